Source: an optimization exercise on an open RTL-to-GDS flow (aim: small area and a short achievable clock period). Production flows keep margins and buffers that such runs may drop. The RTL was checked by simulation tests, not by an equivalence proof against the original design. Order is by start time. A run may have started before the one above it ended, and the first run may already hold edits. Some runs may be left out. An edit can pass the tests and still lose a function that they never use. Power and IR drop assume default switching activity.

## design/flow/run.sh

```bash
#!/bin/bash
# synth_recipe.tcl (not shown) runs the flow's synth.tcl, then flattens the netlist and writes it again
# the make line also repeats each setting of config.mk as NAME=value (left out here)
make -C /OpenROAD-flow-scripts/flow DESIGN_CONFIG=/design/flow/config.mk WORK_HOME=/design/flow/orfs CLKGATE_MAP_FILE= SYNTH_SCRIPT=/design/flow/synth_recipe.tcl finish
```

## design/flow/config.mk

```make
export PLATFORM = sky130hd
export DESIGN_NAME = int_controller
export DESIGN_NICKNAME = int_controller
export VERILOG_FILES = /design/flow/design.v
export SDC_FILE = /design/flow/constraint.sdc
export NUM_CORES = 8
export LEC_CHECK = 0
export CAP_MARGIN = 20
export CORE_MARGIN = 2
export CORE_UTILIZATION = 40
export SLEW_MARGIN = 20
```

## design/flow/constraint.sdc

```tcl
create_clock -name core_clock -period 9.0 [get_ports {clock}]
set_input_delay 1.8000 -clock core_clock [delete_from_list [all_inputs] [get_ports {clock}]]
set_output_delay 1.8000 -clock core_clock [all_outputs]
set_load 0.01 [all_outputs]
```

## design/flow/design.v

```verilog
module Pixel_Counter(PxOut,clock, reset, ResetPx, IncPx);
input clock,reset,ResetPx,IncPx;
output reg[3:0] PxOut;
always @(posedge clock)
begin
	if(reset) PxOut <= 4'b0000;
	else if(ResetPx) PxOut <= 4'b0000;
	else if(IncPx) PxOut <= PxOut+4'b0001;
end
endmodule
module Line_Counter(LineOut, clock, reset, ResetLine, IncLine);
input clock,reset,ResetLine,IncLine;
output reg[3:0] LineOut;
always @(posedge clock)
begin
	if(reset) LineOut <= 4'b0;
	else if(ResetLine) LineOut <= 4'b0;
	else if(IncLine)LineOut <= LineOut+4'b0001; 
end
endmodule
module Addr0_Counter(Addr0,clock, reset, ResetAddr0, IncAddr0);
input clock,reset,ResetAddr0,IncAddr0;
output reg[6:0] Addr0;
always @(posedge clock)
begin
	if(reset) Addr0 <= 7'b0;
	else if(ResetAddr0) Addr0 <= 7'b0;
	else if(IncAddr0)  
        begin
       	Addr0 <= Addr0 + 7'b01;
	end
end
endmodule
module Addr1_Counter(Addr1,clock, reset, ResetAddr1, IncAddr1);
input clock,reset,ResetAddr1,IncAddr1;
output reg[6:0] Addr1;
always @(posedge clock)
begin
	if(reset) Addr1 <= 7'b0000000;
	else if(ResetAddr1) Addr1 <= 7'b0000000;
	else if(IncAddr1)  
        begin
       	Addr1 <= Addr1 + 7'b01;
	end
end
endmodule
module buf0(red_pix0, green_pix0, blue_pix0, row0, WData, RE0, WE0, Addr0, clock, reset);
output reg [7:0] red_pix0, green_pix0, blue_pix0;
output reg [6:0] row0;
input [23:0] WData;
input RE0, WE0, clock, reset;
input [6:0] Addr0;
reg [23:0] buff0 [99:0];
wire [23:0] out_data;
reg [6:0] i;
assign out_data = (Addr0 < 7'd100) ? buff0[Addr0] : 24'b0;
always@(posedge clock)
begin
	if(RE0)
	begin
		red_pix0 <=  out_data[23:16];
		green_pix0 <= out_data[15:8];
		blue_pix0 <= out_data[7:0];
	end
end
always@(posedge clock)
begin
	if(WE0)
	begin
		buff0[i] <= WData;
	end
end
always@(posedge clock)
begin
	if(reset)
	begin
		i <= 7'b0;
		row0 <= 7'b0;
	end
	else if(WE0)
	begin
		row0 <= i;
		if (i == 7'b1100011) i <= 7'b0;
		else i <= i + 7'b1;
	end
	else if(row0 == 7'b1100011) row0 <= i;
end
endmodule
module buf1(red_pix1, green_pix1, blue_pix1, row1, WData, RE1, WE1, Addr1, clock, reset);
output reg [7:0] red_pix1, green_pix1, blue_pix1;
output reg [6:0] row1;
input [23:0] WData;
input RE1, WE1, clock, reset;
input [6:0] Addr1;
reg [23:0] buff1 [99:0];
wire [23:0] out_data;
reg [6:0] i;
assign out_data = (Addr1 < 7'd100) ? buff1[Addr1] : 24'b0;
always@(posedge clock)
begin
	if(RE1)
	begin
		red_pix1 <=  out_data[23:16];
		green_pix1 <= out_data[15:8];
		blue_pix1 <= out_data[7:0];
	end
end
always@(posedge clock)
begin
	if(WE1)
	begin
		buff1[i] <= WData;
	end
end
always@(posedge clock)
begin
	if(reset)
	begin
		i <= 7'b0;
		row1 <= 7'b0;
	end
	else if(WE1)
	begin
		row1 <= i;
		if (i == 7'b1100011) i <= 7'b0;
		else i <= i + 7'b1;
	end
	else if(row1 == 7'b1100011) row1 <= i;
end
endmodule
module mux_buf0(B0, SelR0, SelG0, SelB0, red_pix0, green_pix0, blue_pix0);
output reg [7:0] B0;
input SelR0, SelG0, SelB0;
input [7:0] red_pix0, green_pix0, blue_pix0;
always@(*)
begin
	if(SelR0) B0 = red_pix0;
	else if(SelG0) B0 = green_pix0;
	else if(SelB0) B0 = blue_pix0;
	else B0 = 8'b0;
end
endmodule
module mux_buf1(B1, SelR1, SelG1, SelB1, red_pix1, green_pix1, blue_pix1);
output reg [7:0] B1;
input SelR1, SelG1, SelB1;
input [7:0] red_pix1, green_pix1, blue_pix1;
always@(*)
begin
	if(SelR1) B1 = red_pix1;
	else if(SelG1) B1 = green_pix1;
	else if(SelB1) B1 = blue_pix1;
	else B1 = 8'b0;
end
endmodule
module frame_mux(FrameIn,B0,B1,SelBuf0,SelBlank,SelBuf1);
output reg[7:0] FrameIn;
input[7:0] B0,B1;
input SelBuf0,SelBlank,SelBuf1;
always@(*)
begin
	FrameIn = 8'b0;
	if(SelBuf0) FrameIn = B0;
	if(SelBlank)FrameIn = 8'b0;
	if(SelBuf1) FrameIn = B1;
end
endmodule
module controller_buff0(RE0, WE0, RE1, WE1, SelR0, SelG0, SelB0, SelR1, SelG1, SelB1, SelBuf0, SelBlank, SelBuf1, IncPx, ResetPx, IncLine, ResetLine, SyncVB, Buf0Empty, Buf1Empty, IncAddr0, ResetAddr0, IncAddr1, ResetAddr1, row0, row1,
			PxOut, LineOut, VBOut, AIPOut, AILOut, CSDisplay, clock, reset);
output reg RE0, WE0, RE1, WE1, SelR0, SelG0, SelB0, SelR1, SelG1, SelB1, SelBuf0, SelBlank, SelBuf1, IncPx, ResetPx, IncLine, ResetLine, SyncVB, Buf0Empty, Buf1Empty, IncAddr0, ResetAddr0, IncAddr1, ResetAddr1;
input [3:0] VBOut, AILOut, AIPOut, PxOut, LineOut;
input [6:0] row0, row1;
input clock, reset, CSDisplay;
reg[8:0] counter;
parameter zero = 9'b0;
reg buf_select;
wire [8:0] cnt = counter + 9'b01;
wire [1:0] rgb_count = cnt % 3;
always@(posedge clock)
begin
	if(reset)
	begin
		counter <= 9'b111111111;
		buf_select <= 1'b0;
		{RE0, WE0, RE1, WE1, SelR0, SelG0, SelB0, SelR1, SelG1, SelB1} <= 10'b0;
		{SelBuf0, SelBlank, SelBuf1, IncPx, ResetPx, IncLine, ResetLine} <= 7'b0;
		{SyncVB, Buf0Empty, Buf1Empty, IncAddr0, ResetAddr0, IncAddr1, ResetAddr1} <= 7'b0;
	end
	else
	begin
	if(CSDisplay)
	begin
	   counter <= cnt;
	  if((cnt == zero) && (buf_select%2 == 0))                     
	  begin
		 SelBlank <= 1'b1;
  		 Buf1Empty <= 1'b1;
		 Buf0Empty <= 1'b0;
  		 SyncVB <= 1'b1;
		 RE0 <= 1'b0;
		 RE1 <= 1'b0;
		 SelB1 <= 1'b0;
		 WE0 <= 1'b1;
	  end
	  else if((cnt == zero) && (buf_select%2 == 1) )              
	  begin
		 SelBlank <= 1'b1;
  		 Buf0Empty <= 1'b1;
		 Buf1Empty <= 1'b0;
  		 SyncVB <= 1'b1;
		 RE0 <= 1'b0;
		 RE1 <= 1'b0;
		 SelB0 <= 1'b0; 
	  end
	  else if(cnt == 1)						
	  begin
	  	SyncVB <= 1'b0;
  	  end
	if(RE0)
	begin
		SelBlank <= 0;
		SelBuf0 <= 1;
		if(PxOut < AIPOut - 1)
	  	begin
			if(rgb_count == 0)			
			begin
				SelR0 <= 1;
				SelB0 <= 0;
				SelG0 <= 0;
				SelBuf0 <= 1;
				RE0 <= 1;
				IncPx <=0;
				IncAddr0 <= 0;
			end
			else if(rgb_count == 1)			
			begin
				SelG0 <= 1;
				SelB0 <= 0;
				SelR0 <= 0;
				SelBuf0 <= 1;
				RE0 <= 1;
				IncAddr0 <= 1;
				IncPx <=0;
			end
			else if(rgb_count == 2)			
			begin
				SelB0 <= 1;
				SelR0 <= 0;
				SelG0 <= 0;
				SelBuf0 <= 1;
				RE0 <= 1;
				IncPx <=1;
				IncAddr0 <= 0;
			end
	 	end
		else if(PxOut == AIPOut - 1)			
		begin
			if(rgb_count == 0)			
			begin
				SelR0 <= 1;
				SelB0 <= 0;
				SelG0 <= 0;
				SelBuf0 <= 1;
				RE0 <= 1;
				IncPx <= 0;
				ResetPx <= 0;
				IncLine <= 0;
				ResetLine <= 0;
				IncAddr0 <= 0;
			end
			else if(rgb_count == 1)			
			begin
				SelG0 <= 1;
				SelB0 <= 0;
				SelR0 <= 0;
				SelBuf0 <= 1;
				IncPx <= 0;
				ResetPx <= 0;
				IncLine <= 0;
				ResetLine <= 0;
				RE0 <= 1;
				IncAddr0 <= 1;
				if(LineOut == AILOut - 1)	
				begin
					ResetAddr0 <=1;
				end
			end
			else if(rgb_count == 2)			
			begin
				ResetPx <= 1;
				IncPx <= 0;
				SelB0 <= 1;
				SelR0 <= 0;
				SelG0 <= 0;
				SelBuf0 <= 1;
				IncAddr0 <= 0;
				if(LineOut < AILOut - 1)	
				begin
					IncLine <= 1;
					SelBlank <= 0;
					ResetLine <= 0;
				end
				else if(LineOut == AILOut - 1)				
				begin
					ResetLine <= 1;
					ResetAddr0 <= 0;
					counter <= 9'b111111111;			 
					buf_select <= buf_select + 1;                     
					RE0 <= 1'b0;
				end
			end
		end    
	end  
	else if(RE1)
	begin
		SelBlank <= 0;
		SelBuf1 <= 1;
		if(PxOut < AIPOut - 1)
	  	begin
	  		if(rgb_count == 0)			
			begin
				SelR1 <= 1;
				SelB1 <= 0;
				SelG1 <= 0;
				SelBuf1 <= 1;
				RE1 <= 1;
				IncPx <=0;
				IncAddr1 <= 0;
			end
			else if(rgb_count == 1)			
			begin
				SelG1 <= 1;
				SelB1 <= 0;
				SelR1 <= 0;
				SelBuf1 <= 1;
				RE1 <= 1;
				IncAddr1 <= 1;
				IncPx <=0;
			end
			else if(rgb_count == 2)			
			begin
				SelB1 <= 1;
				SelR1 <= 0;
				SelG1 <= 0;
				SelBuf1 <= 1;
				RE1 <= 1;
				IncPx <=1;
				IncAddr1 <= 0;
			end
	 	end
		else if(PxOut == AIPOut - 1)			
		begin
			if(rgb_count == 0)			
			begin
				SelR1 <= 1;
				SelB1 <= 0;
				SelG1 <= 0;
				SelBuf1 <= 1;
				RE1 <= 1;
				IncPx <= 0;
				ResetPx <= 0;
				IncLine <= 0;
				ResetLine <= 0;
				IncAddr1 <= 0;
			end
			else if(rgb_count == 1)			
			begin
				SelG1 <= 1;
				SelB1 <= 0;
				SelR1 <= 0;
				SelBuf1 <= 1;
				IncPx <= 0;
				ResetPx <= 0;
				IncLine <= 0;
				ResetLine <= 0;
				RE1 <= 1;
				IncAddr1 <= 1;
				if(LineOut == AILOut - 1)	
				begin
					ResetAddr1 <=1;
				end
			end
			else if(rgb_count == 2)			
			begin
				ResetPx <= 1;
				IncPx <= 0;
				SelB1 <= 1;
				SelR1 <= 0;
				SelG1 <= 0;
				SelBuf1 <= 1;
				IncAddr1 <= 0;
				if(LineOut < AILOut - 1)	
				begin
					IncLine <= 1;
					SelBlank <= 0;
					ResetLine <= 0;
				end
				else if(LineOut == AILOut - 1)				
				begin
					ResetLine <= 1;
					ResetAddr1 <= 0; 
					counter <= 9'b111111111;			 
					buf_select <= buf_select + 1;                      
					RE1 <= 1'b0;
				end
			end
		end   
	end 
	else 
	begin
	SelBuf1 <= 0;
	SelBuf0 <= 0;
	if(rgb_count == 2)
		begin
			if(PxOut < AIPOut - 1)       				
			begin
				IncPx <=1;
				SelBlank <= 1;
			end
			else if(PxOut == AIPOut -1)			    
			begin
				if(LineOut < VBOut - 1)			 
				begin
					ResetPx <= 1;
					IncPx <= 0;
					IncLine <= 1;
					SelBlank <=1;
				end
				else if(LineOut == VBOut -1)				 
				begin
					ResetPx <=1 ;
					ResetLine <= 1;
					IncLine <= 0;
					IncPx <= 0;
					if(buf_select%2 == 0) RE0 <= 1;			 
					else if(buf_select%2 == 1) RE1 <= 1;		 
				end
			end
		end
	else
	begin
		IncPx <= 0;
		ResetPx <= 0;
		ResetLine <= 0;
		IncLine <= 0;
	end
	end  
	end 
	if(CSDisplay)
	begin
		if(row0 == 7'b1100011) 
		begin	
			WE0 <= 1'b0;
			WE1 <= 1'b1;
		end
		if(row1 == 7'b1100011)
		begin
 			WE1 <= 1'b0;
		end
	end
	end 
end 
endmodule
module int_controller(FrameIn, SyncVB, SelBlank, WE0, WE1, Buf0Empty, Buf1Empty,
		WData, CSDisplay, VBOut, AILOut, AIPOut, clock, reset);
input clock, reset,CSDisplay;
input[3:0] VBOut,AILOut,AIPOut;
input [23:0] WData;
output [7:0] FrameIn;
output SyncVB, SelBlank, WE0, WE1, Buf0Empty, Buf1Empty;
wire clock,CSDisplay,reset;
wire [3:0] PxOut, LineOut, VBOut, AIPOut, AILOut ;
wire IncPx, ResetPx, IncLine, ResetLine,ResetAddr0,IncAddr0,ResetAddr1, IncAddr1,RE0, WE0, SelR0, SelG0, SelB0, RE1, WE1, SelR1, SelG1, SelB1, SelBuf0,SelBlank,SelBuf1;
wire[6:0] Addr0, Addr1, row0, row1;
wire[7:0] B0, B1, FrameIn, red_pix0, green_pix0, blue_pix0, red_pix1, green_pix1, blue_pix1;
Pixel_Counter pc (PxOut,clock, reset, ResetPx, IncPx);
Line_Counter  lc (LineOut, clock, reset, ResetLine, IncLine);
Addr0_Counter ac0(Addr0,clock, reset, ResetAddr0, IncAddr0);
buf0 b0 (red_pix0, green_pix0, blue_pix0, row0, WData, RE0, WE0, Addr0, clock, reset);
mux_buf0 mb0 (B0,SelR0, SelG0, SelB0, red_pix0, green_pix0, blue_pix0);
Addr1_Counter ac1(Addr1,clock, reset, ResetAddr1, IncAddr1);
buf1 b1 (red_pix1, green_pix1, blue_pix1, row1, WData, RE1, WE1, Addr1, clock, reset);
mux_buf1 mb1 (B1,SelR1, SelG1, SelB1, red_pix1, green_pix1, blue_pix1);
frame_mux fm (FrameIn,B0,B1,SelBuf0,SelBlank,SelBuf1);
 controller_buff0 cb(RE0, WE0, RE1, WE1, SelR0, SelG0, SelB0, SelR1, SelG1, SelB1, SelBuf0, SelBlank, SelBuf1, IncPx, ResetPx, IncLine, ResetLine, SyncVB, Buf0Empty, Buf1Empty, IncAddr0, ResetAddr0, IncAddr1, ResetAddr1, row0, row1,
			PxOut, LineOut, VBOut, AIPOut, AILOut, CSDisplay, clock, reset);
endmodule
```

==> flow_metrics.env, run 1 <==
export IMPL_worstSetupStartpointType="register"
export IMPL_grt_use_total_pct=19.5
export IMPL_top_usage_layer="met2"
export IMPL_ctsHoldBuffers=0
export IMPL_timing_hold_ws_ps=463
export IMPL_io_pins=53
export IMPL_die_w_um=694
export IMPL_grt_max_degree=134
export IMPL_hpwl_mm=259
export IMPL_hold_path_class="register to register"
export IMPL_port_buffers=52
export IMPL_yosysWarnings=10
export IMPL_p_per_area_nw_per_um2=212
export IMPL_power_mw=45.7
export IMPL_fmax_mhz=135
export IMPL_drt_initial_drc_count=11300
export IMPL_nets=8520
export IMPL_syn_to_final_growth_pct=13.1
export IMPL_grt_pass1_wl_mm=674
export IMPL_fin_crit_sh_pct=82.1
export IMPL_synth_seq_cells=4932
export IMPL_tns_ps=0
export IMPL_gr_total_overflow=0
export IMPL_clkSlewWorstSetupHoldPaths_ps=70
export IMPL_firstDrtPassIters=5
export IMPL_async_flop_share_pct=0
export IMPL_worstPathRequired_ps=9890
export IMPL_clock_sinks=4932
export IMPL_vdd_drop_max_mv=0.181
export IMPL_min_delay_start="cb.Buf0Empty"
export IMPL_drc=0
export IMPL_cap_violations=0
export IMPL_synth_area_top_cells="edfxtp_1 (77%), mux4_2 (18%), dfxtp_1 (0.88%)"
export IMPL_die_h_um=694
export IMPL_gp_congestion=0.811
export IMPL_crit_arrival_ps=8280
export IMPL_final_area_um2=215000
export IMPL_relSlewSlack_pct=20.7
export IMPL_crit_top_cell="ha_1"
export IMPL_drv_slew=0
export IMPL_die_area_um2=481000
export IMPL_setup_ws_ps=1610
export IMPL_initial_core_util_pct=40.1
export IMPL_synth_edf_count=4848
export IMPL_postRouteAntennaNets=0
export IMPL_clock_latency_ps=1020
export IMPL_synth_top_flop_cell="edfxtp_1"
export IMPL_yosys_area_top_type="edfxtp_1"
export IMPL_status="complete, no violations"
export IMPL_finalClockSkew_ps=41.9
export IMPL_viasPerCell=5.80
export IMPL_synth_nets=8134
export IMPL_antenna_found_initial=33
export IMPL_drive_gt1_share_pct=31.1
export IMPL_grtUsageMet3_pct=3.21
export IMPL_period_minus_slack_ps=7390
export IMPL_seq_area_frac_synth_pct=77.4
export IMPL_synth_cell_types=83
export IMPL_startpoint="cb.counter[0]"
export IMPL_cts_resized=0
export IMPL_wl_per_cell_um=31.6
export IMPL_dp_worst_setup_slack_ps=1700
export IMPL_cts_setup_buffers=0
export IMPL_crit_path_max_fanout=21
export IMPL_netlist_area_um2=190000
export IMPL_cp_slowest_stage_delay_ps=660
export IMPL_syn_instance_count=8068
export IMPL_vias=87600
export IMPL_p_leak_nw=63.3
export IMPL_clockBufferDepth=4
export IMPL_rsz0062_at_grt="no"
export IMPL_synth_top_area_share_pct=76.5
export IMPL_crit_path_end_kind="register"
export IMPL_grt_pass1_vias=89500
export IMPL_wl_mm=477
export IMPL_cts_max_level=5
export IMPL_cts_tree="done"
export IMPL_worstSetupPathType="register to register"
export IMPL_crit_slowest_cell="a22o_1"
export IMPL_worstMarginPinSlew_ps=1190
export IMPL_place_area_um2=200000
export IMPL_syn_area_per_cell_um2=23.6
export IMPL_setup_viol=0
export IMPL_cts_inserted_buffers=474
export IMPL_gr_usage_met1_pct=27.5
export IMPL_coreArea_um2=474000
export IMPL_hold_violations=0
export IMPL_rr_startpoint="cb.counter[0]"
export IMPL_cts_root_buf="clkbuf_16"
export IMPL_gr_usage_met2_pct=32.1
export IMPL_rows=253
-- worst max-delay path, delay by kind of cell, from the launching register on --
family	cells	cell delay (ps)
AO/OA/AOI/OAI	9	2840
XOR/XNOR	1	230
adder cells (fa/ha/maj)	4	1510
buffers and inverters	2	430
flip-flops	1	300
multiplexers	1	310
AND/OR/NAND/NOR	9	1670
-- cell families after synthesis --
| logic type | synth area share (%) |
|---|---|
| AO/OA/AOI/OAI | 0.971 |
| buffers and inverters | 0.959 |
| AND/OR/NAND/NOR | 1.56 |
| flip-flops | 77.4 |
| adder cells (fa/ha/maj) | 0.178 |
| multiplexers | 18.7 |
| XOR/XNOR | 0.189 |
-- Yosys cell counts, types with 4 or more instances --
| cell | n |
|---|---|
| edfxtp_1 | 4848 |
| mux4_2 | 1536 |
| nor2_1 | 341 |
| clkbuf_1 | 279 |
| buf_1 | 157 |
| nand2_1 | 144 |
| mux2i_1 | 107 |
| dfxtp_1 | 84 |
| o21ai_0 | 75 |
| a21oi_1 | 51 |
| nand3_1 | 43 |
| inv_1 | 31 |
| nor3_1 | 31 |
| ha_1 | 27 |
| nor2b_1 | 24 |
| xnor2_1 | 22 |
| a22oi_1 | 21 |
| xor2_1 | 19 |
| nand4_1 | 18 |
| o22ai_1 | 14 |
| a211oi_1 | 12 |
| nand2b_1 | 12 |
| a22o_1 | 10 |
| o21a_1 | 10 |
| or3_1 | 9 |
| a21o_1 | 8 |
| a31oi_1 | 8 |
| o21bai_1 | 8 |
| and3_1 | 7 |
| and2_1 | 6 |
| buf_2 | 6 |
| a2111oi_0 | 5 |
| nor4_1 | 5 |
| o2111ai_1 | 5 |
| o211ai_1 | 5 |
| or2_2 | 5 |
| and4_1 | 4 |
| o31a_1 | 4 |
-- final timing paths --
path                   endpoint  slack (ps)  cells past startpoint
setup / recovery  cb.buf_select        1610                     26
hold / removal     cb.Buf0Empty         460                      2
setup reg to reg  cb.buf_select        1610                     26
hold reg to reg    cb.Buf0Empty         460                      2
-- state kept, by name, indices dropped and copies added (netlist names), 8 cells and up --
signal         flops
b0.blue_pix0       8
b0.buff0        2400
b0.green_pix0      8
b0.red_pix0        8
b1.blue_pix1       8
b1.buff1        2400
b1.green_pix1      8
b1.red_pix1        8
cb.counter         9
-- through the flow --
step                      utilization [%]  instances
final                                45.4      15100
after global routing                 45.4      15100
after CTS                            45.3      15100
after detailed placement             42.2      14200
after global placement               42.2      14200
after floorplan                         -       8068
-- power by group --
| part | internal (mW) | switching (mW) |
|---|---|---|
| Clock | 10.6 | 8.49 |
| Sequential | 25.2 | 0.0398 |
| Combinational | 0.355 | 1.05 |
| Total | 36.1 | 9.59 |
-- layout by cell type (no fill, tap or decap), drive strengths merged, types with 14 or more instances in the layout --
master,instances
inv,50
bufinv,29
mux4,1536
xor2,19
clkdlybuf4s50,26
nand2,144
nor3,32
ha,27
nor2b,24
buf,327
dfxtp,84
xnor2,22
a22oi,22
nand3,44
clkbuf,582
nor2,344
o22ai,14
nand4,18
o21ai,78
a211oi,14
clkinv,224
diode,16
edfxtp,4848
a21oi,52
mux2i,107
-- metal layers --
layer	share of wire [%]	vias to the layer above	wire, um
met3	7.7	636	36500
met2	49	3277	234000
met1	41	48200	195000
li1	-	35400	-
met4	2.4	8	11500
met5	0.010	-	50
-- final cells by class --
type,count,area [um2]
Fill cell,38800,259000
Sequential cell,4932,147000
Multi-Input combinational cell,2657,41900
Clock buffer,579,12400
Tap cell,6247,7820
Timing Repair Buffer,356,3410
Clock inverter,282,2290
Inverter,33,124
Antenna cell,16,40.0
==> run 2, diff against run 1 <==
==> design/flow/design.v (replaced) <==
module Pixel_Counter(PxOut,clock, reset, ResetPx, IncPx);
input clock,reset,ResetPx,IncPx;
output reg[3:0] PxOut;
always @(posedge clock)
begin
	if(reset) PxOut <= 4'b0000;
	else if(ResetPx) PxOut <= 4'b0000;
	else if(IncPx) PxOut <= PxOut+4'b0001;
end
endmodule
module Line_Counter(LineOut, clock, reset, ResetLine, IncLine);
input clock,reset,ResetLine,IncLine;
output reg[3:0] LineOut;
always @(posedge clock)
begin
	if(reset) LineOut <= 4'b0;
	else if(ResetLine) LineOut <= 4'b0;
	else if(IncLine)LineOut <= LineOut+4'b0001; 
end
endmodule
module Addr0_Counter(lo_n, mid_n, hi_n, clock, reset, ResetAddr0, IncAddr0);
input clock,reset,ResetAddr0,IncAddr0;
output reg [3:0] lo_n, mid_n;
output reg [7:0] hi_n;
reg [3:0] lo, mid;
reg [7:0] hi;
always @(*)
begin
	lo_n = lo;
	mid_n = mid;
	hi_n = hi;
	if(ResetAddr0)
	begin
		lo_n = 4'b0001;
		mid_n = 4'b0001;
		hi_n = 8'b00000001;
	end
	else if(IncAddr0)
	begin
		lo_n = {lo[2:0], lo[3]};
		if(lo[3]) mid_n = {mid[2:0], mid[3]};
		if(lo[3] && mid[3]) hi_n = {hi[6:0], hi[7]};
	end
end
always @(posedge clock)
begin
	if(reset)
	begin
		lo <= 4'b0001;
		mid <= 4'b0001;
		hi <= 8'b00000001;
	end
	else
	begin
		lo <= lo_n;
		mid <= mid_n;
		hi <= hi_n;
	end
end
endmodule
module Addr1_Counter(lo_n, mid_n, hi_n, clock, reset, ResetAddr1, IncAddr1);
input clock,reset,ResetAddr1,IncAddr1;
output reg [3:0] lo_n, mid_n;
output reg [7:0] hi_n;
reg [3:0] lo, mid;
reg [7:0] hi;
always @(*)
begin
	lo_n = lo;
	mid_n = mid;
	hi_n = hi;
	if(ResetAddr1)
	begin
		lo_n = 4'b0001;
		mid_n = 4'b0001;
		hi_n = 8'b00000001;
	end
	else if(IncAddr1)
	begin
		lo_n = {lo[2:0], lo[3]};
		if(lo[3]) mid_n = {mid[2:0], mid[3]};
		if(lo[3] && mid[3]) hi_n = {hi[6:0], hi[7]};
	end
end
always @(posedge clock)
begin
	if(reset)
	begin
		lo <= 4'b0001;
		mid <= 4'b0001;
		hi <= 8'b00000001;
	end
	else
	begin
		lo <= lo_n;
		mid <= mid_n;
		hi <= hi_n;
	end
end
endmodule
module buf0(out_data, row0_99, WData, WE0, lo, mid, hi, clock, reset);
output reg row0_99;
input [23:0] WData;
input WE0, clock, reset;
input [3:0] lo, mid;
input [7:0] hi;
reg [2399:0] buff0;
reg [6:0] i;
output reg [23:0] out_data;
reg [23:0] rd;
integer k;
always @(*)
begin
	rd = 24'b0;
	for (k = 0; k < 100; k = k + 1)
		rd = rd | (buff0[k*24 +: 24] & {24{lo[k%4] & mid[(k/4)%4] & hi[k/16]}});
end
wire hit = WE0 & lo[i[1:0]] & mid[i[3:2]] & hi[i[6:4]];
always@(posedge clock)
	out_data <= hit ? WData : rd;
genvar r;
generate
	for (r = 0; r < 100; r = r + 1) begin : row
		always@(posedge clock)
			if (WE0 && i == r) buff0[r*24 +: 24] <= WData;
	end
endgenerate
always@(posedge clock)
begin
	if(reset)
	begin
		i <= 7'b0;
		row0_99 <= 1'b0;
	end
	else
	begin
		row0_99 <= (WE0 | row0_99) & (i == 7'd99);
		if(WE0)
		begin
			if (i == 7'd99) i <= 7'b0;
			else i <= i + 7'b1;
		end
	end
end
endmodule
module buf1(out_data, row1_99, WData, WE1, lo, mid, hi, clock, reset);
output reg row1_99;
input [23:0] WData;
input WE1, clock, reset;
input [3:0] lo, mid;
input [7:0] hi;
reg [2399:0] buff1;
reg [6:0] i;
output reg [23:0] out_data;
reg [23:0] rd;
integer k;
always @(*)
begin
	rd = 24'b0;
	for (k = 0; k < 100; k = k + 1)
		rd = rd | (buff1[k*24 +: 24] & {24{lo[k%4] & mid[(k/4)%4] & hi[k/16]}});
end
wire hit = WE1 & lo[i[1:0]] & mid[i[3:2]] & hi[i[6:4]];
always@(posedge clock)
	out_data <= hit ? WData : rd;
genvar r;
generate
	for (r = 0; r < 100; r = r + 1) begin : row
		always@(posedge clock)
			if (WE1 && i == r) buff1[r*24 +: 24] <= WData;
	end
endgenerate
always@(posedge clock)
begin
	if(reset)
	begin
		i <= 7'b0;
		row1_99 <= 1'b0;
	end
	else
	begin
		row1_99 <= (WE1 | row1_99) & (i == 7'd99);
		if(WE1)
		begin
			if (i == 7'd99) i <= 7'b0;
			else i <= i + 7'b1;
		end
	end
end
endmodule
module mux_buf0(B0, SelR0, SelG0, SelB0, red_pix0, green_pix0, blue_pix0);
output reg [7:0] B0;
input SelR0, SelG0, SelB0;
input [7:0] red_pix0, green_pix0, blue_pix0;
always@(*)
begin
	if(SelR0) B0 = red_pix0;
	else if(SelG0) B0 = green_pix0;
	else if(SelB0) B0 = blue_pix0;
	else B0 = 8'b0;
end
endmodule
module mux_buf1(B1, SelR1, SelG1, SelB1, red_pix1, green_pix1, blue_pix1);
output reg [7:0] B1;
input SelR1, SelG1, SelB1;
input [7:0] red_pix1, green_pix1, blue_pix1;
always@(*)
begin
	if(SelR1) B1 = red_pix1;
	else if(SelG1) B1 = green_pix1;
	else if(SelB1) B1 = blue_pix1;
	else B1 = 8'b0;
end
endmodule
module frame_mux(FrameIn,P0,P1,SelR0,SelG0,SelB0,SelR1,SelG1,SelB1,SelBuf0,SelBlank,SelBuf1,
		rgb,PxOut,AIPOut,RE0,RE1,CSDisplay,reset,clock);
output reg[7:0] FrameIn;
input [23:0] P0,P1;
input SelR0,SelG0,SelB0,SelR1,SelG1,SelB1,SelBuf0,SelBlank,SelBuf1;
input [1:0] rgb;
input [3:0] PxOut, AIPOut;
input RE0,RE1,CSDisplay,reset,clock;
wire le = (AIPOut == 4'd0) | (PxOut < AIPOut);
wire [7:0] H0, H1;
mux_buf0 mb0 (H0, SelR0, SelG0, SelB0, P0[23:16], P0[15:8], P0[7:0]);
mux_buf1 mb1 (H1, SelR1, SelG1, SelB1, P1[23:16], P1[15:8], P1[7:0]);
wire [7:0] C0, C1;
mux_buf0 mc0 (C0, rgb == 2'd0, rgb == 2'd1, rgb == 2'd2, P0[23:16], P0[15:8], P0[7:0]);
mux_buf1 mc1 (C1, rgb == 2'd0, rgb == 2'd1, rgb == 2'd2, P1[23:16], P1[15:8], P1[7:0]);
always@(posedge clock)
begin
	if(reset) FrameIn <= 8'b0;
	else if(RE0)
	begin
		if(CSDisplay) FrameIn <= le ? C0 : H0;
		else FrameIn <= (SelBuf0 & ~SelBlank) ? H0 : 8'b0;
	end
	else if(RE1)
	begin
		if(CSDisplay) FrameIn <= le ? C1 : H1;
		else FrameIn <= SelBuf1 ? H1 : 8'b0;
	end
	else if(CSDisplay) FrameIn <= 8'b0;
end
endmodule
module controller_buff0(RE0, WE0, RE1, WE1, SelR0, SelG0, SelB0, SelR1, SelG1, SelB1, SelBuf0, SelBlank, SelBuf1, IncPx, ResetPx, IncLine, ResetLine, SyncVB, Buf0Empty, Buf1Empty, IncAddr0, ResetAddr0, IncAddr1, ResetAddr1, row0_99, row1_99, ph,
			PxOut, LineOut, VBOut, AIPOut, AILOut, CSDisplay, clock, reset);
output reg RE0, WE0, RE1, WE1, SelR0, SelG0, SelB0, SelR1, SelG1, SelB1, SelBuf0, SelBlank, SelBuf1, IncPx, ResetPx, IncLine, ResetLine, SyncVB, Buf0Empty, Buf1Empty, IncAddr0, ResetAddr0, IncAddr1, ResetAddr1;
input [3:0] VBOut, AILOut, AIPOut, PxOut, LineOut;
input row0_99, row1_99;
input clock, reset, CSDisplay;
reg[8:0] counter;
parameter zero = 9'b0;
reg buf_select;
output reg [1:0] ph;
wire [8:0] cnt = counter + 9'b01;
wire [1:0] rgb_count = ph;
wire cnt_is0 = (counter == 9'd511);
wire cnt_is1 = (counter == 9'd0);
wire cnt_is511 = (counter == 9'd510);
wire [1:0] ph_inc = cnt_is511 ? 2'd0 : (ph == 2'd2) ? 2'd0 : ph + 2'd1;
reg [8:0] counter_n;
reg [1:0] ph_n;
reg SelR0_n, SelG0_n, SelB0_n, SelR1_n, SelG1_n, SelB1_n, SelBuf0_n, SelBlank_n, SelBuf1_n;
reg buf_select_n, RE0_n, WE0_n, RE1_n, WE1_n, IncPx_n, ResetPx_n, IncLine_n, ResetLine_n, SyncVB_n, Buf0Empty_n, Buf1Empty_n, IncAddr0_n, ResetAddr0_n, IncAddr1_n, ResetAddr1_n;
always @(*)
begin
	counter_n = counter;
	ph_n = ph;
	buf_select_n = buf_select;
	RE0_n = RE0;
	WE0_n = WE0;
	RE1_n = RE1;
	WE1_n = WE1;
	SelR0_n = SelR0;
	SelG0_n = SelG0;
	SelB0_n = SelB0;
	SelR1_n = SelR1;
	SelG1_n = SelG1;
	SelB1_n = SelB1;
	SelBuf0_n = SelBuf0;
	SelBlank_n = SelBlank;
	SelBuf1_n = SelBuf1;
	IncPx_n = IncPx;
	ResetPx_n = ResetPx;
	IncLine_n = IncLine;
	ResetLine_n = ResetLine;
	SyncVB_n = SyncVB;
	Buf0Empty_n = Buf0Empty;
	Buf1Empty_n = Buf1Empty;
	IncAddr0_n = IncAddr0;
	ResetAddr0_n = ResetAddr0;
	IncAddr1_n = IncAddr1;
	ResetAddr1_n = ResetAddr1;
	if(reset)
	begin
		counter_n = 9'b111111111;
		ph_n = 2'd0;
		buf_select_n = 1'b0;
		{RE0_n, WE0_n, RE1_n, WE1_n, SelR0_n, SelG0_n, SelB0_n, SelR1_n, SelG1_n, SelB1_n} = 10'b0;
		{SelBuf0_n, SelBlank_n, SelBuf1_n, IncPx_n, ResetPx_n, IncLine_n, ResetLine_n} = 7'b0;
		{SyncVB_n, Buf0Empty_n, Buf1Empty_n, IncAddr0_n, ResetAddr0_n, IncAddr1_n, ResetAddr1_n} = 7'b0;
	end
	else
	begin
	if(CSDisplay)
	begin
	   counter_n = cnt;
	   ph_n = ph_inc;
	  if(cnt_is0 && (buf_select%2 == 0))                     
	  begin
		 SelBlank_n = 1'b1;
  		 Buf1Empty_n = 1'b1;
		 Buf0Empty_n = 1'b0;
  		 SyncVB_n = 1'b1;
		 RE0_n = 1'b0;
		 RE1_n = 1'b0;
		 SelB1_n = 1'b0;
		 WE0_n = 1'b1;
	  end
	  else if(cnt_is0 && (buf_select%2 == 1) )              
	  begin
		 SelBlank_n = 1'b1;
  		 Buf0Empty_n = 1'b1;
		 Buf1Empty_n = 1'b0;
  		 SyncVB_n = 1'b1;
		 RE0_n = 1'b0;
		 RE1_n = 1'b0;
		 SelB0_n = 1'b0; 
	  end
	  else if(cnt_is1)						
	  begin
	  	SyncVB_n = 1'b0;
  	  end
	if(RE0)
	begin
		SelBlank_n = 0;
		SelBuf0_n = 1;
		if(PxOut < AIPOut - 1)
	  	begin
			if(rgb_count == 0)			
			begin
				SelR0_n = 1;
				SelB0_n = 0;
				SelG0_n = 0;
				SelBuf0_n = 1;
				RE0_n = 1;
				IncPx_n =0;
				IncAddr0_n = 0;
			end
			else if(rgb_count == 1)			
			begin
				SelG0_n = 1;
				SelB0_n = 0;
				SelR0_n = 0;
				SelBuf0_n = 1;
				RE0_n = 1;
				IncAddr0_n = 1;
				IncPx_n =0;
			end
			else if(rgb_count == 2)			
			begin
				SelB0_n = 1;
				SelR0_n = 0;
				SelG0_n = 0;
				SelBuf0_n = 1;
				RE0_n = 1;
				IncPx_n =1;
				IncAddr0_n = 0;
			end
	 	end
		else if(PxOut == AIPOut - 1)			
		begin
			if(rgb_count == 0)			
			begin
				SelR0_n = 1;
				SelB0_n = 0;
				SelG0_n = 0;
				SelBuf0_n = 1;
				RE0_n = 1;
				IncPx_n = 0;
				ResetPx_n = 0;
				IncLine_n = 0;
				ResetLine_n = 0;
				IncAddr0_n = 0;
			end
			else if(rgb_count == 1)			
			begin
				SelG0_n = 1;
				SelB0_n = 0;
				SelR0_n = 0;
				SelBuf0_n = 1;
				IncPx_n = 0;
				ResetPx_n = 0;
				IncLine_n = 0;
				ResetLine_n = 0;
				RE0_n = 1;
				IncAddr0_n = 1;
				if(LineOut == AILOut - 1)	
				begin
					ResetAddr0_n =1;
				end
			end
			else if(rgb_count == 2)			
			begin
				ResetPx_n = 1;
				IncPx_n = 0;
				SelB0_n = 1;
				SelR0_n = 0;
				SelG0_n = 0;
				SelBuf0_n = 1;
				IncAddr0_n = 0;
				if(LineOut < AILOut - 1)	
				begin
					IncLine_n = 1;
					SelBlank_n = 0;
					ResetLine_n = 0;
				end
				else if(LineOut == AILOut - 1)				
				begin
					ResetLine_n = 1;
					ResetAddr0_n = 0;
					ph_n = 2'd0;
					counter_n = 9'b111111111;			 
					buf_select_n = buf_select + 1;                     
					RE0_n = 1'b0;
				end
			end
		end    
	end  
	else if(RE1)
	begin
		SelBlank_n = 0;
		SelBuf1_n = 1;
		if(PxOut < AIPOut - 1)
	  	begin
	  		if(rgb_count == 0)			
			begin
				SelR1_n = 1;
				SelB1_n = 0;
				SelG1_n = 0;
				SelBuf1_n = 1;
				RE1_n = 1;
				IncPx_n =0;
				IncAddr1_n = 0;
			end
			else if(rgb_count == 1)			
			begin
				SelG1_n = 1;
				SelB1_n = 0;
				SelR1_n = 0;
				SelBuf1_n = 1;
				RE1_n = 1;
				IncAddr1_n = 1;
				IncPx_n =0;
			end
			else if(rgb_count == 2)			
			begin
				SelB1_n = 1;
				SelR1_n = 0;
				SelG1_n = 0;
				SelBuf1_n = 1;
				RE1_n = 1;
				IncPx_n =1;
				IncAddr1_n = 0;
			end
	 	end
		else if(PxOut == AIPOut - 1)			
		begin
			if(rgb_count == 0)			
			begin
				SelR1_n = 1;
				SelB1_n = 0;
				SelG1_n = 0;
				SelBuf1_n = 1;
				RE1_n = 1;
				IncPx_n = 0;
				ResetPx_n = 0;
				IncLine_n = 0;
				ResetLine_n = 0;
				IncAddr1_n = 0;
			end
			else if(rgb_count == 1)			
			begin
				SelG1_n = 1;
				SelB1_n = 0;
				SelR1_n = 0;
				SelBuf1_n = 1;
				IncPx_n = 0;
				ResetPx_n = 0;
				IncLine_n = 0;
				ResetLine_n = 0;
				RE1_n = 1;
				IncAddr1_n = 1;
				if(LineOut == AILOut - 1)	
				begin
					ResetAddr1_n =1;
				end
			end
			else if(rgb_count == 2)			
			begin
				ResetPx_n = 1;
				IncPx_n = 0;
				SelB1_n = 1;
				SelR1_n = 0;
				SelG1_n = 0;
				SelBuf1_n = 1;
				IncAddr1_n = 0;
				if(LineOut < AILOut - 1)	
				begin
					IncLine_n = 1;
					SelBlank_n = 0;
					ResetLine_n = 0;
				end
				else if(LineOut == AILOut - 1)				
				begin
					ResetLine_n = 1;
					ResetAddr1_n = 0; 
					ph_n = 2'd0;
					counter_n = 9'b111111111;			 
					buf_select_n = buf_select + 1;                      
					RE1_n = 1'b0;
				end
			end
		end   
	end 
	else 
	begin
	SelBuf1_n = 0;
	SelBuf0_n = 0;
	if(rgb_count == 2)
		begin
			if(PxOut < AIPOut - 1)       				
			begin
				IncPx_n =1;
				SelBlank_n = 1;
			end
			else if(PxOut == AIPOut -1)			    
			begin
				if(LineOut < VBOut - 1)			 
				begin
					ResetPx_n = 1;
					IncPx_n = 0;
					IncLine_n = 1;
					SelBlank_n =1;
				end
				else if(LineOut == VBOut -1)				 
				begin
					ResetPx_n =1 ;
					ResetLine_n = 1;
					IncLine_n = 0;
					IncPx_n = 0;
					if(buf_select%2 == 0) RE0_n = 1;			 
					else if(buf_select%2 == 1) RE1_n = 1;		 
				end
			end
		end
	else
	begin
		IncPx_n = 0;
		ResetPx_n = 0;
		ResetLine_n = 0;
		IncLine_n = 0;
	end
	end  
	end 
	if(CSDisplay)
	begin
		if(row0_99) 
		begin	
			WE0_n = 1'b0;
			WE1_n = 1'b1;
		end
		if(row1_99)
		begin
 			WE1_n = 1'b0;
		end
	end
	end 
end 
always @(posedge clock)
begin
	counter <= counter_n;
	ph <= ph_n;
	buf_select <= buf_select_n;
	RE0 <= RE0_n;
	WE0 <= WE0_n;
	RE1 <= RE1_n;
	WE1 <= WE1_n;
	SelR0 <= SelR0_n;
	SelG0 <= SelG0_n;
	SelB0 <= SelB0_n;
	SelR1 <= SelR1_n;
	SelG1 <= SelG1_n;
	SelB1 <= SelB1_n;
	SelBuf0 <= SelBuf0_n;
	SelBlank <= SelBlank_n;
	SelBuf1 <= SelBuf1_n;
	IncPx <= IncPx_n;
	ResetPx <= ResetPx_n;
	IncLine <= IncLine_n;
	ResetLine <= ResetLine_n;
	SyncVB <= SyncVB_n;
	Buf0Empty <= Buf0Empty_n;
	Buf1Empty <= Buf1Empty_n;
	IncAddr0 <= IncAddr0_n;
	ResetAddr0 <= ResetAddr0_n;
	IncAddr1 <= IncAddr1_n;
	ResetAddr1 <= ResetAddr1_n;
end
endmodule
module int_controller(FrameIn, SyncVB, SelBlank, WE0, WE1, Buf0Empty, Buf1Empty,
		WData, CSDisplay, VBOut, AILOut, AIPOut, clock, reset);
input clock, reset,CSDisplay;
input[3:0] VBOut,AILOut,AIPOut;
input [23:0] WData;
output [7:0] FrameIn;
output SyncVB, SelBlank, WE0, WE1, Buf0Empty, Buf1Empty;
wire clock,CSDisplay,reset;
wire [3:0] PxOut, LineOut, VBOut, AIPOut, AILOut ;
wire IncPx, ResetPx, IncLine, ResetLine,ResetAddr0,IncAddr0,ResetAddr1, IncAddr1,RE0, WE0, SelR0, SelG0, SelB0, RE1, WE1, SelR1, SelG1, SelB1, SelBuf0,SelBlank,SelBuf1;
wire [1:0] ph;
wire [3:0] lo0, mid0, lo1, mid1;
wire [7:0] hi0, hi1;
wire row0_99, row1_99;
wire [23:0] rd0, rd1;
wire[7:0] FrameIn;
Pixel_Counter pc (PxOut,clock, reset, ResetPx, IncPx);
Line_Counter  lc (LineOut, clock, reset, ResetLine, IncLine);
Addr0_Counter ac0(lo0, mid0, hi0, clock, reset, ResetAddr0, IncAddr0);
buf0 b0 (rd0, row0_99, WData, WE0, lo0, mid0, hi0, clock, reset);
Addr1_Counter ac1(lo1, mid1, hi1, clock, reset, ResetAddr1, IncAddr1);
buf1 b1 (rd1, row1_99, WData, WE1, lo1, mid1, hi1, clock, reset);
frame_mux fm (FrameIn,rd0,rd1,SelR0,SelG0,SelB0,SelR1,SelG1,SelB1,SelBuf0,SelBlank,SelBuf1,
		ph,PxOut,AIPOut,RE0,RE1,CSDisplay,reset,clock);
 controller_buff0 cb(RE0, WE0, RE1, WE1, SelR0, SelG0, SelB0, SelR1, SelG1, SelB1, SelBuf0, SelBlank, SelBuf1, IncPx, ResetPx, IncLine, ResetLine, SyncVB, Buf0Empty, Buf1Empty, IncAddr0, ResetAddr0, IncAddr1, ResetAddr1, row0_99, row1_99, ph,
			PxOut, LineOut, VBOut, AIPOut, AILOut, CSDisplay, clock, reset);
endmodule
==> run 2 against run 1 <==
Against the previous run:
- critical endpoint is now b1.out_data[6]
- die area shrank 3.5%
- sequential share of layout area up 0.33 points
- sequential power about the same
- largest cell class unchanged
- the layout now fails its checks (capacitance limit, slew limit)
- via count rose by 53%
- register-to-register slack improved by 850 ps
- total power increased by 2.4%
==> flow_metrics.env, run 2 <==
export IMPL_status="failed layout checks"
export IMPL_so_faults="capacitance limit, slew limit"
export IMPL_synth_compound_area_share_pct=12.3
export IMPL_clkSlewWorstSetupHoldPaths_ps=60
export IMPL_setup_viol=0
export IMPL_worstMarginPinSlew_ps=1500
export IMPL_cp_slowest_stage_delay_ps=1450
export IMPL_viasPerCell=7.46
export IMPL_port_buffers=52
export IMPL_cts_tree="done"
export IMPL_synth_top_family_by_area="compound AO/OA/AOI/OAI gates"
export IMPL_synth_edf_count=4800
export IMPL_gp_congestion=1.09
export IMPL_relSlewSlack_pct=-0.130
export IMPL_io_pins=53
export IMPL_synth_area_top_cells="edfxtp_1 (79%), a22oi_1 (5.5%), a22o_1 (1.8%)"
export IMPL_grt_max_degree=155
export IMPL_period_minus_slack_ps=6530
export IMPL_tns_ps=0
export IMPL_final_area_um2=214000
export IMPL_rr_startpoint="ac1.lo[3]"
export IMPL_drc=0
export IMPL_grt_pass1_wl_mm=1220
export IMPL_synth_xor_area_share_pct=0.143
export IMPL_die_w_um=681
export IMPL_layout_common_cells="edfxtp_1 (4,800), a22oi_1 (1,336), buf_4 (685)"
export IMPL_synthAdderAreaFrac_pct=0.259
export IMPL_synth_seq_cells=4948
export IMPL_seq_area_frac_synth_pct=80.2
export IMPL_yosysWarnings=10
export IMPL_cts_root_buf="clkbuf_16"
export IMPL_startpoint="ac1.lo[3]"
export IMPL_p_seq_share_pct=54.3
export IMPL_clockBufferDepth=4
export IMPL_wl_per_cell_um=54.0
export IMPL_worstSetupStartpointType="register"
export IMPL_synthMostInstantiatedCell="edfxtp_1"
export IMPL_netlist_area_um2=184000
export IMPL_drv_slew=1
export IMPL_synth_cell_types=104
export IMPL_yosys_area_top_type="edfxtp_1"
export IMPL_cap_violations=1
export IMPL_hold_path_class="register to register"
export IMPL_die_h_um=681
export IMPL_synth_top_area_share_pct=78.5
export IMPL_syn_to_final_growth_pct=16.6
export IMPL_synth_top_flop_cell="edfxtp_1"
export IMPL_crit_chain="nand3_4 -> a21oi_4 -> buf_4 -> nor2_4 -> buf_4 -> a221o_1 -> nor4_1 -> nand4_1 -> nor4_1 -> a31oi_1"
export IMPL_postRouteAntennaNets=0
export IMPL_rsz0062_at_grt="no"
export IMPL_cts_inserted_buffers=468
export IMPL_rows=248
export IMPL_yosys_area_share_simple_pct=5.36
export IMPL_final_common_cell="edfxtp_1"
export IMPL_wl_mm=966
export IMPL_syn_instance_count=10500
export IMPL_intPower_mw=36.8
export IMPL_fillers=38300
export IMPL_worstSetupPathType="register to register"
export IMPL_p_per_area_nw_per_um2=219
export IMPL_cts_setup_buffers=0
export IMPL_fin_crit_sh_pct=72.6
export IMPL_vdd_drop_max_mv=0.175
export IMPL_grtUsageMet3_pct=19.1
export IMPL_grt_use_total_pct=40.7
export IMPL_p_sw_share_pct=21.5
export IMPL_hpwl_mm=585
export IMPL_crit_arrival_ps=7470
export IMPL_coreArea_um2=456000
export IMPL_cts_max_level=5
export IMPL_async_flop_share_pct=0
export IMPL_crit_path_end_kind="register"
export IMPL_min_delay_start="cb.Buf0Empty"
export IMPL_largestRegisters="b0.buff0 (2400), b1.buff1 (2400)"
export IMPL_ys_top_cells_by_count="edfxtp_1 (4,800), a22oi_1 (1,341), nor2_1 (508), nand2_1 (459), clkbuf_1 (402)"
export IMPL_fmax_mhz=153
export IMPL_clkPwrFrac_pct=43.7
export IMPL_die_area_um2=464000
export IMPL_top_usage_layer="met2"
export IMPL_worstPathRequired_ps=9940
export IMPL_ctsHoldBuffers=0
export IMPL_clock_latency_ps=1120
export IMPL_grt_pass1_vias=117000
export IMPL_antenna_found_initial=174
export IMPL_firstDrtPassIters=10
export IMPL_nets=11300
export IMPL_vias=134000
export IMPL_clock_sinks=4948
export IMPL_gr_usage_met2_pct=56.3
export IMPL_drt_initial_drc_count=34900
export IMPL_syn_area_per_cell_um2=17.4
export IMPL_drive_gt1_share_pct=17.4
export IMPL_hold_violations=0
export IMPL_gr_total_overflow=0
export IMPL_synth_area_mux_share_pct=0.343
export IMPL_finalClockSkew_ps=66.4
export IMPL_crit_path_max_fanout=27
export IMPL_cts_resized=0
export IMPL_p_comb_share_pct=2.0
export IMPL_gr_usage_met1_pct=46.8
export IMPL_place_area_um2=198000
export IMPL_synth_nets=10600
export IMPL_initial_core_util_pct=40.2
export IMPL_switchingPower_mw=10.1
export IMPL_crit_slowest_cell="nor4_1"
export IMPL_p_leak_nw=65.9
==> run 2: stage by stage <==
stage / hold WS (ps) / worst slack (ps) / power [mW] / util, % / instances
2_1_floorplan: 418 / 4960 / 26.0 / - / 10500
3_3_place_gp: 456 / 2250 / 26.7 / 43.2 / 16800
3_5_place_dp: 456 / 3090 / 26.7 / 43.3 / 16800
4_1_cts: 465 / 3010 / 46.5 / 46.7 / 17700
5_1_grt: 503 / 2590 / 47.4 / 46.8 / 17800
6_report: 468 / 2470 / 46.8 / 46.9 / 17900
==> run 2: area by class of cell <==
| type | instances | area [um2] | share of cell area (%) |
|---|---|---|---|
| clock buffers | 592 | 12500 | 5.85 |
| flip-flops and latches | 4948 | 147000 | 68.8 |
| inverters | 30 | 113 | 0.0526 |
| multi-input cells | 4972 | 36700 | 17.1 |
| repair buffers | 785 | 6510 | 3.04 |
| well taps | 6125 | 7660 | 3.58 |
| diodes | 168 | 420 | 0.197 |
| clock inverters | 275 | 2930 | 1.37 |
==> run 2: worst paths after layout <==
| check | to | slack (ps) | cells past startpoint |
|---|---|---|---|
| min reg2reg | cb.Buf0Empty | 470 | 2 |
| max | b1.out_data[6] | 2470 | 10 |
| max reg2reg | b1.out_data[6] | 2470 | 10 |
| min | cb.Buf0Empty | 470 | 2 |
==> run 2: logic make-up after synthesis <==
logic type | Yosys count
flip-flops | 4948
AO/OA/AOI/OAI | 2885
AND/OR/NAND/NOR | 1963
buffers and inverters | 617
multiplexers | 56
adder cells (fa/ha/maj) | 38
XOR/XNOR | 30
==> run 2: metal layers <==
layer | vias to the layer above | routed length, um
li1 | 45800 | -
met1 | 66800 | 295000
met2 | 16400 | 393000
met3 | 4395 | 167000
met4 | 76 | 111000
met5 | - | 975
==> run 2: worst max-delay path: cells and delay by family (launching register included) <==
family | cells | cell delay, ps
simple gates | 5 | 3410
buf+inv | 2 | 850
compound gates | 3 | 920
flops | 1 | 990
==> run 2: power groups by stage <==
| stage | combinational, mW | clock (mW) | sequential [mW] |
|---|---|---|---|
| finish | 0.937 | 20.5 | 25.4 |
| global route | 0.907 | 21.1 | 25.4 |
| CTS | 0.862 | 20.3 | 25.4 |
| detailed placement | 0.862 | 0 | 25.9 |
| global placement | 0.835 | 0 | 25.9 |
| floorplan | 0.167 | 0 | 25.8 |
==> run 3, diff against run 2 <==
--- a/design/flow/config.mk
+++ b/design/flow/config.mk
@@ -8,4 +8,5 @@
 export CAP_MARGIN = 20
 export CORE_MARGIN = 2
 export CORE_UTILIZATION = 40
+export SETUP_SLACK_MARGIN = 4.5
 export SLEW_MARGIN = 20
==> run 3 against run 2 <==
Against the previous run:
- still fails the layout checks on capacitance limit, slew limit
- critical endpoint is now b1.out_data[23]
- fmax is 29% higher
- sequential power hardly changed
- core utilization up 0.53 points
- sequential share of layout area decreased by 0.76 points
- hold slack worse by 1.7 ps
- via count grew 0.95%
- total power hardly changed
- wire length grew 1.0%
- cell area increased by 1.1%
- first-iteration DRC count down 0.89%
- non-clock buffer count is 116 higher
==> flow_metrics.env, run 3 <==
export IMPL_status="failed layout checks"
export IMPL_so_faults="capacitance limit, slew limit"
export IMPL_timing_hold_ws_ps=466
export IMPL_coreArea_um2=456000
export IMPL_ys_top_cells_by_count="edfxtp_1 (4,800), a22oi_1 (1,341), nor2_1 (508), nand2_1 (459), clkbuf_1 (402)"
export IMPL_synth_area_top_cells="edfxtp_1 (79%), a22oi_1 (5.5%), a22o_1 (1.8%)"
export IMPL_finalClockSkew_ps=73.3
export IMPL_crit_chain="buf_12 -> buf_16 -> a21oi_2 -> buf_4 -> a22o_1 -> a22oi_2 -> nand4_1 -> or4_4 -> nor4_4 -> a41oi_1"
export IMPL_p_leak_nw=66.9
export IMPL_tns_ps=0
export IMPL_crit_path_end_kind="register"
export IMPL_drv_slew=3
export IMPL_worstSetupPathType="register to register"
export IMPL_synth_top_area_share_pct=78.5
export IMPL_largestRegisters="b0.buff0 (2400), b1.buff1 (2400)"
export IMPL_regArea_um2=147000
export IMPL_cts_inserted_buffers=468
export IMPL_rsz0062_at_grt="yes"
export IMPL_clock_sinks=4948
export IMPL_clkSlewWorstSetupHoldPaths_ps=60
export IMPL_die_area_um2=464000
export IMPL_grt_pass1_vias=118000
export IMPL_synth_top_flop_cell="edfxtp_1"
export IMPL_synth_xor_area_share_pct=0.143
export IMPL_gp_congestion=1.09
export IMPL_relSlewSlack_pct=-14.2
export IMPL_crit_arrival_ps=6000
export IMPL_fmax_mhz=198
export IMPL_worstMarginPinSlew_ps=1710
export IMPL_wl_per_cell_um=54.3
export IMPL_synthMostInstantiatedCell="edfxtp_1"
export IMPL_hpwl_mm=585
export IMPL_final_common_cell="edfxtp_1"
export IMPL_rows=248
export IMPL_vdd_drop_max_mv=0.175
export IMPL_postRouteAntennaNets=0
export IMPL_critPathBufInv=3
export IMPL_die_w_um=681
export IMPL_synth_cell_types=104
export IMPL_syn_to_final_growth_pct=17.9
export IMPL_yosys_area_share_simple_pct=5.36
export IMPL_crit_path_max_fanout=26
export IMPL_async_flop_share_pct=0
export IMPL_drc=0
export IMPL_p_per_area_nw_per_um2=217
export IMPL_clockBufferDepth=4
export IMPL_drive_gt1_share_pct=19.1
export IMPL_synth_area_mux_share_pct=0.343
export IMPL_crit_cells=10
export IMPL_wl_mm=976
export IMPL_die_h_um=681
export IMPL_cp_slowest_stage_delay_ps=990
export IMPL_yosysWarnings=10
export IMPL_port_buffers=52
export IMPL_cts_tree="done"
export IMPL_grt_use_total_pct=40.9
export IMPL_cts_max_level=5
export IMPL_nets=11400
export IMPL_io_pins=53
export IMPL_setup_viol=0
export IMPL_cts_root_buf="clkbuf_16"
export IMPL_cp_top_family="simple AND/OR/NAND/NOR gates"
export IMPL_synth_top_family_by_area="compound AO/OA/AOI/OAI gates"
export IMPL_initial_core_util_pct=40.2
export IMPL_grt_pass1_wl_mm=1230
export IMPL_period_minus_slack_ps=5060
export IMPL_multiInputGateArea_um2=37600
export IMPL_crit_slowest_cell="nand4_1"
export IMPL_hold_violations=0
export IMPL_antenna_found_initial=146
export IMPL_gr_total_overflow=0
export IMPL_syn_area_per_cell_um2=17.4
export IMPL_vias=135000
export IMPL_hold_path_class="register to register"
export IMPL_holdPathStages=2
export IMPL_grt_max_degree=155
export IMPL_firstDrtPassIters=10
export IMPL_worstPathRequired_ps=9950
export IMPL_seq_area_frac_synth_pct=80.2
export IMPL_clock_latency_ps=1150
export IMPL_synth_edf_count=4800
export IMPL_fillers=38100
export IMPL_worstRegToRegCells=10
export IMPL_yosys_area_top_type="edfxtp_1"
export IMPL_synth_seq_cells=4948
export IMPL_drt_initial_drc_count=34600
export IMPL_syn_instance_count=10500
export IMPL_synth_nets=10600
export IMPL_cap_violations=1
export IMPL_synth_compound_area_share_pct=12.3
export IMPL_synthAdderAreaFrac_pct=0.259
export IMPL_fin_crit_sh_pct=56.2
export IMPL_layout_common_cells="edfxtp_1 (4,800), a22oi_1 (1,327), buf_4 (726)"
export IMPL_worstSetupStartpointType="register"
export IMPL_netlist_area_um2=184000
export IMPL_viasPerCell=7.49
[run 3: cell types whose count changed in the layout (fill, tap and decap cells not counted), sizes merged]
cell,previous run,this run
diode,168,142
nand2,464,465
nand3,188,190
clkbuf,620,634
buf,730,832
and3,84,87
[run 3: power by group]
| part | switching (mW) | internal [mW] |
|---|---|---|
| logic | 0.802 | 0.140 |
| registers | 0.120 | 25.3 |
| clock network | 9.18 | 11.3 |
[run 3: layer usage]
layer	up-vias	part of all wire, %	track usage [%]
met5	-	0.090	1.02
met3	4606	18	19.7
met2	16800	40	56.1
li1	46100	-	-
met4	57	12	37.1
met1	67300	30	46.8
[run 3: timing repair]
action                     in CTS  in global routing
hold buffers                    0                  0
setup endpoints to repair      48                 39
setup buffers                  18                 89
gates resized for setup       113                185
pin swaps                      21                 48
gates cloned                    4                 12
[run 3: layout make-up]
| class | count | share of cell area, % |
|---|---|---|
| repair buffers | 901 | 3.74 |
| diodes | 142 | 0.164 |
| well taps | 6125 | 3.54 |
| clock inverters | 275 | 1.35 |
| multi-input cells | 4978 | 17.4 |
| clock buffers | 592 | 5.78 |
| inverters | 30 | 0.0520 |
| flip-flops and latches | 4948 | 68.0 |
[run 3: cell families after synthesis]
logic type               Yosys count
AND/OR/NAND/NOR                 1963
AO/OA/AOI/OAI                   2885
XOR/XNOR                          30
adder cells (fa/ha/maj)           38
multiplexers                      56
buffers and inverters            617
flip-flops                      4948
[run 3: worst reg2reg max path: cells and delay by family, from the launching register on]
kind                   cells  cell delay, ps
AO/OA/AOI/OAI              4             900
buffers and inverters      3             680
flip-flops                 1             490
AND/OR/NAND/NOR            3            2830
[run 3: final timing paths]
kind                                     from              end  slack (ps)
worst max-delay path            cb.ResetAddr1  b1.out_data[23]        3940
worst min-delay path             cb.Buf0Empty     cb.Buf0Empty         470
worst max register to register  cb.ResetAddr1  b1.out_data[23]        3940
worst min register to register   cb.Buf0Empty     cb.Buf0Empty         470
[run 3: metrics by stage]
| step | cells | power, mW | setup WS, ps | instance area [um2] | util [%] |
|---|---|---|---|---|---|
| floorplan | 10500 | 26.0 | 4960 | 184000 | - |
| global placement | 16800 | 26.7 | 2250 | 197000 | 43.2 |
| detailed placement | 16800 | 26.7 | 3090 | 198000 | 43.3 |
| CTS | 17700 | 46.5 | 4410 | 214000 | 46.9 |
| global route | 17900 | 47.4 | 4250 | 216000 | 47.3 |
| finish | 18000 | 46.9 | 3940 | 216000 | 47.4 |
==> run 4, diff against run 3 <==
--- a/design/flow/design.v
+++ b/design/flow/design.v
@@ -1,21 +1,21 @@
-module Pixel_Counter(PxOut,clock, reset, ResetPx, IncPx);
+module Pixel_Counter(Px1, clock, reset, ResetPx, IncPx);
 input clock,reset,ResetPx,IncPx;
-output reg[3:0] PxOut;
+output reg[4:0] Px1;
 always @(posedge clock)
 begin
-	if(reset) PxOut <= 4'b0000;
-	else if(ResetPx) PxOut <= 4'b0000;
-	else if(IncPx) PxOut <= PxOut+4'b0001;
+	if(reset) Px1 <= 5'd1;
+	else if(ResetPx) Px1 <= 5'd1;
+	else if(IncPx) Px1 <= (Px1 == 5'd16) ? 5'd1 : Px1 + 5'd1;
 end
 endmodule
-module Line_Counter(LineOut, clock, reset, ResetLine, IncLine);
+module Line_Counter(Ln1, clock, reset, ResetLine, IncLine);
 input clock,reset,ResetLine,IncLine;
-output reg[3:0] LineOut;
+output reg[4:0] Ln1;
 always @(posedge clock)
 begin
-	if(reset) LineOut <= 4'b0;
-	else if(ResetLine) LineOut <= 4'b0;
-	else if(IncLine)LineOut <= LineOut+4'b0001; 
+	if(reset) Ln1 <= 5'd1;
+	else if(ResetLine) Ln1 <= 5'd1;
+	else if(IncLine) Ln1 <= (Ln1 == 5'd16) ? 5'd1 : Ln1 + 5'd1;
 end
 endmodule
 module Addr0_Counter(lo_n, mid_n, hi_n, clock, reset, ResetAddr0, IncAddr0);
@@ -106,18 +106,20 @@
 input [7:0] hi;
 reg [2399:0] buff0;
 reg [6:0] i;
-output reg [23:0] out_data;
-reg [23:0] rd;
+output reg [95:0] out_data;
+reg [95:0] rd;
 integer k;
 always @(*)
 begin
-	rd = 24'b0;
+	rd = 96'b0;
 	for (k = 0; k < 100; k = k + 1)
-		rd = rd | (buff0[k*24 +: 24] & {24{lo[k%4] & mid[(k/4)%4] & hi[k/16]}});
+		rd[(k/32)*24 +: 24] = rd[(k/32)*24 +: 24] | (buff0[k*24 +: 24] & {24{lo[k%4] & mid[(k/4)%4] & hi[k/16]}});
 end
 wire hit = WE0 & lo[i[1:0]] & mid[i[3:2]] & hi[i[6:4]];
+integer g;
 always@(posedge clock)
-	out_data <= hit ? WData : rd;
+	for (g = 0; g < 4; g = g + 1)
+		out_data[g*24 +: 24] <= (hit && i[6:5] == g) ? WData : rd[g*24 +: 24];
 genvar r;
 generate
 	for (r = 0; r < 100; r = r + 1) begin : row
@@ -151,18 +153,20 @@
 input [7:0] hi;
 reg [2399:0] buff1;
 reg [6:0] i;
-output reg [23:0] out_data;
-reg [23:0] rd;
+output reg [95:0] out_data;
+reg [95:0] rd;
 integer k;
 always @(*)
 begin
-	rd = 24'b0;
+	rd = 96'b0;
 	for (k = 0; k < 100; k = k + 1)
-		rd = rd | (buff1[k*24 +: 24] & {24{lo[k%4] & mid[(k/4)%4] & hi[k/16]}});
+		rd[(k/32)*24 +: 24] = rd[(k/32)*24 +: 24] | (buff1[k*24 +: 24] & {24{lo[k%4] & mid[(k/4)%4] & hi[k/16]}});
 end
 wire hit = WE1 & lo[i[1:0]] & mid[i[3:2]] & hi[i[6:4]];
+integer g;
 always@(posedge clock)
-	out_data <= hit ? WData : rd;
+	for (g = 0; g < 4; g = g + 1)
+		out_data[g*24 +: 24] <= (hit && i[6:5] == g) ? WData : rd[g*24 +: 24];
 genvar r;
 generate
 	for (r = 0; r < 100; r = r + 1) begin : row
@@ -212,15 +216,18 @@
 	else B1 = 8'b0;
 end
 endmodule
-module frame_mux(FrameIn,P0,P1,SelR0,SelG0,SelB0,SelR1,SelG1,SelB1,SelBuf0,SelBlank,SelBuf1,
-		rgb,PxOut,AIPOut,RE0,RE1,CSDisplay,reset,clock);
+module frame_mux(FrameIn,Q0,Q1,SelR0,SelG0,SelB0,SelR1,SelG1,SelB1,SelBuf0,SelBlank,SelBuf1,
+		rgb,Px1,AIPOut,RE0,RE1,CSDisplay,reset,clock);
 output reg[7:0] FrameIn;
-input [23:0] P0,P1;
+input [95:0] Q0,Q1;
+wire [23:0] P0 = Q0[23:0] | Q0[47:24] | Q0[71:48] | Q0[95:72];
+wire [23:0] P1 = Q1[23:0] | Q1[47:24] | Q1[71:48] | Q1[95:72];
 input SelR0,SelG0,SelB0,SelR1,SelG1,SelB1,SelBuf0,SelBlank,SelBuf1;
 input [1:0] rgb;
-input [3:0] PxOut, AIPOut;
+input [4:0] Px1;
+input [3:0] AIPOut;
 input RE0,RE1,CSDisplay,reset,clock;
-wire le = (AIPOut == 4'd0) | (PxOut < AIPOut);
+wire le = (AIPOut == 4'd0) | (Px1 <= {1'b0, AIPOut});
 wire [7:0] H0, H1;
 mux_buf0 mb0 (H0, SelR0, SelG0, SelB0, P0[23:16], P0[15:8], P0[7:0]);
 mux_buf1 mb1 (H1, SelR1, SelG1, SelB1, P1[23:16], P1[15:8], P1[7:0]);
@@ -244,9 +251,16 @@
 end
 endmodule
 module controller_buff0(RE0, WE0, RE1, WE1, SelR0, SelG0, SelB0, SelR1, SelG1, SelB1, SelBuf0, SelBlank, SelBuf1, IncPx, ResetPx, IncLine, ResetLine, SyncVB, Buf0Empty, Buf1Empty, IncAddr0, ResetAddr0, IncAddr1, ResetAddr1, row0_99, row1_99, ph,
-			PxOut, LineOut, VBOut, AIPOut, AILOut, CSDisplay, clock, reset);
+			Px1, Ln1, VBOut, AIPOut, AILOut, CSDisplay, clock, reset);
 output reg RE0, WE0, RE1, WE1, SelR0, SelG0, SelB0, SelR1, SelG1, SelB1, SelBuf0, SelBlank, SelBuf1, IncPx, ResetPx, IncLine, ResetLine, SyncVB, Buf0Empty, Buf1Empty, IncAddr0, ResetAddr0, IncAddr1, ResetAddr1;
-input [3:0] VBOut, AILOut, AIPOut, PxOut, LineOut;
+input [3:0] VBOut, AILOut, AIPOut;
+input [4:0] Px1, Ln1;
+wire px_lt = (AIPOut == 4'd0) | (Px1 < {1'b0, AIPOut});
+wire px_eq = (Px1 == {1'b0, AIPOut});
+wire al_lt = (AILOut == 4'd0) | (Ln1 < {1'b0, AILOut});
+wire al_eq = (Ln1 == {1'b0, AILOut});
+wire vb_lt = (VBOut == 4'd0) | (Ln1 < {1'b0, VBOut});
+wire vb_eq = (Ln1 == {1'b0, VBOut});
 input row0_99, row1_99;
 input clock, reset, CSDisplay;
 reg[8:0] counter;
@@ -336,7 +350,7 @@
 	begin
 		SelBlank_n = 0;
 		SelBuf0_n = 1;
-		if(PxOut < AIPOut - 1)
+		if(px_lt)
 	  	begin
 			if(rgb_count == 0)			
 			begin
@@ -369,7 +383,7 @@
 				IncAddr0_n = 0;
 			end
 	 	end
-		else if(PxOut == AIPOut - 1)			
+		else if(px_eq)			
 		begin
 			if(rgb_count == 0)			
 			begin
@@ -396,7 +410,7 @@
 				ResetLine_n = 0;
 				RE0_n = 1;
 				IncAddr0_n = 1;
-				if(LineOut == AILOut - 1)	
+				if(al_eq)	
 				begin
 					ResetAddr0_n =1;
 				end
@@ -410,13 +424,13 @@
 				SelG0_n = 0;
 				SelBuf0_n = 1;
 				IncAddr0_n = 0;
-				if(LineOut < AILOut - 1)	
+				if(al_lt)	
 				begin
 					IncLine_n = 1;
 					SelBlank_n = 0;
 					ResetLine_n = 0;
 				end
-				else if(LineOut == AILOut - 1)				
+				else if(al_eq)				
 				begin
 					ResetLine_n = 1;
 					ResetAddr0_n = 0;
@@ -432,7 +446,7 @@
 	begin
 		SelBlank_n = 0;
 		SelBuf1_n = 1;
-		if(PxOut < AIPOut - 1)
+		if(px_lt)
 	  	begin
 	  		if(rgb_count == 0)			
 			begin
@@ -465,7 +479,7 @@
 				IncAddr1_n = 0;
 			end
 	 	end
-		else if(PxOut == AIPOut - 1)			
+		else if(px_eq)			
 		begin
 			if(rgb_count == 0)			
 			begin
@@ -492,7 +506,7 @@
 				ResetLine_n = 0;
 				RE1_n = 1;
 				IncAddr1_n = 1;
-				if(LineOut == AILOut - 1)	
+				if(al_eq)	
 				begin
 					ResetAddr1_n =1;
 				end
@@ -506,13 +520,13 @@
 				SelG1_n = 0;
 				SelBuf1_n = 1;
 				IncAddr1_n = 0;
-				if(LineOut < AILOut - 1)	
+				if(al_lt)	
 				begin
 					IncLine_n = 1;
 					SelBlank_n = 0;
 					ResetLine_n = 0;
 				end
-				else if(LineOut == AILOut - 1)				
+				else if(al_eq)				
 				begin
 					ResetLine_n = 1;
 					ResetAddr1_n = 0; 
@@ -530,21 +544,21 @@
 	SelBuf0_n = 0;
 	if(rgb_count == 2)
 		begin
-			if(PxOut < AIPOut - 1)       				
+			if(px_lt)       				
 			begin
 				IncPx_n =1;
 				SelBlank_n = 1;
 			end
-			else if(PxOut == AIPOut -1)			    
+			else if(px_eq)			    
 			begin
-				if(LineOut < VBOut - 1)			 
+				if(vb_lt)			 
 				begin
 					ResetPx_n = 1;
 					IncPx_n = 0;
 					IncLine_n = 1;
 					SelBlank_n =1;
 				end
-				else if(LineOut == VBOut -1)				 
+				else if(vb_eq)				 
 				begin
 					ResetPx_n =1 ;
 					ResetLine_n = 1;
@@ -617,22 +631,23 @@
 output [7:0] FrameIn;
 output SyncVB, SelBlank, WE0, WE1, Buf0Empty, Buf1Empty;
 wire clock,CSDisplay,reset;
-wire [3:0] PxOut, LineOut, VBOut, AIPOut, AILOut ;
+wire [3:0] VBOut, AIPOut, AILOut ;
+wire [4:0] Px1, Ln1;
 wire IncPx, ResetPx, IncLine, ResetLine,ResetAddr0,IncAddr0,ResetAddr1, IncAddr1,RE0, WE0, SelR0, SelG0, SelB0, RE1, WE1, SelR1, SelG1, SelB1, SelBuf0,SelBlank,SelBuf1;
 wire [1:0] ph;
 wire [3:0] lo0, mid0, lo1, mid1;
 wire [7:0] hi0, hi1;
 wire row0_99, row1_99;
-wire [23:0] rd0, rd1;
+wire [95:0] rd0, rd1;
 wire[7:0] FrameIn;
-Pixel_Counter pc (PxOut,clock, reset, ResetPx, IncPx);
-Line_Counter  lc (LineOut, clock, reset, ResetLine, IncLine);
+Pixel_Counter pc (Px1,clock, reset, ResetPx, IncPx);
+Line_Counter  lc (Ln1, clock, reset, ResetLine, IncLine);
 Addr0_Counter ac0(lo0, mid0, hi0, clock, reset, ResetAddr0, IncAddr0);
 buf0 b0 (rd0, row0_99, WData, WE0, lo0, mid0, hi0, clock, reset);
 Addr1_Counter ac1(lo1, mid1, hi1, clock, reset, ResetAddr1, IncAddr1);
 buf1 b1 (rd1, row1_99, WData, WE1, lo1, mid1, hi1, clock, reset);
 frame_mux fm (FrameIn,rd0,rd1,SelR0,SelG0,SelB0,SelR1,SelG1,SelB1,SelBuf0,SelBlank,SelBuf1,
-		ph,PxOut,AIPOut,RE0,RE1,CSDisplay,reset,clock);
+		ph,Px1,AIPOut,RE0,RE1,CSDisplay,reset,clock);
  controller_buff0 cb(RE0, WE0, RE1, WE1, SelR0, SelG0, SelB0, SelR1, SelG1, SelB1, SelBuf0, SelBlank, SelBuf1, IncPx, ResetPx, IncLine, ResetLine, SyncVB, Buf0Empty, Buf1Empty, IncAddr0, ResetAddr0, IncAddr1, ResetAddr1, row0_99, row1_99, ph,
-			PxOut, LineOut, VBOut, AIPOut, AILOut, CSDisplay, clock, reset);
+			Px1, Ln1, VBOut, AIPOut, AILOut, CSDisplay, clock, reset);
 endmodule
==> design/flow/flow/run.sh (new file) <==
#!/bin/bash
set -euo pipefail
bash standard.sh SETUP_SLACK_MARGIN=5.6 finish > layout.log 2>&1
==> design/flow/standard.sh (new file) <==
#!/bin/bash
# synth_recipe.tcl (not shown) runs the flow's synth.tcl, then flattens the netlist and writes it again
# the make line also repeats each setting of config.mk as NAME=value (left out here)
make -C /OpenROAD-flow-scripts/flow DESIGN_CONFIG=/design/flow/config.mk WORK_HOME=/design/flow/orfs CLKGATE_MAP_FILE= SYNTH_SCRIPT=/design/flow/synth_recipe.tcl "${@:-finish}"
==> design/flow/config.mk (replaced) <==
export PLATFORM = sky130hd
export DESIGN_NAME = int_controller
export DESIGN_NICKNAME = int_controller
export VERILOG_FILES = /design/flow/design.v
export SDC_FILE = /design/flow/constraint.sdc
export NUM_CORES = 8
export LEC_CHECK = 0
export CAP_MARGIN = 35
export CORE_MARGIN = 2
export CORE_UTILIZATION = 40
export SLEW_MARGIN = 35
removed: design/flow/run.sh
==> run 4 against run 3 <==
Against the previous run:
- the run now finishes clean
- die area up 0.68%
- fmax increased by 45%
- synthesized cell count is 2.3% higher
- critical path type unchanged
- critical endpoint is now b0.out_data[10]
==> flow_metrics.env, run 4 <==
export IMPL_p_leak_nw=68.0
export IMPL_drive_gt1_share_pct=16.4
export IMPL_setup_ws_ps=5520
export IMPL_startpoint="cb.ResetAddr0"
export IMPL_period_minus_slack_ps=3480
export IMPL_die_h_um=684
export IMPL_worstPathRequired_ps=9910
export IMPL_wl_mm=665
export IMPL_ys_top_cells_by_count="edfxtp_1 (4,800), a22oi_1 (2,214), nand2_1 (696), nor2_1 (660), clkbuf_1 (469)"
export IMPL_ctsHoldBuffers=0
export IMPL_antenna_found_initial=48
export IMPL_cts_max_level=6
export IMPL_synth_top_flop_cell="edfxtp_1"
export IMPL_cts_tree="done"
export IMPL_synthMostInstantiatedCell="edfxtp_1"
export IMPL_synth_seq_cells=5094
export IMPL_wl_per_cell_um=37.1
export IMPL_die_area_um2=467000
export IMPL_p_per_area_nw_per_um2=224
export IMPL_largestRegisters="b0.buff0 (2400), b1.buff1 (2400)"
export IMPL_hold_violations=0
export IMPL_final_common_cell="edfxtp_1"
export IMPL_crit_arrival_ps=4400
export IMPL_drc=0
export IMPL_clockBufferDepth=4
export IMPL_postRouteAntennaNets=0
export IMPL_vias=116000
export IMPL_cts_root_buf="clkbuf_16"
export IMPL_hold_path_class="register to register"
export IMPL_initial_core_util_pct=40.2
export IMPL_dp_worst_setup_slack_ps=3990
export IMPL_synth_area_top_cells="edfxtp_1 (78%), a22oi_1 (9.0%), dfxtp_1 (3.2%)"
export IMPL_hpwl_mm=344
export IMPL_synth_top_area_share_pct=78.0
export IMPL_fin_crit_sh_pct=38.7
export IMPL_drv_slew=0
export IMPL_worstSetupStartpointType="register"
export IMPL_setup_viol=0
export IMPL_crit_path_max_fanout=37
export IMPL_clkSlewWorstSetupHoldPaths_ps=60
export IMPL_tns_ps=0
export IMPL_grt_pass1_wl_mm=901
export IMPL_clock_latency_ps=1080
export IMPL_min_delay_start="cb.SelBuf1"
export IMPL_finalClockSkew_ps=80.0
export IMPL_synth_cell_types=82
export IMPL_viasPerCell=6.47
export IMPL_worstMarginPinSlew_ps=1130
export IMPL_status="complete, no violations"
export IMPL_cts_inserted_buffers=523
export IMPL_yosys_area_top_type="edfxtp_1"
export IMPL_port_buffers=52
export IMPL_grt_use_total_pct=27.5
export IMPL_syn_area_per_cell_um2=17.1
export IMPL_place_area_um2=197000
export IMPL_final_area_um2=215000
export IMPL_gp_congestion=0.908
export IMPL_rows=249
export IMPL_relSlewSlack_pct=24.8
export IMPL_syn_instance_count=10800
export IMPL_fmax_mhz=287
export IMPL_clock_sinks=5094
export IMPL_gr_total_overflow=0
export IMPL_layout_common_cells="edfxtp_1 (4,800), a22oi_1 (2,212), nand2_1 (694)"
export IMPL_io_pins=53
export IMPL_grt_pass1_vias=110000
export IMPL_syn_to_final_growth_pct=16.4
export IMPL_synth_nets=10800
export IMPL_netlist_area_um2=185000
export IMPL_firstDrtPassIters=7
export IMPL_crit_path_end_kind="register"
export IMPL_synth_edf_count=4800
export IMPL_vdd_drop_max_mv=0.205
export IMPL_nets=11400
export IMPL_drt_initial_drc_count=20000
export IMPL_seq_area_frac_synth_pct=81.2
export IMPL_rsz0062_at_grt="yes"
export IMPL_rr_startpoint="cb.ResetAddr0"
export IMPL_die_w_um=684
export IMPL_worstSetupPathType="register to register"
export IMPL_yosysWarnings=10
export IMPL_grt_max_degree=150
export IMPL_cap_violations=0
export IMPL_async_flop_share_pct=0
export IMPL_coreArea_um2=460000
## run 4: cell types whose count changed after synthesis, sizes merged, moves of 121 or more
cell	delta
a22o	-344
a221oi	-241
dfxtp	+146
a31oi	+121
a22oi	+871
nand2	+232
nor2	+150
## run 4: logic make-up (layout without fill, tap and decap cells)
kind of cell / count (synthesis) / count (layout) / synth area share, %
other cells: 0 / 22 / 0
flops: 5094 / 5094 / 81.2
compound gates: 2823 / 2823 / 11.4
fa+ha+maj: 32 / 32 / 0.217
simple gates: 2103 / 2106 / 5.22
xor+xnor: 23 / 23 / 0.109
mux: 79 / 81 / 0.507
buf+inv: 624 / 1587 / 1.33
## run 4: critical path: stages, from the launching register on
cell and delay [ps]:
dfxtp_2 390, buf_12 200, nor2_2 520, a32oi_4 260
buf_12 190, nor2_4 310, buf_4 490, a22oi_1 170
nand4_1 320, nor4_1 130, a21oi_1 350
## run 4: path summary, 6_finish.rpt
path	endpoint	slack (ps)	cells after the start
min	cb.SelBuf1	480	2
max	b0.out_data[10]	5520	10
max reg2reg	b0.out_data[10]	5520	10
min reg2reg	cb.SelBuf1	480	2
## run 4: layout make-up
type | instances | area [um2]
clock buffers | 692 | 14200
repair buffers | 594 | 5270
inverters | 46 | 191
flip-flops and latches | 5094 | 150000
diodes | 22 | 55.1
fillers | 38500 | 245000
multi-input cells | 5065 | 35100
well taps | 6149 | 7690
clock inverters | 254 | 2430
repair inverters | 1 | 5.00
## run 4: where the power goes
group          total, mW  switching (mW)  internal [mW]
combinational      0.767           0.629          0.138
clock               21.3            9.24           12.0
sequential          26.0          0.0846           25.9
## run 4: stage by stage
step / total power, mW / hold WS (ps) / util, % / instances
floorplan: 26.7 / 419 / - / 10800
global placement: 27.2 / 468 / 42.8 / 16900
detailed placement: 27.3 / 469 / 42.9 / 16900
CTS: 48.1 / 477 / 46.6 / 17900
global route: 49.1 / 499 / 46.8 / 17900
finish: 48.1 / 479 / 46.8 / 17900
## run 4: layer usage
metal | up-vias | global-route usage [%] | wire length (um)
met5 | - | 0 | 214
met4 | 32 | 12.6 | 36800
met3 | 1741 | 7.52 | 94600
met2 | 9431 | 42.3 | 297000
met1 | 59400 | 36.6 | 237000
li1 | 45300 | - | -
## run 4: repair_timing
item,in CTS,in global routing
endpoints found under the hold margin,0,0
resized for setup,202,44
setup buffers,10,13
pin swaps,5,6
gates cloned,6,1
setup endpoints to repair,302,115
==> run 5, diff against run 4 <==
--- a/design/flow/config.mk
+++ b/design/flow/config.mk
@@ -8,4 +8,6 @@
 export CAP_MARGIN = 35
 export CORE_MARGIN = 2
 export CORE_UTILIZATION = 40
+export CTS_CLUSTER_DIAMETER = 60
+export CTS_CLUSTER_SIZE = 25
 export SLEW_MARGIN = 35
==> run 5 against run 4 <==
Against the previous run:
- still clean on timing, DRC and antenna
- area after synthesis is the same
- critical path depth down 9
- combinational power is essentially flat
- fmax decreased by 1.1%
- clock power down 16%
- total power is 7.1% lower
- synthesized cell count is the same
- die area unchanged
- first-iteration DRC count shrank 0.58%
- critical endpoint is now WE0
==> flow_metrics.env, run 5 <==
export IMPL_p_sw_share_pct=22.4
export IMPL_yosysWarnings=10
export IMPL_hold_path_class="register to register"
export IMPL_clkSlewWorstSetupHoldPaths_ps=80
export IMPL_intPower_mw=34.7
export IMPL_clock_latency_ps=1020
export IMPL_p_per_area_nw_per_um2=211
export IMPL_synthMostInstantiatedCell="edfxtp_1"
export IMPL_crit_arrival_ps=1720
export IMPL_clkPwrFrac_pct=40.1
export IMPL_viasPerCell=6.51
export IMPL_grt_pass1_wl_mm=894
export IMPL_syn_to_final_growth_pct=14.4
export IMPL_layout_common_cells="edfxtp_1 (4,800), a22oi_1 (2,212), nand2_1 (694)"
export IMPL_nets=11200
export IMPL_cts_tree="done"
export IMPL_grt_use_total_pct=27.4
export IMPL_status="complete, no violations"
export IMPL_gp_congestion=0.908
export IMPL_tns_ps=0
export IMPL_largestRegisters="b0.buff0 (2400), b1.buff1 (2400)"
export IMPL_io_pins=53
export IMPL_die_w_um=684
export IMPL_syn_area_per_cell_um2=17.1
export IMPL_fin_crit_sh_pct=39.1
export IMPL_p_seq_share_pct=58.2
export IMPL_final_common_cell="edfxtp_1"
export IMPL_fillers=38800
export IMPL_die_area_um2=467000
export IMPL_synth_nets=10800
export IMPL_synth_top_area_share_pct=78.0
export IMPL_antenna_found_initial=36
export IMPL_synth_cell_types=82
export IMPL_cp_top_family="flip-flops"
export IMPL_cts_inserted_buffers=360
export IMPL_vdd_drop_max_mv=0.162
export IMPL_cts_root_buf="clkbuf_16"
export IMPL_crit_path_end_kind="output pin"
export IMPL_drc=0
export IMPL_firstDrtPassIters=9
export IMPL_gr_total_overflow=0
export IMPL_worstSetupPathType="register to output pin"
export IMPL_crit_chain="clkbuf_4"
export IMPL_period_minus_slack_ps=3520
export IMPL_rsz0062_at_grt="yes"
export IMPL_fmax_mhz=284
export IMPL_initial_core_util_pct=40.2
export IMPL_syn_instance_count=10800
export IMPL_relSlewSlack_pct=23.0
export IMPL_synth_seq_cells=5094
export IMPL_wl_mm=661
export IMPL_cp_slowest_stage_delay_ps=470
export IMPL_worstRegToRegCells=8
export IMPL_cts_max_level=5
export IMPL_yosys_area_top_type="edfxtp_1"
export IMPL_cap_violations=0
export IMPL_grt_max_degree=150
export IMPL_wl_per_cell_um=37.5
export IMPL_vias=115000
export IMPL_seq_area_frac_synth_pct=81.2
export IMPL_p_leak_nw=66.1
export IMPL_hpwl_mm=344
export IMPL_final_core_util_pct=46.0
export IMPL_die_h_um=684
export IMPL_rows=249
export IMPL_p_comb_share_pct=1.7
export IMPL_finalClockSkew_ps=85.2
export IMPL_netlist_area_um2=185000
export IMPL_postRouteAntennaNets=0
export IMPL_drv_slew=0
export IMPL_port_buffers=52
export IMPL_worstSetupStartpointType="register"
export IMPL_coreArea_um2=460000
export IMPL_drt_initial_drc_count=19900
export IMPL_crit_cells=1
export IMPL_switchingPower_mw=10.0
export IMPL_crit_slowest_cell="dfxtp_4"
export IMPL_critPathBufInv=1
export IMPL_synth_edf_count=4800
export IMPL_ys_top_cells_by_count="edfxtp_1 (4,800), a22oi_1 (2,214), nand2_1 (696), nor2_1 (660), clkbuf_1 (469)"
export IMPL_synth_top_flop_cell="edfxtp_1"
export IMPL_power_mw=44.7
export IMPL_holdPathStages=2
export IMPL_synth_area_top_cells="edfxtp_1 (78%), a22oi_1 (9.0%), dfxtp_1 (3.2%)"
export IMPL_crit_path_max_fanout=14
export IMPL_grt_pass1_vias=108000
export IMPL_worstMarginPinSlew_ps=1160
export IMPL_clockBufferDepth=4
export IMPL_drive_gt1_share_pct=16.1
export IMPL_worstPathRequired_ps=7200
export IMPL_setup_viol=0
export IMPL_async_flop_share_pct=0
export IMPL_clock_sinks=5094
export IMPL_hold_violations=0
run 5: changes by cell type in the layout (fill, tap and decap cells not counted), sizes merged:
cell and change:
buf +1, inv +122, clkinv -84, clkbuf -304, bufinv -10, diode +8, clkinvlp +5, dlygate4sd2 -3
run 5: routing by layer:
layer	share of wire, %	global-route usage, %
met5	0.018	0
met4	5.7	12.8
met3	14	6.98
met2	45	42.1
met1	36	36.5
run 5: worst min-delay path: cells and delay by family (launching register included):
| kind | cells | cell delay (ps) |
|---|---|---|
| AO/OA/AOI/OAI | 2 | 130 |
| flip-flops | 1 | 310 |
run 5: power by group through the flow:
| stage | logic (mW) | registers, mW | clock network, mW |
|---|---|---|---|
| 2_1_floorplan | 0.186 | 26.5 | 0 |
| 3_3_place_gp | 0.695 | 26.5 | 0 |
| 3_5_place_dp | 0.727 | 26.5 | 0 |
| 4_1_cts | 0.734 | 26.0 | 18.0 |
| 5_1_grt | 0.803 | 26.0 | 18.8 |
| 6_report | 0.764 | 26.0 | 17.9 |
run 5: kinds of logic after synthesis:
logic type / share of synthesized area [%]
xor+xnor: 0.109
compound gates: 11.4
simple gates: 5.22
flops: 81.2
buf+inv: 1.33
mux: 0.507
fa+ha+maj: 0.217
run 5: final cells by class:
type	instances	area (um2)	share of cell area, %
Inverter	46	191	0.0906
Clock inverter	288	3740	1.77
Tap cell	6149	7690	3.64
Sequential cell	5094	150000	71.0
Antenna cell	30	75.1	0.0355
Timing Repair Buffer	595	5200	2.46
Multi-Input combinational cell	5065	35100	16.6
Clock buffer	385	9260	4.38
run 5: repair_timing:
action / in CTS / in global routing
gates resized for setup: 204 / 45
hold buffers: 0 / 0
cloned: 6 / 0
pin swaps: 8 / 10
endpoints found under the setup margin: 302 / 104
buffers inserted: 12 / 14
run 5: path summary, 6_finish.rpt:
check	from	end	slack, ps
worst max-delay path	cb.WE0	WE0	5480
worst max register to register	cb.IncAddr0	b0.out_data[71]	5560
worst min-delay path	cb.SelBuf1	cb.SelBuf1	480
worst min register to register	cb.SelBuf1	cb.SelBuf1	480
run 5: through the flow:
step | setup WS, ps | cell area (um2) | hold slack, ps | cells
after floorplan | 5480 | 185000 | 419 | 10800
after global placement | 3720 | 197000 | 468 | 16900
after detailed placement | 3990 | 197000 | 469 | 16900
after CTS | 5350 | 211000 | 480 | 17600
after global routing | 5460 | 211000 | 501 | 17600
final | 5480 | 211000 | 480 | 17700
==> run 6, diff against run 5 <==
==> design/flow/flow/run.sh (replaced) <==
#!/bin/bash
set -euo pipefail
bash standard.sh SETUP_SLACK_MARGIN=6.0 finish > layout.log 2>&1
==> run 6 against run 5 <==
Against the previous run:
- fmax grew 4.7%
- non-clock buffer count grew 121
- sequential share of layout area shrank 0.92 points
- clock skew grew 12 ps
- wire length grew 1.4%
- critical endpoint is now FrameIn[0]
- largest cell class unchanged
==> flow_metrics.env, run 6 <==
export IMPL_nets=11400
export IMPL_gp_congestion=0.890
export IMPL_postRouteAntennaNets=0
export IMPL_synth_seq_cells=5094
export IMPL_initial_core_util_pct=40.2
export IMPL_viasPerCell=6.53
export IMPL_vias=116000
export IMPL_cp_slowest_stage_delay_ps=470
export IMPL_drive_gt1_share_pct=18.0
export IMPL_fmax_mhz=297
export IMPL_yosysWarnings=10
export IMPL_final_common_cell="edfxtp_1"
export IMPL_firstDrtPassIters=9
export IMPL_relSlewSlack_pct=18.9
export IMPL_die_w_um=684
export IMPL_vdd_drop_max_mv=0.177
export IMPL_critPathBufInv=1
export IMPL_clock_sinks=5094
export IMPL_cts_root_buf="clkbuf_16"
export IMPL_syn_instance_count=10800
export IMPL_tns_ps=0
export IMPL_yosys_area_top_type="edfxtp_1"
export IMPL_clock_latency_ps=1040
export IMPL_crit_arrival_ps=1560
export IMPL_dp_cells=16900
export IMPL_synth_area_top_cells="edfxtp_1 (78%), a22oi_1 (9.0%), dfxtp_1 (3.2%)"
export IMPL_grt_max_degree=131
export IMPL_synth_edf_count=4800
export IMPL_syn_to_final_growth_pct=15.9
export IMPL_largestRegisters="b0.buff0 (2400), b1.buff1 (2400)"
export IMPL_worstPathRequired_ps=7200
export IMPL_netlist_area_um2=185000
export IMPL_synthMostInstantiatedCell="edfxtp_1"
export IMPL_layout_cells_non_filler=17800
export IMPL_worstMarginPinSlew_ps=1210
export IMPL_coreArea_um2=460000
export IMPL_port_buffers=52
export IMPL_cts_inserted_buffers=369
export IMPL_gr_total_overflow=0
export IMPL_clkSlewWorstSetupHoldPaths_ps=60
export IMPL_ys_top_cells_by_count="edfxtp_1 (4,800), a22oi_1 (2,214), nand2_1 (696), nor2_1 (660), clkbuf_1 (469)"
export IMPL_drv_slew=0
export IMPL_crit_path_end_kind="output pin"
export IMPL_grt_pass1_vias=109000
export IMPL_final_core_util_pct=46.6
export IMPL_async_flop_share_pct=0
export IMPL_io_pins=53
export IMPL_rows=249
export IMPL_clockBufferDepth=4
export IMPL_status="complete, no violations"
export IMPL_drt_initial_drc_count=19500
export IMPL_cp_top_family="flip-flops"
export IMPL_crit_chain="buf_6"
export IMPL_wl_per_cell_um=37.7
export IMPL_die_h_um=684
export IMPL_wl_mm=671
export IMPL_p_per_area_nw_per_um2=209
export IMPL_synth_nets=10800
export IMPL_period_minus_slack_ps=3360
export IMPL_cts_tree="done"
export IMPL_place_area_um2=197000
export IMPL_hold_violations=0
export IMPL_drc=0
export IMPL_p_leak_nw=67.3
export IMPL_seq_area_frac_synth_pct=81.2
export IMPL_rsz0062_at_grt="yes"
export IMPL_final_area_um2=214000
export IMPL_cap_violations=0
export IMPL_antenna_found_initial=47
export IMPL_syn_area_per_cell_um2=17.1
export IMPL_synth_cell_types=82
export IMPL_worstSetupStartpointType="register"
export IMPL_grt_pass1_wl_mm=903
export IMPL_grt_use_total_pct=27.6
export IMPL_worstSetupPathType="register to output pin"
export IMPL_synth_top_area_share_pct=78.0
export IMPL_crit_path_max_fanout=2
export IMPL_cts_max_level=5
export IMPL_hold_path_class="register to register"
export IMPL_synth_top_flop_cell="edfxtp_1"
export IMPL_crit_slowest_cell="dfxtp_4"
export IMPL_layout_common_cells="edfxtp_1 (4,800), a22oi_1 (2,208), nand2_1 (694)"
export IMPL_finalClockSkew_ps=97.0
export IMPL_fin_crit_sh_pct=37.4
export IMPL_hpwl_mm=342
export IMPL_die_area_um2=467000
export IMPL_setup_viol=0
## run 6: cell counts after synthesis
Identical to the previous run, type by type.
## run 6: power breakdown
part	switching [mW]	internal [mW]	leakage, nW
combinational	0.642	0.162	15.4
sequential	0.0853	25.9	45.5
clock	9.43	8.58	6.34
## run 6: worst paths after layout
| kind | cells past startpoint | startpoint | endpoint | slack (ps) |
|---|---|---|---|---|
| worst max register to register | 4 | b1.i[6] | b1.buff1[1612] | 5750 |
| worst min-delay path | 2 | cb.SelBuf0 | cb.SelBuf0 | 490 |
| worst min register to register | 2 | cb.SelBuf0 | cb.SelBuf0 | 490 |
| worst max-delay path | 1 | fm.FrameIn[0] | FrameIn[0] | 5640 |
## run 6: routing by layer
metal  vias to the layer above  global-route usage [%]  routed length (um)
met1                     59400                    36.6              237000
met4                        32                    13.1               38300
met2                      9606                    42.5              300000
met3                      1829                    7.29               95400
met5                         -                       0                 205
li1                      45300                       -                   -
## run 6: metrics by stage
| stage | worst slack (ps) | power (mW) | hold WS (ps) |
|---|---|---|---|
| floorplan | 5480 | 26.7 | 419 |
| global placement | 3760 | 27.2 | 468 |
| detailed placement | 3760 | 27.3 | 471 |
| CTS | 5580 | 44.8 | 482 |
| global route | 5620 | 45.7 | 530 |
| finish | 5640 | 44.8 | 493 |
## run 6: timing repair
item / in CTS / in global routing
gates resized for setup: 413 / 198
cloned: 15 / 13
pin swaps: 46 / 51
setup buffers: 85 / 58
endpoints found under the setup margin: 1163 / 431
hold buffers: 0 / 0
## run 6: area by class of cell
class                           count  area [um2]
Antenna cell                       22        55.1
Tap cell                         6149        7690
Fill cell                       38600      246000
Clock buffer                      395        9400
Multi-Input combinational cell   5075       36200
Sequential cell                  5094      150000
Timing Repair Buffer              716        6890
Clock inverter                    289        3680
Timing Repair inverter              1        5.00
Inverter                           46         203
## run 6: logic make-up after synthesis
group                      count (synthesis)  share of synthesized area, %
DFF                                     5094                          81.2
xor gates and xnor gates                  23                         0.109
and+or+nand+nor                         2103                          5.22
AOI/OAI and AO/OA                       2823                          11.4
adders and majority gates                 32                         0.217
muxes                                     79                         0.507
buffers and inverters                    624                          1.33
## run 6: worst register-to-register path, delay by kind of cell (launching register included)
kind | cells | cell delay (ps)
and+or+nand+nor | 3 | 1700
DFF | 1 | 460
buffers and inverters | 1 | 670
==> run 7, diff against run 6 <==
==> design/flow/flow/run.sh (replaced) <==
#!/bin/bash
set -euo pipefail
bash standard.sh SETUP_SLACK_MARGIN=6.3 'BUFFER_PORTS_ARGS=-buffer_cell sky130_fd_sc_hd__buf_4' finish > layout.log 2>&1
==> run 7 against run 6 <==
Against the previous run:
- fmax shrank 1.8%
- clock power is 15% lower
- clock skew is 54 ps lower
- first-iteration DRC count increased by 16%
- area after synthesis unchanged
- sequential power about the same
- count of clock-buffer cells in the layout is 26 lower
- largest power group unchanged
- highest routed layer unchanged
==> flow_metrics.env, run 7 <==
export IMPL_setup_viol=0
export IMPL_vdd_drop_max_mv=0.221
export IMPL_viasPerCell=6.65
export IMPL_synth_nets=10800
export IMPL_status="complete, no violations"
export IMPL_ctsHoldBuffers=0
export IMPL_clockBufferDepth=4
export IMPL_yosys_area_top_type="edfxtp_1"
export IMPL_crit_path_max_fanout=2
export IMPL_crit_path_end_kind="output pin"
export IMPL_clock_sinks=5094
export IMPL_wl_mm=720
export IMPL_worstSetupPathType="register to output pin"
export IMPL_grt_pass1_vias=112000
export IMPL_grt_max_degree=138
export IMPL_ys_top_cells_by_count="edfxtp_1 (4,800), a22oi_1 (2,214), nand2_1 (696), nor2_1 (660), clkbuf_1 (469)"
export IMPL_rows=249
export IMPL_drive_gt1_share_pct=25.3
export IMPL_rsz0062_at_grt="yes"
export IMPL_die_w_um=684
export IMPL_drt_initial_drc_count=22600
export IMPL_cts_tree="done"
export IMPL_layout_common_cells="edfxtp_1 (4,800), a22oi_1 (2,012), nand2_1 (664)"
export IMPL_vias=121000
export IMPL_postRouteAntennaNets=0
export IMPL_syn_area_per_cell_um2=17.1
export IMPL_drv_slew=0
export IMPL_finalClockSkew_ps=42.8
export IMPL_initial_core_util_pct=40.2
export IMPL_final_common_cell="edfxtp_1"
export IMPL_dp_worst_setup_slack_ps=4550
export IMPL_synth_edf_count=4800
export IMPL_period_minus_slack_ps=3420
export IMPL_worstPathRequired_ps=7200
export IMPL_setup_ws_ps=5580
export IMPL_synth_top_area_share_pct=78.0
export IMPL_antenna_found_initial=52
export IMPL_p_leak_nw=71.3
export IMPL_cap_violations=0
export IMPL_netlist_area_um2=185000
export IMPL_drc=0
export IMPL_io_pins=53
export IMPL_relSlewSlack_pct=30.0
export IMPL_port_buffers=52
export IMPL_die_area_um2=467000
export IMPL_final_core_util_pct=49.0
export IMPL_wl_per_cell_um=39.5
export IMPL_fmax_mhz=292
export IMPL_hpwl_mm=356
export IMPL_tns_ps=0
export IMPL_grt_pass1_wl_mm=933
export IMPL_largestRegisters="b0.buff0 (2400), b1.buff1 (2400)"
export IMPL_synth_seq_cells=5094
export IMPL_crit_arrival_ps=1620
export IMPL_hold_path_class="register to register"
export IMPL_syn_instance_count=10800
export IMPL_async_flop_share_pct=0
export IMPL_cts_max_level=5
export IMPL_gr_total_overflow=0
export IMPL_cts_inserted_buffers=294
export IMPL_die_h_um=684
export IMPL_yosysWarnings=10
export IMPL_synth_cell_types=82
export IMPL_worstMarginPinSlew_ps=1050
export IMPL_clock_latency_ps=1000
export IMPL_firstDrtPassIters=8
export IMPL_cts_root_buf="clkbuf_16"
export IMPL_worstSetupStartpointType="register"
export IMPL_gp_congestion=0.916
export IMPL_synth_area_top_cells="edfxtp_1 (78%), a22oi_1 (9.0%), dfxtp_1 (3.2%)"
export IMPL_grt_use_total_pct=28.6
export IMPL_synthMostInstantiatedCell="edfxtp_1"
export IMPL_syn_to_final_growth_pct=21.9
export IMPL_p_per_area_nw_per_um2=188
export IMPL_seq_area_frac_synth_pct=81.2
export IMPL_clkSlewWorstSetupHoldPaths_ps=90
export IMPL_coreArea_um2=460000
export IMPL_fin_crit_sh_pct=38.0
export IMPL_hold_violations=0
export IMPL_synth_top_flop_cell="edfxtp_1"
export IMPL_nets=11900
run 7: cell counts after synthesis:
Identical to the previous run, type by type.
run 7: area by class of cell:
type | count | area [um2]
Antenna cell | 39 | 97.6
Clock buffer | 369 | 7880
Clock inverter | 161 | 2130
Fill cell | 37000 | 235000
Inverter | 46 | 208
Multi-Input combinational cell | 5072 | 40100
Sequential cell | 5094 | 150000
Tap cell | 6149 | 7690
Timing Repair Buffer | 1325 | 17000
run 7: per-layer routing:
metal	share of wire, %	track usage, %	up-vias
li1	-	-	46300
met1	33	36.8	61600
met5	0.025	0	-
met3	15	7.27	2481
met4	7.4	15.7	28
met2	44	44.6	11000
run 7: power breakdown:
part	switching [mW]	leakage [nW]	internal, mW	total, mW
logic	0.706	20.9	0.211	0.916
registers	0.0957	45.5	25.9	26.0
clock network	8.37	4.82	6.97	15.3
run 7: timing repair:
item,in CTS,in global routing
cloned,65,62
setup endpoints to repair,2006,2079
pin swaps,247,451
setup buffers,345,263
gates resized for setup,1045,901
run 7: worst max-delay path: stages, from the launching register on:
cell,delay (ps)
dfxtp_4,370
buf_12,130
buf_12,130
run 7: through the flow:
step	hold slack [ps]	area (um2)	total power [mW]	instances
after CTS	482	217000	42.1	17900
after global placement	469	197000	27.2	16900
after floorplan	419	185000	26.7	10800
after global routing	516	225000	43.0	18200
after detailed placement	470	198000	27.3	16900
final	484	225000	42.3	18300
run 7: logic make-up after synthesis:
| kind of cell | share of synthesized area (%) |
|---|---|
| AOI/OAI and AO/OA | 11.4 |
| xor gates and xnor gates | 0.109 |
| adders and majority gates | 0.217 |
| buffers and inverters | 1.33 |
| DFF | 81.2 |
| muxes | 0.507 |
| and+or+nand+nor | 5.22 |
run 7: path summary, 6_finish.rpt:
| check | start | to | slack, ps | cells after the start |
|---|---|---|---|---|
| setup / recovery | cb.WE0 | WE0 | 5580 | 2 |
| hold / removal | cb.SelBuf1 | cb.SelBuf1 | 480 | 2 |
| setup reg to reg | cb.IncAddr1 | b1.out_data[86] | 5930 | 11 |
| hold reg to reg | cb.SelBuf1 | cb.SelBuf1 | 480 | 2 |
==> run 8, diff against run 7 <==
==> design/flow/flow/run.sh (replaced) <==
#!/bin/bash
set -euo pipefail
bash standard.sh SETUP_SLACK_MARGIN=6.6 'BUFFER_PORTS_ARGS=-buffer_cell sky130_fd_sc_hd__buf_4' finish > layout.log 2>&1
==> run 8 against run 7 <==
Against the previous run:
- combinational power up 5.6%
- area after synthesis unchanged
- sequential share of layout area decreased by 1.5 points
- hold slack got worse by 18 ps
- global-route usage grew 0.73 points
- total power grew 4.9%
- sequential power about the same
- clock power increased by 14%
==> flow_metrics.env, run 8 <==
export IMPL_vias=123000
export IMPL_holdPathStages=1
export IMPL_synth_area_mux_share_pct=0.507
export IMPL_multiInputGateArea_um2=41000
export IMPL_crit_chain="buf_6"
export IMPL_grt_pass1_wl_mm=953
export IMPL_p_comb_share_pct=2.2
export IMPL_syn_area_per_cell_um2=17.1
export IMPL_clkPwrFrac_pct=39.2
export IMPL_synth_top_flop_cell="edfxtp_1"
export IMPL_worstSetupPathType="register to output pin"
export IMPL_cts_root_buf="clkbuf_16"
export IMPL_vdd_drop_max_mv=0.161
export IMPL_cts_tree="done"
export IMPL_p_leak_nw=73.3
export IMPL_drive_gt1_share_pct=27.4
export IMPL_rows=249
export IMPL_synth_top_area_share_pct=78.0
export IMPL_p_sw_share_pct=22.9
export IMPL_port_buffers=52
export IMPL_critPathBufInv=1
export IMPL_synth_area_top_cells="edfxtp_1 (78%), a22oi_1 (9.0%), dfxtp_1 (3.2%)"
export IMPL_dp_worst_setup_slack_ps=4620
export IMPL_layout_common_cells="edfxtp_1 (4,800), a22oi_1 (2,013), nand2_1 (648)"
export IMPL_worstMarginPinSlew_ps=1060
export IMPL_fin_crit_sh_pct=38.3
export IMPL_hold_end="cb.WE1"
export IMPL_synth_nets=10800
export IMPL_wl_mm=735
export IMPL_cp_top_family="flip-flops"
export IMPL_io_pins=53
export IMPL_die_h_um=684
export IMPL_drv_slew=0
export IMPL_regArea_um2=150000
export IMPL_yosys_area_share_simple_pct=5.22
export IMPL_syn_to_final_growth_pct=24.7
export IMPL_final_common_cell="edfxtp_1"
export IMPL_min_delay_start="b1.row1_99"
export IMPL_setup_viol=0
export IMPL_cts_inserted_buffers=348
export IMPL_gr_total_overflow=0
export IMPL_grt_use_total_pct=29.4
export IMPL_netlist_area_um2=185000
export IMPL_initial_core_util_pct=40.2
export IMPL_synth_compound_area_share_pct=11.4
export IMPL_viasPerCell=6.66
export IMPL_relSlewSlack_pct=29.3
export IMPL_p_per_area_nw_per_um2=192
export IMPL_synth_cell_types=82
export IMPL_drt_initial_drc_count=22900
export IMPL_synth_xor_area_share_pct=0.109
export IMPL_worstRegToRegCells=13
export IMPL_grt_max_degree=106
export IMPL_cp_slowest_stage_delay_ps=460
export IMPL_worstPathRequired_ps=7200
export IMPL_gp_congestion=0.927
export IMPL_clock_sinks=5094
export IMPL_rsz0062_at_grt="yes"
export IMPL_crit_slowest_cell="dfxtp_4"
export IMPL_cts_max_level=5
export IMPL_firstDrtPassIters=9
export IMPL_switchingPower_mw=10.1
export IMPL_synthMostInstantiatedCell="edfxtp_1"
export IMPL_wl_per_cell_um=39.8
export IMPL_drc=0
export IMPL_p_seq_share_pct=58.6
export IMPL_die_w_um=684
export IMPL_seq_area_frac_synth_pct=81.2
export IMPL_syn_instance_count=10800
export IMPL_ys_top_cells_by_count="edfxtp_1 (4,800), a22oi_1 (2,214), nand2_1 (696), nor2_1 (660), clkbuf_1 (469)"
export IMPL_antenna_found_initial=75
export IMPL_worstSetupStartpointType="register"
export IMPL_clockBufferDepth=4
export IMPL_largestRegisters="b0.buff0 (2400), b1.buff1 (2400)"
export IMPL_nets=12000
export IMPL_period_minus_slack_ps=3450
export IMPL_synthAdderAreaFrac_pct=0.217
export IMPL_cap_violations=0
export IMPL_coreArea_um2=460000
export IMPL_fmax_mhz=290
export IMPL_crit_arrival_ps=1650
export IMPL_status="complete, no violations"
export IMPL_synth_edf_count=4800
export IMPL_postRouteAntennaNets=0
export IMPL_hold_violations=0
export IMPL_tns_ps=0
export IMPL_grt_pass1_vias=113000
export IMPL_hold_path_class="register to register"
export IMPL_crit_path_max_fanout=2
export IMPL_setup_ws_ps=5550
export IMPL_synth_top_family_by_area="compound AO/OA/AOI/OAI gates"
export IMPL_yosysWarnings=10
export IMPL_intPower_mw=34.2
export IMPL_clkSlewWorstSetupHoldPaths_ps=90
export IMPL_rr_startpoint="cb.IncAddr1"
export IMPL_hpwl_mm=359
export IMPL_final_core_util_pct=50.1
export IMPL_crit_path_end_kind="output pin"
export IMPL_timing_rr_end="b1.out_data[2]"
export IMPL_finalClockSkew_ps=70.8
export IMPL_fillers=36600
export IMPL_rrSetupSlack_ps=5810
export IMPL_async_flop_share_pct=0
export IMPL_die_area_um2=467000
export IMPL_yosys_area_top_type="edfxtp_1"
export IMPL_clock_latency_ps=1050
export IMPL_synth_seq_cells=5094
[run 8: cell counts after synthesis]
No cell type changed its count.
[run 8: power by group through the flow]
stage	Sequential [mW]	Clock [mW]	Combinational [mW]
global route	26.0	18.2	0.992
global placement	26.5	0	0.725
finish	26.0	17.4	0.967
floorplan	26.5	0	0.201
CTS	26.0	17.4	0.915
detailed placement	26.5	0	0.754
[run 8: layout make-up]
class | instances | area share [%]
Timing Repair Buffer | 1406 | 8.19
Antenna cell | 40 | 0.0435
Inverter | 46 | 0.0956
Tap cell | 6149 | 3.34
Multi-Input combinational cell | 5078 | 17.8
Clock inverter | 272 | 1.51
Clock buffer | 377 | 3.88
Sequential cell | 5094 | 65.2
[run 8: timing repair]
item,CTS,global route
pin swaps,359,419
cloned,84,52
resized for setup,1544,780
hold buffers,0,0
buffers inserted,439,253
endpoints found under the setup margin,6048,2865
[run 8: worst max-delay path by stage]
stage,cells past startpoint,endpoint,start,slack (ps)
global placement,8,b1.out_data[53],ac1.lo[3],4270
CTS,1,SyncVB,cb.SyncVB,5530
global route,1,Buf1Empty,cb.Buf1Empty,5560
finish,1,Buf1Empty,cb.Buf1Empty,5550
floorplan,9,cb.IncLine,AIPOut[3],5480
detailed placement,9,cb.counter[1],AIPOut[2],4620
[run 8: cell families (layout without fill, tap and decap cells)]
| family | count (synthesis) | count (layout) |
|---|---|---|
| buffers and inverters | 624 | 2101 |
| AND/OR/NAND/NOR | 2103 | 2113 |
| adder cells (fa/ha/maj) | 32 | 32 |
| AO/OA/AOI/OAI | 2823 | 2824 |
| multiplexers | 79 | 86 |
| flip-flops | 5094 | 5094 |
| XOR/XNOR | 23 | 23 |
| other | 0 | 40 |
[run 8: layer usage]
| metal | vias up | global-route usage, % | part of all wire [%] |
|---|---|---|---|
| met4 | 50 | 14.8 | 6.6 |
| li1 | 46700 | - | - |
| met3 | 2329 | 8.42 | 16 |
| met1 | 62400 | 39.3 | 34 |
| met5 | - | 0 | 0.064 |
| met2 | 11500 | 43.9 | 43 |
[run 8: per-stage QoR]
step                instances  total power, mW  cell area, um2  hold slack, ps
global route            18400             45.2          230000             493
CTS                     18100             44.3          223000             464
floorplan               10800             26.7          186000             418
finish                  18500             44.3          230000             466
detailed placement      16900             27.3          198000             461
global placement        16900             27.3          197000             442
==> run 9, diff against run 8 <==
--- a/design/flow/design.v
+++ b/design/flow/design.v
@@ -105,7 +105,9 @@
 input [3:0] lo, mid;
 input [7:0] hi;
 reg [2399:0] buff0;
-reg [6:0] i;
+reg [3:0] wlo, wmid;
+reg [6:0] whi;
+wire at99 = wlo[3] & wmid[0] & whi[6];
 output reg [95:0] out_data;
 reg [95:0] rd;
 integer k;
@@ -115,32 +117,44 @@
 	for (k = 0; k < 100; k = k + 1)
 		rd[(k/32)*24 +: 24] = rd[(k/32)*24 +: 24] | (buff0[k*24 +: 24] & {24{lo[k%4] & mid[(k/4)%4] & hi[k/16]}});
 end
-wire hit = WE0 & lo[i[1:0]] & mid[i[3:2]] & hi[i[6:4]];
+wire hit = WE0 & |(lo & wlo) & |(mid & wmid) & |(hi[6:0] & whi);
 integer g;
 always@(posedge clock)
 	for (g = 0; g < 4; g = g + 1)
-		out_data[g*24 +: 24] <= (hit && i[6:5] == g) ? WData : rd[g*24 +: 24];
+		out_data[g*24 +: 24] <= (hit && (g == 3 ? whi[6] : (whi[2*g] | whi[2*g+1]))) ? WData : rd[g*24 +: 24];
 genvar r;
 generate
 	for (r = 0; r < 100; r = r + 1) begin : row
 		always@(posedge clock)
-			if (WE0 && i == r) buff0[r*24 +: 24] <= WData;
+			if (WE0 && wlo[r%4] && wmid[(r/4)%4] && whi[r/16]) buff0[r*24 +: 24] <= WData;
 	end
 endgenerate
 always@(posedge clock)
 begin
 	if(reset)
 	begin
-		i <= 7'b0;
+		wlo <= 4'b0001;
+		wmid <= 4'b0001;
+		whi <= 7'b0000001;
 		row0_99 <= 1'b0;
 	end
 	else
 	begin
-		row0_99 <= (WE0 | row0_99) & (i == 7'd99);
+		row0_99 <= (WE0 | row0_99) & at99;
 		if(WE0)
 		begin
-			if (i == 7'd99) i <= 7'b0;
-			else i <= i + 7'b1;
+			if (at99)
+			begin
+				wlo <= 4'b0001;
+				wmid <= 4'b0001;
+				whi <= 7'b0000001;
+			end
+			else
+			begin
+				wlo <= {wlo[2:0], wlo[3]};
+				if(wlo[3]) wmid <= {wmid[2:0], wmid[3]};
+				if(wlo[3] && wmid[3]) whi <= {whi[5:0], whi[6]};
+			end
 		end
 	end
 end
@@ -152,7 +166,9 @@
 input [3:0] lo, mid;
 input [7:0] hi;
 reg [2399:0] buff1;
-reg [6:0] i;
+reg [3:0] wlo, wmid;
+reg [6:0] whi;
+wire at99 = wlo[3] & wmid[0] & whi[6];
 output reg [95:0] out_data;
 reg [95:0] rd;
 integer k;
@@ -162,32 +178,44 @@
 	for (k = 0; k < 100; k = k + 1)
 		rd[(k/32)*24 +: 24] = rd[(k/32)*24 +: 24] | (buff1[k*24 +: 24] & {24{lo[k%4] & mid[(k/4)%4] & hi[k/16]}});
 end
-wire hit = WE1 & lo[i[1:0]] & mid[i[3:2]] & hi[i[6:4]];
+wire hit = WE1 & |(lo & wlo) & |(mid & wmid) & |(hi[6:0] & whi);
 integer g;
 always@(posedge clock)
 	for (g = 0; g < 4; g = g + 1)
-		out_data[g*24 +: 24] <= (hit && i[6:5] == g) ? WData : rd[g*24 +: 24];
+		out_data[g*24 +: 24] <= (hit && (g == 3 ? whi[6] : (whi[2*g] | whi[2*g+1]))) ? WData : rd[g*24 +: 24];
 genvar r;
 generate
 	for (r = 0; r < 100; r = r + 1) begin : row
 		always@(posedge clock)
-			if (WE1 && i == r) buff1[r*24 +: 24] <= WData;
+			if (WE1 && wlo[r%4] && wmid[(r/4)%4] && whi[r/16]) buff1[r*24 +: 24] <= WData;
 	end
 endgenerate
 always@(posedge clock)
 begin
 	if(reset)
 	begin
-		i <= 7'b0;
+		wlo <= 4'b0001;
+		wmid <= 4'b0001;
+		whi <= 7'b0000001;
 		row1_99 <= 1'b0;
 	end
 	else
 	begin
-		row1_99 <= (WE1 | row1_99) & (i == 7'd99);
+		row1_99 <= (WE1 | row1_99) & at99;
 		if(WE1)
 		begin
-			if (i == 7'd99) i <= 7'b0;
-			else i <= i + 7'b1;
+			if (at99)
+			begin
+				wlo <= 4'b0001;
+				wmid <= 4'b0001;
+				whi <= 7'b0000001;
+			end
+			else
+			begin
+				wlo <= {wlo[2:0], wlo[3]};
+				if(wlo[3]) wmid <= {wmid[2:0], wmid[3]};
+				if(wlo[3] && wmid[3]) whi <= {whi[5:0], whi[6]};
+			end
 		end
 	end
 end
==> design/flow/flow/run.sh (replaced) <==
#!/bin/bash
set -euo pipefail
R=orfs/results/sky130hd/int_controller/base
bash standard.sh SETUP_SLACK_MARGIN=6.0 place > layout_place.log 2>&1
cp $R/3_place.odb $R/3_place_unmoved.odb
IN_ODB=$R/3_place_unmoved.odb OUT_ODB=$R/3_place.odb openroad -exit flow/move_out_flops.tcl > move.log 2>&1
bash standard.sh SETUP_SLACK_MARGIN=6.0 finish > layout_finish.log 2>&1
==> design/flow/flow/move_out_flops.tcl (new file) <==
# Move each flip-flop that drives only an output port's buffer next to
# that buffer, then legalize. Reads and writes the odb named by env.
read_db $::env(IN_ODB)
set block [ord::get_db_block]
set moved 0
foreach bt [$block getBTerms] {
  if {[$bt getIoType] ne "OUTPUT"} continue
  set net [$bt getNet]
  set buf ""
  foreach it [$net getITerms] { if {[$it isOutputSignal]} { set buf [$it getInst] } }
  if {$buf eq ""} continue
  set in ""
  foreach it [$buf getITerms] { if {[$it isInputSignal]} { set in [$it getNet] } }
  if {$in eq ""} continue
  set drv ""; set nload 0
  foreach it [$in getITerms] { if {[$it isOutputSignal]} { set drv [$it getInst] } else { incr nload } }
  if {$drv eq "" || $nload > 2} continue
  if {![string match "*df*" [[$drv getMaster] getName]]} continue
  set loc [$buf getLocation]
  $drv setLocation [lindex $loc 0] [lindex $loc 1]
  incr moved
  puts "moved [$drv getName] to buffer [$buf getName] of [$bt getName]"
}
puts "MOVED $moved"
detailed_placement
check_placement
write_db $::env(OUT_ODB)
==> run 9 against run 8 <==
Against the previous run:
- flip-flop and latch count rose by 16
- worst setup slack got worse by 60 ps
- die area rose by 1.7%
- via count rose by 4.7%
- hold slack got worse by 19 ps
- final cell count rose by 2.3%
- area after synthesis rose by 1.7%
- clock power rose by 3%
- fmax fell by 1.7%
- critical endpoint is now b0.out_data[57]
- largest cell class unchanged
- highest routed layer unchanged
==> flow_metrics.env, run 9 <==
export IMPL_status="complete, no violations"
export IMPL_p_seq_share_pct=57.7
export IMPL_yosys_area_top_type="edfxtp_1"
export IMPL_clkPwrFrac_pct=40.0
export IMPL_cts_max_level=5
export IMPL_syn_instance_count=11000
export IMPL_worstPathRequired_ps=9840
export IMPL_antenna_found_initial=67
export IMPL_crit_chain="buf_12 -> buf_12 -> mux2_4 -> buf_12 -> o211ai_4 -> buf_12 -> nor2_2 -> buf_6 -> a22o_1 -> a221oi_2 -> nand4_1 -> nor3_4 -> a31oi_4"
export IMPL_vias=129000
export IMPL_p_sw_share_pct=22.8
export IMPL_drc=0
export IMPL_clockBufferDepth=4
export IMPL_crit_slowest_cell="nor3_4"
export IMPL_worstSetupStartpointType="register"
export IMPL_netlist_area_um2=188000
export IMPL_final_core_util_pct=49.5
export IMPL_die_h_um=690
export IMPL_yosysWarnings=10
export IMPL_final_common_cell="edfxtp_1"
export IMPL_firstDrtPassIters=8
export IMPL_largestRegisters="b0.buff0 (2400), b1.buff1 (2400)"
export IMPL_synth_nets=11100
export IMPL_hpwl_mm=413
export IMPL_postRouteAntennaNets=0
export IMPL_fmax_mhz=285
export IMPL_drive_gt1_share_pct=25.8
export IMPL_gr_total_overflow=0
export IMPL_io_pins=53
export IMPL_intPower_mw=34.8
export IMPL_viasPerCell=6.82
export IMPL_p_leak_nw=73.5
export IMPL_nets=12400
export IMPL_cap_violations=0
export IMPL_cts_inserted_buffers=361
export IMPL_synth_edf_count=4800
export IMPL_synth_cell_types=97
export IMPL_relSlewSlack_pct=15.6
export IMPL_clock_sinks=5110
export IMPL_synth_top_flop_cell="edfxtp_1"
export IMPL_async_flop_share_pct=0
export IMPL_grt_use_total_pct=30.8
export IMPL_seq_area_frac_synth_pct=80.0
export IMPL_clock_latency_ps=1070
export IMPL_drv_slew=0
export IMPL_die_area_um2=476000
export IMPL_grt_pass1_vias=118000
export IMPL_grt_pass1_wl_mm=1010
export IMPL_crit_arrival_ps=4350
export IMPL_cp_slowest_stage_delay_ps=650
export IMPL_vdd_drop_max_mv=0.188
export IMPL_cts_root_buf="clkbuf_16"
export IMPL_die_w_um=690
export IMPL_fin_crit_sh_pct=39.0
export IMPL_period_minus_slack_ps=3510
export IMPL_rows=251
export IMPL_finalClockSkew_ps=76.4
export IMPL_grt_max_degree=148
export IMPL_coreArea_um2=468000
export IMPL_port_buffers=52
export IMPL_crit_path_end_kind="register"
export IMPL_gp_congestion=0.945
export IMPL_worstSetupPathType="register to register"
export IMPL_crit_top_cell="buf_12"
export IMPL_cts_tree="done"
export IMPL_layout_common_cells="edfxtp_1 (4,800), a22oi_1 (1,176), buf_4 (959)"
export IMPL_rsz0062_at_grt="yes"
export IMPL_clkSlewWorstSetupHoldPaths_ps=80
export IMPL_synth_seq_cells=5110
export IMPL_initial_core_util_pct=40.2
export IMPL_synthMostInstantiatedCell="edfxtp_1"
export IMPL_p_per_area_nw_per_um2=195
export IMPL_syn_to_final_growth_pct=23.0
export IMPL_setup_viol=0
export IMPL_wl_mm=766
export IMPL_synth_top_area_share_pct=76.7
export IMPL_drt_initial_drc_count=26000
export IMPL_worstMarginPinSlew_ps=1270
export IMPL_hold_violations=0
export IMPL_synth_area_top_cells="edfxtp_1 (77%), a22oi_1 (5.0%), dfxtp_1 (3.3%)"
export IMPL_switchingPower_mw=10.3
export IMPL_crit_path_max_fanout=8
export IMPL_ys_top_cells_by_count="edfxtp_1 (4,800), a22oi_1 (1,259), nor2_1 (605), nand2_1 (491), clkbuf_1 (426)"
export IMPL_hold_path_class="register to register"
export IMPL_tns_ps=0
export IMPL_p_comb_share_pct=2.2
export IMPL_wl_per_cell_um=40.6
export IMPL_syn_area_per_cell_um2=17.0
run 9: cell count changes in the layout (fill, tap and decap cells not counted), moves of 115 or more:
cell      change
a22oi_1     -837
buf_4       +439
a222oi_1    +261
nor2_1      +242
a21oi_1     +212
nand2_1     -197
nor2_4      -193
a22o_1      +167
and2_1      +154
a22oi_2     -118
buf_6       -115
run 9: cells by family (layout without fill, tap and decap cells):
logic type | count (synthesis) | after routing | share of synthesized area (%)
xor+xnor | 16 | 16 | 0.0745
simple gates | 1969 | 1976 | 5.02
other cells | 0 | 52 | 0
flops | 5110 | 5110 | 80.0
mux | 47 | 48 | 0.281
buf+inv | 692 | 2293 | 1.53
compound gates | 3174 | 3176 | 13.0
fa+ha+maj | 24 | 24 | 0.160
run 9: worst paths after layout:
check	slack, ps	end	from	cells after the start
worst max-delay path	5490	b0.out_data[57]	cb.IncAddr0	13
worst min-delay path	450	cb.WE1	b1.row1_99	1
worst max register to register	5490	b0.out_data[57]	cb.IncAddr0	13
worst min register to register	450	cb.WE1	b1.row1_99	1
run 9: stage by stage:
| stage | total power, mW | area [um2] | setup WS (ps) | instances | hold slack, ps |
|---|---|---|---|---|---|
| final | 45.1 | 231000 | 5490 | 18900 | 447 |
| after detailed placement | 27.4 | 199000 | 3500 | 17300 | 448 |
| after CTS | 45.0 | 226000 | 5650 | 18600 | 449 |
| after global routing | 45.9 | 231000 | 5540 | 18800 | 467 |
| after floorplan | 26.7 | 188000 | 5500 | 11000 | 418 |
| after global placement | 27.4 | 199000 | 2980 | 17200 | 436 |
run 9: what timing repair did:
item	in CTS	in global routing
hold buffers	0	0
resized for setup	1567	467
setup buffers	546	246
setup endpoints to repair	246	265
cloned	90	28
pin swaps	435	318
run 9: layer usage:
layer	part of all wire [%]	up-vias	track usage, %
li1	-	48700	-
met5	0.066	-	0.374
met2	42	12600	45.0
met4	7.4	48	17.6
met3	17	2668	11.4
met1	33	64800	39.6
run 9: area by class of cell:
cell class	instances	area, um2
inverter	28	139
clock buffer	390	9350
fill	37500	236000
timing repair buffer	1596	18000
clock inverter	279	3610
multi-input combinational	5240	41900
antenna	52	130
sequential	5110	150000
tap	6198	7750
run 9: critical path, delay by kind of cell (launching register included):
kind	cells	cell delay [ps]
compound gates	4	810
mux	1	330
simple gates	3	990
flops	1	440
buf+inv	5	740
run 9: power by group through the flow:
stage	Clock [mW]	Sequential, mW	Combinational [mW]
after CTS	18.0	26.0	0.920
after global placement	0	26.6	0.771
after detailed placement	0	26.6	0.803
after global routing	18.8	26.0	1.02
after floorplan	0	26.5	0.191
final	18.0	26.0	1.01
==> run 10, diff against run 9 <==
==> design/flow/flow/run.sh (replaced) <==
#!/bin/bash
set -euo pipefail
bash standard.sh SETUP_SLACK_MARGIN=6.0 finish > layout.log 2>&1
removed: design/flow/flow/move_out_flops.tcl
==> run 10 against run 9 <==
Against the previous run:
- still clean
- worst setup slack got worse by 130 ps
- cell area decreased by 1.2%
- register-to-register slack got worse by 130 ps
- sequential share of layout area is 0.82 points higher
==> flow_metrics.env, run 10 <==
export IMPL_p_leak_nw=72.0
export IMPL_antenna_found_initial=57
export IMPL_drive_gt1_share_pct=24.3
export IMPL_netlist_area_um2=188000
export IMPL_synth_edf_count=4800
export IMPL_hold_end="cb.WE1"
export IMPL_postRouteAntennaNets=0
export IMPL_yosysWarnings=10
export IMPL_grt_pass1_vias=117000
export IMPL_cap_violations=0
export IMPL_die_area_um2=476000
export IMPL_worstPathRequired_ps=9840
export IMPL_async_flop_share_pct=0
export IMPL_io_pins=53
export IMPL_hold_path_class="register to register"
export IMPL_clock_sinks=5110
export IMPL_dp_cells=17300
export IMPL_worstRegToRegCells=12
export IMPL_viasPerCell=6.80
export IMPL_coreArea_um2=468000
export IMPL_hold_violations=0
export IMPL_status="complete, no violations"
export IMPL_hpwl_mm=413
export IMPL_yosys_area_top_type="edfxtp_1"
export IMPL_cts_tree="done"
export IMPL_dp_worst_setup_slack_ps=3500
export IMPL_largestRegisters="b0.buff0 (2400), b1.buff1 (2400)"
export IMPL_p_comb_share_pct=2.2
export IMPL_clock_latency_ps=1060
export IMPL_clkPwrFrac_pct=38.7
export IMPL_crit_cells=12
export IMPL_crit_top_cell="buf_12"
export IMPL_fin_crit_sh_pct=40.4
export IMPL_syn_to_final_growth_pct=21.5
export IMPL_die_h_um=690
export IMPL_synth_seq_cells=5110
export IMPL_layout_common_cells="edfxtp_1 (4,800), a22oi_1 (1,203), buf_4 (872)"
export IMPL_crit_slowest_cell="nor3_4"
export IMPL_crit_path_max_fanout=28
export IMPL_min_delay_start="b1.row1_99"
export IMPL_rows=251
export IMPL_setup_viol=0
export IMPL_worstSetupPathType="register to register"
export IMPL_die_w_um=690
export IMPL_period_minus_slack_ps=3630
export IMPL_firstDrtPassIters=10
export IMPL_ys_top_cells_by_count="edfxtp_1 (4,800), a22oi_1 (1,259), nor2_1 (605), nand2_1 (491), clkbuf_1 (426)"
export IMPL_cp_slowest_stage_delay_ps=560
export IMPL_seq_area_frac_synth_pct=80.0
export IMPL_drc=0
export IMPL_synth_nets=11100
export IMPL_synth_area_top_cells="edfxtp_1 (77%), a22oi_1 (5.0%), dfxtp_1 (3.3%)"
export IMPL_layout_cells_non_filler=18700
export IMPL_synthMostInstantiatedCell="edfxtp_1"
export IMPL_vias=127000
export IMPL_drt_initial_drc_count=25700
export IMPL_final_common_cell="edfxtp_1"
export IMPL_worstMarginPinSlew_ps=1180
export IMPL_p_sw_share_pct=22.9
export IMPL_syn_area_per_cell_um2=17.0
export IMPL_holdPathStages=1
export IMPL_timing_hold_ws_ps=447
export IMPL_rrSetupSlack_ps=5370
export IMPL_power_mw=44.1
export IMPL_grt_use_total_pct=30.6
export IMPL_rsz0062_at_grt="yes"
export IMPL_relSlewSlack_pct=21.1
export IMPL_setup_ws_ps=5370
export IMPL_synth_top_flop_cell="edfxtp_1"
export IMPL_port_buffers=52
export IMPL_clockBufferDepth=4
export IMPL_grt_max_degree=148
export IMPL_gr_total_overflow=0
export IMPL_cts_max_level=5
export IMPL_worstSetupStartpointType="register"
export IMPL_tns_ps=0
export IMPL_timing_rr_end="b0.out_data[57]"
export IMPL_crit_arrival_ps=4480
export IMPL_cts_inserted_buffers=334
export IMPL_ctsHoldBuffers=0
export IMPL_p_seq_share_pct=59.0
export IMPL_cts_root_buf="clkbuf_16"
export IMPL_finalClockSkew_ps=94.1
export IMPL_grt_pass1_wl_mm=1000
export IMPL_fmax_mhz=275
export IMPL_nets=12200
export IMPL_drv_slew=0
export IMPL_vdd_drop_max_mv=0.164
export IMPL_critPathBufInv=5
export IMPL_cp_top_family="simple AND/OR/NAND/NOR gates"
export IMPL_switchingPower_mw=10.1
export IMPL_synth_cell_types=97
export IMPL_rr_startpoint="cb.IncAddr0"
export IMPL_synth_top_area_share_pct=76.7
export IMPL_clkSlewWorstSetupHoldPaths_ps=100
export IMPL_intPower_mw=34.0
export IMPL_p_per_area_nw_per_um2=193
export IMPL_initial_core_util_pct=40.2
export IMPL_crit_chain="buf_12 -> buf_16 -> buf_6 -> nand3_4 -> mux2i_4 -> buf_12 -> nor2_1 -> buf_4 -> a22oi_2 -> nand4_1 -> nor3_4 -> a31oi_4"
export IMPL_wl_mm=756
export IMPL_crit_path_end_kind="register"
export IMPL_syn_instance_count=11000
export IMPL_gp_congestion=0.945
export IMPL_wl_per_cell_um=40.5
[run 10: cell counts after synthesis]
No cell type changed its count.
[run 10: cell type report]
type	instances	area (um2)
fillers	37800	239000
flip-flops and latches	5110	150000
multi-input cells	5242	41500
repair buffers	1466	16600
clock buffers	372	8710
well taps	6198	7750
clock inverters	243	3200
inverters	28	135
diodes	24	60.1
[run 10: repair_timing]
| item | in CTS | in global routing |
|---|---|---|
| resized for setup | 1434 | 477 |
| setup endpoints to repair | 250 | 226 |
| pin swaps | 397 | 203 |
| gates cloned | 93 | 23 |
| setup buffers | 490 | 179 |
| endpoints found under the hold margin | 0 | 0 |
[run 10: power by group through the flow]
stage | Clock (mW) | Combinational (mW) | Sequential (mW)
2_1_floorplan | 0 | 0.191 | 26.5
3_3_place_gp | 0 | 0.771 | 26.6
3_5_place_dp | 0 | 0.803 | 26.6
4_1_cts | 17.0 | 0.885 | 26.0
5_1_grt | 17.9 | 0.986 | 26.1
6_report | 17.1 | 0.977 | 26.1
[run 10: per-stage QoR]
step	instance area, um2	utilization (%)
floorplan	188000	-
global placement	199000	42.6
detailed placement	199000	42.6
CTS	224000	47.9
global route	228000	48.8
finish	228000	48.8
[run 10: worst reg2reg max path, delay by kind of cell, from the launching register on]
family / cells / cell delay, ps
buffers and inverters: 5 / 950
muxes: 1 / 280
DFF: 1 / 420
AOI/OAI and AO/OA: 2 / 600
and+or+nand+nor: 4 / 1200
[run 10: routing by layer]
layer	GRT usage (%)	vias to the layer above	routed length, um
met5	0.344	-	568
met4	17.2	48	55500
met3	10.8	2602	124000
met2	45.0	12200	322000
met1	39.4	64000	254000
li1	-	48300	-
[run 10: kinds of logic (layout without fill, tap and decap cells)]
logic type,Yosys count,in the layout,share of synthesized area [%]
flops,5110,5110,80.0
compound gates,3174,3176,13.0
simple gates,1969,1977,5.02
buf+inv,692,2109,1.53
mux,47,49,0.281
fa+ha+maj,24,24,0.160
xor+xnor,16,16,0.0745
other cells,0,24,0
[run 10: how the worst max path moves through the flow]
stage	from	end	slack, ps
finish	cb.IncAddr0	b0.out_data[57]	5370
global route	cb.IncAddr0	b0.out_data[31]	5470
CTS	fm.FrameIn[0]	FrameIn[0]	5570
detailed placement	AIPOut[1]	fm.FrameIn[3]	3500
global placement	ac0.lo[3]	b0.out_data[15]	2980
floorplan	AIPOut[1]	cb.ResetAddr1	5500
==> run 11, diff against run 10 <==
==> design/flow/design.v: back to that of run 4 <==
--- a/design/flow/config.mk
+++ b/design/flow/config.mk
@@ -8,6 +8,7 @@
 export CAP_MARGIN = 35
 export CORE_MARGIN = 2
 export CORE_UTILIZATION = 40
-export CTS_CLUSTER_DIAMETER = 60
+export CTS_CLUSTER_DIAMETER = 90
 export CTS_CLUSTER_SIZE = 25
+export PLACE_DENSITY = 0.75
 export SLEW_MARGIN = 35
==> run 11 against run 10 <==
Against the previous run:
- register-to-register slack gained 350 ps
- critical path depth shrank 10
- sequential share of layout area grew 5.6 points
- sequential power is essentially flat
- wire length shrank 16%
- critical path type is now register to output pin
- clock power shrank 28%
- clock skew grew 42 ps
- count of clock-buffer cells in the layout grew 35
- first-iteration DRC count shrank 8.4%
- cell area shrank 8.1%
==> flow_metrics.env, run 11 <==
export IMPL_grt_use_total_pct=25.4
export IMPL_finalClockSkew_ps=137
export IMPL_coreArea_um2=460000
export IMPL_drc=0
export IMPL_relSlewSlack_pct=32.1
export IMPL_synthMostInstantiatedCell="edfxtp_1"
export IMPL_rsz0062_at_grt="yes"
export IMPL_vdd_drop_max_mv=0.237
export IMPL_cts_tree="done"
export IMPL_worstPathRequired_ps=7200
export IMPL_die_h_um=684
export IMPL_ys_top_cells_by_count="edfxtp_1 (4,800), a22oi_1 (2,214), nand2_1 (696), nor2_1 (660), clkbuf_1 (469)"
export IMPL_worstMarginPinSlew_ps=1020
export IMPL_worstSetupStartpointType="register"
export IMPL_place_area_um2=197000
export IMPL_grt_pass1_vias=108000
export IMPL_cap_violations=0
export IMPL_multiInputGateArea_um2=36300
export IMPL_viasPerCell=6.66
export IMPL_nets=11300
export IMPL_synth_top_flop_cell="edfxtp_1"
export IMPL_cp_top_family="flip-flops"
export IMPL_regArea_um2=150000
export IMPL_cts_root_buf="clkbuf_16"
export IMPL_cts_inserted_buffers=231
export IMPL_crit_slowest_cell="dfxtp_4"
export IMPL_final_area_um2=210000
export IMPL_antenna_found_initial=47
export IMPL_crit_path_max_fanout=2
export IMPL_clock_sinks=5094
export IMPL_critPathBufInv=2
export IMPL_dp_cells=16900
export IMPL_gp_congestion=0.922
export IMPL_cts_max_level=4
export IMPL_gr_total_overflow=0
export IMPL_drive_gt1_share_pct=16.0
export IMPL_syn_to_final_growth_pct=13.6
export IMPL_period_minus_slack_ps=3500
export IMPL_drt_initial_drc_count=23500
export IMPL_hold_violations=0
export IMPL_dp_worst_setup_slack_ps=3990
export IMPL_io_pins=53
export IMPL_holdPathStages=2
export IMPL_fillers=37600
export IMPL_layout_cells_non_filler=17600
export IMPL_final_common_cell="edfxtp_1"
export IMPL_crit_cells=2
export IMPL_grt_max_degree=131
export IMPL_postRouteAntennaNets=0
export IMPL_hpwl_mm=327
export IMPL_die_w_um=684
export IMPL_syn_instance_count=10800
export IMPL_status="complete, no violations"
export IMPL_synth_nets=10800
export IMPL_synth_seq_cells=5094
export IMPL_p_leak_nw=65.1
export IMPL_p_per_area_nw_per_um2=186
export IMPL_synth_cell_types=82
export IMPL_cp_slowest_stage_delay_ps=370
export IMPL_final_core_util_pct=45.7
export IMPL_die_area_um2=467000
export IMPL_seq_area_frac_synth_pct=81.2
export IMPL_wl_per_cell_um=36.0
export IMPL_synth_top_area_share_pct=78.0
export IMPL_rows=249
export IMPL_crit_chain="buf_12 -> buf_8"
export IMPL_vias=117000
export IMPL_yosys_area_top_type="edfxtp_1"
export IMPL_grt_pass1_wl_mm=844
export IMPL_layout_common_cells="edfxtp_1 (4,800), a22oi_1 (2,181), nand2_1 (693)"
export IMPL_fin_crit_sh_pct=38.8
export IMPL_synth_edf_count=4800
export IMPL_syn_area_per_cell_um2=17.1
export IMPL_clock_latency_ps=1050
export IMPL_fmax_mhz=286
export IMPL_yosysWarnings=10
export IMPL_netlist_area_um2=185000
export IMPL_async_flop_share_pct=0
export IMPL_hold_path_class="register to register"
export IMPL_port_buffers=52
export IMPL_setup_viol=0
export IMPL_initial_core_util_pct=40.2
export IMPL_worstRegToRegCells=12
export IMPL_synth_area_top_cells="edfxtp_1 (78%), a22oi_1 (9.0%), dfxtp_1 (3.2%)"
export IMPL_clkSlewWorstSetupHoldPaths_ps=100
export IMPL_crit_arrival_ps=1700
export IMPL_largestRegisters="b0.buff0 (2400), b1.buff1 (2400)"
export IMPL_wl_mm=635
export IMPL_setup_ws_ps=5500
export IMPL_drv_slew=0
export IMPL_crit_path_end_kind="output pin"
export IMPL_tns_ps=0
export IMPL_clockBufferDepth=4
export IMPL_worstSetupPathType="register to output pin"
export IMPL_firstDrtPassIters=9
run 11: cell types whose count changed in the layout (fill, tap and decap cells not counted), moves of 152 or more:
cell | previous run | this run
a22oi_1 | 1203 | 2181
buf_4 | 872 | 505
a222oi_1 | 346 | 85
nand2_1 | 456 | 693
a21oi_1 | 281 | 77
a22o_1 | 195 | 27
and2_1 | 159 | 7
run 11: repair_timing:
item                       4_1_cts  5_1_grt
setup endpoints to repair      428      426
gates cloned                    12       32
hold buffers                     0        0
setup buffers                   71      127
resized for setup              383      410
pin swaps                       47       85
run 11: cell type report:
cell class | instances | area share [%]
Multi-Input combinational cell | 5072 | 17.3
Sequential cell | 5094 | 71.5
Clock buffer | 407 | 3.12
Inverter | 46 | 0.0965
Antenna cell | 24 | 0.0286
Clock inverter | 22 | 0.148
Tap cell | 6149 | 3.66
Timing Repair Buffer | 814 | 4.16
run 11: logic make-up after synthesis:
group	Yosys count	share of synthesized area (%)
compound gates	2823	11.4
xor+xnor	23	0.109
fa+ha+maj	32	0.217
buf+inv	624	1.33
flops	5094	81.2
mux	79	0.507
simple gates	2103	5.22
run 11: worst paths after layout:
kind / start / to / slack (ps)
worst max-delay path: cb.WE1 / WE1 / 5500
worst min-delay path: cb.SelBuf1 / cb.SelBuf1 / 490
worst max register to register: cb.IncAddr1 / b1.out_data[66] / 5720
worst min register to register: cb.SelBuf1 / cb.SelBuf1 / 490
run 11: power by group:
group	internal, mW	switching, mW	leakage [nW]	total, mW
clock	5.03	7.27	3.25	12.3
sequential	25.9	0.0787	45.5	26.0
combinational	0.165	0.657	16.3	0.822
total	31.1	8.00	65.1	39.1
run 11: layer usage:
metal / global-route usage, % / share of wire [%]
met1: 32.5 / 31
met2: 38.1 / 43
met3: 8.28 / 18
met4: 14.8 / 7.8
met5: 0 / 0.056
run 11: worst register-to-register path, cell delays in order, from the launching register on:
cell and delay (ps):
dfxtp_4 420, buf_6 120, and3_4 260, buf_6 140, mux2i_4 310, buf_12 170, buf_12 110, nor2_2 30
buf_4 230, a22o_1 300, a221oi_2 240, nand4_1 350, o32a_1 450
run 11: stage by stage:
| stage | power (mW) | hold WS [ps] |
|---|---|---|
| floorplan | 26.7 | 419 |
| global placement | 27.2 | 463 |
| detailed placement | 27.3 | 472 |
| CTS | 38.9 | 486 |
| global route | 39.8 | 519 |
| finish | 39.1 | 489 |
==> run 12, diff against run 11 <==
==> design/flow/flow/run.sh (replaced) <==
#!/bin/bash
set -euo pipefail
bash standard.sh SETUP_SLACK_MARGIN=5.8 finish > layout.log 2>&1
==> run 12 against run 11 <==
Against the previous run:
- now fails the layout checks on antenna rules
- sequential power is essentially flat
- clock skew shrank 4.6 ps
- final cell count shrank 0.83%
- critical path depth is the same
- die area is the same
- global-route usage shrank 0.15 points
- highest routed layer unchanged
- critical endpoint unchanged
- sequential share of layout area grew 1.2 points
- count of clock-buffer cells in the layout is the same
- non-clock buffer count shrank 151
- fmax grew 0.46%
- synthesized cell count is the same
==> flow_metrics.env, run 12 <==
export IMPL_status="failed layout checks"
export IMPL_so_faults="antenna rules"
export IMPL_rrSetupSlack_ps=5670
export IMPL_die_area_um2=467000
export IMPL_grt_max_degree=131
export IMPL_grt_use_total_pct=25.3
export IMPL_clock_sinks=5094
export IMPL_intPower_mw=31.1
export IMPL_setup_viol=0
export IMPL_cap_violations=0
export IMPL_clkPwrFrac_pct=31.4
export IMPL_yosysWarnings=10
export IMPL_clockBufferDepth=4
export IMPL_wl_mm=619
export IMPL_cp_slowest_stage_delay_ps=370
export IMPL_fin_crit_sh_pct=38.7
export IMPL_p_seq_share_pct=66.5
export IMPL_async_flop_share_pct=0
export IMPL_rsz0062_at_grt="yes"
export IMPL_crit_arrival_ps=1680
export IMPL_initial_core_util_pct=40.2
export IMPL_cp_top_family="flip-flops"
export IMPL_fillers=38200
export IMPL_p_per_area_nw_per_um2=189
export IMPL_p_leak_nw=63.6
export IMPL_multiInputGateArea_um2=35300
export IMPL_worstPathRequired_ps=7200
export IMPL_vias=115000
export IMPL_crit_path_max_fanout=2
export IMPL_tns_ps=0
export IMPL_port_buffers=52
export IMPL_gp_congestion=0.922
export IMPL_syn_area_per_cell_um2=17.1
export IMPL_rows=249
export IMPL_switchingPower_mw=7.98
export IMPL_synth_top_flop_cell="edfxtp_1"
export IMPL_hold_path_class="register to register"
export IMPL_viasPerCell=6.60
export IMPL_hpwl_mm=327
export IMPL_syn_to_final_growth_pct=11.7
export IMPL_crit_chain="buf_12 -> buf_12"
export IMPL_drt_initial_drc_count=23100
export IMPL_nets=11200
export IMPL_finalClockSkew_ps=132
export IMPL_cts_root_buf="clkbuf_16"
export IMPL_coreArea_um2=460000
export IMPL_die_h_um=684
export IMPL_postRouteAntennaNets=1
export IMPL_cts_max_level=4
export IMPL_ys_top_cells_by_count="edfxtp_1 (4,800), a22oi_1 (2,214), nand2_1 (696), nor2_1 (660), clkbuf_1 (469)"
export IMPL_crit_top_cell="buf_12"
export IMPL_layout_common_cells="edfxtp_1 (4,800), a22oi_1 (2,214), nand2_1 (694)"
export IMPL_cts_tree="done"
export IMPL_worstRegToRegCells=9
export IMPL_p_sw_share_pct=20.4
export IMPL_die_w_um=684
export IMPL_synth_seq_cells=5094
export IMPL_wl_per_cell_um=35.4
export IMPL_clkSlewWorstSetupHoldPaths_ps=100
export IMPL_critPathBufInv=2
export IMPL_grt_pass1_vias=107000
export IMPL_worstSetupPathType="register to output pin"
export IMPL_period_minus_slack_ps=3480
export IMPL_synth_top_area_share_pct=78.0
export IMPL_clock_latency_ps=1070
export IMPL_yosys_area_top_type="edfxtp_1"
export IMPL_synth_nets=10800
export IMPL_synth_edf_count=4800
export IMPL_io_pins=53
export IMPL_synth_area_top_cells="edfxtp_1 (78%), a22oi_1 (9.0%), dfxtp_1 (3.2%)"
export IMPL_fmax_mhz=287
export IMPL_final_core_util_pct=44.9
export IMPL_rr_startpoint="cb.IncAddr0"
export IMPL_drive_gt1_share_pct=13.8
export IMPL_syn_instance_count=10800
export IMPL_crit_path_end_kind="output pin"
export IMPL_hold_violations=0
export IMPL_hold_end="cb.SelBuf1"
export IMPL_synth_cell_types=82
export IMPL_timing_rr_end="b0.out_data[51]"
export IMPL_cts_inserted_buffers=231
export IMPL_netlist_area_um2=185000
export IMPL_regArea_um2=150000
export IMPL_synthMostInstantiatedCell="edfxtp_1"
export IMPL_min_delay_start="cb.SelBuf1"
export IMPL_worstMarginPinSlew_ps=1050
export IMPL_vdd_drop_max_mv=0.235
export IMPL_p_comb_share_pct=2.1
export IMPL_antenna_found_initial=37
export IMPL_holdPathStages=2
export IMPL_firstDrtPassIters=10
export IMPL_drc=0
export IMPL_seq_area_frac_synth_pct=81.2
export IMPL_final_common_cell="edfxtp_1"
export IMPL_relSlewSlack_pct=30.1
export IMPL_worstSetupStartpointType="register"
export IMPL_crit_slowest_cell="dfxtp_4"
export IMPL_drv_slew=0
export IMPL_grt_pass1_wl_mm=838
export IMPL_largestRegisters="b0.buff0 (2400), b1.buff1 (2400)"
export IMPL_gr_total_overflow=0
==> run 12: changes by cell type in the layout (fill, tap and decap cells not counted), moves of 13 or more <==
cell,previous run,this run
buf_4,505,533
a31oi_1,152,165
mux2_2,24,42
a22oi_2,33,0
nor2_1,248,262
nor3_1,107,130
buf_12,60,13
buf_6,132,41
nor2_4,193,169
clkbuf_16,256,236
a22oi_1,2181,2214
buf_8,26,9
nor3_4,20,5
mux2_4,24,6
==> run 12: timing repair <==
item,CTS,global route
hold buffers,0,0
pin swaps,14,28
resized for setup,255,93
buffers inserted,30,44
endpoints found under the setup margin,268,200
cloned,8,7
==> run 12: cell families (layout without fill, tap and decap cells) <==
kind of cell / after synthesis / in the layout / share of synthesized area [%]
compound gates: 2823 / 2823 / 11.4
xor+xnor: 23 / 23 / 0.109
fa+ha+maj: 32 / 32 / 0.217
buf+inv: 624 / 1138 / 1.33
flops: 5094 / 5094 / 81.2
mux: 79 / 85 / 0.507
other cells: 0 / 31 / 0
simple gates: 2103 / 2107 / 5.22
==> run 12: worst max path at each step <==
stage,start,endpoint,slack (ps),cells after the start
floorplan,AIPOut[3],cb.counter[1],5480,9
global placement,VBOut[3],cb.ResetPx,3900,11
detailed placement,VBOut[3],cb.IncLine,3990,11
CTS,cb.WE0,WE0,5520,2
global route,cb.WE0,WE0,5520,2
finish,cb.WE1,WE1,5520,2
==> run 12: worst reg2reg max path: cells and delay by family (launching register included) <==
kind                   cells  cell delay [ps]
buffers and inverters      2              740
AO/OA/AOI/OAI              4             1380
AND/OR/NAND/NOR            3              690
flip-flops                 1              450
==> run 12: routing by layer <==
| metal | up-vias | part of all wire, % | global-route usage [%] | wire length [um] |
|---|---|---|---|---|
| li1 | 44600 | - | - | - |
| met4 | 30 | 7.4 | 14.4 | 45500 |
| met2 | 11600 | 43 | 38.1 | 268000 |
| met1 | 56700 | 32 | 32.4 | 196000 |
| met5 | - | 0.032 | 0 | 198 |
| met3 | 2413 | 18 | 8.03 | 109000 |
==> run 12: power groups by stage <==
stage                     logic [mW]  clock network [mW]  registers, mW
after floorplan                0.187                   0           26.5
after global placement         0.709                   0           26.5
after detailed placement       0.736                   0           26.5
after CTS                      0.765                12.2           26.0
after global routing           0.843                13.0           26.0
final                          0.815                12.3           26.0
==> run 12: cell type report <==
type / instances / area share, %
Timing Repair Buffer: 663 / 3.00
Clock inverter: 22 / 0.151
Tap cell: 6149 / 3.73
Antenna cell: 31 / 0.0376
Clock buffer: 407 / 3.17
Sequential cell: 5094 / 72.7
Inverter: 46 / 0.0982
Multi-Input combinational cell: 5070 / 17.1
==> run 12: metrics by stage <==
step | hold slack, ps | total power [mW] | worst slack, ps | cell area, um2 | instances
2_1_floorplan | 419 | 26.7 | 5480 | 185000 | 10800
3_3_place_gp | 463 | 27.2 | 3900 | 196000 | 16900
3_5_place_dp | 472 | 27.3 | 3990 | 197000 | 16900
4_1_cts | 486 | 38.9 | 5520 | 205000 | 17400
5_1_grt | 519 | 39.8 | 5520 | 206000 | 17500
6_report | 489 | 39.1 | 5520 | 206000 | 17500
==> run 13, diff against run 12 <==
==> design/flow/flow/run.sh (replaced) <==
#!/bin/bash
set -euo pipefail
bash standard.sh SETUP_SLACK_MARGIN=6.0 finish > layout.log 2>&1
--- a/design/flow/config.mk
+++ b/design/flow/config.mk
@@ -8,7 +8,7 @@
 export CAP_MARGIN = 35
 export CORE_MARGIN = 2
 export CORE_UTILIZATION = 40
-export CTS_CLUSTER_DIAMETER = 90
+export CTS_CLUSTER_DIAMETER = 60
 export CTS_CLUSTER_SIZE = 25
 export PLACE_DENSITY = 0.75
 export SLEW_MARGIN = 35
==> run 13 against run 12 <==
Against the previous run:
- worst setup slack improved by 17 ps
- clock skew fell by 42 ps
- total power is 9.5% higher
- the run now finishes clean
- critical path type unchanged
- fmax rose by 0.49%
- largest cell class unchanged
==> flow_metrics.env, run 13 <==
export IMPL_rsz0062_at_grt="yes"
export IMPL_vias=118000
export IMPL_die_w_um=684
export IMPL_synth_edf_count=4800
export IMPL_startpoint="fm.FrameIn[7]"
export IMPL_final_common_cell="edfxtp_1"
export IMPL_tns_ps=0
export IMPL_status="complete, no violations"
export IMPL_viasPerCell=6.65
export IMPL_worstPathRequired_ps=7200
export IMPL_synth_nets=10800
export IMPL_clock_latency_ps=1040
export IMPL_syn_to_final_growth_pct=15.1
export IMPL_crit_path_max_fanout=2
export IMPL_yosysWarnings=10
export IMPL_die_h_um=684
export IMPL_p_per_area_nw_per_um2=201
export IMPL_power_mw=42.8
export IMPL_worstMarginPinSlew_ps=1070
export IMPL_worstSetupStartpointType="register"
export IMPL_synth_area_top_cells="edfxtp_1 (78%), a22oi_1 (9.0%), dfxtp_1 (3.2%)"
export IMPL_largestRegisters="b0.buff0 (2400), b1.buff1 (2400)"
export IMPL_fmax_mhz=289
export IMPL_drv_slew=0
export IMPL_async_flop_share_pct=0
export IMPL_layout_common_cells="edfxtp_1 (4,800), a22oi_1 (2,195), nand2_1 (694)"
export IMPL_cts_root_buf="clkbuf_16"
export IMPL_rr_startpoint="cb.IncAddr0"
export IMPL_gp_congestion=0.922
export IMPL_drive_gt1_share_pct=17.6
export IMPL_ys_top_cells_by_count="edfxtp_1 (4,800), a22oi_1 (2,214), nand2_1 (696), nor2_1 (660), clkbuf_1 (469)"
export IMPL_grt_pass1_wl_mm=852
export IMPL_drt_initial_drc_count=24100
export IMPL_fin_crit_sh_pct=38.5
export IMPL_syn_area_per_cell_um2=17.1
export IMPL_relSlewSlack_pct=28.9
export IMPL_grt_max_degree=131
export IMPL_cts_tree="done"
export IMPL_wl_per_cell_um=35.6
export IMPL_critPathBufInv=1
export IMPL_finalClockSkew_ps=90.1
export IMPL_cp_top_family="flip-flops"
export IMPL_synth_top_flop_cell="edfxtp_1"
export IMPL_cp_slowest_stage_delay_ps=480
export IMPL_hold_violations=0
export IMPL_cts_inserted_buffers=311
export IMPL_drc=0
export IMPL_io_pins=53
export IMPL_syn_instance_count=10800
export IMPL_firstDrtPassIters=9
export IMPL_postRouteAntennaNets=0
export IMPL_grt_use_total_pct=25.7
export IMPL_cts_max_level=5
export IMPL_hpwl_mm=327
export IMPL_fillers=37300
export IMPL_grt_pass1_vias=109000
export IMPL_seq_area_frac_synth_pct=81.2
export IMPL_crit_chain="buf_6"
export IMPL_port_buffers=52
export IMPL_crit_arrival_ps=1660
export IMPL_cap_violations=0
export IMPL_crit_path_end_kind="output pin"
export IMPL_p_leak_nw=66.6
export IMPL_synth_seq_cells=5094
export IMPL_gr_total_overflow=0
export IMPL_hold_path_class="register to register"
export IMPL_clkSlewWorstSetupHoldPaths_ps=100
export IMPL_synth_cell_types=82
export IMPL_clock_sinks=5094
export IMPL_netlist_area_um2=185000
export IMPL_rows=249
export IMPL_period_minus_slack_ps=3460
export IMPL_clockBufferDepth=4
export IMPL_synth_top_area_share_pct=78.0
export IMPL_setup_viol=0
export IMPL_initial_core_util_pct=40.2
export IMPL_worstSetupPathType="register to output pin"
export IMPL_antenna_found_initial=46
export IMPL_synthMostInstantiatedCell="edfxtp_1"
export IMPL_vdd_drop_max_mv=0.244
export IMPL_die_area_um2=467000
export IMPL_crit_slowest_cell="dfxtp_4"
export IMPL_wl_mm=632
export IMPL_multiInputGateArea_um2=36000
export IMPL_nets=11400
export IMPL_yosys_area_top_type="edfxtp_1"
export IMPL_coreArea_um2=460000
export IMPL_regArea_um2=150000
export IMPL_min_delay_start="cb.SelBuf1"
run 13: cell counts after synthesis:
Identical to the previous run, type by type.
run 13: kinds of logic after synthesis:
group / share of synthesized area [%]
muxes: 0.507
buffers and inverters: 1.33
AOI/OAI and AO/OA: 11.4
and+or+nand+nor: 5.22
xor gates and xnor gates: 0.109
DFF: 81.2
adders and majority gates: 0.217
run 13: repair_timing:
item | in CTS | in global routing
setup buffers | 67 | 119
hold endpoints to repair | 0 | 0
gates resized for setup | 391 | 260
hold buffers | 0 | 0
endpoints found under the setup margin | 378 | 394
pin swaps | 45 | 67
cloned | 17 | 12
run 13: final timing paths:
| path | endpoint | slack, ps | cells after the start |
|---|---|---|---|
| worst max register to register | b0.out_data[25] | 5780 | 10 |
| worst min register to register | cb.SelBuf1 | 490 | 2 |
| worst min-delay path | cb.SelBuf1 | 490 | 2 |
| worst max-delay path | FrameIn[7] | 5540 | 1 |
run 13: cell type report:
cell class / instances / area share (%)
inverters: 46 / 0.0953
clock buffers: 368 / 3.87
flip-flops and latches: 5094 / 70.6
diodes: 18 / 0.0212
clock inverters: 201 / 1.23
multi-input cells: 5075 / 16.9
repair buffers: 784 / 3.67
well taps: 6149 / 3.62
run 13: through the flow:
stage,utilization [%],worst slack [ps],std cells,area (um2),hold slack (ps)
floorplan,-,5480,10800,185000,419
finish,46.3,5540,17700,213000,492
global route,46.3,5530,17700,213000,511
CTS,45.7,5550,17600,210000,484
detailed placement,42.9,3990,16900,197000,472
global placement,42.7,3900,16900,196000,463
run 13: routing by layer:
metal	GRT usage (%)	share of wire, %
met5	0	0.050
met4	15.6	8.0
met3	8.45	18
met1	32.7	31
met2	38.2	43
run 13: where the power goes:
group	switching, mW	internal (mW)	total (mW)
logic	0.664	0.170	0.835
clock network	8.61	7.37	16.0
registers	0.0808	25.9	26.0
total	9.36	33.4	42.8
==> run 14, diff against run 13 <==
==> design/flow/flow/run.sh (replaced) <==
#!/bin/bash
set -euo pipefail
bash standard.sh SETUP_SLACK_MARGIN=5.8 finish > layout.log 2>&1
--- a/design/flow/config.mk
+++ b/design/flow/config.mk
@@ -10,5 +10,4 @@
 export CORE_UTILIZATION = 40
 export CTS_CLUSTER_DIAMETER = 60
 export CTS_CLUSTER_SIZE = 25
-export PLACE_DENSITY = 0.75
 export SLEW_MARGIN = 35
==> run 14 against run 13 <==
Against the previous run:
- die area is the same
- via count shrank 1.9%
- total power grew 4.6%
- clock skew grew 9.4 ps
- clock power grew 12%
- sequential power is essentially flat
- first-iteration DRC count shrank 17%
- critical path depth grew 3
- fmax grew 1.1%
- cell area shrank 0.17%
- flip-flop and latch count is the same
- sequential share of layout area grew 0.12 points
==> flow_metrics.env, run 14 <==
export IMPL_largestRegisters="b0.buff0 (2400), b1.buff1 (2400)"
export IMPL_hpwl_mm=342
export IMPL_hold_violations=0
export IMPL_final_core_util_pct=46.2
export IMPL_ys_top_cells_by_count="edfxtp_1 (4,800), a22oi_1 (2,214), nand2_1 (696), nor2_1 (660), clkbuf_1 (469)"
export IMPL_syn_to_final_growth_pct=14.9
export IMPL_synth_top_flop_cell="edfxtp_1"
export IMPL_period_minus_slack_ps=3430
export IMPL_firstDrtPassIters=7
export IMPL_relSlewSlack_pct=28.3
export IMPL_syn_area_per_cell_um2=17.1
export IMPL_crit_chain="nor2b_2 -> nand2b_2 -> nor2_4 -> buf_4"
export IMPL_worstMarginPinSlew_ps=1070
export IMPL_gr_total_overflow=0
export IMPL_async_flop_share_pct=0
export IMPL_cts_tree="done"
export IMPL_wl_per_cell_um=37.6
export IMPL_rsz0062_at_grt="yes"
export IMPL_coreArea_um2=460000
export IMPL_status="complete, no violations"
export IMPL_worstSetupPathType="register to register"
export IMPL_syn_instance_count=10800
export IMPL_die_area_um2=467000
export IMPL_vias=116000
export IMPL_layout_common_cells="edfxtp_1 (4,800), a22oi_1 (2,214), nand2_1 (694)"
export IMPL_worstSetupStartpointType="register"
export IMPL_yosys_area_top_type="edfxtp_1"
export IMPL_cap_violations=0
export IMPL_clkSlewWorstSetupHoldPaths_ps=80
export IMPL_synth_cell_types=82
export IMPL_setup_viol=0
export IMPL_grt_use_total_pct=27.5
export IMPL_drc=0
export IMPL_drt_initial_drc_count=20000
export IMPL_postRouteAntennaNets=0
export IMPL_hold_path_class="register to register"
export IMPL_startpoint="b1.i[6]"
export IMPL_port_buffers=52
export IMPL_fin_crit_sh_pct=38.1
export IMPL_die_h_um=684
export IMPL_grt_pass1_vias=109000
export IMPL_worstPathRequired_ps=9580
export IMPL_timing_hold_ws_ps=494
export IMPL_clock_latency_ps=1030
export IMPL_crit_end="b1.buff1[1612]"
export IMPL_cp_slowest_stage_delay_ps=900
export IMPL_timing_rr_end="b1.buff1[1612]"
export IMPL_yosysWarnings=10
export IMPL_synth_nets=10800
export IMPL_wl_mm=666
export IMPL_drv_slew=0
export IMPL_synthMostInstantiatedCell="edfxtp_1"
export IMPL_viasPerCell=6.53
export IMPL_netlist_area_um2=185000
export IMPL_cts_max_level=5
export IMPL_worstRegToRegCells=4
export IMPL_crit_path_max_fanout=24
export IMPL_nets=11300
export IMPL_crit_arrival_ps=4010
export IMPL_synth_area_top_cells="edfxtp_1 (78%), a22oi_1 (9.0%), dfxtp_1 (3.2%)"
export IMPL_final_common_cell="edfxtp_1"
export IMPL_synth_edf_count=4800
export IMPL_cts_root_buf="clkbuf_16"
export IMPL_gp_congestion=0.890
export IMPL_rr_startpoint="b1.i[6]"
export IMPL_seq_area_frac_synth_pct=81.2
export IMPL_clockBufferDepth=4
export IMPL_crit_slowest_cell="nor2b_2"
export IMPL_synth_seq_cells=5094
export IMPL_vdd_drop_max_mv=0.177
export IMPL_drive_gt1_share_pct=16.8
export IMPL_fmax_mhz=292
export IMPL_power_mw=44.8
export IMPL_tns_ps=0
export IMPL_antenna_found_initial=47
export IMPL_p_per_area_nw_per_um2=211
export IMPL_initial_core_util_pct=40.2
export IMPL_rows=249
export IMPL_die_w_um=684
export IMPL_synth_top_area_share_pct=78.0
export IMPL_crit_path_end_kind="register"
export IMPL_grt_max_degree=131
export IMPL_clock_sinks=5094
export IMPL_grt_pass1_wl_mm=900
export IMPL_finalClockSkew_ps=99.5
export IMPL_cts_inserted_buffers=369
export IMPL_rrSetupSlack_ps=5570
export IMPL_io_pins=53
export IMPL_p_leak_nw=66.6
==> run 14: cell types whose count changed in the layout (fill, tap and decap cells not counted), sizes merged, moves of 2 or more <==
cell / delta
buf: -132
inv: +52
clkinv: +36
diode: +19
clkbuf: +18
dlygate4sd2: -3
bufbuf: -2
nor2: -2
==> run 14: per-layer routing <==
| layer | GRT usage [%] | part of all wire (%) | up-vias |
|---|---|---|---|
| met2 | 42.5 | 45 | 9329 |
| met4 | 12.7 | 5.6 | 32 |
| met5 | 0 | 0.067 | - |
| met1 | 36.5 | 35 | 59500 |
| met3 | 7.24 | 14 | 1753 |
| li1 | - | - | 45100 |
==> run 14: report_power, final <==
part | internal (mW) | switching, mW | leakage (nW)
Sequential | 25.9 | 0.0853 | 45.5
Combinational | 0.148 | 0.633 | 14.7
Clock | 8.58 | 9.42 | 6.34
Total | 34.6 | 10.1 | 66.6
==> run 14: repair_timing <==
| action | 4_1_cts | 5_1_grt |
|---|---|---|
| endpoints found under the setup margin | 430 | 251 |
| cloned | 11 | 4 |
| pin swaps | 24 | 26 |
| setup buffers | 50 | 29 |
| resized for setup | 278 | 83 |
| hold buffers | 0 | 0 |
==> run 14: layout make-up <==
type                    count  area, um2
fillers                 38800     247000
flip-flops and latches   5094     150000
multi-input cells        5072      35500
clock buffers             395       9400
well taps                6149       7690
repair buffers            641       5700
clock inverters           289       3680
inverters                  46        199
diodes                     37       92.6
repair inverters            1       7.51
==> run 14: worst min path at each step <==
stage / startpoint / to / slack, ps / cells after the start
6_report: cb.SelBuf1 / cb.SelBuf1 / 490 / 2
5_1_grt: cb.SelBuf0 / cb.SelBuf0 / 520 / 2
4_1_cts: cb.SelBuf1 / cb.SelBuf1 / 480 / 2
3_5_place_dp: cb.SelBuf0 / cb.SelBuf0 / 470 / 2
3_3_place_gp: cb.SelBuf1 / cb.SelBuf1 / 470 / 2
2_1_floorplan: b1.row1_99 / cb.WE1 / 420 / 1
==> run 14: cell families after synthesis <==
family / count (synthesis) / share of synthesized area (%)
xor gates and xnor gates: 23 / 0.109
buffers and inverters: 624 / 1.33
and+or+nand+nor: 2103 / 5.22
adders and majority gates: 32 / 0.217
muxes: 79 / 0.507
DFF: 5094 / 81.2
AOI/OAI and AO/OA: 2823 / 11.4
==> run 14: stage by stage <==
step           cells  cell area [um2]  setup WS [ps]
4_1_cts        17700           211000           5580
6_report       17700           212000           5570
3_3_place_gp   16900           197000           3760
2_1_floorplan  10800           185000           5480
5_1_grt        17700           212000           5570
3_5_place_dp   16900           197000           3760
==> run 14: worst max-delay path: cells and delay by family (launching register included) <==
family / cells / cell delay, ps
and+or+nand+nor: 3 / 1860
buffers and inverters: 1 / 670
DFF: 1 / 460
==> run 15, diff against run 14 <==
==> design/flow/flow/run.sh (replaced) <==
#!/bin/bash
set -euo pipefail
R=orfs/results/sky130hd/int_controller/base
bash standard.sh SETUP_SLACK_MARGIN=6.0 place > layout_place.log 2>&1
cp $R/3_place.odb $R/3_place_unmoved.odb
IN_ODB=$R/3_place_unmoved.odb OUT_ODB=$R/3_place.odb openroad -exit flow/move_out_flops.tcl > move.log 2>&1
bash standard.sh SETUP_SLACK_MARGIN=6.0 finish > layout_finish.log 2>&1
==> design/flow/flow/move_out_flops.tcl (new file) <==
# Move each flip-flop that drives only an output port's buffer next to
# that buffer, then legalize. Reads and writes the odb named by env.
read_db $::env(IN_ODB)
set block [ord::get_db_block]
set moved 0
foreach bt [$block getBTerms] {
  if {[$bt getIoType] ne "OUTPUT"} continue
  set net [$bt getNet]
  set buf ""
  foreach it [$net getITerms] { if {[$it isOutputSignal]} { set buf [$it getInst] } }
  if {$buf eq ""} continue
  set in ""
  foreach it [$buf getITerms] { if {[$it isInputSignal]} { set in [$it getNet] } }
  if {$in eq ""} continue
  set drv ""; set nload 0
  foreach it [$in getITerms] { if {[$it isOutputSignal]} { set drv [$it getInst] } else { incr nload } }
  if {$drv eq "" || $nload > 2} continue
  if {![string match "*df*" [[$drv getMaster] getName]]} continue
  set loc [$buf getLocation]
  $drv setLocation [lindex $loc 0] [lindex $loc 1]
  incr moved
  puts "moved [$drv getName] to buffer [$buf getName] of [$bt getName]"
}
puts "MOVED $moved"
detailed_placement
check_placement
write_db $::env(OUT_ODB)
==> run 15 against run 14 <==
Against the previous run:
- area after synthesis unchanged
- sequential share of layout area decreased by 1.1 points
- first-iteration DRC count increased by 0.54%
- global-route usage increased by 0.33 points
- flip-flop and latch count unchanged
- wire length increased by 1.8%
- clock skew increased by 16 ps
- register-to-register slack improved by 260 ps
- non-clock buffer count increased by 129
- final cell count increased by 1.2%
- total power increased by 1.3%
==> flow_metrics.env, run 15 <==
export IMPL_grt_pass1_wl_mm=910
export IMPL_fin_crit_sh_pct=38.3
export IMPL_synth_cell_types=82
export IMPL_layout_cells_non_filler=17900
export IMPL_drc=0
export IMPL_worstSetupStartpointType="register"
export IMPL_synth_seq_cells=5094
export IMPL_synthMostInstantiatedCell="edfxtp_1"
export IMPL_drive_gt1_share_pct=18.8
export IMPL_cp_slowest_stage_delay_ps=460
export IMPL_p_per_area_nw_per_um2=210
export IMPL_gp_congestion=0.890
export IMPL_synth_top_area_share_pct=78.0
export IMPL_grt_max_degree=131
export IMPL_die_w_um=684
export IMPL_fmax_mhz=290
export IMPL_fillers=38500
export IMPL_relSlewSlack_pct=24.8
export IMPL_die_area_um2=467000
export IMPL_coreArea_um2=460000
export IMPL_final_common_cell="edfxtp_1"
export IMPL_async_flop_share_pct=0
export IMPL_worstMarginPinSlew_ps=1130
export IMPL_clkSlewWorstSetupHoldPaths_ps=90
export IMPL_cts_max_level=5
export IMPL_antenna_found_initial=61
export IMPL_yosysWarnings=10
export IMPL_crit_arrival_ps=1650
export IMPL_dp_cells=16900
export IMPL_worstSetupPathType="register to output pin"
export IMPL_hold_violations=0
export IMPL_nets=11400
export IMPL_wl_mm=678
export IMPL_postRouteAntennaNets=0
export IMPL_ctsHoldBuffers=0
export IMPL_p_leak_nw=67.9
export IMPL_crit_path_end_kind="output pin"
export IMPL_layout_common_cells="edfxtp_1 (4,800), a22oi_1 (2,207), nand2_1 (693)"
export IMPL_synth_top_flop_cell="edfxtp_1"
export IMPL_cts_root_buf="clkbuf_16"
export IMPL_drv_slew=0
export IMPL_cts_inserted_buffers=375
export IMPL_clock_sinks=5094
export IMPL_tns_ps=0
export IMPL_io_pins=53
export IMPL_period_minus_slack_ps=3450
export IMPL_crit_path_max_fanout=3
export IMPL_synth_edf_count=4800
export IMPL_cts_tree="done"
export IMPL_grt_use_total_pct=27.8
export IMPL_cp_top_family="flip-flops"
export IMPL_cap_violations=0
export IMPL_vias=117000
export IMPL_ys_top_cells_by_count="edfxtp_1 (4,800), a22oi_1 (2,214), nand2_1 (696), nor2_1 (660), clkbuf_1 (469)"
export IMPL_status="complete, no violations"
export IMPL_worstPathRequired_ps=7200
export IMPL_critPathBufInv=1
export IMPL_syn_to_final_growth_pct=16.7
export IMPL_yosys_area_top_type="edfxtp_1"
export IMPL_netlist_area_um2=185000
export IMPL_gr_total_overflow=0
export IMPL_synth_area_top_cells="edfxtp_1 (78%), a22oi_1 (9.0%), dfxtp_1 (3.2%)"
export IMPL_crit_slowest_cell="dfxtp_4"
export IMPL_rows=249
export IMPL_initial_core_util_pct=40.2
export IMPL_crit_chain="buf_6"
export IMPL_hpwl_mm=342
export IMPL_syn_instance_count=10800
export IMPL_hold_path_class="register to register"
export IMPL_viasPerCell=6.54
export IMPL_grt_pass1_vias=110000
export IMPL_vdd_drop_max_mv=0.178
export IMPL_drt_initial_drc_count=20100
export IMPL_clock_latency_ps=1050
export IMPL_syn_area_per_cell_um2=17.1
export IMPL_setup_viol=0
export IMPL_synth_nets=10800
export IMPL_place_area_um2=197000
export IMPL_final_area_um2=216000
export IMPL_rsz0062_at_grt="yes"
export IMPL_port_buffers=52
export IMPL_seq_area_frac_synth_pct=81.2
export IMPL_clockBufferDepth=4
export IMPL_wl_per_cell_um=37.8
export IMPL_finalClockSkew_ps=116
export IMPL_die_h_um=684
export IMPL_firstDrtPassIters=9
export IMPL_largestRegisters="b0.buff0 (2400), b1.buff1 (2400)"
-- run 15: layer usage --
metal | vias up | routed length, um | track usage (%)
li1 | 45500 | - | -
met1 | 60300 | 238000 | 36.6
met2 | 9693 | 304000 | 42.9
met3 | 1910 | 95600 | 7.29
met4 | 32 | 40500 | 13.8
met5 | - | 207 | 0
-- run 15: layout make-up --
cell class / instances / area [um2] / share of cell area (%)
Sequential cell: 5094 / 150000 / 69.6
Multi-Input combinational cell: 5077 / 36400 / 16.9
Clock buffer: 409 / 9680 / 4.49
Tap cell: 6149 / 7690 / 3.57
Timing Repair Buffer: 770 / 7450 / 3.45
Clock inverter: 296 / 3900 / 1.81
Antenna cell: 100 / 250 / 0.116
Inverter: 46 / 203 / 0.0940
-- run 15: repair_timing --
action                      CTS  global route
gates cloned                 17            17
pin swaps                    74            56
resized for setup           448           227
buffers inserted            120            76
setup endpoints to repair  1155           754
-- run 15: worst paths after layout --
| check | startpoint | to | slack (ps) | cells past startpoint |
|---|---|---|---|---|
| max | cb.SelBlank | SelBlank | 5550 | 1 |
| min | cb.SelBuf0 | cb.SelBuf0 | 490 | 2 |
| min reg2reg | cb.SelBuf0 | cb.SelBuf0 | 490 | 2 |
| max reg2reg | b1.i[1] | b1.buff1[1623] | 5830 | 4 |
-- run 15: power by group --
| part | leakage (nW) | switching [mW] | total (mW) | internal, mW |
|---|---|---|---|---|
| clock network | 6.57 | 9.15 | 18.5 | 9.39 |
| logic | 15.7 | 0.671 | 0.834 | 0.163 |
| registers | 45.5 | 0.0744 | 26.0 | 25.9 |
-- run 15: metrics by stage --
stage / setup WS, ps / util (%) / hold slack (ps) / power, mW
2_1_floorplan: 5480 / - / 419 / 26.7
3_3_place_gp: 3760 / 42.8 / 468 / 27.2
3_5_place_dp: 3760 / 42.8 / 471 / 27.3
4_1_cts: 5500 / 46.4 / 486 / 45.4
5_1_grt: 5580 / 46.9 / 522 / 46.3
6_report: 5550 / 46.9 / 486 / 45.4
-- run 15: cells by family (layout without fill, tap and decap cells) --
group / after synthesis / count (layout) / share of synthesized area (%)
AOI/OAI and AO/OA: 2823 / 2824 / 11.4
muxes: 79 / 87 / 0.507
and+or+nand+nor: 2103 / 2111 / 5.22
adders and majority gates: 32 / 32 / 0.217
other: 0 / 100 / 0
xor gates and xnor gates: 23 / 23 / 0.109
buffers and inverters: 624 / 1521 / 1.33
DFF: 5094 / 5094 / 81.2

[separate check: timing with driven ports]
How much do the figures lean on ideal ports? The routed layouts below were timed once more, with nothing changed but the port constraints.
Step 1, drivers: a clkbuf_16 drives clock and a buf_2 each remaining input, both assumed.
Step 2 also shifts input and output timing later by t, the mid clock arrival at the registers, as if the neighbouring blocks saw the same clock.
a / b / c = no drivers / after step 1 / after step 2; a / b = the first two.
run	t (ns)	setup WS [ns]	worst hold slack (ns)	worst setup path at the end	worst slew at a driven data input, ns
run 1	1.100	1.613 / 1.613 / 1.613	0.463 / 0.463 / 0.463	register to register	0.31
run 2	1.216	2.467 / 2.467 / 2.467	0.468 / 0.468 / 0.468	register to register	0.06
run 3	1.228	3.945 / 3.945 / 3.677	0.466 / 0.466 / 0.466	input to register	0.06
run 4	1.143	5.515 / 5.413 / 4.573	0.479 / 0.479 / 0.479	input to register	0.12
run 5	1.083	5.478 / 5.369 / 4.696	0.480 / 0.480 / 0.480	input to register	0.12
run 6	1.119	5.636 / 5.501 / 4.989	0.493 / 0.493 / 0.493	input to register	0.19
run 7	1.090	5.576 / 5.464 / 4.943	0.484 / 0.484 / 0.484	input to register	0.20
run 8	1.126	5.550 / 5.436 / 5.088	0.466 / 0.466 / 0.466	input to register	0.34
run 9	1.160	5.491 / 5.491 / 4.568	0.447 / 0.447 / 0.447	input to register	0.28
run 10	1.136	5.365 / 5.365 / 4.908	0.447 / 0.447 / 0.447	input to register	0.25
run 11	1.100	5.504 / 5.399 / 5.024	0.489 / 0.489 / 0.489	input to register	0.12
run 12	1.124	5.520 / 5.397 / 4.763	0.489 / 0.489 / 0.489	input to register	0.13
run 13	1.113	5.537 / 5.431 / 4.909	0.492 / 0.492 / 0.492	input to register	0.13
run 14	1.109	5.574 / 5.487 / 4.751	0.494 / 0.494 / 0.494	input to register	0.21
run 15	1.133	5.554 / 5.416 / 4.654	0.486 / 0.486 / 0.486	input to register	0.20
The setup slack of run 4, which loses most, moves by -0.102 ns with the drivers and by -0.942 ns with both steps.
